This is an optimization exercise on Yosys and OpenROAD, whose aim is a short achievable clock period and few clock cycles, not a production implementation. Function was checked by simulation only, so behaviour that the tests miss may differ from the original. The runs stand in the order in which they began. Some may have run side by side, so a run need not build on the results above it, and the first need not be the original design. Some runs may be left out. An edit can pass the tests and still lose a function that they never use. Power and IR drop assume default switching activity.

==> design.v <==
module regfile(clk,write,writenum,readnum,data_in,data_out);
  input clk,write;
  input [2:0] writenum, readnum;
  input [15:0] data_in;
  output [15:0] data_out;
  wire [7:0] readout, writeout;
  wire [15:0] R7, R6, R5, R4, R3, R2, R1, R0;
  dec #(3,8) read_num(readnum, readout);
  dec #(3,8) write_num(writenum, writeout);
  vDFFE #(16) write_reg0(clk, (write & writeout[0]), data_in, R0);
  vDFFE #(16) write_reg1(clk, (write & writeout[1]), data_in, R1);
  vDFFE #(16) write_reg2(clk, (write & writeout[2]), data_in, R2);
  vDFFE #(16) write_reg3(clk, (write & writeout[3]), data_in, R3);
  vDFFE #(16) write_reg4(clk, (write & writeout[4]), data_in, R4);
  vDFFE #(16) write_reg5(clk, (write & writeout[5]), data_in, R5);
  vDFFE #(16) write_reg6(clk, (write & writeout[6]), data_in, R6);
  vDFFE #(16) write_reg7(clk, (write & writeout[7]), data_in, R7);
  mux8 #(16) read_mux(R7, R6, R5, R4, R3, R2, R1, R0, readout, data_out);
endmodule
module dec(a,b);
  parameter n = 2;
  parameter m = 4;
  input [n-1:0] a;
  output [m-1:0] b;
  wire[m-1:0] b = 1<<a;
endmodule 
module vDFFE(clk,en,in,out);
  parameter n = 3;
  input clk, en;
  input [n-1:0] in;
  output reg [n-1:0] out;
  wire [n-1:0] nextout;
  assign nextout = en ? in:out;
  always @(posedge clk)
    out <= nextout;
  endmodule 
module mux8(r7, r6, r5, r4, r3, r2, r1, r0, s, b);
  parameter k = 1;
  input [k-1:0] r7, r6, r5, r4, r3, r2, r1, r0;
  input [7:0] s;
  output [k-1:0] b;
  wire [k-1:0] b = ({k{s[0]}} & r0) |
		   ({k{s[1]}} & r1) |    
		   ({k{s[2]}} & r2) |
		   ({k{s[3]}} & r3) | 
		   ({k{s[4]}} & r4) |
		   ({k{s[5]}} & r5) |
		   ({k{s[6]}} & r6) |
		   ({k{s[7]}} & r7) ;
endmodule
module shifter(shift,bin,out);
input [15:0] bin;
input [1:0] shift;
output reg [15:0] out;  
  always @(*) begin
    case(shift) 
      2'b01: out = bin << 1;  
      2'b10: out = bin >> 1;  
      2'b11: out = $signed(bin) >>> 1;  
      default: out = bin;  
    endcase 
  end 
endmodule 
module alu(ALUop,Ain,Bin,out,status);
  input [1:0] ALUop; 
  input [15:0] Ain, Bin;
  output reg [15:0] out;
  output [2:0] status;
  wire ovf;
  wire [15:0] sout;
  Addsub #(16) a(Ain, Bin, 1'b1, sout, ovf);
  assign status[2] = ((out == 16'b0) ? 1'b1:1'b0);  
  assign status[1] = ovf;  
  assign status[0] = out[15];  
  always @(*) begin
    case (ALUop)
      2'b00: out = Ain + Bin;
      2'b01: out = Ain - Bin; 
      2'b10: out = Ain & Bin;
      2'b11: out = ~Bin;
      default: out = 16'bx;
    endcase	
  end
endmodule
module Addsub(a,b,sub,s,ovf);
  parameter n = 8;
  input [n-1:0] a, b;  
  input sub ;  
  output [n-1:0] s;
  output ovf;   
  wire c1, c2;
  assign ovf = c1 ^ c2;  
  Adder1 #(n-1) ai(a[n-2:0],b[n-2:0]^{n-1{sub}},sub,c1,s[n-2:0]);
  Adder1 #(1) as(a[n-1],b[n-1]^sub,c1,c2,s[n-1]);
endmodule 
module Adder1(a,b,cin,cout,s);
  parameter n = 8;
  input [n-1:0] a, b;
  input cin ;
  output [n-1:0] s;
  output cout;
  assign {cout, s} = a + b + cin;
endmodule
module datapath(clk, readnum, vsel, loada, loadb, shift, asel, bsel,
		ALUop, loadc, loads, writenum, write, mdata, 
		status, C, sximm8, PC, sximm5, muxccontrol);
  input clk, loada, loadb, loadc, loads, asel, bsel, write, muxccontrol;
  input [1:0] vsel;
  input [1:0] shift, ALUop; 
  input [2:0] writenum, readnum;  
  input [15:0] mdata, sximm8, sximm5;
  input [8:0] PC;
  output wire [2:0] status;
  output wire [15:0] C;
  reg [15:0] data_in;
  wire [15:0] muxa, muxb, aout, bout, bout_shift, data_out, ALUout;
  wire [2:0] status_out;
  wire [15:0] muxc;
  always @(*)
    case(vsel)
      2'b00: data_in = C; 
      2'b01: data_in = {7'b0,PC};
      2'b10: data_in = sximm8;
      2'b11: data_in = mdata;
    endcase
  regfile REGFILE( .clk(clk), 
           		.write(write),
			.writenum(writenum),
			.readnum(readnum),
			.data_in(data_in),
			.data_out(data_out)
  );
  vDFFE #(16) reg_a(clk, loada, muxc, aout);
  vDFFE #(16) reg_b(clk, loadb, muxc, bout); 
  vDFFE #(16) reg_c(clk, loadc, ALUout, C);
  vDFFE #(3) status_block(.clk(clk), .en(loads), .in(status_out), .out(status));
  assign muxc = muxccontrol ? data_in:data_out;
  shifter shift_b(shift, bout, bout_shift);
  assign muxa = asel ? 16'b0:aout;
  assign muxb = bsel ? sximm5:bout_shift;
  alu ALU( .ALUop(ALUop), .Ain(muxa), .Bin(muxb), .out(ALUout), .status(status_out));
endmodule 
module FSM(clk, reset, opcode, op, cond, nsel,loada,loadb,loadc,vsel,write,loads,asel,bsel,reset_pc,load_pc,addr_sel,
		mem_cmd,load_ir,load_addr,muxccontrol,N,V,Z,PC_sel,halt);
  input clk, reset; 
  input [2:0] opcode;
  input [1:0] op;
  input [2:0] cond;
  input N,V,Z;  
  output reg load_ir;  
  output reg [2:0] nsel;
  output reg loada,loadb,loadc,loads,write,asel,bsel;
  output reg load_pc,reset_pc,addr_sel,load_addr;  
  output reg [1:0] vsel;
  output reg [1:0] mem_cmd;  
  output reg muxccontrol,PC_sel,halt;  
  wire [3:0] state;
  reg [3:0] next_state;
  assign state =  reset ? 4'b0000:next_state;
  always @(posedge clk) begin
    casex({reset,opcode,op,cond,state})
	{6'b1xxxxx,3'bx,4'b0000}: {nsel, next_state,loada,loadb,loadc,vsel,write,loads,asel,bsel,reset_pc,load_pc,addr_sel,load_ir,mem_cmd,load_addr,muxccontrol,PC_sel,halt} 
				<= {3'b000,4'b0101,1'b0,1'b0,1'b0,2'b00,1'b0,1'b0,1'b0,1'b0,1'b1,1'b1,1'b0,1'b0,2'b00,1'b0,1'b0,1'b0,1'b0};  
	{6'b0xxxxx,3'bx,4'b0101}: {nsel,next_state,loada,loadb,loadc,vsel,write,loads,asel,bsel,reset_pc,load_pc,addr_sel,load_ir,mem_cmd,load_addr,PC_sel,muxccontrol,halt}
				<= {3'b000,4'b0110,1'b0,1'b0,1'b0,2'b00,1'b0,1'b0,1'b0,1'b0,1'b0,1'b0,1'b1,1'b0,2'b01,1'b0,1'b0,1'b0,1'b0};  
	{6'b0xxxxx,3'bx,4'b0110}: {next_state,reset_pc,load_pc,addr_sel,load_ir,mem_cmd}
				<= {4'b0111,1'b0,1'b0,1'b1,1'b1,2'b01};  
        {6'b0xxxxx,3'bx,4'b0111}: {next_state,reset_pc,load_pc,addr_sel,load_ir,mem_cmd}
				<= {4'b1000,1'b0,1'b1,1'b0,1'b0,2'b00};  
        {6'b011010,3'bx,4'b1000}: {nsel, next_state,loada,loadb,loadc,vsel,write,loads,asel,bsel,load_pc,load_ir,PC_sel} 
				<= {3'b001,4'b0001,1'b0,1'b0,1'b0,2'b10,1'b1,1'b0,1'b0,1'b0,1'b0,1'b0,1'b0};  
	{6'b011010,3'bx,4'b0001}: {nsel, next_state,loada,loadb,loadc,vsel,write,loads,asel,bsel} 
				<= {3'b000,4'b0101,1'b0,1'b0,1'b0,2'b00,1'b0,1'b0,1'b0,1'b0};  
        {6'b011000,3'bx,4'b1000}: {nsel, next_state,loada,loadb,loadc,vsel,write,loads,asel,bsel,load_pc,load_ir,PC_sel} 
				<= {3'b100,4'b0001,1'b0,1'b1,1'b0,2'b00,1'b0,1'b0,1'b0,1'b1,1'b0,1'b0,1'b0};  
	{6'b011000,3'bx,4'b0001}: {nsel,next_state,loada,loadb,loadc,vsel,write,loads,asel,bsel}
				<= {3'b000,4'b0010,1'b0,1'b0,1'b1,2'b00,1'b0,1'b0,1'b1,1'b0};  
	{6'b011000,3'bx,4'b0010}: {nsel,next_state,loada,loadb,loadc,vsel,write,loads,asel,bsel}
				<= {3'b010,4'b0011,1'b0,1'b0,1'b0,2'b00,1'b1,1'b0,1'b0,1'b0};  
	{6'b011000,3'bx,4'b0011}: {nsel,next_state,loada,loadb,loadc,vsel,write,loads,asel,bsel}
				<= {3'b000,4'b0101,1'b0,1'b0,1'b0,2'b00,1'b0,1'b0,1'b0,1'b0};  
	{6'b010100,3'bx,4'b1000}: {nsel,next_state,loada,loadb,loadc,vsel,write,loads,asel,bsel,load_pc,load_ir,PC_sel}
				<= {3'b001,4'b0001,1'b1,1'b0,1'b0,2'b10,1'b0,1'b0,1'b0,1'b0,1'b0,1'b0,1'b0};  
	{6'b010100,3'bx,4'b0001}: {nsel,next_state,loada,loadb,loadc,vsel,write,loads,asel,bsel}
				<= {3'b100,4'b0010,1'b0,1'b1,1'b0,2'b10,1'b0,1'b0,1'b0,1'b0};  
	{6'b010100,3'bx,4'b0010}: {nsel,next_state,loada,loadb,loadc,vsel,write,loads,asel,bsel}
				<= {3'b000,4'b0011,1'b0,1'b0,1'b1,2'b00,1'b0,1'b0,1'b0,1'b0};  
	{6'b010100,3'bx,4'b0011}: {nsel,next_state,loada,loadb,loadc,vsel,write,loads,asel,bsel}
				<= {3'b010,4'b0100,1'b0,1'b0,1'b0,2'b00,1'b1,1'b0,1'b0,1'b0};  
	{6'b010100,3'bx,4'b0100}: {nsel,next_state,loada,loadb,loadc,vsel,write,loads,asel,bsel}
				<= {3'b000,4'b0101,1'b0,1'b0,1'b0,2'b00,1'b0,1'b0,1'b0,1'b0};  
	{6'b010101,3'bx,4'b1000}: {nsel,next_state,loada,loadb,loadc,vsel,write,loads,asel,bsel,load_pc,load_ir,PC_sel}
				<= {3'b001,4'b0001,1'b1,1'b0,1'b0,2'b10,1'b0,1'b0,1'b0,1'b0,1'b0,1'b0,1'b0};  
	{6'b010101,3'bx,4'b0001}: {nsel,next_state,loada,loadb,loadc,vsel,write,loads,asel,bsel}
				<= {3'b100,4'b0010,1'b0,1'b1,1'b0,2'b10,1'b0,1'b0,1'b0,1'b0};  
	{6'b010101,3'bx,4'b0010}: {nsel,next_state,loada,loadb,loadc,vsel,write,loads,asel,bsel}
				<= {3'b000,4'b0011,1'b0,1'b0,1'b0,2'b00,1'b0,1'b1,1'b0,1'b0};  
   	{6'b010101,3'bx,4'b0011}: {nsel,next_state,loada,loadb,loadc,vsel,write,loads,asel,bsel}
				<= {3'b000,4'b0101,1'b0,1'b0,1'b0,2'b00,1'b0,1'b0,1'b0,1'b0};  
	{6'b010110,3'bx,4'b1000}: {nsel,next_state,loada,loadb,loadc,vsel,write,loads,asel,bsel,load_pc,load_ir,PC_sel}
				<= {3'b001,4'b0001,1'b1,1'b0,1'b0,2'b10,1'b0,1'b0,1'b0,1'b0,1'b0,1'b0,1'b0};  
	{6'b010110,3'bx,4'b0001}: {nsel,next_state,loada,loadb,loadc,vsel,write,loads,asel,bsel}
				<= {3'b100,4'b0010,1'b0,1'b1,1'b0,2'b10,1'b0,1'b0,1'b0,1'b0};  
	{6'b010110,3'bx,4'b0010}: {nsel,next_state,loada,loadb,loadc,vsel,write,loads,asel,bsel}
				<= {3'b000,4'b0011,1'b0,1'b0,1'b1,2'b00,1'b0,1'b0,1'b0,1'b0};  
	{6'b010110,3'bx,4'b0011}: {nsel,next_state,loada,loadb,loadc,vsel,write,loads,asel,bsel}
				<= {3'b010,4'b0100,1'b0,1'b0,1'b0,2'b00,1'b1,1'b0,1'b0,1'b0};  
	{6'b010110,3'bx,4'b0100}: {nsel,next_state,loada,loadb,loadc,vsel,write,loads,asel,bsel}
				<= {3'b000,4'b0101,1'b0,1'b0,1'b0,2'b00,1'b0,1'b0,1'b0,1'b0};  
	{6'b010111,3'bx,4'b1000}: {nsel,next_state,loada,loadb,loadc,vsel,write,loads,asel,bsel,load_pc,load_ir,PC_sel}
				<= {3'b100,4'b0001,1'b0,1'b1,1'b0,2'b10,1'b0,1'b0,1'b1,1'b0,1'b0,1'b0,1'b0};  
	{6'b010111,3'bx,4'b0001}: {nsel,next_state,loada,loadb,loadc,vsel,write,loads,asel,bsel}
				<= {3'b000,4'b0010,1'b0,1'b0,1'b1,2'b00,1'b0,1'b0,1'b1,1'b0};  
	{6'b010111,3'bx,4'b0010}: {nsel,next_state,loada,loadb,loadc,vsel,write,loads,asel,bsel}
				<= {3'b010,4'b0011,1'b0,1'b0,1'b0,2'b00,1'b1,1'b0,1'b0,1'b0};  
	{6'b010111,3'bx,4'b0011}: {nsel,next_state,loada,loadb,loadc,vsel,write,loads,asel,bsel}
				<= {3'b000,4'b0101,1'b0,1'b0,1'b0,2'b00,1'b0,1'b0,1'b0,1'b0};  
	{6'b001100,3'bx,4'b1000}: {nsel,next_state,loada,loadb,loadc,vsel,write,loads,asel,bsel,load_pc,load_ir,PC_sel}
				<= {3'b001,4'b0001,1'b1,1'b0,1'b0,2'b10,1'b0,1'b0,1'b0,1'b0,1'b0,1'b0,1'b0};  
	{6'b001100,3'bx,4'b0001}: {nsel,next_state,loada,loadb,loadc,vsel,write,loads,asel,bsel}
				<= {3'b000,4'b0010,1'b0,1'b0,1'b1,2'b00,1'b0,1'b0,1'b0,1'b1};  
	{6'b001100,3'bx,4'b0010}: {next_state,load_addr} <= {4'b0011,1'b1};  
	{6'b001100,3'bx,4'b0011}: {next_state,addr_sel,mem_cmd} <= {4'b0100,1'b0,2'b01};  
	{6'b001100,3'bx,4'b0100}: {nsel,next_state,loada,loadb,loadc,vsel,write,loads,asel,bsel,load_addr}
				<= {3'b010,4'b1010,1'b0,1'b0,1'b0,2'b11,1'b1,1'b0,1'b0,1'b0,1'b0};  
	{6'b001100,3'bx,4'b1010}: {nsel,next_state,loada,loadb,loadc,vsel,write,loads,asel,bsel,addr_sel,mem_cmd}
				<= {3'b000,4'b0101,1'b0,1'b0,1'b0,2'b00,1'b0,1'b0,1'b0,1'b0,1'b1,2'b00};  
	{6'b010000,3'bx,4'b1000}: {nsel,next_state,loada,loadb,loadc,vsel,write,loads,asel,bsel,load_pc,load_ir,PC_sel}
				<= {3'b001,4'b0001,1'b1,1'b0,1'b0,2'b10,1'b0,1'b0,1'b0,1'b0,1'b0,1'b0,1'b0};  
	{6'b010000,3'bx,4'b0001}: {nsel,next_state,loada,loadb,loadc,vsel,write,loads,asel,bsel}
				<= {3'b000,4'b0010,1'b0,1'b0,1'b1,2'b00,1'b0,1'b0,1'b0,1'b1};  
	{6'b010000,3'bx,4'b0010}: {next_state,load_addr} <= {4'b0011,1'b1};  
        {6'b010000,3'bx,4'b0011}: {next_state,load_addr} <= {4'b0100,1'b0};  
        {6'b010000,3'bx,4'b0100}: {nsel,next_state,loada,loadb,loadc,vsel,write,loads,asel,bsel,load_pc}
				<= {3'b010,4'b1010,1'b0,1'b1,1'b0,2'b00,1'b0,1'b0,1'b0,1'b0,1'b0};  
	{6'b010000,3'bx,4'b1010}: {nsel,next_state,loada,loadb,loadc,vsel,write,loads,asel,bsel}
				<= {3'b000,4'b1011,1'b0,1'b0,1'b1,2'b00,1'b0,1'b0,1'b1,1'b0};  
	{6'b010000,3'bx,4'b1011}: {next_state,addr_sel,mem_cmd} <= {4'b0101,1'b0,2'b10};  
	{6'b011100,3'bx,4'b1000}: {next_state,load_pc,load_ir,halt,PC_sel} <= {4'b1001,1'b0,1'b0,1'b1,1'b0};  
	{6'b0xxxxx,3'bx,4'b1001}: {next_state} <= {4'b1001};  
        {6'b1xxxxx,3'bx,4'b1001}: {next_state,halt} <= {4'b0000,1'b0};
	{9'b000100000,4'b1000}: {nsel,next_state,loada,loadb,muxccontrol,loadc,vsel,write,loads,asel,bsel,load_ir,mem_cmd,load_addr,PC_sel,load_pc}
                  		<={3'b0,4'b0001,1'b1,1'b0,1'b1,1'b0,2'b10,1'b0,1'b0,1'b0,1'b0,1'b0,2'b00,1'b0,1'b0,1'b0};  
	{9'b000100xxx,4'b0001}: {nsel, next_state,loada,loadb,muxccontrol,loadc,vsel,write,loads,asel,bsel,load_addr,PC_sel}
                  		<={3'b0,4'b0010,1'b0,1'b1,1'b1,1'b0,2'b01,1'b0,1'b0,1'b0,1'b0,1'b0,1'b0};  
	{9'b000100xxx,4'b0010}: {nsel, next_state,loada,loadb,muxccontrol,loadc,vsel,write,loads,asel,bsel,load_addr, PC_sel}
                   		<={3'b0,4'b0011,1'b0,1'b0,1'b0,1'b1,2'b00,1'b0,1'b0,1'b0,1'b0,1'b0,1'b1};  
	{9'b000100xxx,4'b0011}: {nsel, next_state,loada,loadb,muxccontrol,loadc,vsel,write,loads,asel,bsel,load_addr,PC_sel}
                   		<={3'b0,4'b1100,1'b0,1'b0,1'b0,1'b0,2'b00,1'b0,1'b0,1'b0,1'b0,1'b0,1'b1};  
	{6'b0xxxxx,3'bx,4'b1100}: {nsel,next_state,loada,loadb,loadc,vsel,write,loads,asel,bsel,reset_pc,load_pc,addr_sel,load_ir,mem_cmd,load_addr,PC_sel,muxccontrol,halt}
				<= {3'b000,4'b1101,1'b0,1'b0,1'b0,2'b00,1'b0,1'b0,1'b0,1'b0,1'b0,1'b0,1'b1,1'b0,2'b01,1'b0,1'b1,1'b0,1'b0};  
	{6'b0xxxxx,3'bx,4'b1101}: {next_state,reset_pc,load_pc,addr_sel,load_ir,mem_cmd}
				<= {4'b1111,1'b0,1'b0,1'b1,1'b1,2'b01};  
        {6'b0xxxxx,3'bx,4'b1111}:{next_state,reset_pc,load_pc,addr_sel,load_ir,mem_cmd}
				<= {4'b1000,1'b0,1'b1,1'b0,1'b0,2'b00};  
	{9'b000100001,4'b1000}: if(Z ==1'b1) 
				{nsel,next_state,loada,loadb,muxccontrol,loadc,vsel,write,loads,asel,bsel,load_ir,mem_cmd,load_pc,load_addr,PC_sel}
                  		<={3'b0,4'b0001,1'b1,1'b0,1'b1,1'b0,2'b10,1'b0,1'b0,1'b0,1'b0,1'b0,2'b00,1'b0,1'b0,1'b0};  
                   	     else {next_state,load_pc} <= {4'b0101,1'b0};  
	{9'b000100010,4'b1000}: if(Z ==1'b0) 
				{nsel,next_state,loada,loadb,muxccontrol,loadc,vsel,write,loads,asel,bsel,load_ir,mem_cmd,load_addr,PC_sel,load_pc}
                  		<={3'b0,4'b0001,1'b1,1'b0,1'b1,1'b0,2'b10,1'b0,1'b0,1'b0,1'b0,1'b0,2'b00,1'b0,1'b0,1'b0};  
                   	     else {next_state,load_pc} <= {4'b0101,1'b0};  
	{9'b000100011,4'b1000}: if(N != V) 
				{nsel,next_state,loada,loadb,muxccontrol,loadc,vsel,write,loads,asel,bsel,load_ir,mem_cmd,load_addr,PC_sel,load_pc}
                  		<={3'b0,4'b0001,1'b1,1'b0,1'b1,1'b0,2'b10,1'b0,1'b0,1'b0,1'b0,1'b0,2'b00,1'b0,1'b0,1'b0};  
                  	    else {next_state,load_pc} <= {4'b0101,1'b0};   
	{9'b000100100,4'b1000}: if(N != V || Z == 1'b1) 
				{nsel,next_state,loada,loadb,muxccontrol,loadc,vsel,write,loads,asel,bsel,load_ir,mem_cmd,load_addr,PC_sel,load_pc}
                  		<={3'b0,4'b0001,1'b1,1'b0,1'b1,1'b0,2'b10,1'b0,1'b0,1'b0,1'b0,1'b0,2'b00,1'b0,1'b0,1'b0};  
                  	    else {next_state,load_pc} <= {4'b0101,1'b0};   
	{6'b001011,3'bx,4'b1000}: {nsel,next_state,loada,loadb,muxccontrol,loadc,vsel,write,loads,asel,bsel,load_ir,mem_cmd,load_addr,PC_sel,load_pc}
				<={3'b001,4'b0001,1'b0,1'b0,1'b0,1'b0,2'b01,1'b1,1'b0,1'b0,1'b0,1'b0,2'b00,1'b0,1'b0,1'b0};  
	{6'b001011,3'bx,4'b0001}:{nsel, next_state,loada,loadb,muxccontrol,loadc,vsel,write,loads,asel,bsel,load_addr,PC_sel}
                  		<={3'b0,4'b0010,1'b0,1'b1,1'b1,1'b0,2'b01,1'b0,1'b0,1'b0,1'b0,1'b0,1'b0};  
	{6'b001011,3'bx,4'b0010}:{nsel, next_state,loada,loadb,muxccontrol,loadc,vsel,write,loads,asel,bsel,load_addr,PC_sel}
                  		<={3'b0,4'b0011,1'b1,1'b0,1'b1,1'b0,2'b10,1'b0,1'b0,1'b0,1'b0,1'b0,1'b0}; 
	{6'b001011,3'bx,4'b0011}:{nsel, next_state,loada,loadb,muxccontrol,loadc,vsel,write,loads,asel,bsel,load_addr, PC_sel}
                   		<={3'b0,4'b0100,1'b0,1'b0,1'b0,1'b1,2'b00,1'b0,1'b0,1'b0,1'b0,1'b0,1'b1}; 
	{6'b001011,3'bx,4'b0100}:{nsel, next_state,loada,loadb,muxccontrol,loadc,vsel,write,loads,asel,bsel,load_addr,PC_sel}
                   		<={3'b0,4'b1100,1'b0,1'b0,1'b0,1'b0,2'b00,1'b0,1'b0,1'b0,1'b0,1'b0,1'b1};   
	{6'b001000,3'bx,4'b1000}:{nsel,next_state,loada,loadb,muxccontrol,loadc,vsel,write,loads,asel,bsel,load_ir,mem_cmd,load_addr,PC_sel,load_pc}
				<={3'b010,4'b0001,1'b0,1'b1,1'b0,1'b0,2'b00,1'b0,1'b0,1'b1,1'b0,1'b0,2'b00,1'b0,1'b0,1'b0};  
	{6'b001000,3'bx,4'b0001}:{next_state,loadb,loadc,PC_sel} <= {4'b0010,1'b0,1'b1,1'b1};  
	{6'b001000,3'bx,4'b0010}:{next_state,loadc,asel} <= {4'b1100,1'b0,1'b0};  
	{6'b001010,3'bx,4'b1000}:{nsel,next_state,loada,loadb,muxccontrol,loadc,vsel,write,loads,asel,bsel,load_ir,mem_cmd,load_addr,PC_sel,load_pc}
				<={3'b001,4'b0001,1'b0,1'b0,1'b0,1'b0,2'b01,1'b1,1'b0,1'b0,1'b0,1'b0,2'b00,1'b0,1'b0,1'b0};  
	{6'b001010,3'bx,4'b0001}:{nsel,next_state,loada,loadb,muxccontrol,loadc,vsel,write,loads,asel,bsel,load_addr,PC_sel}
				<={3'b010,4'b0010,1'b0,1'b1,1'b0,1'b0,2'b00,1'b0,1'b0,1'b1,1'b0,1'b0,1'b0};  
	{6'b001010,3'bx,4'b0010}:{nsel,next_state,loada,loadb,muxccontrol,loadc,vsel,write,loads,asel,bsel,load_addr,PC_sel}
				<={3'b000,4'b0011,1'b0,1'b0,1'b0,1'b1,2'b00,1'b0,1'b0,1'b1,1'b0,1'b0,1'b1};  
	{6'b001010,3'bx,4'b0011}:{nsel,next_state,loada,loadb,muxccontrol,loadc,vsel,write,loads,asel,bsel,load_addr,PC_sel}
				<={3'b000,4'b1100,1'b0,1'b0,1'b0,1'b0,2'b00,1'b0,1'b0,1'b0,1'b0,1'b0,1'b1}; 
	default: {nsel,next_state,loada,loadb,loadc,vsel,write,loads,asel,bsel,reset_pc,load_pc,addr_sel,load_ir,mem_cmd,load_addr,PC_sel,muxccontrol,load_pc}
				<= {3'b000,4'b0000,1'b0,1'b0,1'b0,2'b00,1'b0,1'b0,1'b0,1'b0,1'b0,1'b0,1'b0,1'b0,2'b00,1'b0,1'b0,1'b0,1'b0};  
   endcase
  end
endmodule 
module cpu(clk,reset,in,out,N,V,Z,mem_cmd,mem_addr,halt);
  input clk, reset;
  input [15:0] in;  
  output [15:0] out;  
  output [1:0] mem_cmd;
  output [8:0] mem_addr;
  output N, V, Z; 
  wire load_ir;  
  wire [15:0] instruction_out;
  wire loada,loadb,loads,loadc,write,asel,bsel;
  wire [2:0] status;
  wire [1:0] op, ALUop, shift, vsel;
  wire [2:0] opcode, readnum, writenum, nsel;  
  wire [15:0] sximm5, sximm8; 
  wire addr_sel; 
  wire load_pc; 
  wire reset_pc; 
  wire load_addr;
  wire [8:0] output_from_data_address;
  wire [2:0] cond;
  wire [8:0] PC_out;		
  wire PC_sel;		
  wire muxccontrol;
  output halt;
  wire [8:0] next_pc;
  wire [8:0] PC; 
  vDFFE #(16) instruct_reg(clk, load_ir, in, instruction_out); 
  instruct_decoder decoder(   .instruction_out(instruction_out),
			        .nsel(nsel),
				.opcode(opcode),
				.op(op),
				.ALUop(ALUop),
				.sximm5(sximm5),
				.sximm8(sximm8),
				.shift(shift),
				.readnum(readnum),
				.writenum(writenum),
				.cond(cond)
  );
  FSM FSM(    .clk(clk),
			.reset(reset),
			.opcode(opcode),
			.op(op),
			.nsel(nsel),
			.loada(loada),
			.loadb(loadb),
			.loadc(loadc),
			.loads(loads),
			.vsel(vsel),
			.write(write),
			.asel(asel),
		        .bsel(bsel),
		        .reset_pc(reset_pc),
		        .load_pc(load_pc),
		        .addr_sel(addr_sel),
		        .mem_cmd(mem_cmd),
		        .load_ir(load_ir),
		        .load_addr(load_addr),
			.cond(cond),
			.N(N),
			.V(V),
			.Z(Z),
			.PC_sel(PC_sel),
			.muxccontrol(muxccontrol),
			.halt(halt)
  );
  datapath DP(          .clk(clk),
			.readnum(readnum),
			.writenum(writenum),
			.write(write),
			.vsel(vsel),
			.loada(loada),
			.loadb(loadb),
			.loadc(loadc),
			.loads(loads),
			.shift(shift),
			.ALUop(ALUop),
			.asel(asel),
			.bsel(bsel),
			.mdata(in),
			.status(status),
			.C(out),
			.sximm8(sximm8),
			.sximm5(sximm5),
			.PC(PC_out),
			.muxccontrol(muxccontrol)
  );	
  vDFFE #(9) Program_counter(clk,load_pc,next_pc,PC_out);
  assign next_pc = reset_pc ? 9'b0:(PC+1'b1);
  vDFFE #(9) Data_address(clk,load_addr,out[8:0],output_from_data_address);
  assign mem_addr = addr_sel ? PC:output_from_data_address;
  assign PC = PC_sel ? out[8:0]:PC_out;
  assign N = status[0];
  assign V = status[1]; 
  assign Z = status[2];  
endmodule
module instruct_decoder( instruction_out, 
			 nsel, 
			 opcode,
			 op,
			 ALUop, 
			 sximm5, 
			 sximm8, 
			 shift,
			 readnum,
			 writenum,
			 cond);
  input [15:0] instruction_out;
  input [2:0] nsel;
  output [2:0] opcode,cond;
  output reg [2:0] readnum, writenum;
  output [1:0] shift, ALUop, op;
  output [15:0] sximm5, sximm8;
  wire [2:0] Rn, Rd, Rm;
  wire [4:0] imm5;
  wire [7:0] imm8;
  setval retval(instruction_out,opcode,op,cond,ALUop,imm5,imm8,shift,Rn,Rd,Rm);
  assign sximm5 = imm5[4] ? {11'b11111111111,imm5}:{11'b00000000000,imm5}; 
  assign sximm8 = imm8[7] ? {8'b11111111,imm8}:{8'b00000000,imm8};
  always @(*) 
    case(nsel)
      3'b001: {readnum,writenum} = {Rn,Rn};  
      3'b010: {readnum,writenum} = {Rd,Rd};  
      3'b100: {readnum,writenum} = {Rm,Rm};  
      default: {readnum,writenum} = 6'bx;  
    endcase
endmodule
module setval(instruction_out,opcode,op,cond,ALUop,imm5,imm8,shift,Rn,Rd,Rm);
  input [15:0] instruction_out;
  output reg [2:0] opcode,cond,Rn,Rd,Rm;
  output reg [1:0] op, ALUop, shift;
  output reg [4:0] imm5;
  output reg [7:0] imm8;
  always @(*) begin 
    cond = instruction_out[10:8];  
    casex(instruction_out)
	{5'b11010,11'bx}: {opcode,op,ALUop,Rn,imm8,imm5,Rd,shift,Rm} = {instruction_out[15:13],2'b10,2'b0,instruction_out[10:8],instruction_out[7:0],
						5'b0,3'b0,2'b0,3'b0}; 
	{8'b11000000,8'bx}: {opcode,op,ALUop,Rn,imm8,imm5,Rd,shift,Rm} = {instruction_out[15:13],2'b0,2'b0,3'b0,8'b0,5'b0, instruction_out[7:5],
						instruction_out[4:3],instruction_out[2:0]}; 
	{5'b10100,11'bx}: {opcode,op,ALUop,Rn,imm8,imm5,Rd,shift,Rm} = {instruction_out[15:13],2'b0,2'b0,instruction_out[10:8],
						8'b0,5'b0,instruction_out[7:5],instruction_out[4:3],instruction_out[2:0]}; 
	{5'b10101,11'bx}: {opcode,op,ALUop,Rn,imm8,imm5,Rd,shift,Rm} = {instruction_out[15:13],2'b01,2'b01,instruction_out[10:8],
						8'b0,5'b0,3'b0, instruction_out[4:3], instruction_out[2:0]}; 
 	{5'b10110,11'bx}: {opcode,op,ALUop,Rn,imm8,imm5,Rd,shift,Rm} = {instruction_out[15:13],2'b10,2'b10,instruction_out[10:8],
						8'b0,5'b0,instruction_out[7:5],instruction_out[4:3],instruction_out[2:0]}; 
	{5'b10111,11'bx}: {opcode,op,ALUop,Rn,imm8,imm5,Rd,shift,Rm} = {instruction_out[15:13],2'b11,2'b11,3'b0,
						8'b0,5'b0,instruction_out[7:5],instruction_out[4:3],instruction_out[2:0]}; 
	{5'b01100,11'bx}: {opcode,op,ALUop,Rn,imm8,imm5,Rd,shift,Rm} = {instruction_out[15:13],2'b0,2'b0,instruction_out[10:8],
						8'b0,instruction_out[4:0],instruction_out[7:5],2'b0,3'b0};  
	{5'b10000,11'bx}: {opcode,op,ALUop,Rn,imm8,imm5,Rd,shift,Rm} = {instruction_out[15:13],2'b0,2'b0,instruction_out[10:8],
						8'b0,instruction_out[4:0],instruction_out[7:5],2'b0,3'b0};  
	{3'b111,13'bx}: {opcode,op,ALUop,Rn,imm8,imm5,Rd,shift,Rm} = {instruction_out[15:13],2'b0,2'b0,3'b0,
						8'b0,5'b0,3'b0,2'b0,3'b0};  
	{5'b00100,11'bx}:{opcode,op,cond,ALUop,Rn,imm8,imm5,Rd,shift,Rm} = {instruction_out[15:13],instruction_out[12:11],instruction_out[10:8],
						2'b0,3'b0,instruction_out[7:0],5'b0,3'b0,2'b0,3'b0};  
	{3'b010,13'bx}:{opcode,op,ALUop,Rn,imm8,imm5,Rd,shift,Rm} = {instruction_out[15:13],instruction_out[12:11],2'b0,
						instruction_out[10:8],instruction_out[7:0],5'b0,instruction_out[7:5],2'b0,3'b0};  
	default: {opcode,op,cond,ALUop,Rn,imm8,imm5,Rd,shift,Rm} = {3'bx,2'bx,3'bx,2'bx,3'bx,8'bx,5'bx,3'bx,2'bx,3'bx};  
    endcase
end
endmodule
==> run.sh <==
#!/bin/bash
# synth_recipe.tcl (not shown) runs the flow's synth.tcl, then flattens the netlist and writes it again
# the make line also repeats each setting of config.mk as NAME=value (left out here)
make -C /OpenROAD-flow-scripts/flow DESIGN_CONFIG=/design/flow/config.mk WORK_HOME=/design/flow/orfs CLKGATE_MAP_FILE= SYNTH_SCRIPT=/design/flow/synth_recipe.tcl finish
==> config.mk <==
export PLATFORM = sky130hd
export DESIGN_NAME = cpu
export DESIGN_NICKNAME = cpu
export VERILOG_FILES = /design/flow/design.v
export SDC_FILE = /design/flow/constraint.sdc
export NUM_CORES = 4
export LEC_CHECK = 0
export CAP_MARGIN = 20
export CORE_MARGIN = 2
export CORE_UTILIZATION = 40
export PLACE_DENSITY = 0.6
export SLEW_MARGIN = 20
==> constraint.sdc <==
create_clock -name core_clock -period 6.0 [get_ports {clk}]
set_input_delay 1.2000 -clock core_clock [delete_from_list [all_inputs] [get_ports {clk}]]
set_output_delay 1.2000 -clock core_clock [all_outputs]
set_load 0.01 [all_outputs]
==> flow_summary.json, run 1 <==
{
  "numCtsBuffers": 25,
  "synth_edf_count": 235,
  "worstMarginPinSlew_ps": 1120,
  "cts_tree": "done",
  "cp_slowest_stage_delay_ps": 750,
  "synthArstFlopShare": 0,
  "die_area_mm2": 0.0357,
  "wl_per_cell_um": 24.4,
  "crit_type": "reg2reg",
  "yosys_warnings": 9,
  "r2r_cells": 18,
  "hold_depth": 0,
  "dp_hpwl_um": 31300,
  "cp_common_cell": "a21oi_1",
  "path_clk_slew_ps": 70,
  "ctsRootBufferMaster": "clkbuf_16",
  "drtIter0Drc": 963,
  "critPathBufInv": 0,
  "antenna_found_initial": 1,
  "via_per_inst": 6.03,
  "holdPathEnd": "Data_address.out[1]",
  "place_ws_ps": 388,
  "ant_nets": 0,
  "yosysMostFrequentCell": "edfxtp_1",
  "setup_ws_ps": 320,
  "grt_max_degree": 33,
  "synth_area_leader_cell": "edfxtp_1",
  "final-hold-violation-count": 0,
  "cts.sinks": 239,
  "fin_total_pwr_w": 0.00469,
  "status": "timing/DRC/antenna clean",
  "overflow": 0,
  "cp-end-kind": "flip-flop",
  "fin_crit_ps": 5680,
  "rrSetupSlack_ps": 320,
  "start_util": 0.407,
  "synth_area_leaders": "edfxtp_1 52%, ha_1 4.3%, a21oi_1 3.8%",
  "timing.rr.end": "DP.status_block.out[2]",
  "synth_cell_types": 98,
  "hold_buffers": 0,
  "r2r-start": "instruct_reg.out[10]",
  "tns_ps": 0,
  "grt_usage": 0.238,
  "setup_violations": 0,
  "cp_top_family": "simple AND/OR/NAND/NOR gates",
  "first_pass_iters": 5,
  "nNetsFinal": 1366,
  "hold_ws_ps": 560,
  "maxSlewHeadroom": 0.255,
  "hp-class": "reg2reg",
  "port_buffers": 48,
  "routed_wirelength_um": 43100,
  "grt_pass1_vias": 10300,
  "drv_slew": 0,
  "dieHeight_um": 189,
  "hp-start": "DP.reg_c.out[1]",
  "slowest_stage": "or4b_1",
  "path_max_fanout": 7,
  "clock_latency_ps": 570,
  "cp.required_ps": 6380,
  "synth_area_mm2": 0.0137,
  "area_delta_synth_final_pct": 12.5,
  "grt_pass1_wl_um": 64200,
  "cp_data_arrival_time_ps": 6050,
  "layout-drive-gt1-share": 0.0842,
  "worstSetupStartpointType": "flip-flop",
  "drv_cap": 0,
  "dpl.cell_count": 1721,
  "ys.flop_type": "edfxtp_1",
  "fillers": 3110,
  "clockBufferDepth": 3,
  "rsz0062_at_grt": "false",
  "cp_cell_sequence": "or4b_1, o21ai_4, a21oi_1, o31a_1, ha_1, nor2_1, a21oi_1, fa_1, nand2b_1, a21oi_1, o221ai_1, o311a_1, or3_1, or3b_1, nor4_2, o2111ai_1, nand4b_4, a2111oi_2",
  "synth-seq-cells": 239,
  "rows": 67,
  "drc": 0,
  "powerDensity_mw_per_mm2": 305,
  "yosysSeqAreaShare": 0.522,
  "synth.net_count": 1337,
  "vdd_drop_max_mv": 0.235,
  "fmax_mhz": 176,
  "ys_top_cells_by_count": "235 x edfxtp_1, 123 x nor2_1, 117 x nand2_1",
  "die_w_um": 189,
  "post-route-period-util": 0.947,
  "gp_congestion": 0.938,
  "synth_top_area_share": 0.516,
  "io_pins": 49,
  "p_leak_nw": 5.38,
  "htreeDepth": 1,
  "core_area_mm2": 0.0336,
  "finClkSkew_ps": 24.9,
  "avgSynthCellArea_um2": 10.8,
  "dr_total_vias": 10700,
  "synth_cells": 1271,
  "stdcell_count": 1767
}
kinds of logic (layout without fill, tap and decap cells):
logic type               Yosys count  in the layout  synth area share
buffers and inverters            111            158            0.0346
multiplexers                      47             47            0.0385
XOR/XNOR                          36             36            0.0231
flip-flops                       239            239             0.522
other                              0              1                 0
AND/OR/NAND/NOR                  449            449             0.166
adder cells (fa/ha/maj)           48             48            0.0445
AO/OA/AOI/OAI                    341            341             0.172
worst max-delay path by stage:
stage	from	end	cells after the start
after global placement	instruct_reg.out[9]	DP.status_block.out[2]	18
after floorplan	instruct_reg.out[8]	DP.status_block.out[2]	20
after global routing	instruct_reg.out[9]	DP.status_block.out[2]	19
after detailed placement	instruct_reg.out[9]	DP.status_block.out[2]	18
after CTS	instruct_reg.out[8]	DP.status_block.out[2]	18
final	instruct_reg.out[10]	DP.status_block.out[2]	18
timing repair:
item	in CTS	in global routing
endpoints found under the setup margin	0	1
setup buffers	0	0
resized for setup	0	2
hold endpoints to repair	0	0
flip-flops by register name, indices dropped and copies added, names as in the netlist, 2 cells and up:
signal                     cells
DP.REGFILE.write_reg2.out     16
instruct_reg.out              16
Program_counter.out            9
DP.reg_a.out                  16
DP.REGFILE.write_reg3.out     16
Data_address.out               9
FSM.vsel                       2
DP.reg_b.out                  16
FSM.next_state                 4
DP.REGFILE.write_reg4.out     16
DP.REGFILE.write_reg6.out     16
FSM.mem_cmd                    2
DP.REGFILE.write_reg7.out     16
DP.reg_c.out                  16
DP.REGFILE.write_reg0.out     16
DP.status_block.out            3
FSM.nsel                       3
DP.REGFILE.write_reg1.out     16
DP.REGFILE.write_reg5.out     16
stage by stage:
stage,area (um^2),util
floorplan,13700,-
global placement,14600,0.435
detailed placement,14600,0.435
CTS,15400,0.457
global route,15400,0.457
finish,15400,0.457
area by class of cell:
type,count,area (um^2),share of cell area
clock buffers,34,669,0.0435
inverters,37,139,0.00903
repair buffers,76,691,0.0449
diodes,1,2.50,0.000163
multi-input cells,921,6110,0.397
clock inverters,11,70.1,0.00456
well taps,448,561,0.0365
flip-flops and latches,239,7140,0.464
per-layer routing:
metal / vias to the layer above / GRT usage / routed length (um) / share of wire
met1: 5242 / 0.339 / 19100 / 0.44
met2: 488 / 0.378 / 19500 / 0.45
li1: 4862 / - / - / -
met4: 0 / 0.0679 / 1130 / 0.026
met3: 67 / 0.0378 / 3290 / 0.076
met5: - / 0 / 0 / 0
worst register-to-register path, cell delays in order, from the launching register on:
cell and delay, ps:
edfxtp_1 500, or4b_1 750, o21ai_4 270, a21oi_1 90, o31a_1 380, ha_1 330, nor2_1 100, a21oi_1 80
fa_1 430, nand2b_1 200, a21oi_1 240, o221ai_1 270, o311a_1 190, or3_1 390, or3b_1 390, nor4_2 160
o2111ai_1 170, nand4b_4 220, a2111oi_2 330
layout by cell type, fill, tap and decap left out, types with 9 or more instances in the layout:
cell type / n
nor3_1: 32
buf_4: 28
nand3_1: 27
a221oi_1: 14
and2_1: 12
xor2_1: 9
a31oi_1: 11
or3_1: 13
o21ai_1: 10
clkbuf_16: 25
o21a_1: 18
a22oi_1: 12
nor4_1: 10
and3_1: 12
a21oi_1: 104
a21o_1: 9
a221o_1: 9
nor2b_1: 31
mux2_1: 9
a211oi_1: 10
nand2b_1: 20
ha_1: 47
xnor2_1: 27
o211ai_1: 12
inv_1: 34
o21ai_0: 50
nor2_1: 123
clkdlybuf4s50_1: 48
nand2_1: 117
mux2i_1: 29
edfxtp_1: 235
report_power, final:
group / internal [W] / switching [W]
Combinational: 0.000421 / 0.000702
Clock: 0.000785 / 0.000665
Sequential: 0.00200 / 0.000113
Total: 0.00321 / 0.00148
Testbench counts, summed over its fixed seeds: cycles 150,650.
==> run 2, diff against run 1 <==
==> design.v (replaced) <==
module cpu(clk,reset,in,out,N,V,Z,mem_cmd,mem_addr,halt);
  input clk, reset;
  input [15:0] in;
  output [15:0] out;
  output N, V, Z;
  output [1:0] mem_cmd;
  output [8:0] mem_addr;
  output halt;
  reg [15:0] R0, R1, R2, R3, R4, R5, R6, R7;
  reg fN, fV, fZ;
  reg halted;
  reg [8:0] fpc;         
  reg       fv;          
  reg [8:0] fpn;         
  reg [2:0]  qv;
  reg [15:0] qi0, qi1, qi2;
  reg [8:0]  qp0, qp1, qp2;    
  reg [8:0]  qt0, qt1, qt2;    
  reg       mld, mst;
  reg [8:0] maddr;
  reg [15:0] mdata;
  reg [2:0] mrd;         
  reg       lv;          
  reg [2:0] lrd;
  wire [15:0] x = qi0;
  wire xv = qv[0];
  wire [2:0] op3 = x[15:13];
  wire [1:0] op2 = x[12:11];
  wire [2:0] rn = x[10:8], rd = x[7:5], rm = x[2:0];
  wire [1:0] sh = x[4:3];
  wire i_movi = op3 == 3'b110 &  op2[1];
  wire i_movr = op3 == 3'b110 & ~op2[1];
  wire i_alu  = op3 == 3'b101;
  wire i_add  = i_alu & op2 == 2'b00;
  wire i_cmp  = i_alu & op2 == 2'b01;
  wire i_and  = i_alu & op2 == 2'b10;
  wire i_mvn  = i_alu & op2 == 2'b11;
  wire i_ldr  = op3 == 3'b011;
  wire i_str  = op3 == 3'b100;
  wire i_b    = op3 == 3'b001;
  wire i_bx   = op3 == 3'b010 & op2 == 2'b00;
  wire i_blx  = op3 == 3'b010 & op2 == 2'b10;
  wire i_bl   = op3 == 3'b010 & op2 == 2'b11;
  wire i_halt = op3 == 3'b111;
  wire rd_rn = i_alu & ~i_mvn | i_ldr | i_str;
  wire rd_rm = i_movr | i_alu;
  wire rd_rd = i_str | i_bx | i_blx;
  wire wr_rn = i_movi | i_bl | i_blx;
  wire wr_rd = i_movr | i_alu & ~i_cmp;
  wire hz_m = mld & (rd_rn & rn == mrd | rd_rm & rm == mrd | rd_rd & rd == mrd |
                     wr_rn & rn == mrd | wr_rd & rd == mrd);
  wire hz_l = lv  & (rd_rn & rn == lrd | rd_rm & rm == lrd | rd_rd & rd == lrd);
  wire hz_h = i_halt & mst;
  wire go = xv & ~halted & ~(hz_m | hz_l | hz_h);
  function [15:0] rsel;
    input [2:0] s;
    input [15:0] a0, a1, a2, a3, a4, a5, a6, a7;
    case (s)
      3'd0: rsel = a0; 3'd1: rsel = a1; 3'd2: rsel = a2; 3'd3: rsel = a3;
      3'd4: rsel = a4; 3'd5: rsel = a5; 3'd6: rsel = a6; default: rsel = a7;
    endcase
  endfunction
  wire [15:0] vn = rsel(rn, R0, R1, R2, R3, R4, R5, R6, R7);
  wire [15:0] vm = rsel(rm, R0, R1, R2, R3, R4, R5, R6, R7);
  wire [15:0] vd = rsel(rd, R0, R1, R2, R3, R4, R5, R6, R7);
  reg [15:0] vs;
  always @(*)
    case (sh)
      2'b00: vs = vm;
      2'b01: vs = {vm[14:0], 1'b0};
      2'b10: vs = {1'b0, vm[15:1]};
      default: vs = {vm[15], vm[15:1]};
    endcase
  wire [15:0] sum = vn + vs;
  wire [15:0] dif = vn - vs;
  wire cN = dif[15];
  wire cZ = vn == vs;
  wire cV = (vn[15] ^ vs[15]) & (dif[15] ^ vn[15]);
  reg [15:0] res;
  always @(*) begin
    res = {{8{x[7]}}, x[7:0]};
    if (i_movr) res = vs;
    if (i_add)  res = sum;
    if (i_and)  res = vn & vs;
    if (i_mvn)  res = ~vs;
    if (i_bl | i_blx) res = {7'b0, qp0};
  end
  wire [2:0] wsel = wr_rn ? rn : rd;
  wire we = go & (wr_rn | wr_rd);
  reg ctake;
  always @(*)
    case (rn)
      3'd0: ctake = 1'b1;
      3'd1: ctake = fZ;
      3'd2: ctake = ~fZ;
      3'd3: ctake = fN ^ fV;
      3'd4: ctake = (fN ^ fV) | fZ;
      default: ctake = 1'b0;
    endcase
  wire take_imm = i_b & ctake | i_bl;
  wire take_reg = i_bx | i_blx;
  wire redir = go & (take_imm | take_reg);
  wire [8:0] rtgt = (i_blx & rd == rn) ? qp0 : vd[8:0];
  wire [8:0] tgt = take_reg ? rtgt : qt0;
  wire hnow = xv & ~halted & i_halt & ~mst;
  wire mbusy = mld | mst;
  wire arr = fv & ~redir;
  wire room = ~qv[2] & ~(qv[1] & arr);
  wire fetch = ~mbusy & ~halted & ~hnow & (redir | room);
  wire [8:0] faddr = redir ? tgt : fpc;
  assign mem_addr = mbusy ? maddr : faddr;
  assign mem_cmd = mld ? 2'b01 : mst ? 2'b10 : fetch ? 2'b01 : 2'b00;
  assign out = mdata;
  assign halt = halted | hnow;
  assign N = fN; assign V = fV; assign Z = fZ;
  wire [8:0] aaddr = vn[8:0] + {{4{x[4]}}, x[4:0]};
  wire pop = go;
  wire [33:0] e0 = {qi0, qp0, qt0};
  wire [33:0] e1 = {qi1, qp1, qt1};
  wire [33:0] e2 = {qi2, qp2, qt2};
  wire [33:0] ea = {in, fpn, fpn + {in[7], in[7:0]}};
  wire [2:0] sv = pop ? {1'b0, qv[2:1]} : qv;
  wire [33:0] s0 = pop ? e1 : e0;
  wire [33:0] s1 = pop ? e2 : e1;
  reg [33:0] n0, n1, n2;
  reg [2:0] nv;
  always @(*) begin
    n0 = s0; n1 = s1; n2 = e2; nv = sv;
    if (arr) begin
      if (~sv[0]) begin n0 = ea; nv[0] = 1'b1; end
      else if (~sv[1]) begin n1 = ea; nv[1] = 1'b1; end
      else begin n2 = ea; nv[2] = 1'b1; end
    end
    if (redir) nv = 3'b000;
  end
  always @(posedge clk) begin
    {qi0, qp0, qt0} <= n0;
    {qi1, qp1, qt1} <= n1;
    {qi2, qp2, qt2} <= n2;
    fpn <= faddr + 9'd1;
    if (fetch) fpc <= faddr + 9'd1;
    else if (redir) fpc <= tgt;
    lrd <= mrd;
    if (go & (i_ldr | i_str)) maddr <= aaddr;
    if (go & i_str) mdata <= vd;
    if (go & i_ldr) mrd <= rd;
    if (go & i_cmp) begin fN <= cN; fV <= cV; fZ <= cZ; end
    if (reset) begin
      qv <= 3'b000; fv <= 1'b0; fpc <= 9'd0; mld <= 1'b0; mst <= 1'b0;
      lv <= 1'b0; halted <= 1'b0;
    end else begin
      qv <= nv; fv <= fetch; mld <= go & i_ldr; mst <= go & i_str;
      lv <= mld;
      if (hnow) halted <= 1'b1;
    end
  end
  always @(posedge clk) begin
    if (we & wsel == 3'd0) R0 <= res; else if (lv & lrd == 3'd0) R0 <= in;
    if (we & wsel == 3'd1) R1 <= res; else if (lv & lrd == 3'd1) R1 <= in;
    if (we & wsel == 3'd2) R2 <= res; else if (lv & lrd == 3'd2) R2 <= in;
    if (we & wsel == 3'd3) R3 <= res; else if (lv & lrd == 3'd3) R3 <= in;
    if (we & wsel == 3'd4) R4 <= res; else if (lv & lrd == 3'd4) R4 <= in;
    if (we & wsel == 3'd5) R5 <= res; else if (lv & lrd == 3'd5) R5 <= in;
    if (we & wsel == 3'd6) R6 <= res; else if (lv & lrd == 3'd6) R6 <= in;
    if (we & wsel == 3'd7) R7 <= res; else if (lv & lrd == 3'd7) R7 <= in;
  end
endmodule
==> run 2 against run 1 <==
Compared with the run above:
- non-clock buffer count rose by 49
- final area rose by 36%
- critical path depth fell by 9
- combinational power rose to 7.7 times the previous value
- wire length rose by 64%
- critical path type is now reg2out
==> flow_summary.json, run 2 <==
{
  "dpl.cell_count": 2585,
  "final-hold-violation-count": 0,
  "gp_congestion": 1.03,
  "worstSetupStartpointType": "flip-flop",
  "synth_cells": 2012,
  "post-route-period-util": 0.932,
  "dieHeight_um": 220,
  "post-route-util": 0.452,
  "slowest_stage": "dfxtp_1",
  "yosys_warnings": 1,
  "wl_per_cell_um": 26.6,
  "place_ws_ps": 863,
  "synth_area_leaders": "edfxtp_1 31%, dfxtp_1 10%, nand2_1 5.2%",
  "worstMarginPinSlew_ps": 1200,
  "ctsRootBufferMaster": "clkbuf_16",
  "p_int_w": 0.00699,
  "htreeDepth": 2,
  "yosysSeqAreaShare": 0.414,
  "rrSetupSlack_ps": 700,
  "synthArstFlopShare": 0,
  "setup_ws_ps": 405,
  "clockBufferDepth": 3,
  "post_dp_cell_area_mm2": 0.0198,
  "synth_area_leader_cell": "edfxtp_1",
  "rsz0062_at_grt": "false",
  "crit_type": "reg2out",
  "fin_area_mm2": 0.0209,
  "ant_nets": 0,
  "setup_violations": 0,
  "cp.required_ps": 4800,
  "cp-end-kind": "output port",
  "synth_area_mm2": 0.0187,
  "mostFrequentLayoutCell": "nand2_1",
  "cts_resized": 0,
  "r2r_cells": 17,
  "cts.sinks": 290,
  "power_frac_seq": 0.232,
  "die_w_um": 220,
  "nNetsFinal": 2083,
  "stdcell_count": 2646,
  "fmax_mhz": 179,
  "synth.net_count": 2081,
  "overflow": 0,
  "port_buffers": 48,
  "hold_depth": 2,
  "power_frac_clock": 0.152,
  "ys_top_cells_by_count": "259 x nand2_1, 193 x edfxtp_1, 185 x nor2_1",
  "core_area_mm2": 0.0464,
  "powerDensity_mw_per_mm2": 666,
  "area_delta_synth_final_pct": 12.1,
  "path_depth": 9,
  "critPathBufInv": 1,
  "start_util": 0.403,
  "finClkSkew_ps": 15.9,
  "via_per_inst": 6.22,
  "avgSynthCellArea_um2": 9.28,
  "yosysMostFrequentCell": "nand2_1",
  "numCtsBuffers": 34,
  "drv_cap": 0,
  "path_clk_slew_ps": 60,
  "hold_buffers": 0,
  "synth-seq-cells": 290,
  "layout-drive-gt1-share": 0.131,
  "swShare": 0.498,
  "path_max_fanout": 18,
  "hp-class": "reg2reg",
  "grt_pass1_wl_um": 103000,
  "dp_hpwl_um": 51500,
  "drtIter0Drc": 2272,
  "dr_total_vias": 16500,
  "tns_ps": 0,
  "status": "timing/DRC/antenna clean",
  "grt_pass1_vias": 15500,
  "drv_slew": 0,
  "clock_latency_ps": 560,
  "cts_tree": "done",
  "grt_usage": 0.292,
  "rows": 79,
  "n_antenna_cell": 0,
  "vdd_drop_max_mv": 0.486,
  "cp_data_arrival_time_ps": 4390,
  "synth_edf_count": 193,
  "drc": 0,
  "fin_crit_ps": 5590,
  "cp_slowest_stage_delay_ps": 780,
  "layout_common_cells": "258 x nand2_1, 193 x edfxtp_1, 184 x nor2_1, 156 x a21oi_1, 100 x o21ai_0",
  "antenna_found_initial": 1,
  "cts_setup_buffers": 0,
  "grt_max_degree": 64,
  "synth_cell_types": 90,
  "die_area_mm2": 0.0484,
  "synth_top_area_share": 0.310,
  "switchingPower_w": 0.00695,
  "p_comb_frac": 0.616,
  "cp_cell_sequence": "nor2b_1, o21ai_1, or4_1, o211a_1, o211ai_2, a311oi_1, a21oi_1, o21ai_0, clkdlybuf4s50_1",
  "routed_wirelength_um": 70400,
  "cp_top_family": "compound AO/OA/AOI/OAI gates",
  "first_pass_iters": 8,
  "p_leak_nw": 7.74,
  "ys.flop_type": "edfxtp_1",
  "io_pins": 49,
  "maxSlewHeadroom": 0.199,
  "fillers": 4488
}
-- run 2: cell types whose count changed after synthesis, sizes merged, moves of 57 or more --
cell,before,now
nor2,124,186
nand2,118,259
dfxtp,4,97
o21ai,63,174
buf,30,87
mux2i,29,97
-- run 2: worst reg2reg max path: stages, from the launching register on --
cell and delay, ps:
dfxtp_2 800, buf_12 270, mux4_2 520, mux2i_1 420, nand2_1 120, o311a_1 140
a21oi_1 360, inv_1 100, ha_1 450, nand2_1 100, nor2_1 120, nand3_1 90
o211ai_1 380, a21oi_1 150, xor2_1 170, a211oi_1 110, a221oi_2 560, o21ai_1 160
-- run 2: metal layers --
| layer | routed length [um] | up-vias | track usage |
|---|---|---|---|
| met5 | 0 | - | 0 |
| met4 | 3440 | 0 | 0.134 |
| met3 | 6900 | 176 | 0.0582 |
| met2 | 31000 | 944 | 0.445 |
| met1 | 29100 | 7940 | 0.398 |
| li1 | - | 7395 | - |
-- run 2: cells by family after synthesis --
family,share of synthesized area
compound gates,0.202
xor+xnor,0.0285
fa+ha+maj,0.0354
buf+inv,0.0512
flops,0.414
mux,0.114
simple gates,0.155
-- run 2: power by group through the flow --
| stage | registers [W] | logic (W) | clock network [W] |
|---|---|---|---|
| final | 0.00324 | 0.00859 | 0.00211 |
| after global routing | 0.00328 | 0.00921 | 0.00221 |
| after CTS | 0.00323 | 0.00835 | 0.00214 |
| after detailed placement | 0.00327 | 0.00829 | 0 |
| after global placement | 0.00326 | 0.00822 | 0 |
| after floorplan | 0.00285 | 0.00590 | 0 |
-- run 2: through the flow --
step | hold slack (ps) | power (W)
finish | 476 | 0.0139
global route | 514 | 0.0147
CTS | 483 | 0.0137
detailed placement | 472 | 0.0116
global placement | 464 | 0.0115
floorplan | 403 | 0.00875
-- run 2: path summary, 6_finish.rpt --
| check | startpoint | endpoint |
|---|---|---|
| max reg2reg | qi0[0] | R1[11] |
| max | qi0[13] | mem_addr[8] |
| min reg2reg | qp1[4] | qp0[4] |
| min | qp1[4] | qp0[4] |
-- run 2: layout make-up --
type	count	area (um^2)	share of cell area
clock buffer	39	901	0.0430
timing repair buffer	125	1070	0.0512
inverter	54	203	0.00968
tap	607	759	0.0363
clock inverter	22	205	0.00980
sequential	290	7750	0.370
multi-input combinational	1509	10000	0.480
Testbench counts for the RTL of run 2, summed over its fixed seeds: cycles 29,089.
==> run 3, diff against run 2 <==
--- a/design.v
+++ b/design.v
@@ -11,17 +11,28 @@
   reg halted;
+  reg [8:0]  pa;
+  reg        pf, pl, ps, pr;    
+  reg [15:0] md;
+  reg [2:0]  plrd;              
+  reg        lv;                
+  reg [2:0]  lrd;
   reg [8:0] fpc;         
   reg       fv;          
-  reg [8:0] fpn;         
+  reg [8:0] fa, fa1;     
+  reg [8:0] fnp;         
+  reg [8:0] fno;         
+  reg       fhit;        
+  reg [31:0] bv, bret, bcall;
+  reg [3:0]  btag [0:31];
+  reg [8:0]  btgt [0:31];
+  reg [8:0]  ras;
   reg [2:0]  qv;
-  reg [15:0] qi0, qi1, qi2;
+  reg [15:0] qi0, qi1, qi2;    
+  reg [8:0]  qc0, qc1, qc2;    
   reg [8:0]  qp0, qp1, qp2;    
   reg [8:0]  qt0, qt1, qt2;    
-  reg       mld, mst;
-  reg [8:0] maddr;
-  reg [15:0] mdata;
-  reg [2:0] mrd;         
-  reg       lv;          
-  reg [2:0] lrd;
+  reg [8:0]  qn0, qn1, qn2;    
+  reg        qa0, qa1, qa2;    
+  reg        qb0, qb1, qb2;    
+  reg        qh0, qh1, qh2;    
   wire [15:0] x = qi0;
-  wire xv = qv[0];
   wire [2:0] op3 = x[15:13];
@@ -43,3 +54,2 @@
   wire i_bl   = op3 == 3'b010 & op2 == 2'b11;
-  wire i_halt = op3 == 3'b111;
   wire rd_rn = i_alu & ~i_mvn | i_ldr | i_str;
@@ -49,7 +59,7 @@
   wire wr_rd = i_movr | i_alu & ~i_cmp;
-  wire hz_m = mld & (rd_rn & rn == mrd | rd_rm & rm == mrd | rd_rd & rd == mrd |
-                     wr_rn & rn == mrd | wr_rd & rd == mrd);
-  wire hz_l = lv  & (rd_rn & rn == lrd | rd_rm & rm == lrd | rd_rd & rd == lrd);
-  wire hz_h = i_halt & mst;
-  wire go = xv & ~halted & ~(hz_m | hz_l | hz_h);
+  wire hz_m = pl & (rd_rn & rn == plrd | rd_rm & rm == plrd | rd_rd & rd == plrd |
+                    wr_rn & rn == plrd | wr_rd & rd == plrd);
+  wire hz_l = lv & (rd_rn & rn == lrd | rd_rm & rm == lrd | rd_rd & rd == lrd);
+  wire hnow = qv[0] & qh0 & ~ps & ~halted;
+  wire go = qv[0] & ~qh0 & ~halted & ~hz_m & ~hz_l;
   function [15:0] rsel;
@@ -101,26 +111,31 @@
   wire take_reg = i_bx | i_blx;
-  wire redir = go & (take_imm | take_reg);
   wire [8:0] rtgt = (i_blx & rd == rn) ? qp0 : vd[8:0];
-  wire [8:0] tgt = take_reg ? rtgt : qt0;
-  wire hnow = xv & ~halted & i_halt & ~mst;
-  wire mbusy = mld | mst;
-  wire arr = fv & ~redir;
-  wire room = ~qv[2] & ~(qv[1] & arr);
-  wire fetch = ~mbusy & ~halted & ~hnow & (redir | room);
-  wire [8:0] faddr = redir ? tgt : fpc;
-  assign mem_addr = mbusy ? maddr : faddr;
-  assign mem_cmd = mld ? 2'b01 : mst ? 2'b10 : fetch ? 2'b01 : 2'b00;
-  assign out = mdata;
-  assign halt = halted | hnow;
-  assign N = fN; assign V = fV; assign Z = fZ;
-  wire [8:0] aaddr = vn[8:0] + {{4{x[4]}}, x[4:0]};
+  wire [8:0] xt = take_imm ? qt0 : take_reg ? rtgt : qp0;    
+  wire xred = go & (take_imm ? ~qb0 : take_reg ? rtgt != qn0 : ~qa0);
+  wire a_b   = in[15:11] == 5'b00100;
+  wire a_bal = a_b & in[10:8] == 3'b000;
+  wire a_bl  = in[15:11] == 5'b01011;
+  wire a_bx  = in[15:11] == 5'b01000;
+  wire [8:0] aimm = {in[7], in[7:0]};
+  wire [8:0] atg = fa1 + aimm;
+  wire [8:0] roff = ras - fa1;
+  wire dred = fv & ~fhit & ~xred & (a_bal | a_bl | a_b & in[7] | a_bx);
+  wire [8:0] dtg = a_bx ? ras : atg;
+  wire ea_a = ~fv ? 1'b0 : dred ? (a_bx ? ras == fa1 : aimm == 9'd0) : fnp == fa1;
+  wire ea_b = ~fv ? 1'b0 : dred ? (a_bx ? roff == aimm : 1'b1) : fno == aimm;
+  wire [8:0] ea_n = dred ? dtg : fnp;
+  wire ea_h = in[15:13] == 3'b111;
+  wire [4:0] bi = pa[4:0];
+  wire hit = bv[bi] & btag[bi] == pa[8:5];
+  wire [8:0] pa1 = pa + 9'd1;
+  wire [8:0] pn = hit ? (bret[bi] ? ras : btgt[bi]) : pa1;
   wire pop = go;
-  wire [33:0] e0 = {qi0, qp0, qt0};
-  wire [33:0] e1 = {qi1, qp1, qt1};
-  wire [33:0] e2 = {qi2, qp2, qt2};
-  wire [33:0] ea = {in, fpn, fpn + {in[7], in[7:0]}};
+  wire [79:0] e0 = {qi0, qc0, qp0, qt0, qn0, qa0, qb0, qh0};
+  wire [79:0] e1 = {qi1, qc1, qp1, qt1, qn1, qa1, qb1, qh1};
+  wire [79:0] e2 = {qi2, qc2, qp2, qt2, qn2, qa2, qb2, qh2};
+  wire [79:0] ea = {in, fa, fa1, atg, ea_n, ea_a, ea_b, ea_h};
   wire [2:0] sv = pop ? {1'b0, qv[2:1]} : qv;
-  wire [33:0] s0 = pop ? e1 : e0;
-  wire [33:0] s1 = pop ? e2 : e1;
-  reg [33:0] n0, n1, n2;
+  wire [79:0] s0 = pop ? e1 : e0;
+  wire [79:0] s1 = pop ? e2 : e1;
+  reg [79:0] n0, n1, n2;
   reg [2:0] nv;
@@ -128,3 +143,3 @@
     n0 = s0; n1 = s1; n2 = e2; nv = sv;
-    if (arr) begin
+    if (fv) begin
       if (~sv[0]) begin n0 = ea; nv[0] = 1'b1; end
@@ -133,23 +148,45 @@
     end
-    if (redir) nv = 3'b000;
-  end
+    if (xred) nv = 3'b000;
+  end
+  wire dop = go & (i_ldr | i_str);
+  wire [8:0] aaddr = vn[8:0] + {{4{x[4]}}, x[4:0]};
+  wire [8:0] nfa = xred ? xt : dred ? dtg : pf ? pn : fpc;
+  wire nfv = pf & ~xred & ~dred;                  
+  wire room = ~nv[2] & ~(nv[1] & nfv);
+  wire nfetch = ~dop & ~hnow & ~halted & room;
   always @(posedge clk) begin
-    {qi0, qp0, qt0} <= n0;
-    {qi1, qp1, qt1} <= n1;
-    {qi2, qp2, qt2} <= n2;
-    fpn <= faddr + 9'd1;
-    if (fetch) fpc <= faddr + 9'd1;
-    else if (redir) fpc <= tgt;
-    lrd <= mrd;
-    if (go & (i_ldr | i_str)) maddr <= aaddr;
-    if (go & i_str) mdata <= vd;
-    if (go & i_ldr) mrd <= rd;
+    {qi0, qc0, qp0, qt0, qn0, qa0, qb0, qh0} <= n0;
+    {qi1, qc1, qp1, qt1, qn1, qa1, qb1, qh1} <= n1;
+    {qi2, qc2, qp2, qt2, qn2, qa2, qb2, qh2} <= n2;
+    fpc <= nfa;
+    pa <= dop ? aaddr : nfa;
+    fa <= pa; fa1 <= pa1; fnp <= pn; fno <= pn - pa1; fhit <= hit;
+    if (go & i_str) md <= vd;
+    if (go & i_ldr) plrd <= rd;
+    lrd <= plrd;
     if (go & i_cmp) begin fN <= cN; fV <= cV; fZ <= cZ; end
+    if (xred & (i_bl | i_blx)) ras <= qp0;
+    else if (dred & a_bl) ras <= fa1;
+    else if (nfv & hit & bcall[bi]) ras <= pa1;
+    if (go & (i_b | i_bl | i_bx | i_blx) & xt != qp0) begin
+      btag[qc0[4:0]] <= qc0[8:5];
+      btgt[qc0[4:0]] <= xt;
+      bret[qc0[4:0]] <= i_bx;
+      bcall[qc0[4:0]] <= i_bl | i_blx;
+    end
     if (reset) begin
-      qv <= 3'b000; fv <= 1'b0; fpc <= 9'd0; mld <= 1'b0; mst <= 1'b0;
-      lv <= 1'b0; halted <= 1'b0;
+      qv <= 3'b000; fv <= 1'b0; lv <= 1'b0; halted <= 1'b0; bv <= 32'd0;
+      pa <= 9'd0; pf <= 1'b1; pr <= 1'b1; pl <= 1'b0; ps <= 1'b0;
+      ras <= 9'd0;
     end else begin
-      qv <= nv; fv <= fetch; mld <= go & i_ldr; mst <= go & i_str;
-      lv <= mld;
+      qv <= nv;
+      fv <= nfv;
+      pf <= nfetch;
+      pl <= go & i_ldr;
+      ps <= go & i_str;
+      pr <= nfetch | go & i_ldr;
+      lv <= pl;
       if (hnow) halted <= 1'b1;
+      if (go & (i_b | i_bl | i_bx | i_blx) & xt != qp0) bv[qc0[4:0]] <= 1'b1;
+      else if (xred) bv[qc0[4:0]] <= 1'b0;
     end
@@ -166,2 +203,7 @@
   end
+  assign mem_addr = pa;
+  assign mem_cmd = {ps, pr};
+  assign out = md;
+  assign halt = halted | hnow;
+  assign N = fN; assign V = fV; assign Z = fZ;
 endmodule
--- a/config.mk
+++ b/config.mk
@@ -7,2 +7,3 @@
 export LEC_CHECK = 0
+export ABC_CLOCK_PERIOD_IN_PS = 2500
 export CAP_MARGIN = 20
@@ -11,2 +12,4 @@
 export PLACE_DENSITY = 0.6
+export SETUP_SLACK_MARGIN = 3.5
 export SLEW_MARGIN = 20
+export TNS_END_PERCENT = 100
==> run 3 against run 2 <==
Compared with the run above:
- still clean on timing, DRC and antenna
- count of clock-buffer cells in the layout is 86 higher
- die area increased by 140%
- wire length grew to 2.7 times the previous value
- setup slack gained 1400 ps
- sequential cell count up 614
- synthesized cell count increased by 86%
- critical endpoint is now fV
==> flow_summary.json, run 3 <==
{
  "endpoint": "fV",
  "rows": 122,
  "synth_area_mm2": 0.0447,
  "mostFrequentLayoutCell": "edfxtp_1",
  "start_util": 0.403,
  "grt_pass1_wl_um": 260000,
  "cp-startpoint": "qi0[1]",
  "wl_per_cell_um": 32.0,
  "final-hold-violation-count": 0,
  "ctsRootBufferMaster": "clkbuf_16",
  "slowest_stage": "dfxtp_4",
  "finClkSkew_ps": 58.4,
  "synth-seq-cells": 904,
  "die_area_mm2": 0.114,
  "status": "timing/DRC/antenna clean",
  "synth_cells": 3742,
  "synth-compound-area-share": 0.127,
  "synthMuxAreaShare": 0.140,
  "rrSetupSlack_ps": 1760,
  "p_leak_nw": 24.0,
  "area_delta_synth_final_pct": 45.2,
  "hp-class": "reg2reg",
  "largest_register_ffs": 288,
  "yosysMostFrequentCell": "edfxtp_1",
  "rsz0062_at_grt": "true",
  "synth_cell_types": 88,
  "synth_top_area_share": 0.460,
  "cts_tree": "done",
  "synth_simple_gate_area_share": 0.0915,
  "synth_top_family_by_area": "multiplexers",
  "multi_input_area_mm2": 0.0222,
  "dr_total_vias": 38500,
  "tns_ps": 0,
  "yosys_warnings": 1,
  "drtIter0Drc": 5325,
  "worstMarginPinSlew_ps": 1130,
  "clockBufferDepth": 3,
  "numCtsBuffers": 98,
  "drv_cap": 0,
  "crit_type": "reg2reg",
  "switchingPower_w": 0.0169,
  "layout_common_cells": "685 x edfxtp_1, 326 x nand2_1, 307 x buf_4, 215 x mux2i_1, 214 x buf_6",
  "synth.net_count": 3833,
  "path_max_fanout": 5,
  "antenna_found_initial": 5,
  "core_area_mm2": 0.111,
  "drv_slew": 0,
  "dp_hpwl_um": 94900,
  "cp.required_ps": 6470,
  "layout-drive-gt1-share": 0.416,
  "grt_pass1_vias": 35500,
  "gp_congestion": 0.922,
  "overflow": 0,
  "hold_ws_ps": 473,
  "synth_area_leaders": "edfxtp_1 46%, dfxtp_1 9.8%, mux4_2 6.3%",
  "first_pass_iters": 6,
  "timing.rr.end": "fV",
  "drc": 0,
  "synthAdderAreaFrac": 0.0213,
  "post-route-period-util": 0.707,
  "cp_data_arrival_time_ps": 4710,
  "fmax_mhz": 236,
  "synthArstFlopShare": 0,
  "power_frac_clock": 0.158,
  "synth_xor_xnor_area_share": 0.0243,
  "htreeDepth": 3,
  "cp_slowest_stage_delay_ps": 450,
  "fin_crit_ps": 4240,
  "r2r-start": "qi0[1]",
  "cp_common_cell": "buf_6",
  "synth_area_leader_cell": "edfxtp_1",
  "via_per_inst": 6.38,
  "setup_violations": 0,
  "ys_top_cells_by_count": "685 x edfxtp_1, 393 x nand2_1, 305 x o21ai_0",
  "fillers": 8265,
  "synth_edf_count": 685,
  "port_buffers": 48,
  "ant_nets": 0,
  "avgSynthCellArea_um2": 11.9,
  "die_w_um": 338,
  "maxSlewHeadroom": 0.245,
  "p_comb_frac": 0.603,
  "ys.flop_type": "edfxtp_1",
  "seqCellArea_mm2": 0.0251,
  "grt_usage": 0.311,
  "dieHeight_um": 338,
  "path_clk_slew_ps": 60,
  "p_int_w": 0.0227,
  "cp-end-kind": "flip-flop",
  "io_pins": 49,
  "swShare": 0.427,
  "cts.sinks": 904,
  "nNetsFinal": 4554,
  "routed_wirelength_um": 193000,
  "yosysSeqAreaShare": 0.558,
  "grt_max_degree": 35,
  "powerDensity_mw_per_mm2": 609,
  "clock_latency_ps": 730,
  "vdd_drop_max_mv": 0.423,
  "worstSetupStartpointType": "flip-flop",
  "r2r_cells": 25,
  "power_frac_seq": 0.239
}
## run 3: cell types whose count changed after synthesis, sizes merged, moves of 37 or more
cell,before,now
mux4,18,126
a22oi,7,53
inv,53,106
clkbuf,72,155
xor2,18,55
nand3,30,77
nand2,259,394
dfxtp,97,219
edfxtp,193,685
mux2i,97,246
o21ai,174,317
## run 3: metrics by stage
stage | cells | instance area [um^2] | setup WS, ps | utilization | total power, W
6_report | 6040 | 64900 | 1760 | 0.586 | 0.0396
5_1_grt | 6037 | 64900 | 1580 | 0.586 | 0.0406
4_1_cts | 5858 | 61500 | 1890 | 0.555 | 0.0359
3_5_place_dp | 5116 | 48100 | 994 | 0.434 | 0.0232
3_3_place_gp | 5116 | 48100 | 972 | 0.434 | 0.0232
2_1_floorplan | 3742 | 46800 | 2250 | - | 0.0192
## run 3: cell families after synthesis
family / count (synthesis)
AO/OA/AOI/OAI: 899
buffers and inverters: 383
multiplexers: 455
flip-flops: 904
AND/OR/NAND/NOR: 904
XOR/XNOR: 124
adder cells (fa/ha/maj): 73
## run 3: per-layer routing
layer  up-vias  global-route usage  part of all wire
met5         -                   0           0.00020
met4         6               0.203             0.084
met3       857              0.0895              0.13
met2      2966               0.464              0.43
met1     19000               0.396              0.36
li1      15700                   -                 -
## run 3: timing repair
| item | in CTS | in global routing |
|---|---|---|
| setup buffers | 449 | 155 |
| cloned | 107 | 24 |
| hold buffers | 0 | 0 |
| endpoints found under the setup margin | 1419 | 1380 |
| resized for setup | 985 | 412 |
| pin swaps | 177 | 144 |
## run 3: power groups by stage
| stage | Sequential [W] | Combinational, W | Clock [W] |
|---|---|---|---|
| floorplan | 0.00885 | 0.0104 | 0 |
| global placement | 0.00969 | 0.0135 | 0 |
| detailed placement | 0.00969 | 0.0136 | 0 |
| CTS | 0.00931 | 0.0203 | 0.00627 |
| global route | 0.00947 | 0.0246 | 0.00653 |
| finish | 0.00944 | 0.0239 | 0.00626 |
## run 3: worst min-delay path by stage
stage,start,end,slack [ps],depth (start not counted)
finish,fa[6],qc2[6],470,0
global route,fa[4],qc2[4],480,0
CTS,fa[5],qc2[5],460,0
detailed placement,fa[5],qc2[5],440,0
global placement,fa[7],qc2[7],440,0
floorplan,pa[1],fa[1],390,0
## run 3: cell type report
| class | count | share of cell area |
|---|---|---|
| tap | 1488 | 0.0287 |
| inverter | 109 | 0.00717 |
| multi-input combinational | 2475 | 0.342 |
| clock buffer | 125 | 0.0420 |
| antenna | 3 | 0.000116 |
| clock inverter | 61 | 0.00938 |
| sequential | 904 | 0.386 |
| timing repair buffer | 873 | 0.185 |
| timing repair inverter | 2 | 0.000250 |
## run 3: worst max-delay path, delay by kind of cell (launching register included)
family,cells,cell delay [ps]
AO/OA/AOI/OAI,9,1580
buffers and inverters,10,1070
flip-flops,1,450
AND/OR/NAND/NOR,3,330
adder cells (fa/ha/maj),1,140
XOR/XNOR,1,140
multiplexers,1,250
Testbench counts for the RTL of run 3, summed over its fixed seeds: cycles 27,003.
==> run 4, diff against run 3 <==
==> design.v (replaced) <==
module cpu(clk,reset,in,out,N,V,Z,mem_cmd,mem_addr,halt);
  input clk, reset;
  input [15:0] in;
  output [15:0] out;
  output N, V, Z;
  output [1:0] mem_cmd;
  output [8:0] mem_addr;
  output halt;
  function [15:0] add16;
    input [15:0] a, b;
    input cin;
    reg [15:0] g, p, G, P;
    integer i, d;
    begin
      g = a & b; p = a ^ b;
      G = g; P = p;
      G[0] = g[0] | (p[0] & cin);
      for (d = 1; d < 16; d = d * 2)
        for (i = 15; i >= d; i = i - 1) begin
          G[i] = G[i] | (P[i] & G[i-d]);
          P[i] = P[i] & P[i-d];
        end
      add16 = p ^ {G[14:0], cin};
    end
  endfunction
  reg [15:0] R0, R1, R2, R3, R4, R5, R6, R7;
  reg fN, fV, fZ;
  reg halted;
  reg [8:0]  pa;
  reg        pf, pl, ps, pr;    
  reg [15:0] md;
  reg [2:0]  plrd;              
  reg        lv;                
  reg [2:0]  lrd;
  reg       gv;          
  reg [8:0] ga;          
  reg       fv;          
  reg       fc;          
  reg       fr;          
  reg [15:0] cw;
  reg [8:0] fa, fa1;     
  reg [8:0] fnp;         
  reg [8:0] fno;         
  reg       fhit;        
  reg [31:0] bv, bret, bcall;
  reg [3:0]  btag [0:31];
  reg [8:0]  btgt [0:31];
  reg [8:0]  ras;
  reg [31:0] cv;
  reg [3:0]  ctag [0:31];
  reg [15:0] cdat [0:31];
  wire chit = cv[ga[4:0]] & ctag[ga[4:0]] == ga[8:5];
  wire gok = gv & (pf | chit);
  reg [2:0]  qv;
  reg [15:0] qi0, qi1, qi2;    
  reg [8:0]  qc0, qc1, qc2;    
  reg [8:0]  qp0, qp1, qp2;    
  reg [8:0]  qt0, qt1, qt2;    
  reg [8:0]  qn0, qn1, qn2;    
  reg        qa0, qa1, qa2;    
  reg        qb0, qb1, qb2;    
  reg        qh0, qh1, qh2;    
  reg        xv;
  reg        xadd, xand, xmvn, xcmp, xldr, xstr, xbc, xbl, xbx, xblx, xhalt, xsame;
  reg        xwe;
  reg [2:0]  xws, xrd, xcond;
  reg [4:0]  xim;
  reg [15:0] xA, xB, xD;
  reg [8:0]  xc, xp, xt, xn;
  reg        xqa, xqb;
  wire [15:0] sum = add16(xA, xB, 1'b0);
  wire [15:0] dif = add16(xA, ~xB, 1'b1);
  wire [15:0] xres = xadd ? sum : xand ? (xA & xB) : xmvn ? ~xB : xB;
  wire cN = dif[15];
  wire cZ = xA == xB;
  wire cV = (xA[15] ^ xB[15]) & (dif[15] ^ xA[15]);
  wire xw = xv & xwe;
  reg ctake;
  always @(*)
    case (xcond)
      3'd0: ctake = 1'b1;
      3'd1: ctake = fZ;
      3'd2: ctake = ~fZ;
      3'd3: ctake = fN ^ fV;
      3'd4: ctake = (fN ^ fV) | fZ;
      default: ctake = 1'b0;
    endcase
  wire take_imm = xbc & ctake | xbl;
  wire take_reg = xbx | xblx;
  wire [8:0] rtgt = xsame ? xp : xD[8:0];
  wire [8:0] xnext = take_imm ? xt : take_reg ? rtgt : xp;    
  wire xred = xv & (take_imm ? ~xqb : take_reg ? rtgt != xn : ~xqa);
  wire hnow = xv & xhalt & ~ps & ~halted;
  wire xstuck = xv & xhalt;
  wire dop = xv & (xldr | xstr);
  wire [8:0] aaddr = xA[8:0] + {{4{xim[4]}}, xim};
  wire xtrain = xv & (xbc | xbl | xbx | xblx) & xnext != xp;
  wire [15:0] d = qi0;
  wire [2:0] dop3 = d[15:13];
  wire [1:0] dop2 = d[12:11];
  wire [2:0] rn = d[10:8], rd = d[7:5], rm = d[2:0];
  wire [1:0] sh = d[4:3];
  wire i_movi = dop3 == 3'b110 &  dop2[1];
  wire i_movr = dop3 == 3'b110 & ~dop2[1];
  wire i_alu  = dop3 == 3'b101;
  wire i_add  = i_alu & dop2 == 2'b00;
  wire i_cmp  = i_alu & dop2 == 2'b01;
  wire i_and  = i_alu & dop2 == 2'b10;
  wire i_mvn  = i_alu & dop2 == 2'b11;
  wire i_ldr  = dop3 == 3'b011;
  wire i_str  = dop3 == 3'b100;
  wire i_b    = dop3 == 3'b001;
  wire i_bx   = dop3 == 3'b010 & dop2 == 2'b00;
  wire i_blx  = dop3 == 3'b010 & dop2 == 2'b10;
  wire i_bl   = dop3 == 3'b010 & dop2 == 2'b11;
  wire rd_rn = i_alu & ~i_mvn | i_ldr | i_str;
  wire rd_rm = i_movr | i_alu;
  wire rd_rd = i_str | i_bx | i_blx;
  wire wr_rn = i_movi | i_bl | i_blx;
  wire wr_rd = i_movr | i_alu & ~i_cmp;
  wire hz_x = xv & xldr & (rd_rn & rn == xrd | rd_rm & rm == xrd | rd_rd & rd == xrd |
                           wr_rn & rn == xrd | wr_rd & rd == xrd);
  wire hz_p = pl & (rd_rn & rn == plrd | rd_rm & rm == plrd | rd_rd & rd == plrd);
  wire dgo = qv[0] & ~hz_x & ~hz_p & ~xstuck & ~xred;
  function [15:0] rsel;
    input [2:0] s;
    input [15:0] a0, a1, a2, a3, a4, a5, a6, a7;
    case (s)
      3'd0: rsel = a0; 3'd1: rsel = a1; 3'd2: rsel = a2; 3'd3: rsel = a3;
      3'd4: rsel = a4; 3'd5: rsel = a5; 3'd6: rsel = a6; default: rsel = a7;
    endcase
  endfunction
  wire [15:0] rfn = rsel(rn, R0, R1, R2, R3, R4, R5, R6, R7);
  wire [15:0] rfm = rsel(rm, R0, R1, R2, R3, R4, R5, R6, R7);
  wire [15:0] rfd = rsel(rd, R0, R1, R2, R3, R4, R5, R6, R7);
  wire [15:0] vn = xw & xws == rn ? xres : lv & lrd == rn ? in : rfn;
  wire [15:0] vm = xw & xws == rm ? xres : lv & lrd == rm ? in : rfm;
  wire [15:0] vd = xw & xws == rd ? xres : lv & lrd == rd ? in : rfd;
  reg [15:0] vs;
  always @(*)
    case (sh)
      2'b00: vs = vm;
      2'b01: vs = {vm[14:0], 1'b0};
      2'b10: vs = {1'b0, vm[15:1]};
      default: vs = {vm[15], vm[15:1]};
    endcase
  wire [15:0] dB = i_movi ? {{8{d[7]}}, d[7:0]} : (i_bl | i_blx) ? {7'b0, qp0} : vs;
  wire [15:0] w = fc ? cw : in;
  wire a_b   = w[15:11] == 5'b00100;
  wire a_bal = a_b & w[10:8] == 3'b000;
  wire a_bl  = w[15:11] == 5'b01011;
  wire a_bx  = w[15:11] == 5'b01000;
  wire [8:0] aimm = {w[7], w[7:0]};
  wire [8:0] atg = fa1 + aimm;
  wire [8:0] roff = ras - fa1;
  wire dred = fv & ~fhit & ~xred & (a_bal | a_bl | a_b & w[7] | a_bx);
  wire [8:0] dtg = a_bx ? ras : atg;
  wire ea_a = ~fv ? 1'b0 : dred ? (a_bx ? ras == fa1 : aimm == 9'd0) : fnp == fa1;
  wire ea_b = ~fv ? 1'b0 : dred ? (a_bx ? roff == aimm : 1'b1) : fno == aimm;
  wire [8:0] ea_n = dred ? dtg : fnp;
  wire ea_h = w[15:13] == 3'b111;
  wire [4:0] bi = ga[4:0];
  wire hit = bv[bi] & btag[bi] == ga[8:5];
  wire [8:0] pa1 = ga + 9'd1;
  wire [8:0] pn = hit ? (bret[bi] ? ras : btgt[bi]) : pa1;
  wire pop = dgo;
  wire [79:0] e0 = {qi0, qc0, qp0, qt0, qn0, qa0, qb0, qh0};
  wire [79:0] e1 = {qi1, qc1, qp1, qt1, qn1, qa1, qb1, qh1};
  wire [79:0] e2 = {qi2, qc2, qp2, qt2, qn2, qa2, qb2, qh2};
  wire [79:0] ea = {w, fa, fa1, atg, ea_n, ea_a, ea_b, ea_h};
  wire [2:0] sv = pop ? {1'b0, qv[2:1]} : qv;
  wire [79:0] s0 = pop ? e1 : e0;
  wire [79:0] s1 = pop ? e2 : e1;
  reg [79:0] n0, n1, n2;
  reg [2:0] nv;
  always @(*) begin
    n0 = s0; n1 = s1; n2 = e2; nv = sv;
    if (fv) begin
      if (~sv[0]) begin n0 = ea; nv[0] = 1'b1; end
      else if (~sv[1]) begin n1 = ea; nv[1] = 1'b1; end
      else begin n2 = ea; nv[2] = 1'b1; end
    end
    if (xred) nv = 3'b000;
  end
  wire [8:0] nfa = xred ? xnext : dred ? dtg : gok ? pn : ga;
  wire nfv = gok & ~xred & ~dred;                 
  wire room = ~nv[2] & ~(nv[1] & nfv);
  wire ngv = ~hnow & ~xstuck & ~halted & room;
  wire nfetch = ~dop & ngv;
  always @(posedge clk) begin
    {qi0, qc0, qp0, qt0, qn0, qa0, qb0, qh0} <= n0;
    {qi1, qc1, qp1, qt1, qn1, qa1, qb1, qh1} <= n1;
    {qi2, qc2, qp2, qt2, qn2, qa2, qb2, qh2} <= n2;
    ga <= nfa;
    pa <= dop ? aaddr : nfa;
    cw <= cdat[ga[4:0]];
    fa <= ga; fa1 <= pa1; fnp <= pn; fno <= pn - pa1; fhit <= hit;
    if (xv & xstr) md <= xD;
    if (xv & xldr) plrd <= xrd;
    lrd <= plrd;
    if (xv & xcmp) begin fN <= cN; fV <= cV; fZ <= cZ; end
    if (~xstuck) begin
      xadd <= i_add; xand <= i_and; xmvn <= i_mvn; xcmp <= i_cmp;
      xldr <= i_ldr; xstr <= i_str; xbc <= i_b; xbl <= i_bl; xbx <= i_bx; xblx <= i_blx;
      xhalt <= qh0; xsame <= i_blx & rd == rn;
      xwe <= wr_rn | wr_rd;
      xws <= wr_rn ? rn : rd;
      xrd <= rd; xcond <= rn; xim <= d[4:0];
      xA <= vn; xB <= dB; xD <= vd;
      xc <= qc0; xp <= qp0; xt <= qt0; xn <= qn0; xqa <= qa0; xqb <= qb0;
    end
    if (xred & (xbl | xblx)) ras <= xp;
    else if (dred & a_bl) ras <= fa1;
    else if (nfv & hit & bcall[bi]) ras <= pa1;
    if (fr) begin ctag[fa[4:0]] <= fa[8:5]; cdat[fa[4:0]] <= in; end
    if (xtrain) begin
      btag[xc[4:0]] <= xc[8:5];
      btgt[xc[4:0]] <= xnext;
      bret[xc[4:0]] <= xbx;
      bcall[xc[4:0]] <= xbl | xblx;
    end
    if (reset) begin
      qv <= 3'b000; xv <= 1'b0; fv <= 1'b0; lv <= 1'b0; halted <= 1'b0;
      bv <= 32'd0; cv <= 32'd0; fr <= 1'b0; fc <= 1'b0; gv <= 1'b1; ga <= 9'd0;
      pa <= 9'd0; pf <= 1'b1; pr <= 1'b1; pl <= 1'b0; ps <= 1'b0;
      ras <= 9'd0;
    end else begin
      qv <= nv;
      if (~xstuck) xv <= dgo;
      fv <= nfv;
      fc <= ~pf;
      fr <= pf;
      gv <= ngv;
      if (fr) cv[fa[4:0]] <= 1'b1;
      if (ps) cv[pa[4:0]] <= 1'b0;
      pf <= nfetch;
      pl <= xv & xldr;
      ps <= xv & xstr;
      pr <= nfetch | xv & xldr;
      lv <= pl;
      if (hnow) halted <= 1'b1;
      if (xtrain) bv[xc[4:0]] <= 1'b1;
      else if (xred) bv[xc[4:0]] <= 1'b0;
    end
  end
  always @(posedge clk) begin
    if (xw & xws == 3'd0) R0 <= xres; else if (lv & lrd == 3'd0) R0 <= in;
    if (xw & xws == 3'd1) R1 <= xres; else if (lv & lrd == 3'd1) R1 <= in;
    if (xw & xws == 3'd2) R2 <= xres; else if (lv & lrd == 3'd2) R2 <= in;
    if (xw & xws == 3'd3) R3 <= xres; else if (lv & lrd == 3'd3) R3 <= in;
    if (xw & xws == 3'd4) R4 <= xres; else if (lv & lrd == 3'd4) R4 <= in;
    if (xw & xws == 3'd5) R5 <= xres; else if (lv & lrd == 3'd5) R5 <= in;
    if (xw & xws == 3'd6) R6 <= xres; else if (lv & lrd == 3'd6) R6 <= in;
    if (xw & xws == 3'd7) R7 <= xres; else if (lv & lrd == 3'd7) R7 <= in;
  end
  assign mem_addr = pa;
  assign mem_cmd = {ps, pr};
  assign out = md;
  assign halt = halted | hnow;
  assign N = fN; assign V = fV; assign Z = fZ;
endmodule
==> run 4 against run 3 <==
Compared with the run above:
- the layout now fails its checks (capacitance limit, slew limit)
- hold slack lost 46 ps
- utilization shrank 6.8 points
- setup slack lost 37 ps
- combinational power grew 12%
- total power grew 39%
- global-route usage shrank 6.0 points
- clock skew grew 13 ps
- sequential share of layout area grew 11 points
- wire length grew 32%
- synthesized area grew 69%
- via count grew 34%
==> flow_summary.json, run 4 <==
{
  "drv_cap": 1,
  "place_ws_ps": 944,
  "ant_nets": 0,
  "ys_top_cells_by_count": "1438 x edfxtp_1, 486 x nand2_1, 369 x mux4_2",
  "drc": 0,
  "synth_cell_types": 86,
  "hp-start": "xD[15]",
  "dieHeight_um": 439,
  "largest_register_ffs": 512,
  "via_per_inst": 6.06,
  "yosys_warnings": 1,
  "r2r_cells": 20,
  "cp_data_arrival_time_ps": 5050,
  "clockBufferDepth": 3,
  "drv_slew": 6,
  "failed_checks": "capacitance limit, slew limit",
  "drtIter0Drc": 6731,
  "grt_max_degree": 88,
  "final-hold-violation-count": 0,
  "port_buffers": 48,
  "rrSetupSlack_ps": 1720,
  "yosysMostFrequentCell": "edfxtp_1",
  "synthMuxAreaShare": 0.153,
  "synth_cells": 5241,
  "post-route-util": 0.518,
  "hp-class": "reg2reg",
  "p_leak_nw": 33.6,
  "crit_type": "reg2reg",
  "powerDensity_mw_per_mm2": 565,
  "grt_pass1_wl_um": 354000,
  "setup_ws_ps": 1720,
  "synth_area_mm2": 0.0758,
  "nNetsFinal": 5982,
  "gp_congestion": 0.910,
  "synth_top_area_share": 0.570,
  "cts_tree": "done",
  "finClkSkew_ps": 71.3,
  "worstSetupStartpointType": "flip-flop",
  "area_delta_synth_final_pct": 28.5,
  "io_pins": 49,
  "fmax_mhz": 234,
  "fin_crit_ps": 4280,
  "path_clk_slew_ps": 70,
  "ctsRootBufferMaster": "clkbuf_16",
  "synth-compound-area-share": 0.0805,
  "synth_area_leaders": "edfxtp_1 57%, mux4_2 11%, dfxtp_1 7.2%",
  "rsz0062_at_grt": "true",
  "tns_ps": 0,
  "cp_top_family": "multiplexers",
  "synthAdderAreaFrac": 0.0140,
  "core_area_mm2": 0.188,
  "hold_depth": 0,
  "path_depth": 20,
  "clock_latency_ps": 860,
  "grt_pass1_vias": 49400,
  "worstMarginPinSlew_ps": 1530,
  "cp-end-kind": "flip-flop",
  "dr_total_vias": 51700,
  "synth_simple_gate_area_share": 0.0674,
  "n_antenna_cell": 0,
  "wl_per_cell_um": 29.8,
  "mostFrequentLayoutCell": "edfxtp_1",
  "synthArstFlopShare": 0,
  "status": "complete, but fails checks",
  "routed_wirelength_um": 254000,
  "numCtsBuffers": 176,
  "r2r-start": "ga[0]",
  "yosysSeqAreaShare": 0.641,
  "path_max_fanout": 7,
  "cp.required_ps": 6770,
  "vdd_drop_max_mv": 0.389,
  "layout-drive-gt1-share": 0.352,
  "rows": 159,
  "timing.rr.end": "fno[8]",
  "die_area_mm2": 0.193,
  "overflow": 0,
  "seqCellArea_mm2": 0.0487,
  "cts.sinks": 1709,
  "holdPathEnd": "md[15]",
  "die_w_um": 439,
  "cp_slowest_stage_delay_ps": 560,
  "synth_top_family_by_area": "multiplexers",
  "critPathBufInv": 6,
  "post-route-period-util": 0.713,
  "slowest_stage": "mux4_2",
  "layout_common_cells": "1438 x edfxtp_1, 433 x nand2_1, 369 x mux4_2, 303 x buf_4, 247 x nor2_1",
  "setup_violations": 0,
  "dp_hpwl_um": 138000,
  "avgSynthCellArea_um2": 14.5,
  "grt_usage": 0.251,
  "htreeDepth": 4,
  "multi_input_area_mm2": 0.0292,
  "synth-seq-cells": 1709,
  "ys.flop_type": "edfxtp_1",
  "antenna_found_initial": 5,
  "synth_area_leader_cell": "edfxtp_1",
  "first_pass_iters": 6,
  "synth.net_count": 5341,
  "cp_cell_sequence": "buf_12, buf_12, buf_16, mux4_2, mux4_2, mux2i_4, buf_6, buf_8, nand3_1, o21ai_1, mux2i_4, buf_6, fa_2, a21o_1, a21oi_2, o21bai_1, a21oi_2, o21bai_1, a21oi_1, xnor2_1",
  "synth_xor_xnor_area_share": 0.0183,
  "fillers": 15000,
  "start_util": 0.403,
  "maxSlewHeadroom": -0.0197,
  "synth_edf_count": 1438
}
## run 4: cell count changes in the layout (fill, tap and decap cells not counted), moves of 70 or more
| cell | delta |
|---|---|
| edfxtp_1 | +753 |
| mux4_2 | +243 |
| nand2_1 | +107 |
| nor2_1 | +106 |
| o21ai_1 | -91 |
| clkbuf_16 | +78 |
| a21oi_1 | +74 |
| o21ai_0 | +70 |
## run 4: repair_timing
| action | CTS | global route |
|---|---|---|
| resized for setup | 1019 | 474 |
| pin swaps | 160 | 145 |
| endpoints found under the setup margin | 1790 | 1371 |
| gates cloned | 90 | 32 |
| hold buffers | 0 | 0 |
| buffers inserted | 315 | 142 |
## run 4: where the power goes
group / leakage, nW / internal, W / switching, W / total, W
sequential: 15.4 / 0.0156 / 0.00176 / 0.0173
combinational: 15.3 / 0.0121 / 0.0146 / 0.0267
clock: 2.82 / 0.00618 / 0.00482 / 0.0110
total: 33.6 / 0.0339 / 0.0211 / 0.0550
## run 4: per-stage QoR
stage	cells	power (W)	hold slack [ps]	cell area, um^2
after floorplan	5241	0.0283	326	75900
after global placement	7619	0.0340	412	79800
after detailed placement	7619	0.0342	407	79800
after CTS	8349	0.0514	428	93500
after global routing	8524	0.0568	436	97400
final	8524	0.0550	427	97400
## run 4: metal layers
metal	up-vias	GRT usage	wire [um]
li1	21700	-	-
met5	-	0	0
met2	3026	0.395	118000
met1	26400	0.347	99200
met4	0	0.0999	12100
met3	622	0.0432	24600
## run 4: how the worst max path moves through the flow
stage | start | end | slack (ps)
5_1_grt | ga[0] | fno[8] | 1610
3_5_place_dp | ga[1] | pr | 940
2_1_floorplan | fV | btag[14][0] | 1090
6_report | ga[0] | fno[8] | 1720
4_1_cts | ga[1] | fno[8] | 1750
3_3_place_gp | ga[1] | pr | 1010
## run 4: cells by family (layout without fill, tap and decap cells)
family,after synthesis,count (layout)
flip-flops,1709,1709
AND/OR/NAND/NOR,1170,1172
AO/OA/AOI/OAI,978,987
multiplexers,682,694
buffers and inverters,463,1228
XOR/XNOR,157,157
adder cells (fa/ha/maj),82,82
## run 4: cell type report
type	instances	area share
sequential	1709	0.500
multi-input combinational	3092	0.300
timing repair buffer	790	0.103
timing repair inverter	1	0.0000771
clock inverter	84	0.00959
tap	2495	0.0321
inverter	112	0.00459
clock buffer	241	0.0500
Testbench counts for the RTL of run 4, summed over its fixed seeds: cycles 26,769.
==> run 5, diff against run 4 <==
--- a/design.v
+++ b/design.v
@@ -47,2 +47,3 @@
   reg [8:0]  btgt [0:31];
+  reg [8:0]  boff [0:31];      
   reg [8:0]  ras;
@@ -67,2 +68,4 @@
   reg [4:0]  xim;
+  reg [8:0]  xoff;
+  reg        xzero;
   reg [15:0] xA, xB, xD;
@@ -96,3 +99,3 @@
   wire [8:0] aaddr = xA[8:0] + {{4{xim[4]}}, xim};
-  wire xtrain = xv & (xbc | xbl | xbx | xblx) & xnext != xp;
+  wire xtrain = xv & (take_imm & ~xzero | take_reg & ~xsame);
   wire [15:0] d = qi0;
@@ -123,3 +126,3 @@
   wire hz_p = pl & (rd_rn & rn == plrd | rd_rm & rm == plrd | rd_rd & rd == plrd);
-  wire dgo = qv[0] & ~hz_x & ~hz_p & ~xstuck & ~xred;
+  wire dgo = qv[0] & ~hz_x & ~hz_p & ~xstuck;
   function [15:0] rsel;
@@ -196,3 +199,3 @@
     cw <= cdat[ga[4:0]];
-    fa <= ga; fa1 <= pa1; fnp <= pn; fno <= pn - pa1; fhit <= hit;
+    fa <= ga; fa1 <= pa1; fnp <= pn; fno <= hit ? boff[bi] : 9'd0; fhit <= hit;
     if (xv & xstr) md <= xD;
@@ -208,2 +211,3 @@
       xrd <= rd; xcond <= rn; xim <= d[4:0];
+      xoff <= {d[7], d[7:0]}; xzero <= d[7:0] == 8'd0;
       xA <= vn; xB <= dB; xD <= vd;
@@ -213,3 +217,3 @@
     else if (dred & a_bl) ras <= fa1;
-    else if (nfv & hit & bcall[bi]) ras <= pa1;
+    else if (gok & hit & bcall[bi]) ras <= pa1;
     if (fr) begin ctag[fa[4:0]] <= fa[8:5]; cdat[fa[4:0]] <= in; end
@@ -218,2 +222,3 @@
       btgt[xc[4:0]] <= xnext;
+      boff[xc[4:0]] <= xoff;
       bret[xc[4:0]] <= xbx;
@@ -228,3 +233,3 @@
       qv <= nv;
-      if (~xstuck) xv <= dgo;
+      if (~xstuck) xv <= dgo & ~xred;
       fv <= nfv;
==> run 5 against run 4 <==
Compared with the run above:
- now clean on timing, DRC and antenna
- via count up 12%
- total power rose by 8.8%
- setup slack improved by 430 ps
- count of clock-buffer cells in the layout up 28
- clock power up 15%
- first-iteration DRC count rose by 24%
- final cell count increased by 10%
- critical path depth down 7
- sequential power increased by 12%
- hold slack lost 12 ps
- critical path type unchanged
==> flow_summary.json, run 5 <==
{
  "status": "timing/DRC/antenna clean",
  "synthArstFlopShare": 0,
  "port_buffers": 48,
  "start_util": 0.403,
  "worstSetupStartpointType": "flip-flop",
  "setup_violations": 0,
  "hold_depth": 0,
  "synth_cell_types": 94,
  "drv_slew": 0,
  "cp.required_ps": 6790,
  "numCtsBuffers": 199,
  "path_clk_slew_ps": 70,
  "synth_area_leaders": "edfxtp_1 60%, mux4_2 12%, dfxtp_1 6.3%",
  "ys.flop_type": "edfxtp_1",
  "antenna_found_initial": 11,
  "yosysMostFrequentCell": "edfxtp_1",
  "drc": 0,
  "slowest_stage": "mux4_2",
  "cts_tree": "done",
  "yosys_warnings": 1,
  "grt_pass1_wl_um": 409000,
  "setup_ws_ps": 2150,
  "htreeDepth": 4,
  "hold_buffers": 0,
  "grt_pass1_vias": 54900,
  "dp_hpwl_um": 151000,
  "cp_slowest_stage_delay_ps": 630,
  "fin_crit_ps": 3850,
  "tns_ps": 0,
  "r2r_cells": 13,
  "synth-seq-cells": 1965,
  "dr_total_vias": 58000,
  "worstMarginPinSlew_ps": 1440,
  "fmax_mhz": 260,
  "grt_max_degree": 77,
  "ys_top_cells_by_count": "1695 x edfxtp_1, 539 x nand2_1, 443 x mux4_2",
  "mostFrequentLayoutCell": "edfxtp_1",
  "yosysSeqAreaShare": 0.659,
  "layout_common_cells": "1695 x edfxtp_1, 448 x mux4_2, 443 x nand2_1, 328 x buf_4, 239 x clkbuf_16",
  "path_max_fanout": 8,
  "grt_usage": 0.263,
  "clock_latency_ps": 900,
  "largest_register_ffs": 512,
  "rrSetupSlack_ps": 2150,
  "cp_data_arrival_time_ps": 4640,
  "drv_cap": 0,
  "path_depth": 13,
  "nNetsFinal": 6513,
  "vdd_drop_max_mv": 0.345,
  "fin_total_pwr_w": 0.0599,
  "io_pins": 49,
  "rows": 169,
  "wl_per_cell_um": 32.0,
  "rsz0062_at_grt": "true",
  "core_area_mm2": 0.212,
  "post-route-period-util": 0.641,
  "ctsRootBufferMaster": "clkbuf_16",
  "drtIter0Drc": 8344,
  "dieHeight_um": 466,
  "synth_edf_count": 1695,
  "cp_top_family": "multiplexers",
  "cts.sinks": 1965,
  "post-route-util": 0.530,
  "powerDensity_mw_per_mm2": 532,
  "hp-class": "reg2reg",
  "critPathBufInv": 4,
  "avgSynthCellArea_um2": 15.3,
  "cp_cell_sequence": "buf_12, buf_16, buf_12, mux4_2, mux2i_1, mux4_2, or3_1, or4_4, clkinv_8, mux2i_4, nor2_4, or3_1, a311oi_2",
  "overflow": 0,
  "crit_type": "reg2reg",
  "finClkSkew_ps": 56.4,
  "via_per_inst": 6.16,
  "synth.net_count": 5688,
  "post_dp_cell_area_mm2": 0.0907,
  "die_w_um": 466,
  "layout-drive-gt1-share": 0.389,
  "gp_congestion": 0.892,
  "synth_area_leader_cell": "edfxtp_1",
  "p_leak_nw": 39.1,
  "place_ws_ps": 1140,
  "synth_top_area_share": 0.595,
  "maxSlewHeadroom": 0.0359,
  "cp-end-kind": "flip-flop",
  "final-hold-violation-count": 0,
  "clockBufferDepth": 3,
  "area_delta_synth_final_pct": 31.7,
  "first_pass_iters": 9,
  "fin_area_mm2": 0.113,
  "synth_cells": 5598,
  "die_area_mm2": 0.217,
  "synth_area_mm2": 0.0855,
  "routed_wirelength_um": 302000,
  "ant_nets": 0
}
[run 5: cell count changes in the layout (fill, tap and decap cells not counted), moves of 42 or more]
cell,change
edfxtp_1,+257
buf_12,+108
mux4_2,+79
nor2_1,-55
buf_16,+46
nor2_4,+42
[run 5: final timing paths]
check              start  endpoint
setup / recovery   ga[0]     ga[8]
hold / removal    xD[15]    md[15]
setup reg to reg   ga[0]     ga[8]
hold reg to reg   xD[15]    md[15]
[run 5: worst register-to-register path, cell delays in order (launching register included)]
cell and delay [ps]:
dfxtp_4 360, buf_12 150, buf_16 150, buf_12 140, mux4_2 330, mux2i_1 90, mux4_2 630, or3_1 350
or4_4 500, clkinv_8 100, mux2i_4 290, nor2_4 50, or3_1 360, a311oi_2 240
[run 5: metal layers]
metal | wire length (um) | GRT usage | share of wire | vias up
met2 | 135000 | 0.400 | 0.45 | 3715
met5 | 46 | 0 | 0.00015 | -
met4 | 17500 | 0.114 | 0.058 | 6
li1 | - | - | - | 23600
met3 | 36100 | 0.0642 | 0.12 | 863
met1 | 113000 | 0.358 | 0.38 | 29800
[run 5: metrics by stage]
step	hold WS, ps	instances
after floorplan	329	5598
after global routing	417	9416
after global placement	402	8271
after detailed placement	407	8279
final	415	9418
after CTS	410	9228
[run 5: area by class of cell]
type | instances | area [um^2]
fill | 16500 | 99700
inverter | 105 | 459
multi-input combinational | 3183 | 31600
clock inverter | 102 | 1140
tap | 2821 | 3530
sequential | 1965 | 56400
antenna | 4 | 10.0
timing repair buffer | 969 | 13900
clock buffer | 269 | 5540
[run 5: where the power goes]
group	switching [W]	leakage (nW)	internal (W)
clock network	0.00561	3.25	0.00714
registers	0.00160	17.7	0.0177
logic	0.0154	18.1	0.0124
[run 5: timing repair]
| action | CTS | global route |
|---|---|---|
| endpoints found under the setup margin | 1695 | 1638 |
| setup buffers | 447 | 143 |
| cloned | 131 | 43 |
| hold endpoints to repair | 0 | 0 |
| gates resized for setup | 978 | 539 |
| pin swaps | 207 | 184 |
[run 5: cell families (layout without fill, tap and decap cells)]
family                     Yosys count  after routing  synth area share
DFF                               1965           1965             0.659
and+or+nand+nor                   1221           1252            0.0632
xor gates and xnor gates           147            147            0.0152
adders and majority gates           73             73            0.0110
AOI/OAI and AO/OA                  927            931            0.0663
muxes                              780            780             0.161
other                                0              4                 0
buffers and inverters              485           1445            0.0246
Testbench counts for the RTL of run 5, summed over its fixed seeds: cycles 26,769.
==> run 6, diff against run 5 <==
--- a/design.v
+++ b/design.v
@@ -28,2 +28,3 @@
   reg halted;
+  reg hreg;              
   reg [8:0]  pa;
@@ -36,2 +37,3 @@
   reg [8:0] ga;          
+  reg [31:0] goh;        
   reg       fv;          
@@ -41,2 +43,3 @@
   reg [8:0] fa, fa1;     
+  reg [31:0] fa1_oh;
   reg [8:0] fnp;         
@@ -49,2 +52,3 @@
   reg [8:0]  ras;
+  reg [31:0] ras_oh;
   reg [31:0] cv;
@@ -52,3 +56,12 @@
   reg [15:0] cdat [0:31];
-  wire chit = cv[ga[4:0]] & ctag[ga[4:0]] == ga[8:5];
+  reg chit;
+  reg [15:0] cword;
+  integer k;
+  always @(*) begin
+    chit = 1'b0; cword = 16'd0;
+    for (k = 0; k < 32; k = k + 1) begin
+      chit = chit | goh[k] & cv[k] & ctag[k] == ga[8:5];
+      cword = cword | {16{goh[k]}} & cdat[k];
+    end
+  end
   wire gok = gv & (pf | chit);
@@ -123,5 +136,5 @@
   wire wr_rd = i_movr | i_alu & ~i_cmp;
-  wire hz_x = xv & xldr & (rd_rn & rn == xrd | rd_rm & rm == xrd | rd_rd & rd == xrd |
-                           wr_rn & rn == xrd | wr_rd & rd == xrd);
-  wire hz_p = pl & (rd_rn & rn == plrd | rd_rm & rm == plrd | rd_rd & rd == plrd);
+  reg hz_x, hz_p;           
+  reg fxn, fxm, fxd;        
+  reg fln, flm, fld;        
   wire dgo = qv[0] & ~hz_x & ~hz_p & ~xstuck;
@@ -138,5 +151,5 @@
   wire [15:0] rfd = rsel(rd, R0, R1, R2, R3, R4, R5, R6, R7);
-  wire [15:0] vn = xw & xws == rn ? xres : lv & lrd == rn ? in : rfn;
-  wire [15:0] vm = xw & xws == rm ? xres : lv & lrd == rm ? in : rfm;
-  wire [15:0] vd = xw & xws == rd ? xres : lv & lrd == rd ? in : rfd;
+  wire [15:0] vn = fxn ? xres : fln ? in : rfn;
+  wire [15:0] vm = fxm ? xres : flm ? in : rfm;
+  wire [15:0] vd = fxd ? xres : fld ? in : rfd;
   reg [15:0] vs;
@@ -151,11 +164,25 @@
   wire [15:0] w = fc ? cw : in;
-  wire a_b   = w[15:11] == 5'b00100;
-  wire a_bal = a_b & w[10:8] == 3'b000;
-  wire a_bl  = w[15:11] == 5'b01011;
-  wire a_bx  = w[15:11] == 5'b01000;
+  function [3:0] bdec;      
+    input [15:0] v;
+    reg b, bal, bl, bx;
+    begin
+      b = v[15:11] == 5'b00100; bal = b & v[10:8] == 3'b000;
+      bl = v[15:11] == 5'b01011; bx = v[15:11] == 5'b01000;
+      bdec = {bal | bl | b & v[7] | bx, bl, bx, ~bx};
+    end
+  endfunction
+  wire [3:0] bd_i = bdec(in), bd_c = bdec(cw);
+  wire [3:0] bd = fc ? bd_c : bd_i;
+  wire a_bl = bd[2];
+  wire a_bx = bd[1];
   wire [8:0] aimm = {w[7], w[7:0]};
-  wire [8:0] atg = fa1 + aimm;
+  wire [8:0] atg_i = fa1 + {in[7], in[7:0]};
+  wire [8:0] atg_c = fa1 + {cw[7], cw[7:0]};
+  wire [8:0] atg = fc ? atg_c : atg_i;
+  wire [31:0] atg_oh = fc ? (32'd1 << atg_c[4:0]) : (32'd1 << atg_i[4:0]);
   wire [8:0] roff = ras - fa1;
-  wire dred = fv & ~fhit & ~xred & (a_bal | a_bl | a_b & w[7] | a_bx);
+  wire dq = fv & ~fhit & bd[3];
+  wire dred = dq & ~xred;
   wire [8:0] dtg = a_bx ? ras : atg;
+  wire [31:0] dtg_oh = a_bx ? ras_oh : atg_oh;
   wire ea_a = ~fv ? 1'b0 : dred ? (a_bx ? ras == fa1 : aimm == 9'd0) : fnp == fa1;
@@ -164,6 +191,16 @@
   wire ea_h = w[15:13] == 3'b111;
-  wire [4:0] bi = ga[4:0];
-  wire hit = bv[bi] & btag[bi] == ga[8:5];
+  reg hit, hret, hcall;
+  reg [8:0] htgt, hoff;
+  always @(*) begin
+    hit = 1'b0; hret = 1'b0; hcall = 1'b0; htgt = 9'd0; hoff = 9'd0;
+    for (k = 0; k < 32; k = k + 1) begin
+      hit = hit | goh[k] & bv[k] & btag[k] == ga[8:5];
+      hret = hret | goh[k] & bret[k];
+      hcall = hcall | goh[k] & bcall[k];
+      htgt = htgt | {9{goh[k]}} & btgt[k];
+      hoff = hoff | {9{goh[k]}} & boff[k];
+    end
+  end
   wire [8:0] pa1 = ga + 9'd1;
-  wire [8:0] pn = hit ? (bret[bi] ? ras : btgt[bi]) : pa1;
+  wire [8:0] pn = hit ? (hret ? ras : htgt) : pa1;
   wire pop = dgo;
@@ -187,5 +224,28 @@
   end
-  wire [8:0] nfa = xred ? xnext : dred ? dtg : gok ? pn : ga;
+  wire [15:0] ni = n0[54:39];
+  wire [2:0] nrn = ni[10:8], nrd = ni[7:5], nrm = ni[2:0];
+  wire n_alu = ni[15:13] == 3'b101;
+  wire n_mvn = n_alu & ni[12:11] == 2'b11;
+  wire n_cmp = n_alu & ni[12:11] == 2'b01;
+  wire n_ldr = ni[15:13] == 3'b011;
+  wire n_str = ni[15:13] == 3'b100;
+  wire n_br  = ni[15:13] == 3'b010;
+  wire n_mov = ni[15:13] == 3'b110;
+  wire n_rdn = n_alu & ~n_mvn | n_ldr | n_str;
+  wire n_rdm = n_mov & ~ni[12] | n_alu;
+  wire n_rdd = n_str | n_br & ~ni[11];
+  wire n_wrn = n_mov & ni[12] | n_br & ni[12];
+  wire n_wrd = n_mov & ~ni[12] | n_alu & ~n_cmp;
+  wire dnext = pop & ~xred;                  
+  wire [2:0] dws = wr_rn ? rn : rd;
+  wire dwr = dnext & (wr_rn | wr_rd);
+  wire xl = xv & xldr;                       
+  wire [31:0] goh1 = {goh[30:0], goh[31]};
+  wire [31:0] pn_oh = hit ? (hret ? ras_oh : (32'd1 << htgt[4:0])) : goh1;
+  wire [8:0] nfb = xred ? xnext : gok ? pn : ga;
+  wire [31:0] nob = xred ? (32'd1 << xnext[4:0]) : gok ? pn_oh : goh;
+  wire [8:0] nfa = dred ? dtg : nfb;
+  wire [31:0] noh = dred ? dtg_oh : nob;
   wire nfv = gok & ~xred & ~dred;                 
-  wire room = ~nv[2] & ~(nv[1] & nfv);
+  wire room = ~nv[2] & (~nv[1] | ~gok | xred | dred);
   wire ngv = ~hnow & ~xstuck & ~halted & room;
@@ -197,5 +257,6 @@
     ga <= nfa;
+    goh <= noh;
     pa <= dop ? aaddr : nfa;
-    cw <= cdat[ga[4:0]];
-    fa <= ga; fa1 <= pa1; fnp <= pn; fno <= hit ? boff[bi] : 9'd0; fhit <= hit;
+    cw <= cword;
+    fa <= ga; fa1 <= pa1; fnp <= pn; fno <= hit ? hoff : 9'd0; fhit <= hit;
     if (xv & xstr) md <= xD;
@@ -204,2 +265,7 @@
     if (xv & xcmp) begin fN <= cN; fV <= cV; fZ <= cZ; end
+    hz_x <= dnext & i_ldr & (n_rdn & nrn == rd | n_rdm & nrm == rd | n_rdd & nrd == rd |
+                             n_wrn & nrn == rd | n_wrd & nrd == rd);
+    hz_p <= xl & (n_rdn & nrn == xrd | n_rdm & nrm == xrd | n_rdd & nrd == xrd);
+    fxn <= dwr & nrn == dws; fxm <= dwr & nrm == dws; fxd <= dwr & nrd == dws;
+    fln <= pl & nrn == plrd; flm <= pl & nrm == plrd; fld <= pl & nrd == plrd;
     if (~xstuck) begin
@@ -215,5 +281,6 @@
     end
-    if (xred & (xbl | xblx)) ras <= xp;
-    else if (dred & a_bl) ras <= fa1;
-    else if (gok & hit & bcall[bi]) ras <= pa1;
+    if (dred & a_bl) begin ras <= fa1; ras_oh <= fa1_oh; end
+    else if (xred & (xbl | xblx)) begin ras <= xp; ras_oh <= 32'd1 << xp[4:0]; end
+    else if (gok & hit & hcall) begin ras <= pa1; ras_oh <= goh1; end
+    fa1_oh <= goh1;
     if (fr) begin ctag[fa[4:0]] <= fa[8:5]; cdat[fa[4:0]] <= in; end
@@ -227,6 +294,6 @@
     if (reset) begin
-      qv <= 3'b000; xv <= 1'b0; fv <= 1'b0; lv <= 1'b0; halted <= 1'b0;
-      bv <= 32'd0; cv <= 32'd0; fr <= 1'b0; fc <= 1'b0; gv <= 1'b1; ga <= 9'd0;
+      qv <= 3'b000; xv <= 1'b0; fv <= 1'b0; lv <= 1'b0; halted <= 1'b0; hreg <= 1'b0;
+      bv <= 32'd0; cv <= 32'd0; fr <= 1'b0; fc <= 1'b0; gv <= 1'b1; ga <= 9'd0; goh <= 32'd1;
       pa <= 9'd0; pf <= 1'b1; pr <= 1'b1; pl <= 1'b0; ps <= 1'b0;
-      ras <= 9'd0;
+      ras <= 9'd0; ras_oh <= 32'd1;
     end else begin
@@ -246,2 +313,4 @@
       if (hnow) halted <= 1'b1;
+      hreg <= halted | hnow |
+              ~(xv & xstr) & (xstuck ? 1'b1 : dgo & ~xred & qh0);
       if (xtrain) bv[xc[4:0]] <= 1'b1;
@@ -263,3 +332,3 @@
   assign out = md;
-  assign halt = halted | hnow;
+  assign halt = hreg;
   assign N = fN; assign V = fV; assign Z = fZ;
--- a/config.mk
+++ b/config.mk
@@ -8,3 +8,3 @@
 export ABC_CLOCK_PERIOD_IN_PS = 2500
-export CAP_MARGIN = 20
+export CAP_MARGIN = 30
 export CORE_MARGIN = 2
@@ -13,3 +13,3 @@
 export SETUP_SLACK_MARGIN = 3.5
-export SLEW_MARGIN = 20
+export SLEW_MARGIN = 30
 export TNS_END_PERCENT = 100
==> run 6 against run 5 <==
Compared with the run above:
- fmax rose by 12%
- still clean on timing, DRC and antenna
- register-to-register slack improved by 420 ps
- critical endpoint is now ga[2]
- largest cell class unchanged
- critical path depth rose by 1
- highest routed layer unchanged
- global-route usage rose by 4.7 points
==> flow_summary.json, run 6 <==
{
  "maxSlewHeadroom": 0.366,
  "port_buffers": 48,
  "grt_pass1_wl_um": 498000,
  "ys_top_cells_by_count": "1695 x edfxtp_1, 448 x nand2_1, 425 x a22oi_1",
  "cts.sinks": 2070,
  "core_area_mm2": 0.222,
  "yosysMostFrequentCell": "edfxtp_1",
  "r2r_cells": 14,
  "drtIter0Drc": 11300,
  "final-hold-violation-count": 0,
  "yosysSeqAreaShare": 0.656,
  "tns_ps": 0,
  "die_w_um": 476,
  "cp_data_arrival_time_ps": 4230,
  "fmax_mhz": 291,
  "hp-class": "reg2reg",
  "cts_tree": "done",
  "path_max_fanout": 21,
  "clock_latency_ps": 940,
  "cp-end-kind": "flip-flop",
  "grt_max_degree": 66,
  "start_util": 0.401,
  "synthArstFlopShare": 0,
  "synth_cell_types": 89,
  "rsz0062_at_grt": "true",
  "wl_met3_um": 50100,
  "rows": 173,
  "synth_area_leaders": "edfxtp_1 57%, dfxtp_1 8.4%, a22oi_1 3.6%",
  "synth_top_area_share": 0.572,
  "powerDensity_mw_per_mm2": 540,
  "worstMarginPinSlew_ps": 925,
  "drc": 0,
  "synth_area_leader_cell": "edfxtp_1",
  "synth-seq-cells": 2070,
  "stdcell_count": 10800,
  "clockBufferDepth": 3,
  "dp_hpwl_um": 208000,
  "p_leak_nw": 40.3,
  "nNetsFinal": 7684,
  "post-route-util": 0.521,
  "routed-wl-met2_um": 160000,
  "hold_buffers": 0,
  "r2r-start": "ga[7]",
  "synth.net_count": 6968,
  "ys.flop_type": "edfxtp_1",
  "synth_edf_count": 1695,
  "post-route-period-util": 0.572,
  "numCtsBuffers": 208,
  "area_delta_synth_final_pct": 29.8,
  "rrSetupSlack_ps": 2570,
  "largest_register_ffs": 512,
  "dr_total_vias": 70700,
  "wl_per_cell_um": 34.8,
  "first_pass_iters": 10,
  "fin_crit_ps": 3430,
  "m1WireLength_um": 133000,
  "cp.required_ps": 6800,
  "gp_congestion": 0.948,
  "timing.rr.end": "ga[2]",
  "synth_area_mm2": 0.0890,
  "dpl.cell_count": 9691,
  "layout_common_cells": "1695 x edfxtp_1, 416 x a22oi_1, 408 x nand2_1, 393 x buf_4, 302 x dfxtp_1",
  "vdd_drop_max_mv": 0.325,
  "io_pins": 49,
  "status": "timing/DRC/antenna clean",
  "die_area_mm2": 0.226,
  "cp-startpoint": "ga[7]",
  "worstSetupStartpointType": "flip-flop",
  "grt_usage": 0.310,
  "avgSynthCellArea_um2": 13.0,
  "post_dp_cell_area_mm2": 0.0944,
  "drv_slew": 0,
  "routed_wirelength_um": 375000,
  "antenna_found_initial": 20,
  "maxUsedRoutingLayer": "met5",
  "dieHeight_um": 476,
  "crit_type": "reg2reg",
  "finClkSkew_ps": 77.7,
  "htreeDepth": 4,
  "path_clk_slew_ps": 60,
  "overflow": 0,
  "layout-drive-gt1-share": 0.283,
  "drv_cap": 0,
  "endpoint": "ga[2]",
  "setup_violations": 0,
  "ant_nets": 0,
  "via_per_inst": 6.57,
  "fin_area_mm2": 0.115,
  "ctsRootBufferMaster": "clkbuf_16",
  "grt_pass1_vias": 64700,
  "synth_cells": 6869,
  "mostFrequentLayoutCell": "edfxtp_1",
  "yosys_warnings": 1
}
[run 6: cell types whose count changed after synthesis, sizes merged, moves of 52 or more]
cell	previous run	this run
mux4	460	35
a221oi	24	127
xor2	67	200
nor2	324	408
nor3	50	116
a22oi	17	425
xnor2	79	137
nand4	42	180
nand2	539	449
a211oi	53	105
dfxtp	270	375
a22o	12	158
clkbuf	262	351
inv	102	169
[run 6: through the flow]
| step | hold WS [ps] | worst slack (ps) | total power, W |
|---|---|---|---|
| 2_1_floorplan | 332 | 789 | 0.0314 |
| 3_3_place_gp | 407 | 1060 | 0.0395 |
| 3_5_place_dp | 409 | 1030 | 0.0399 |
| 4_1_cts | 423 | 2730 | 0.0575 |
| 5_1_grt | 430 | 2530 | 0.0635 |
| 6_report | 419 | 2570 | 0.0624 |
[run 6: worst min path at each step]
stage               endpoint  slack [ps]  startpoint  cells after the start
floorplan              fa[5]         330       ga[5]                      0
global placement       xt[8]         410      qt0[8]                      0
detailed placement    md[12]         410      xD[12]                      0
CTS                   md[12]         420      xD[12]                      0
global route          md[14]         430      xD[14]                      0
finish                 xc[4]         420      qc0[4]                      0
[run 6: final cells by class]
cell class	count	area, um^2
clock buffer	305	5850
fill	18000	106000
sequential	2070	58600
clock inverter	93	1080
inverter	172	709
timing repair inverter	2	15.0
antenna	12	30.0
multi-input combinational	4151	32700
tap	2975	3720
timing repair buffer	980	12800
[run 6: routing by layer]
layer / track usage / vias up
li1: - / 28200
met1: 0.406 / 34800
met2: 0.467 / 5984
met3: 0.0769 / 1710
met4: 0.181 / 12
met5: 0 / -
[run 6: what timing repair did]
item	CTS	global route
resized for setup	1189	553
pin swaps	228	202
buffers inserted	400	144
gates cloned	72	43
endpoints found under the setup margin	1550	1709
[run 6: worst max-delay path: stages, from the launching register on]
cell and delay, ps:
dfxtp_4 430, buf_12 140, inv_12 70, o2111ai_1 260
nor3_1 90, or4_4 530, nor4_4 290, buf_6 190
buf_12 120, nand2_8 80, buf_6 130, buf_6 130
mux2i_4 180, a221o_1 410, nor3_2 250
[run 6: where the power goes]
group          switching [W]  internal, W
clock network        0.00594      0.00743
logic                 0.0176       0.0107
registers            0.00219       0.0185
total                 0.0257       0.0366
[run 6: cells by family (layout without fill, tap and decap cells)]
family	after synthesis	in the layout	share of synthesized area
flip-flops	2070	2070	0.656
AO/OA/AOI/OAI	1853	1856	0.144
AND/OR/NAND/NOR	1548	1554	0.0831
buffers and inverters	659	1552	0.0292
XOR/XNOR	337	337	0.0332
multiplexers	321	323	0.0422
adder cells (fa/ha/maj)	81	81	0.0118
other	0	12	0
Testbench counts for the RTL of run 6, summed over its fixed seeds: cycles 26,769.
==> run 7, diff against run 6 <==
--- a/design.v
+++ b/design.v
@@ -56,9 +56,12 @@
   reg [15:0] cdat [0:31];
-  reg chit;
+  reg chit_r;
   reg [15:0] cword;
+  reg dflag;             
+  reg [31:0] gohd;       
+  wire chit = chit_r & ~dflag;
   integer k;
   always @(*) begin
-    chit = 1'b0; cword = 16'd0;
+    chit_r = 1'b0; cword = 16'd0;
     for (k = 0; k < 32; k = k + 1) begin
-      chit = chit | goh[k] & cv[k] & ctag[k] == ga[8:5];
+      chit_r = chit_r | goh[k] & cv[k] & ctag[k] == ga[8:5];
       cword = cword | {16{goh[k]}} & cdat[k];
@@ -137,5 +140,6 @@
   reg hz_x, hz_p;           
+  reg hz_s;                 
   reg fxn, fxm, fxd;        
   reg fln, flm, fld;        
-  wire dgo = qv[0] & ~hz_x & ~hz_p & ~xstuck;
+  wire dgo = qv[0] & ~hz_x & ~hz_p & ~hz_s & ~xstuck;
   function [15:0] rsel;
@@ -152,3 +156,3 @@
   wire [15:0] vn = fxn ? xres : fln ? in : rfn;
-  wire [15:0] vm = fxm ? xres : flm ? in : rfm;
+  wire [15:0] vm = flm ? in : rfm;
   wire [15:0] vd = fxd ? xres : fld ? in : rfd;
@@ -162,3 +166,3 @@
     endcase
-  wire [15:0] dB = i_movi ? {{8{d[7]}}, d[7:0]} : (i_bl | i_blx) ? {7'b0, qp0} : vs;
+  wire [15:0] dB = fxm ? xres : i_movi ? {{8{d[7]}}, d[7:0]} : (i_bl | i_blx) ? {7'b0, qp0} : vs;
   wire [15:0] w = fc ? cw : in;
@@ -187,2 +191,5 @@
   wire [31:0] dtg_oh = a_bx ? ras_oh : atg_oh;
+  reg rpend;             
+  reg [8:0] rpv;
+  reg [31:0] rpoh;
   wire ea_a = ~fv ? 1'b0 : dred ? (a_bx ? ras == fa1 : aimm == 9'd0) : fnp == fa1;
@@ -191,8 +198,8 @@
   wire ea_h = w[15:13] == 3'b111;
-  reg hit, hret, hcall;
+  reg hit_r, hret, hcall;
   reg [8:0] htgt, hoff;
   always @(*) begin
-    hit = 1'b0; hret = 1'b0; hcall = 1'b0; htgt = 9'd0; hoff = 9'd0;
+    hit_r = 1'b0; hret = 1'b0; hcall = 1'b0; htgt = 9'd0; hoff = 9'd0;
     for (k = 0; k < 32; k = k + 1) begin
-      hit = hit | goh[k] & bv[k] & btag[k] == ga[8:5];
+      hit_r = hit_r | goh[k] & bv[k] & btag[k] == ga[8:5];
       hret = hret | goh[k] & bret[k];
@@ -204,2 +211,3 @@
   wire [8:0] pa1 = ga + 9'd1;
+  wire hit = hit_r & ~dflag;
   wire [8:0] pn = hit ? (hret ? ras : htgt) : pa1;
@@ -242,8 +250,8 @@
   wire xl = xv & xldr;                       
-  wire [31:0] goh1 = {goh[30:0], goh[31]};
+  wire [31:0] gohe = dflag ? gohd : goh;
+  wire [31:0] goh1 = {gohe[30:0], gohe[31]};
   wire [31:0] pn_oh = hit ? (hret ? ras_oh : (32'd1 << htgt[4:0])) : goh1;
   wire [8:0] nfb = xred ? xnext : gok ? pn : ga;
-  wire [31:0] nob = xred ? (32'd1 << xnext[4:0]) : gok ? pn_oh : goh;
+  wire [31:0] nob = xred ? (32'd1 << xnext[4:0]) : gok ? pn_oh : gohe;
   wire [8:0] nfa = dred ? dtg : nfb;
-  wire [31:0] noh = dred ? dtg_oh : nob;
   wire nfv = gok & ~xred & ~dred;                 
@@ -257,3 +265,4 @@
     ga <= nfa;
-    goh <= noh;
+    goh <= nob;
+    gohd <= dtg_oh;
     pa <= dop ? aaddr : nfa;
@@ -268,3 +277,4 @@
     hz_p <= xl & (n_rdn & nrn == xrd | n_rdm & nrm == xrd | n_rdd & nrd == xrd);
-    fxn <= dwr & nrn == dws; fxm <= dwr & nrm == dws; fxd <= dwr & nrd == dws;
+    fxn <= dwr & nrn == dws; fxm <= dwr & n_rdm & nrm == dws;
+    hz_s <= dwr & n_rdm & nrm == dws & ni[4:3] != 2'b00; fxd <= dwr & nrd == dws;
     fln <= pl & nrn == plrd; flm <= pl & nrm == plrd; fld <= pl & nrd == plrd;
@@ -281,5 +291,6 @@
     end
-    if (dred & a_bl) begin ras <= fa1; ras_oh <= fa1_oh; end
-    else if (xred & (xbl | xblx)) begin ras <= xp; ras_oh <= 32'd1 << xp[4:0]; end
+    if (xred & (xbl | xblx)) begin ras <= xp; ras_oh <= 32'd1 << xp[4:0]; end
+    else if (rpend) begin ras <= rpv; ras_oh <= rpoh; end
     else if (gok & hit & hcall) begin ras <= pa1; ras_oh <= goh1; end
+    rpv <= fa1; rpoh <= fa1_oh;
     fa1_oh <= goh1;
@@ -297,5 +308,7 @@
       pa <= 9'd0; pf <= 1'b1; pr <= 1'b1; pl <= 1'b0; ps <= 1'b0;
-      ras <= 9'd0; ras_oh <= 32'd1;
+      ras <= 9'd0; ras_oh <= 32'd1; dflag <= 1'b0; rpend <= 1'b0;
     end else begin
       qv <= nv;
+      dflag <= dred;
+      rpend <= dred & a_bl;
       if (~xstuck) xv <= dgo & ~xred;
==> run 7 against run 6 <==
Compared with the run above:
- still clean on timing, DRC and antenna
- global-route usage about the same
- sequential share of layout area increased by 0.43 points
- final area increased by 1.8%
- combinational power decreased by 17%
- clock power about the same
==> flow_summary.json, run 7 <==
{
  "wl_per_cell_um": 34.7,
  "grt_max_degree": 80,
  "cp_slowest_stage_delay_ps": 700,
  "synth.net_count": 7171,
  "powerDensity_mw_per_mm2": 494,
  "r2r-start": "goh[17]",
  "p_leak_nw": 40.8,
  "cp_top_family": "simple AND/OR/NAND/NOR gates",
  "hold_ws_ps": 318,
  "setup_violations": 0,
  "drtIter0Drc": 12600,
  "hp-start": "fa1_oh[20]",
  "cts_tree": "done",
  "clockBufferDepth": 3,
  "rows": 174,
  "dieHeight_um": 480,
  "die_area_mm2": 0.230,
  "routed_wirelength_um": 380000,
  "tns_ps": 0,
  "rsz0062_at_grt": "true",
  "maxSlewHeadroom": 0.195,
  "ys_top_cells_by_count": "1695 x edfxtp_1, 654 x nand2_1, 451 x dfxtp_1",
  "synth_top_area_share": 0.561,
  "worstMarginPinSlew_ps": 1200,
  "numCtsBuffers": 211,
  "crit_type": "reg2reg",
  "gp_congestion": 0.924,
  "synth_area_mm2": 0.0907,
  "synth_cell_types": 93,
  "start_util": 0.403,
  "ys.flop_type": "edfxtp_1",
  "fin_total_pwr_w": 0.0581,
  "drv_slew": 0,
  "cp_cell_sequence": "a22oi_2, nand4_1, or4_4, nor2b_2, buf_6, a21oi_1, mux2_4, and3_4, o41a_1",
  "synth_edf_count": 1695,
  "dp_hpwl_um": 212000,
  "layout_common_cells": "1695 x edfxtp_1, 619 x nand2_1, 428 x a22oi_1, 381 x buf_4, 375 x dfxtp_1",
  "timing.rr.end": "pa[4]",
  "path_clk_slew_ps": 70,
  "synth-seq-cells": 2146,
  "port_buffers": 48,
  "switchingPower_w": 0.0227,
  "fmax_mhz": 301,
  "hold_buffers": 0,
  "fin_crit_ps": 3320,
  "avgSynthCellArea_um2": 12.8,
  "vdd_drop_max_mv": 0.283,
  "ant_nets": 0,
  "power_frac_clock": 0.235,
  "layout-drive-gt1-share": 0.274,
  "cp-end-kind": "flip-flop",
  "synth_area_leaders": "edfxtp_1 56%, dfxtp_1 10%, a22oi_1 3.6%",
  "slowest_stage": "or4_4",
  "rrSetupSlack_ps": 2680,
  "core_area_mm2": 0.225,
  "grt_pass1_wl_um": 508000,
  "die_w_um": 480,
  "p_int_w": 0.0354,
  "overflow": 0,
  "antenna_found_initial": 15,
  "io_pins": 49,
  "htreeDepth": 4,
  "holdPathEnd": "rpoh[20]",
  "swShare": 0.391,
  "area_delta_synth_final_pct": 29.6,
  "grt_pass1_vias": 65400,
  "final-hold-violation-count": 0,
  "synthArstFlopShare": 0,
  "yosys_warnings": 1,
  "mostFrequentLayoutCell": "edfxtp_1",
  "post-route-util": 0.522,
  "synth_cells": 7072,
  "cp_data_arrival_time_ps": 4080,
  "largest_register_ffs": 512,
  "hp-class": "reg2reg",
  "r2r_cells": 9,
  "drc": 0,
  "drv_cap": 0,
  "grt_usage": 0.309,
  "fin_area_mm2": 0.118,
  "critPathBufInv": 1,
  "post-route-period-util": 0.554,
  "cp.required_ps": 6750,
  "first_pass_iters": 8,
  "dr_total_vias": 71400,
  "cts.sinks": 2146,
  "path_max_fanout": 13,
  "yosysMostFrequentCell": "edfxtp_1",
  "synth_area_leader_cell": "edfxtp_1",
  "hold_depth": 0,
  "clock_latency_ps": 940,
  "nNetsFinal": 7860,
  "p_comb_frac": 0.405,
  "post_dp_cell_area_mm2": 0.0964,
  "power_frac_seq": 0.360,
  "ctsRootBufferMaster": "clkbuf_16",
  "via_per_inst": 6.51,
  "status": "timing/DRC/antenna clean",
  "worstSetupStartpointType": "flip-flop",
  "finClkSkew_ps": 102,
  "yosysSeqAreaShare": 0.661
}
==> run 7: cell count changes in the layout (fill, tap and decap cells not counted), sizes merged, moves of 19 or more <==
cell	delta
nand3	+37
a222oi	-22
a221oi	-19
a21oi	-61
clkinv	+19
mux2i	-32
a211oi	-50
clkbuf	-29
a31oi	+66
nor2	-34
nor3	+29
dfxtp	+76
nand2	+210
o21ai	-31
==> run 7: timing repair <==
item | 4_1_cts | 5_1_grt
gates resized for setup | 1084 | 506
pin swaps | 248 | 231
cloned | 93 | 22
buffers inserted | 420 | 128
setup endpoints to repair | 2005 | 1660
==> run 7: layout make-up <==
class                   count  area (um^2)
repair buffers            963        13000
repair inverters            3         20.0
multi-input cells        4273        33000
well taps                2992         3740
flip-flops and latches   2146        60100
fillers                 18200       108000
clock buffers             288         5840
inverters                 163          644
clock inverters           115         1200
diodes                     16         40.0
==> run 7: power groups by stage <==
stage | clock (W) | combinational (W) | sequential (W)
global placement | 0 | 0.0154 | 0.0215
floorplan | 0 | 0.0105 | 0.0201
CTS | 0.0136 | 0.0204 | 0.0208
detailed placement | 0 | 0.0158 | 0.0215
finish | 0.0136 | 0.0235 | 0.0209
global route | 0.0142 | 0.0243 | 0.0210
==> run 7: metrics by stage <==
step | worst slack [ps] | instances
finish | 2680 | 11000
global route | 2680 | 10900
CTS | 2800 | 10800
detailed placement | 1440 | 9876
global placement | 1430 | 9844
floorplan | 2680 | 7072
==> run 7: worst max-delay path by stage <==
stage	start	slack, ps	cells after the start	endpoint
3_3_place_gp	in[9]	1430	11	ga[8]
4_1_cts	xA[4]	2800	11	xD[15]
5_1_grt	xA[1]	2680	11	xD[15]
2_1_floorplan	in[0]	2680	11	pa[8]
3_5_place_dp	in[2]	1440	12	ga[8]
6_report	goh[17]	2680	9	pa[4]
==> run 7: cell families after synthesis <==
group / after synthesis / synth area share
multiplexers: 281 / 0.0371
XOR/XNOR: 366 / 0.0354
adder cells (fa/ha/maj): 81 / 0.0116
AND/OR/NAND/NOR: 1780 / 0.0913
buffers and inverters: 670 / 0.0303
flip-flops: 2146 / 0.661
AO/OA/AOI/OAI: 1748 / 0.133
==> run 7: per-layer routing <==
layer / track usage / up-vias / wire, um
li1: - / 28600 / -
met5: 0.00290 / - / 131
met1: 0.414 / 35500 / 138000
met2: 0.464 / 5796 / 164000
met3: 0.0716 / 1383 / 50900
met4: 0.169 / 8 / 26800
Testbench counts for the RTL of run 7, summed over its fixed seeds: cycles 27,257.
==> run 8, diff against run 7 <==
--- a/design.v
+++ b/design.v
@@ -8,9 +8,8 @@
   output halt;
-  function [15:0] add16;
-    input [15:0] a, b;
+  function [15:0] carry16;
+    input [15:0] g, p;
     input cin;
-    reg [15:0] g, p, G, P;
+    reg [15:0] G, P;
     integer i, d;
     begin
-      g = a & b; p = a ^ b;
       G = g; P = p;
@@ -22,3 +21,3 @@
         end
-      add16 = p ^ {G[14:0], cin};
+      carry16 = G;
     end
@@ -28,2 +27,3 @@
   reg halted;
+  reg rst2;
   reg hreg;              
@@ -87,10 +87,13 @@
   reg [15:0] xA, xB, xD;
+  reg [15:0] xP, xG, xK;      
   reg [8:0]  xc, xp, xt, xn;
   reg        xqa, xqb;
-  wire [15:0] sum = add16(xA, xB, 1'b0);
-  wire [15:0] dif = add16(xA, ~xB, 1'b1);
-  wire [15:0] xres = xadd ? sum : xand ? (xA & xB) : xmvn ? ~xB : xB;
+  wire [15:0] csum = carry16(xG, xP, 1'b0);
+  wire [15:0] cdif = carry16(xK, ~xP, 1'b1);
+  wire [15:0] sum = xP ^ {csum[14:0], 1'b0};
+  wire [15:0] dif = ~xP ^ {cdif[14:0], 1'b1};
+  wire [15:0] xres = xadd ? sum : xand ? xG : xmvn ? ~xB : xB;
   wire cN = dif[15];
-  wire cZ = xA == xB;
-  wire cV = (xA[15] ^ xB[15]) & (dif[15] ^ xA[15]);
+  wire cZ = ~|xP;
+  wire cV = xP[15] & (dif[15] ^ xA[15]);
   wire xw = xv & xwe;
@@ -116,2 +119,5 @@
   wire xtrain = xv & (take_imm & ~xzero | take_reg & ~xsame);
+  reg tw, ti;                 
+  reg [8:0] ta, tt, to;
+  reg tr, tc;
   wire [15:0] d = qi0;
@@ -192,2 +198,4 @@
   reg rpend;             
+  reg fpend;             
+  wire rpend_n = dred & a_bl;
   reg [8:0] rpv;
@@ -289,2 +297,3 @@
       xA <= vn; xB <= dB; xD <= vd;
+      xP <= vn ^ dB; xG <= vn & dB; xK <= vn & ~dB;
       xc <= qc0; xp <= qp0; xt <= qt0; xn <= qn0; xqa <= qa0; xqb <= qb0;
@@ -293,12 +302,14 @@
     else if (rpend) begin ras <= rpv; ras_oh <= rpoh; end
-    else if (gok & hit & hcall) begin ras <= pa1; ras_oh <= goh1; end
-    rpv <= fa1; rpoh <= fa1_oh;
+    else if (fpend & ~xred) begin ras <= rpv; ras_oh <= rpoh; end
+    fpend <= gok & hit & hcall & ~xred & ~dred;
+    rpv <= rpend_n ? fa1 : pa1; rpoh <= rpend_n ? fa1_oh : goh1;
     fa1_oh <= goh1;
     if (fr) begin ctag[fa[4:0]] <= fa[8:5]; cdat[fa[4:0]] <= in; end
-    if (xtrain) begin
-      btag[xc[4:0]] <= xc[8:5];
-      btgt[xc[4:0]] <= xnext;
-      boff[xc[4:0]] <= xoff;
-      bret[xc[4:0]] <= xbx;
-      bcall[xc[4:0]] <= xbl | xblx;
+    ta <= xc; tt <= xnext; to <= xoff; tr <= xbx; tc <= xbl | xblx;
+    if (tw) begin
+      btag[ta[4:0]] <= ta[8:5];
+      btgt[ta[4:0]] <= tt;
+      boff[ta[4:0]] <= to;
+      bret[ta[4:0]] <= tr;
+      bcall[ta[4:0]] <= tc;
     end
@@ -306,5 +317,5 @@
       qv <= 3'b000; xv <= 1'b0; fv <= 1'b0; lv <= 1'b0; halted <= 1'b0; hreg <= 1'b0;
-      bv <= 32'd0; cv <= 32'd0; fr <= 1'b0; fc <= 1'b0; gv <= 1'b1; ga <= 9'd0; goh <= 32'd1;
+      tw <= 1'b0; ti <= 1'b0; fr <= 1'b0; fc <= 1'b0; gv <= 1'b1; ga <= 9'd0; goh <= 32'd1;
       pa <= 9'd0; pf <= 1'b1; pr <= 1'b1; pl <= 1'b0; ps <= 1'b0;
-      ras <= 9'd0; ras_oh <= 32'd1; dflag <= 1'b0; rpend <= 1'b0;
+      dflag <= 1'b0; rpend <= 1'b0; fpend <= 1'b0;
     end else begin
@@ -328,4 +339,9 @@
               ~(xv & xstr) & (xstuck ? 1'b1 : dgo & ~xred & qh0);
-      if (xtrain) bv[xc[4:0]] <= 1'b1;
-      else if (xred) bv[xc[4:0]] <= 1'b0;
+      tw <= xtrain; ti <= xred;
+      if (tw) bv[ta[4:0]] <= 1'b1;
+      else if (ti) bv[ta[4:0]] <= 1'b0;
+    end
+    rst2 <= reset;
+    if (rst2) begin
+      bv <= 32'd0; cv <= 32'd0; ras <= 9'd0; ras_oh <= 32'd1;
     end
==> run 8 against run 7 <==
Compared with the run above:
- still clean on timing, DRC and antenna
- synthesized cell count decreased by 0.79%
- final cell count decreased by 2.2%
- wire length decreased by 7.0%
- critical path depth increased by 2
- global-route usage decreased by 2.1 points
- via count decreased by 5.0%
- die area increased by 2.2%
- highest routed layer unchanged
==> flow_summary.json, run 8 <==
{
  "status": "timing/DRC/antenna clean",
  "multi_input_area_mm2": 0.0330,
  "yosysMostFrequentCell": "edfxtp_1",
  "area_delta_synth_final_pct": 24.0,
  "dr_total_vias": 67800,
  "worstSetupStartpointType": "flip-flop",
  "synth_area_mm2": 0.0927,
  "grt_max_degree": 94,
  "rrSetupSlack_ps": 2690,
  "io_pins": 49,
  "rows": 176,
  "setup_violations": 0,
  "maxSlewHeadroom": 0.212,
  "worstMarginPinSlew_ps": 1180,
  "rsz0062_at_grt": "true",
  "die_w_um": 485,
  "largest_register_ffs": 512,
  "drtIter0Drc": 10200,
  "powerDensity_mw_per_mm2": 509,
  "crit_type": "reg2reg",
  "ys.flop_type": "edfxtp_1",
  "synthAdderAreaFrac": 0.0113,
  "grt_pass1_vias": 63100,
  "ant_nets": 0,
  "dp_hpwl_um": 210000,
  "die_area_mm2": 0.236,
  "cp.required_ps": 6850,
  "nNetsFinal": 7591,
  "drv_cap": 0,
  "setup_ws_ps": 2690,
  "ys_top_cells_by_count": "1736 x edfxtp_1, 509 x nor2_1, 483 x dfxtp_1",
  "grt_pass1_wl_um": 486000,
  "hold_buffers": 0,
  "synth_area_leader_cell": "edfxtp_1",
  "synthMuxAreaShare": 0.0556,
  "gp_congestion": 0.925,
  "via_per_inst": 6.32,
  "synth_edf_count": 1736,
  "hold_depth": 0,
  "cp-end-kind": "flip-flop",
  "synth-compound-area-share": 0.127,
  "path_clk_slew_ps": 70,
  "overflow": 0,
  "synth_xor_xnor_area_share": 0.0340,
  "fmax_mhz": 302,
  "synth-seq-cells": 2219,
  "r2r_cells": 11,
  "dieHeight_um": 485,
  "synth_cell_types": 96,
  "vdd_drop_max_mv": 0.366,
  "mostFrequentLayoutCell": "edfxtp_1",
  "routed_wirelength_um": 353000,
  "numCtsBuffers": 217,
  "cts.sinks": 2219,
  "yosys_warnings": 1,
  "place_ws_ps": 1430,
  "clock_latency_ps": 920,
  "final-hold-violation-count": 0,
  "hp-class": "reg2reg",
  "grt_usage": 0.288,
  "cts_tree": "done",
  "finClkSkew_ps": 62.9,
  "htreeDepth": 4,
  "post-route-period-util": 0.552,
  "antenna_found_initial": 18,
  "p_leak_nw": 40.5,
  "synthArstFlopShare": 0,
  "layout_common_cells": "1736 x edfxtp_1, 405 x a22oi_1, 390 x buf_4, 384 x dfxtp_1, 367 x nor2_1",
  "wl_per_cell_um": 32.9,
  "synth_area_leaders": "edfxtp_1 56%, dfxtp_1 10%, a22oi_1 3.3%",
  "path_max_fanout": 11,
  "seqCellArea_mm2": 0.0620,
  "first_pass_iters": 8,
  "drc": 0,
  "yosysSeqAreaShare": 0.667,
  "fin_crit_ps": 3310,
  "synth_simple_gate_area_share": 0.0777,
  "layout-drive-gt1-share": 0.269,
  "fillers": 19100,
  "start_util": 0.403,
  "synth_top_area_share": 0.562,
  "ctsRootBufferMaster": "clkbuf_16",
  "avgSynthCellArea_um2": 13.2,
  "port_buffers": 48,
  "synth_cells": 7016,
  "synth_top_family_by_area": "compound AO/OA/AOI/OAI gates",
  "cp_data_arrival_time_ps": 4160,
  "tns_ps": 0,
  "core_area_mm2": 0.230,
  "clockBufferDepth": 3,
  "synth.net_count": 7115,
  "drv_slew": 0
}
-- run 8: where the power goes --
part	total, W	leakage [nW]	switching [W]	internal (W)
combinational	0.0223	17.0	0.0133	0.00894
clock	0.0141	3.59	0.00622	0.00793
sequential	0.0221	19.9	0.00257	0.0195
-- run 8: final cells by class --
type                            instances  area share
Antenna cell                           11    0.000239
Clock buffer                          283      0.0513
Clock inverter                        129      0.0127
Inverter                              150     0.00513
Multi-Input combinational cell       4185       0.287
Sequential cell                      2219       0.540
Tap cell                             3026      0.0329
Timing Repair Buffer                  719      0.0710
-- run 8: routing by layer --
layer | part of all wire | GRT usage
met1 | 0.38 | 0.384
met3 | 0.12 | 0.0616
met4 | 0.058 | 0.138
met2 | 0.45 | 0.446
met5 | 0.00023 | 0
-- run 8: final timing paths --
path	start	end
worst max register to register	ga[6]	ga[2]
worst min-delay path	xc[6]	ta[6]
worst max-delay path	ga[6]	ga[2]
worst min register to register	xc[6]	ta[6]
-- run 8: through the flow --
step                 util  total power [W]  area, um^2  std cells  hold slack (ps)
floorplan               -           0.0313       93900       7016              323
global placement    0.424           0.0374       97700       9830              332
detailed placement  0.427           0.0377       98200       9849              334
CTS                 0.487           0.0556      112000      10600              345
global route        0.499           0.0602      115000      10700              356
finish              0.500           0.0585      115000      10700              349
-- run 8: kinds of logic (layout without fill, tap and decap cells) --
logic type               count (synthesis)  count (layout)
flip-flops                            2219            2219
AO/OA/AOI/OAI                         1743            1743
AND/OR/NAND/NOR                       1537            1554
buffers and inverters                  629            1281
multiplexers                           447             447
XOR/XNOR                               360             360
adder cells (fa/ha/maj)                 81              81
other                                    0              11
-- run 8: critical path, cell delays in order, from the launching register on --
cell       delay [ps]
dfxtp_4           440
buf_16            190
inv_2             150
o2111ai_1         250
nor3_1            110
nor4_2            350
nand4_1           170
o41a_4            640
buf_4             200
mux2_4            310
a211oi_4          270
and2_1            160
-- run 8: timing repair --
action	4_1_cts	5_1_grt
gates cloned	38	9
setup buffers	287	115
gates resized for setup	869	421
endpoints found under the setup margin	1645	771
pin swaps	181	176
hold endpoints to repair	0	0
Testbench counts for the RTL of run 8, summed over its fixed seeds: cycles 27,257.
==> run 9, diff against run 8 <==
--- a/design.v
+++ b/design.v
@@ -70,11 +70,11 @@
   wire gok = gv & (pf | chit);
-  reg [2:0]  qv;
-  reg [15:0] qi0, qi1, qi2;    
-  reg [8:0]  qc0, qc1, qc2;    
-  reg [8:0]  qp0, qp1, qp2;    
-  reg [8:0]  qt0, qt1, qt2;    
-  reg [8:0]  qn0, qn1, qn2;    
-  reg        qa0, qa1, qa2;    
-  reg        qb0, qb1, qb2;    
-  reg        qh0, qh1, qh2;    
+  reg [4:0]  qv;
+  reg [15:0] qi0;    
+  reg [8:0]  qc0;    
+  reg [8:0]  qp0;    
+  reg [8:0]  qt0;    
+  reg [8:0]  qn0;    
+  reg        qa0;    
+  reg        qb0;    
+  reg        qh0;    
   reg        xv;
@@ -111,5 +111,8 @@
   wire take_reg = xbx | xblx;
-  wire [8:0] rtgt = xsame ? xp : xD[8:0];
-  wire [8:0] xnext = take_imm ? xt : take_reg ? rtgt : xp;    
-  wire xred = xv & (take_imm ? ~xqb : take_reg ? rtgt != xn : ~xqa);
+  reg  [8:0] xrt;             
+  reg        xrmis;           
+  reg  [31:0] xt_oh, xp_oh, xrt_oh;    
+  wire [8:0] xnext = take_imm ? xt : take_reg ? xrt : xp;    
+  wire [31:0] xnext_oh = take_imm ? xt_oh : take_reg ? xrt_oh : xp_oh;
+  wire xred = xv & (take_imm ? ~xqb : take_reg ? xrmis : ~xqa);
   wire hnow = xv & xhalt & ~ps & ~halted;
@@ -173,2 +176,3 @@
   wire [15:0] dB = fxm ? xres : i_movi ? {{8{d[7]}}, d[7:0]} : (i_bl | i_blx) ? {7'b0, qp0} : vs;
+  wire [8:0] d_rt = (i_blx & rd == rn) ? qp0 : vd[8:0];
   wire [15:0] w = fc ? cw : in;
@@ -223,19 +227,19 @@
   wire [79:0] e0 = {qi0, qc0, qp0, qt0, qn0, qa0, qb0, qh0};
-  wire [79:0] e1 = {qi1, qc1, qp1, qt1, qn1, qa1, qb1, qh1};
-  wire [79:0] e2 = {qi2, qc2, qp2, qt2, qn2, qa2, qb2, qh2};
+  reg [79:0] qe [1:4];
   wire [79:0] ea = {w, fa, fa1, atg, ea_n, ea_a, ea_b, ea_h};
-  wire [2:0] sv = pop ? {1'b0, qv[2:1]} : qv;
-  wire [79:0] s0 = pop ? e1 : e0;
-  wire [79:0] s1 = pop ? e2 : e1;
-  reg [79:0] n0, n1, n2;
-  reg [2:0] nv;
+  wire [4:0] sv = pop ? {1'b0, qv[4:1]} : qv;
+  reg [79:0] nq [0:4];
+  reg [4:0] nv;
+  reg placed;
+  integer m;
   always @(*) begin
-    n0 = s0; n1 = s1; n2 = e2; nv = sv;
-    if (fv) begin
-      if (~sv[0]) begin n0 = ea; nv[0] = 1'b1; end
-      else if (~sv[1]) begin n1 = ea; nv[1] = 1'b1; end
-      else begin n2 = ea; nv[2] = 1'b1; end
-    end
-    if (xred) nv = 3'b000;
+    nq[0] = pop ? qe[1] : e0;
+    for (m = 1; m < 4; m = m + 1) nq[m] = pop ? qe[m+1] : qe[m];
+    nq[4] = qe[4];
+    nv = sv; placed = 1'b0;
+    for (m = 0; m < 5; m = m + 1)
+      if (fv & ~placed & ~sv[m]) begin nq[m] = ea; nv[m] = 1'b1; placed = 1'b1; end
+    if (xred) nv = 5'd0;
   end
+  wire [79:0] n0 = nq[0];
   wire [15:0] ni = n0[54:39];
@@ -262,6 +266,6 @@
   wire [8:0] nfb = xred ? xnext : gok ? pn : ga;
-  wire [31:0] nob = xred ? (32'd1 << xnext[4:0]) : gok ? pn_oh : gohe;
+  wire [31:0] nob = xred ? xnext_oh : gok ? pn_oh : gohe;
   wire [8:0] nfa = dred ? dtg : nfb;
   wire nfv = gok & ~xred & ~dred;                 
-  wire room = ~nv[2] & (~nv[1] | ~gok | xred | dred);
+  wire room = ~nv[4] & (~nv[3] | ~gok | xred | dred);
   wire ngv = ~hnow & ~xstuck & ~halted & room;
@@ -270,4 +274,3 @@
     {qi0, qc0, qp0, qt0, qn0, qa0, qb0, qh0} <= n0;
-    {qi1, qc1, qp1, qt1, qn1, qa1, qb1, qh1} <= n1;
-    {qi2, qc2, qp2, qt2, qn2, qa2, qb2, qh2} <= n2;
+    for (m = 1; m < 5; m = m + 1) qe[m] <= nq[m];
     ga <= nfa;
@@ -292,2 +295,4 @@
       xhalt <= qh0; xsame <= i_blx & rd == rn;
+      xrt <= d_rt; xrmis <= d_rt != qn0; xrt_oh <= 32'd1 << d_rt[4:0];
+      xt_oh <= 32'd1 << qt0[4:0]; xp_oh <= 32'd1 << qp0[4:0];
       xwe <= wr_rn | wr_rd;
@@ -300,3 +305,3 @@
     end
-    if (xred & (xbl | xblx)) begin ras <= xp; ras_oh <= 32'd1 << xp[4:0]; end
+    if (xred & (xbl | xblx)) begin ras <= xp; ras_oh <= xp_oh; end
     else if (rpend) begin ras <= rpv; ras_oh <= rpoh; end
@@ -316,3 +321,3 @@
     if (reset) begin
-      qv <= 3'b000; xv <= 1'b0; fv <= 1'b0; lv <= 1'b0; halted <= 1'b0; hreg <= 1'b0;
+      qv <= 5'd0; xv <= 1'b0; fv <= 1'b0; lv <= 1'b0; halted <= 1'b0; hreg <= 1'b0;
       tw <= 1'b0; ti <= 1'b0; fr <= 1'b0; fc <= 1'b0; gv <= 1'b1; ga <= 9'd0; goh <= 32'd1;
==> run 9 against run 8 <==
Compared with the run above:
- largest power group is now sequential cells
- count of clock-buffer cells in the layout up 93
- clock skew down 4.2 ps
- wire length up 19%
- via count up 15%
- largest cell class unchanged
==> flow_summary.json, run 9 <==
{
  "ys.flop_type": "edfxtp_1",
  "cp_data_arrival_time_ps": 4150,
  "grt_pass1_vias": 71800,
  "io_pins": 49,
  "rows": 185,
  "yosysMostFrequentCell": "edfxtp_1",
  "powerDensity_mw_per_mm2": 485,
  "worstMarginPinSlew_ps": 1050,
  "clockBufferDepth": 4,
  "cp.required_ps": 6820,
  "yosysSeqAreaShare": 0.678,
  "ant_nets": 0,
  "path_clk_slew_ps": 60,
  "overflow": 0,
  "worstSetupStartpointType": "primary input",
  "synth_area_leaders": "edfxtp_1 60%, dfxtp_1 7.7%, a22oi_1 3.1%",
  "place_ws_ps": 1390,
  "post_dp_cell_area_mm2": 0.107,
  "drv_cap": 0,
  "htreeDepth": 5,
  "start_util": 0.401,
  "drtIter0Drc": 12700,
  "routed_wirelength_um": 419000,
  "first_pass_iters": 6,
  "die_w_um": 508,
  "synth_top_area_share": 0.601,
  "nNetsFinal": 8600,
  "post-route-period-util": 0.555,
  "synth.net_count": 7851,
  "die_area_mm2": 0.259,
  "synthMuxAreaShare": 0.0394,
  "area_delta_synth_final_pct": 29.3,
  "synth_area_leader_cell": "edfxtp_1",
  "synth_cell_types": 99,
  "gp_congestion": 0.939,
  "path_max_fanout": 13,
  "fin_area_mm2": 0.132,
  "numCtsBuffers": 274,
  "layout_common_cells": "2037 x edfxtp_1, 512 x nand2_1, 467 x buf_4, 409 x a22oi_1, 341 x nor2_1",
  "rsz0062_at_grt": "true",
  "ctsRootBufferMaster": "clkbuf_16",
  "wl_per_cell_um": 34.7,
  "grt_usage": 0.305,
  "synthArstFlopShare": 0,
  "final-hold-violation-count": 0,
  "avgSynthCellArea_um2": 13.1,
  "drc": 0,
  "crit_type": "in2reg",
  "cp-end-kind": "flip-flop",
  "hp-class": "reg2reg",
  "setup_violations": 0,
  "grt_pass1_wl_um": 559000,
  "antenna_found_initial": 21,
  "p_leak_nw": 46.5,
  "port_buffers": 48,
  "layout-drive-gt1-share": 0.306,
  "ys_top_cells_by_count": "2037 x edfxtp_1, 671 x nand2_1, 509 x o21ai_0",
  "synth-compound-area-share": 0.127,
  "clock_latency_ps": 950,
  "fin_crit_ps": 3330,
  "core_area_mm2": 0.254,
  "grt_max_degree": 90,
  "dp_hpwl_um": 230000,
  "yosys_warnings": 3,
  "dr_total_vias": 77800,
  "status": "timing/DRC/antenna clean",
  "vdd_drop_max_mv": 0.398,
  "cts.sinks": 2428,
  "largest_register_ffs": 512,
  "synth_xor_xnor_area_share": 0.0315,
  "synth-seq-cells": 2428,
  "mostFrequentLayoutCell": "edfxtp_1",
  "synth_top_family_by_area": "compound AO/OA/AOI/OAI gates",
  "synth_area_mm2": 0.102,
  "cts_tree": "done",
  "synth_cells": 7753,
  "finClkSkew_ps": 58.7,
  "setup_ws_ps": 2670,
  "dieHeight_um": 508,
  "synth_edf_count": 2037,
  "fmax_mhz": 300,
  "synthAdderAreaFrac": 0.0101,
  "tns_ps": 0,
  "synth_simple_gate_area_share": 0.0864,
  "maxSlewHeadroom": 0.297,
  "via_per_inst": 6.44,
  "drv_slew": 0
}
run 9: cell types whose count changed after synthesis, moves of 76 or more:
cell | before | now
edfxtp_1 | 1736 | 2037
a21oi_1 | 415 | 256
nand3_1 | 112 | 188
nand2_1 | 369 | 671
o21ai_0 | 285 | 509
dfxtp_1 | 483 | 391
run 9: logic make-up after synthesis:
family                   after synthesis
AND/OR/NAND/NOR                     1910
multiplexers                         361
buffers and inverters                695
adder cells (fa/ha/maj)               80
AO/OA/AOI/OAI                       1913
XOR/XNOR                             366
flip-flops                          2428
run 9: power by group:
| group | internal [W] | switching (W) | leakage (nW) |
|---|---|---|---|
| Combinational | 0.00915 | 0.0141 | 20.0 |
| Clock | 0.00968 | 0.00686 | 4.21 |
| Sequential | 0.0213 | 0.00267 | 22.3 |
run 9: metrics by stage:
stage	util	hold slack, ps	power, W	instances
finish	0.519	342	0.0638	12100
floorplan	-	323	0.0316	7753
global placement	0.421	334	0.0382	10900
CTS	0.498	341	0.0601	11900
detailed placement	0.422	327	0.0385	10900
global route	0.519	352	0.0651	12100
run 9: worst paths after layout:
check,start,end,slack (ps),depth (start not counted)
max reg2reg,fa1[0],pa[8],2680,11
max,in[2],pa[8],2670,11
min,xc[6],ta[6],340,0
min reg2reg,xc[6],ta[6],340,0
run 9: timing repair:
action                                  CTS  global route
cloned                                   86            32
endpoints found under the hold margin     0             0
setup endpoints to repair              2008          1405
buffers inserted                        403           168
hold buffers                              0             0
pin swaps                               356           340
gates resized for setup                1445           837
run 9: worst max-delay path, stage by stage:
cell	delay, ps
buf_4	200
ha_1	380
a21o_1	220
a211o_1	360
a2111oi_4	380
nor2_1	100
and3_1	170
or4_4	490
o21ai_4	260
a21oi_2	100
a221oi_2	270
run 9: area by class of cell:
| cell class | count | area, um^2 |
|---|---|---|
| antenna | 18 | 45.0 |
| inverter | 174 | 714 |
| fill | 20900 | 122000 |
| clock buffer | 376 | 7680 |
| timing repair buffer | 973 | 11900 |
| clock inverter | 97 | 937 |
| tap | 3366 | 4210 |
| sequential | 2428 | 69200 |
| multi-input combinational | 4651 | 36900 |
run 9: metal layers:
| layer | global-route usage | vias up | part of all wire |
|---|---|---|---|
| li1 | - | 31200 | - |
| met1 | 0.412 | 39000 | 0.37 |
| met2 | 0.449 | 6129 | 0.43 |
| met3 | 0.0808 | 1406 | 0.14 |
| met4 | 0.162 | 18 | 0.066 |
| met5 | 0 | - | 0.00029 |
Testbench counts for the RTL of run 9, summed over its fixed seeds: cycles 27,027.
==> run 10, diff against run 9 <==
--- a/design.v
+++ b/design.v
@@ -112,3 +112,2 @@
   reg  [8:0] xrt;             
-  reg        xrmis;           
   reg  [31:0] xt_oh, xp_oh, xrt_oh;    
@@ -116,3 +115,3 @@
   wire [31:0] xnext_oh = take_imm ? xt_oh : take_reg ? xrt_oh : xp_oh;
-  wire xred = xv & (take_imm ? ~xqb : take_reg ? xrmis : ~xqa);
+  wire xred = xv & (take_imm ? ~xqb : take_reg ? xrt != xn : ~xqa);
   wire hnow = xv & xhalt & ~ps & ~halted;
@@ -295,3 +294,3 @@
       xhalt <= qh0; xsame <= i_blx & rd == rn;
-      xrt <= d_rt; xrmis <= d_rt != qn0; xrt_oh <= 32'd1 << d_rt[4:0];
+      xrt <= d_rt; xrt_oh <= 32'd1 << d_rt[4:0];
       xt_oh <= 32'd1 << qt0[4:0]; xp_oh <= 32'd1 << qp0[4:0];
==> run 10 against run 9 <==
Compared with the run above:
- register-to-register slack about the same
- fmax is 0.43% higher
- synthesized cell count shrank 0.14%
- critical path depth rose by 3
- non-clock buffer count shrank 19
- critical path type is now reg2reg
==> flow_summary.json, run 10 <==
{
  "status": "timing/DRC/antenna clean",
  "gp_congestion": 0.938,
  "grt_max_degree": 103,
  "setup_ws_ps": 2680,
  "port_buffers": 48,
  "overflow": 0,
  "htreeDepth": 4,
  "antenna_found_initial": 28,
  "core_area_mm2": 0.253,
  "routed_wirelength_um": 407000,
  "mostFrequentLayoutCell": "edfxtp_1",
  "clock_latency_ps": 950,
  "rsz0062_at_grt": "true",
  "avgSynthCellArea_um2": 13.1,
  "die_area_mm2": 0.258,
  "area_delta_synth_final_pct": 26.9,
  "via_per_inst": 6.43,
  "seqCellArea_mm2": 0.0695,
  "dp_hpwl_um": 223000,
  "drc": 0,
  "maxSlewHeadroom": 0.165,
  "grt_pass1_vias": 71700,
  "multi_input_area_mm2": 0.0347,
  "cp_cell_sequence": "ha_2, o21a_1, o21a_1, o2111a_2, o41ai_4, buf_4, nand2_2, a21oi_2, xnor2_1, a21oi_1, buf_4, mux2_4, ha_4, inv_2",
  "ctsRootBufferMaster": "clkbuf_16",
  "finClkSkew_ps": 79.7,
  "worstMarginPinSlew_ps": 1220,
  "start_util": 0.401,
  "numCtsBuffers": 241,
  "io_pins": 49,
  "largest_register_ffs": 512,
  "clockBufferDepth": 3,
  "yosysSeqAreaShare": 0.681,
  "synth_cell_types": 89,
  "final-hold-violation-count": 0,
  "crit_type": "reg2reg",
  "fmax_mhz": 302,
  "synth_cells": 7742,
  "nNetsFinal": 8531,
  "fin_crit_ps": 3320,
  "ys_top_cells_by_count": "2045 x edfxtp_1, 691 x nand2_1, 520 x o21ai_0",
  "drv_slew": 0,
  "synth_top_area_share": 0.604,
  "critPathBufInv": 3,
  "synth_area_leaders": "edfxtp_1 60%, dfxtp_1 7.7%, a22oi_1 3.0%",
  "synth_edf_count": 2045,
  "place_ws_ps": 1210,
  "vdd_drop_max_mv": 0.369,
  "ys.flop_type": "edfxtp_1",
  "setup_violations": 0,
  "cp.required_ps": 6630,
  "slowest_stage": "edfxtp_1",
  "wl_per_cell_um": 33.8,
  "dieHeight_um": 508,
  "cts.sinks": 2436,
  "path_depth": 14,
  "drv_cap": 0,
  "post-route-period-util": 0.553,
  "p_leak_nw": 45.6,
  "post_dp_cell_area_mm2": 0.107,
  "synth_area_leader_cell": "edfxtp_1",
  "cp_top_family": "compound AO/OA/AOI/OAI gates",
  "synthArstFlopShare": 0,
  "hold_depth": 0,
  "worstSetupStartpointType": "flip-flop",
  "yosysMostFrequentCell": "edfxtp_1",
  "ant_nets": 0,
  "cp_slowest_stage_delay_ps": 420,
  "cp_data_arrival_time_ps": 3950,
  "synth_area_mm2": 0.102,
  "layout-drive-gt1-share": 0.275,
  "hp-class": "reg2reg",
  "synth-seq-cells": 2436,
  "powerDensity_mw_per_mm2": 436,
  "cp-end-kind": "flip-flop",
  "fin_area_mm2": 0.129,
  "die_w_um": 508,
  "synth.net_count": 7840,
  "grt_usage": 0.297,
  "first_pass_iters": 6,
  "r2r_cells": 14,
  "drtIter0Drc": 12900,
  "dr_total_vias": 77300,
  "tns_ps": 0,
  "yosys_warnings": 3,
  "layout_common_cells": "2045 x edfxtp_1, 622 x nand2_1, 456 x buf_4, 405 x a22oi_1, 326 x o21ai_0",
  "hold_buffers": 0,
  "grt_pass1_wl_um": 546000,
  "rows": 185,
  "fillers": 20800,
  "path_max_fanout": 3,
  "path_clk_slew_ps": 60,
  "cts_tree": "done",
  "hold_ws_ps": 325
}
-- run 10: cell type report --
class,instances,share of cell area
Sequential cell,2436,0.539
Multi-Input combinational cell,4620,0.269
Timing Repair Buffer,954,0.0884
Clock buffer,334,0.0521
Tap cell,3366,0.0327
Clock inverter,127,0.0127
Inverter,179,0.00575
Antenna cell,11,0.000213
Timing Repair inverter,1,0.0000582
-- run 10: layer usage --
layer	up-vias	wire length [um]	track usage
li1	31100	-	-
met1	38900	150000	0.400
met2	5998	176000	0.444
met3	1352	52600	0.0705
met4	18	27800	0.158
met5	-	121	0
-- run 10: timing repair --
item,CTS,global route
gates resized for setup,1294,548
cloned,79,37
endpoints found under the setup margin,1945,1184
setup buffers,400,151
pin swaps,319,175
hold endpoints to repair,0,0
-- run 10: worst reg2reg max path, delay by kind of cell (launching register included) --
kind / cells / cell delay [ps]
adder cells (fa/ha/maj): 2 / 460
flip-flops: 1 / 420
multiplexers: 1 / 280
AO/OA/AOI/OAI: 6 / 1320
XOR/XNOR: 1 / 130
buffers and inverters: 3 / 390
AND/OR/NAND/NOR: 1 / 50
-- run 10: final timing paths --
check	from	to	slack (ps)
worst min register to register	xc[4]	ta[4]	320
worst max register to register	xG[0]	xP[10]	2680
worst max-delay path	xG[0]	xP[10]	2680
worst min-delay path	xc[4]	ta[4]	320
-- run 10: cells by family (layout without fill, tap and decap cells) --
kind of cell             Yosys count  in the layout  share of synthesized area
flip-flops                      2436           2436                      0.681
AO/OA/AOI/OAI                   1972           1974                      0.129
AND/OR/NAND/NOR                 1867           1890                     0.0839
buffers and inverters            711           1595                     0.0287
XOR/XNOR                         342            342                     0.0295
multiplexers                     334            334                     0.0375
adder cells (fa/ha/maj)           80             80                     0.0101
other                              0             11                          0
-- run 10: per-stage QoR --
| stage | util | std cells | power (W) |
|---|---|---|---|
| after global routing | 0.509 | 12000 | 0.0576 |
| after CTS | 0.493 | 11800 | 0.0537 |
| final | 0.509 | 12000 | 0.0563 |
| after global placement | 0.420 | 10900 | 0.0337 |
| after floorplan | - | 7742 | 0.0289 |
| after detailed placement | 0.421 | 10900 | 0.0339 |
-- run 10: power by group --
part	switching (W)	leakage, nW	internal, W	total (W)
logic	0.0104	19.1	0.00693	0.0174
clock network	0.00689	4.06	0.00909	0.0160
registers	0.00202	22.4	0.0209	0.0229
Testbench counts for the RTL of run 10, summed over its fixed seeds: cycles 27,027.
==> run 11, diff against run 10 <==
--- a/design.v
+++ b/design.v
@@ -35,2 +35,5 @@
   reg [2:0]  lrd;
+  reg [15:0] inr;               
+  reg        fr2, fk2;          
+  reg [8:0]  fa2;
   reg       gv;          
@@ -75,5 +78,10 @@
   reg [8:0]  qt0;    
-  reg [8:0]  qn0;    
-  reg        qa0;    
-  reg        qb0;    
+  reg [8:0]  qf0;    
+  reg [8:0]  qr0;    
+  reg        qd0;    
+  reg        qca0;   
+  reg        qcz0;   
+  reg        qcr0;   
+  reg        qcf0;   
+  reg        qco0;   
   reg        qh0;    
@@ -147,2 +155,5 @@
   wire wr_rd = i_movr | i_alu & ~i_cmp;
+  wire [8:0] qn0 = qd0 ? (i_bx ? qr0 : qt0) : qf0;
+  wire qa0 = qd0 ? (i_bx ? qcr0 : qcz0) : qca0;
+  wire qb0 = qd0 ? (i_bx ? qco0 : 1'b1) : qcf0;
   reg hz_x, hz_p;           
@@ -205,6 +216,3 @@
   reg [31:0] rpoh;
-  wire ea_a = ~fv ? 1'b0 : dred ? (a_bx ? ras == fa1 : aimm == 9'd0) : fnp == fa1;
-  wire ea_b = ~fv ? 1'b0 : dred ? (a_bx ? roff == aimm : 1'b1) : fno == aimm;
-  wire [8:0] ea_n = dred ? dtg : fnp;
-  wire ea_h = w[15:13] == 3'b111;
+  wire [6:0] ea_c = {dred, fnp == fa1, aimm == 9'd0, ras == fa1, fno == aimm, roff == aimm, w[15:13] == 3'b111};
   reg hit_r, hret, hcall;
@@ -221,3 +229,6 @@
   end
-  wire [8:0] pa1 = ga + 9'd1;
+  reg [8:0] gad;
+  reg dsel;              
+  wire [8:0] gae = dflag ? gad : ga;
+  wire [8:0] pa1 = gae + 9'd1;
   wire hit = hit_r & ~dflag;
@@ -225,7 +236,7 @@
   wire pop = dgo;
-  wire [79:0] e0 = {qi0, qc0, qp0, qt0, qn0, qa0, qb0, qh0};
-  reg [79:0] qe [1:4];
-  wire [79:0] ea = {w, fa, fa1, atg, ea_n, ea_a, ea_b, ea_h};
+  wire [67:0] e0 = {qi0, qc0, qp0, qt0, qf0, qr0, qd0, qca0, qcz0, qcr0, qcf0, qco0, qh0};
+  reg [67:0] qe [1:4];
+  wire [67:0] ea = {w, fa, fa1, atg, fnp, ras, ea_c};
   wire [4:0] sv = pop ? {1'b0, qv[4:1]} : qv;
-  reg [79:0] nq [0:4];
+  reg [67:0] nq [0:4];
   reg [4:0] nv;
@@ -242,4 +253,4 @@
   end
-  wire [79:0] n0 = nq[0];
-  wire [15:0] ni = n0[54:39];
+  wire [67:0] n0 = nq[0];
+  wire [15:0] ni = n0[67:52];
   wire [2:0] nrn = ni[10:8], nrd = ni[7:5], nrm = ni[2:0];
@@ -264,7 +275,6 @@
   wire [31:0] pn_oh = hit ? (hret ? ras_oh : (32'd1 << htgt[4:0])) : goh1;
-  wire [8:0] nfb = xred ? xnext : gok ? pn : ga;
+  wire [8:0] nfb = xred ? xnext : gok ? pn : gae;
   wire [31:0] nob = xred ? xnext_oh : gok ? pn_oh : gohe;
-  wire [8:0] nfa = dred ? dtg : nfb;
   wire nfv = gok & ~xred & ~dred;                 
-  wire room = ~nv[4] & (~nv[3] | ~gok | xred | dred);
+  wire room = ~nv[4] & (~nv[3] | ~gok | xred);
   wire ngv = ~hnow & ~xstuck & ~halted & room;
@@ -272,10 +282,11 @@
   always @(posedge clk) begin
-    {qi0, qc0, qp0, qt0, qn0, qa0, qb0, qh0} <= n0;
+    {qi0, qc0, qp0, qt0, qf0, qr0, qd0, qca0, qcz0, qcr0, qcf0, qco0, qh0} <= n0;
     for (m = 1; m < 5; m = m + 1) qe[m] <= nq[m];
-    ga <= nfa;
+    ga <= nfb;
+    gad <= dtg;
     goh <= nob;
     gohd <= dtg_oh;
-    pa <= dop ? aaddr : nfa;
+    pa <= dop ? aaddr : nfb;
     cw <= cword;
-    fa <= ga; fa1 <= pa1; fnp <= pn; fno <= hit ? hoff : 9'd0; fhit <= hit;
+    fa <= gae; fa1 <= pa1; fnp <= pn; fno <= hit ? hoff : 9'd0; fhit <= hit;
     if (xv & xstr) md <= xD;
@@ -310,3 +321,5 @@
     fa1_oh <= goh1;
-    if (fr) begin ctag[fa[4:0]] <= fa[8:5]; cdat[fa[4:0]] <= in; end
+    inr <= in; fa2 <= fa;
+    fk2 <= ~(ps & pa[4:0] == fa[4:0]);
+    if (fr2) begin ctag[fa2[4:0]] <= fa2[8:5]; cdat[fa2[4:0]] <= inr; end
     ta <= xc; tt <= xnext; to <= xoff; tr <= xbx; tc <= xbl | xblx;
@@ -321,5 +334,5 @@
       qv <= 5'd0; xv <= 1'b0; fv <= 1'b0; lv <= 1'b0; halted <= 1'b0; hreg <= 1'b0;
-      tw <= 1'b0; ti <= 1'b0; fr <= 1'b0; fc <= 1'b0; gv <= 1'b1; ga <= 9'd0; goh <= 32'd1;
+      tw <= 1'b0; ti <= 1'b0; fr <= 1'b0; fr2 <= 1'b0; fc <= 1'b0; gv <= 1'b1; ga <= 9'd0; goh <= 32'd1;
       pa <= 9'd0; pf <= 1'b1; pr <= 1'b1; pl <= 1'b0; ps <= 1'b0;
-      dflag <= 1'b0; rpend <= 1'b0; fpend <= 1'b0;
+      dflag <= 1'b0; dsel <= 1'b0; rpend <= 1'b0; fpend <= 1'b0;
     end else begin
@@ -327,2 +340,3 @@
       dflag <= dred;
+      dsel <= dred & ~dop;
       rpend <= dred & a_bl;
@@ -333,3 +347,4 @@
       gv <= ngv;
-      if (fr) cv[fa[4:0]] <= 1'b1;
+      fr2 <= fr;
+      if (fr2 & fk2) cv[fa2[4:0]] <= 1'b1;
       if (ps) cv[pa[4:0]] <= 1'b0;
@@ -362,3 +377,3 @@
   end
-  assign mem_addr = pa;
+  assign mem_addr = dsel ? gad : pa;
   assign mem_cmd = {ps, pr};
==> run 11 against run 10 <==
Compared with the run above:
- wire length rose by 5.0%
- setup slack worse by 48 ps
- die area grew 3.5%
- hold slack improved by 2.9 ps
- via count grew 2.7%
- combinational power is 36% higher
- sequential power grew 9%
- synthesized area up 3.6%
==> flow_summary.json, run 11 <==
{
  "cp_cell_sequence": "buf_12, clkinvlp_4, buf_8, buf_6, a222oi_1, a2111oi_4, nand4_1, o31a_4, buf_12, mux2_4, a221o_1, o2bb2ai_1",
  "start_util": 0.402,
  "r2r_cells": 12,
  "drtIter0Drc": 12300,
  "layout-drive-gt1-share": 0.291,
  "ant_nets": 0,
  "maxSlewHeadroom": 0.198,
  "via_per_inst": 6.35,
  "drv_slew": 0,
  "port_buffers": 48,
  "synth_edf_count": 2110,
  "yosys_warnings": 3,
  "p_comb_frac": 0.363,
  "gp_congestion": 0.942,
  "cp_slowest_stage_delay_ps": 680,
  "holdPathEnd": "ta[0]",
  "nNetsFinal": 8866,
  "p_leak_nw": 48.1,
  "power_frac_clock": 0.256,
  "wl_per_cell_um": 34.2,
  "switchingPower_w": 0.0244,
  "synth_top_area_share": 0.602,
  "path_max_fanout": 8,
  "setup_violations": 0,
  "grt_max_degree": 142,
  "cts.sinks": 2538,
  "place_ws_ps": 1200,
  "synthArstFlopShare": 0,
  "fmax_mhz": 297,
  "worstSetupStartpointType": "flip-flop",
  "synth_cells": 7980,
  "synth_area_leader_cell": "edfxtp_1",
  "cp.required_ps": 6780,
  "cts_tree": "done",
  "hp-class": "reg2reg",
  "timing.rr.end": "pa[5]",
  "clockBufferDepth": 4,
  "synth.net_count": 8078,
  "ctsRootBufferMaster": "clkbuf_16",
  "vdd_drop_max_mv": 0.426,
  "avgSynthCellArea_um2": 13.2,
  "ys_top_cells_by_count": "2110 x edfxtp_1, 736 x nand2_1, 516 x nor2_1",
  "overflow": 0,
  "power_frac_seq": 0.382,
  "mostFrequentLayoutCell": "edfxtp_1",
  "swShare": 0.373,
  "grt_pass1_vias": 73700,
  "htreeDepth": 5,
  "cp-end-kind": "flip-flop",
  "dr_total_vias": 79400,
  "yosysSeqAreaShare": 0.683,
  "p_int_w": 0.0409,
  "ys.flop_type": "edfxtp_1",
  "final-hold-violation-count": 0,
  "hold_depth": 0,
  "die_w_um": 517,
  "slowest_stage": "a222oi_1",
  "cp_top_family": "compound AO/OA/AOI/OAI gates",
  "rsz0062_at_grt": "true",
  "status": "timing/DRC/antenna clean",
  "synth_area_mm2": 0.105,
  "core_area_mm2": 0.262,
  "powerDensity_mw_per_mm2": 483,
  "numCtsBuffers": 278,
  "worstMarginPinSlew_ps": 1200,
  "die_area_mm2": 0.267,
  "synth_cell_types": 85,
  "yosysMostFrequentCell": "edfxtp_1",
  "grt_pass1_wl_um": 575000,
  "grt_usage": 0.304,
  "rows": 188,
  "layout_common_cells": "2110 x edfxtp_1, 653 x nand2_1, 463 x buf_4, 403 x a22oi_1, 367 x nor2_1",
  "synth-seq-cells": 2538,
  "clock_latency_ps": 970,
  "dp_hpwl_um": 236000,
  "first_pass_iters": 7,
  "drc": 0,
  "routed_wirelength_um": 427000,
  "post-route-period-util": 0.561,
  "path_clk_slew_ps": 70,
  "setup_ws_ps": 2640,
  "cp_common_cell": "buf_12",
  "antenna_found_initial": 27,
  "hp-start": "xc[0]",
  "crit_type": "reg2reg",
  "area_delta_synth_final_pct": 28.6,
  "largest_register_ffs": 512,
  "fin_crit_ps": 3360,
  "critPathBufInv": 5,
  "synth_area_leaders": "edfxtp_1 60%, dfxtp_1 8.1%, a22oi_1 2.9%",
  "rrSetupSlack_ps": 2640,
  "cp_data_arrival_time_ps": 4150,
  "r2r-start": "ga[5]",
  "io_pins": 49,
  "dieHeight_um": 517,
  "tns_ps": 0,
  "drv_cap": 0,
  "finClkSkew_ps": 90.2
}
## run 11: stage by stage
stage | instance area [um^2] | util | cells | power (W) | hold WS, ps
6_report | 135000 | 0.516 | 12500 | 0.0653 | 328
5_1_grt | 135000 | 0.516 | 12500 | 0.0667 | 341
4_1_cts | 130000 | 0.497 | 12300 | 0.0615 | 339
3_5_place_dp | 111000 | 0.423 | 11300 | 0.0405 | 341
3_3_place_gp | 111000 | 0.422 | 11300 | 0.0402 | 339
2_1_floorplan | 105000 | - | 7980 | 0.0326 | 323
## run 11: worst max-delay path by stage
stage                      start  cells past startpoint  slack (ps)       end
after global placement    in[11]                     10        1180  rpoh[30]
final                      ga[5]                     12        2640     pa[5]
after global routing       ga[6]                     15        2700   goh[21]
after floorplan            in[0]                     11        2690    qt0[8]
after CTS                  xP[1]                     12        2700    xG[14]
after detailed placement  in[11]                     10        1200  rpoh[15]
## run 11: what timing repair did
action,in CTS,in global routing
hold buffers,0,0
cloned,96,29
setup endpoints to repair,1872,1157
buffers inserted,432,163
pin swaps,249,264
gates resized for setup,1441,679
## run 11: area by class of cell
class                   count  area [um^2]
diodes                     12         30.0
clock buffers             382         7700
clock inverters            95          928
fillers                 21300       127000
inverters                 177          744
multi-input cells        4767        36800
flip-flops and latches   2538        72200
well taps                3515         4400
repair buffers           1004        12400
repair inverters            2         15.0
## run 11: power by group through the flow
stage,Clock (W),Sequential (W),Combinational (W)
6_report,0.0167,0.0249,0.0237
5_1_grt,0.0174,0.0250,0.0243
4_1_cts,0.0167,0.0247,0.0201
3_5_place_dp,0,0.0252,0.0153
3_3_place_gp,0,0.0251,0.0151
2_1_floorplan,0,0.0234,0.00924
## run 11: worst reg2reg max path, stage by stage (launching register included)
cell and delay, ps:
dfxtp_4 450, buf_12 150, clkinvlp_4 80, buf_8 150, buf_6 130, a222oi_1 680, a2111oi_4 170, nand4_1 160
o31a_4 280, buf_12 190, mux2_4 320, a221o_1 340, o2bb2ai_1 140
## run 11: routing by layer
layer  share of wire  track usage  wire length [um]
met1            0.36        0.391            152000
met4           0.077        0.188             32900
met5         0.00024            0               102
met3            0.13       0.0811             54900
met2            0.44        0.459            187000
## run 11: logic make-up (layout without fill, tap and decap cells)
kind of cell | count (synthesis) | in the layout | share of synthesized area
DFF | 2538 | 2538 | 0.683
buffers and inverters | 716 | 1660 | 0.0274
AOI/OAI and AO/OA | 1883 | 1884 | 0.119
and+or+nand+nor | 1991 | 2031 | 0.0859
xor gates and xnor gates | 365 | 365 | 0.0304
other | 0 | 12 | 0
adders and majority gates | 80 | 80 | 0.00980
muxes | 407 | 407 | 0.0445
Testbench counts for the RTL of run 11, summed over its fixed seeds: cycles 27,028.
==> run 12, diff against run 11 <==
--- a/design.v
+++ b/design.v
@@ -35,5 +35,2 @@
   reg [2:0]  lrd;
-  reg [15:0] inr;               
-  reg        fr2, fk2;          
-  reg [8:0]  fa2;
   reg       gv;          
@@ -78,10 +75,5 @@
   reg [8:0]  qt0;    
-  reg [8:0]  qf0;    
-  reg [8:0]  qr0;    
-  reg        qd0;    
-  reg        qca0;   
-  reg        qcz0;   
-  reg        qcr0;   
-  reg        qcf0;   
-  reg        qco0;   
+  reg [8:0]  qn0;    
+  reg        qa0;    
+  reg        qb0;    
   reg        qh0;    
@@ -126,4 +118,2 @@
   wire xstuck = xv & xhalt;
-  wire dop = xv & (xldr | xstr);
-  wire [8:0] aaddr = xA[8:0] + {{4{xim[4]}}, xim};
   wire xtrain = xv & (take_imm & ~xzero | take_reg & ~xsame);
@@ -155,6 +145,3 @@
   wire wr_rd = i_movr | i_alu & ~i_cmp;
-  wire [8:0] qn0 = qd0 ? (i_bx ? qr0 : qt0) : qf0;
-  wire qa0 = qd0 ? (i_bx ? qcr0 : qcz0) : qca0;
-  wire qb0 = qd0 ? (i_bx ? qco0 : 1'b1) : qcf0;
-  reg hz_x, hz_p;           
+  reg hz_x;                 
   reg hz_s;                 
@@ -162,3 +149,4 @@
   reg fln, flm, fld;        
-  wire dgo = qv[0] & ~hz_x & ~hz_p & ~hz_s & ~xstuck;
+  wire hz_m = (i_ldr | i_str) & (fxn | fln);
+  wire dgo = qv[0] & ~hz_x & ~hz_s & ~hz_m & ~xstuck;
   function [15:0] rsel;
@@ -187,2 +175,4 @@
   wire [8:0] d_rt = (i_blx & rd == rn) ? qp0 : vd[8:0];
+  wire dop = dgo & ~xred & (i_ldr | i_str);           
+  wire [8:0] aaddr = rfn[8:0] + {{4{d[4]}}, d[4:0]};
   wire [15:0] w = fc ? cw : in;
@@ -216,3 +206,6 @@
   reg [31:0] rpoh;
-  wire [6:0] ea_c = {dred, fnp == fa1, aimm == 9'd0, ras == fa1, fno == aimm, roff == aimm, w[15:13] == 3'b111};
+  wire ea_a = ~fv ? 1'b0 : dred ? (a_bx ? ras == fa1 : aimm == 9'd0) : fnp == fa1;
+  wire ea_b = ~fv ? 1'b0 : dred ? (a_bx ? roff == aimm : 1'b1) : fno == aimm;
+  wire [8:0] ea_n = dred ? dtg : fnp;
+  wire ea_h = w[15:13] == 3'b111;
   reg hit_r, hret, hcall;
@@ -229,6 +222,3 @@
   end
-  reg [8:0] gad;
-  reg dsel;              
-  wire [8:0] gae = dflag ? gad : ga;
-  wire [8:0] pa1 = gae + 9'd1;
+  wire [8:0] pa1 = ga + 9'd1;
   wire hit = hit_r & ~dflag;
@@ -236,7 +226,7 @@
   wire pop = dgo;
-  wire [67:0] e0 = {qi0, qc0, qp0, qt0, qf0, qr0, qd0, qca0, qcz0, qcr0, qcf0, qco0, qh0};
-  reg [67:0] qe [1:4];
-  wire [67:0] ea = {w, fa, fa1, atg, fnp, ras, ea_c};
+  wire [79:0] e0 = {qi0, qc0, qp0, qt0, qn0, qa0, qb0, qh0};
+  reg [79:0] qe [1:4];
+  wire [79:0] ea = {w, fa, fa1, atg, ea_n, ea_a, ea_b, ea_h};
   wire [4:0] sv = pop ? {1'b0, qv[4:1]} : qv;
-  reg [67:0] nq [0:4];
+  reg [79:0] nq [0:4];
   reg [4:0] nv;
@@ -253,4 +243,4 @@
   end
-  wire [67:0] n0 = nq[0];
-  wire [15:0] ni = n0[67:52];
+  wire [79:0] n0 = nq[0];
+  wire [15:0] ni = n0[54:39];
   wire [2:0] nrn = ni[10:8], nrd = ni[7:5], nrm = ni[2:0];
@@ -271,3 +261,2 @@
   wire dwr = dnext & (wr_rn | wr_rd);
-  wire xl = xv & xldr;                       
   wire [31:0] gohe = dflag ? gohd : goh;
@@ -275,6 +264,7 @@
   wire [31:0] pn_oh = hit ? (hret ? ras_oh : (32'd1 << htgt[4:0])) : goh1;
-  wire [8:0] nfb = xred ? xnext : gok ? pn : gae;
+  wire [8:0] nfb = xred ? xnext : gok ? pn : ga;
   wire [31:0] nob = xred ? xnext_oh : gok ? pn_oh : gohe;
+  wire [8:0] nfa = dred ? dtg : nfb;
   wire nfv = gok & ~xred & ~dred;                 
-  wire room = ~nv[4] & (~nv[3] | ~gok | xred);
+  wire room = ~nv[4] & (~nv[3] | ~gok | xred | dred);
   wire ngv = ~hnow & ~xstuck & ~halted & room;
@@ -282,18 +272,15 @@
   always @(posedge clk) begin
-    {qi0, qc0, qp0, qt0, qf0, qr0, qd0, qca0, qcz0, qcr0, qcf0, qco0, qh0} <= n0;
+    {qi0, qc0, qp0, qt0, qn0, qa0, qb0, qh0} <= n0;
     for (m = 1; m < 5; m = m + 1) qe[m] <= nq[m];
-    ga <= nfb;
-    gad <= dtg;
+    ga <= nfa;
     goh <= nob;
     gohd <= dtg_oh;
-    pa <= dop ? aaddr : nfb;
+    pa <= dop ? aaddr : nfa;
     cw <= cword;
-    fa <= gae; fa1 <= pa1; fnp <= pn; fno <= hit ? hoff : 9'd0; fhit <= hit;
-    if (xv & xstr) md <= xD;
-    if (xv & xldr) plrd <= xrd;
+    fa <= ga; fa1 <= pa1; fnp <= pn; fno <= hit ? hoff : 9'd0; fhit <= hit;
+    if (dop & i_str) md <= vd;
+    if (dop & i_ldr) plrd <= rd;
     lrd <= plrd;
     if (xv & xcmp) begin fN <= cN; fV <= cV; fZ <= cZ; end
-    hz_x <= dnext & i_ldr & (n_rdn & nrn == rd | n_rdm & nrm == rd | n_rdd & nrd == rd |
-                             n_wrn & nrn == rd | n_wrd & nrd == rd);
-    hz_p <= xl & (n_rdn & nrn == xrd | n_rdm & nrm == xrd | n_rdd & nrd == xrd);
+    hz_x <= dnext & i_ldr & (n_rdn & nrn == rd | n_rdm & nrm == rd | n_rdd & nrd == rd);
     fxn <= dwr & nrn == dws; fxm <= dwr & n_rdm & nrm == dws;
@@ -321,5 +308,3 @@
     fa1_oh <= goh1;
-    inr <= in; fa2 <= fa;
-    fk2 <= ~(ps & pa[4:0] == fa[4:0]);
-    if (fr2) begin ctag[fa2[4:0]] <= fa2[8:5]; cdat[fa2[4:0]] <= inr; end
+    if (fr) begin ctag[fa[4:0]] <= fa[8:5]; cdat[fa[4:0]] <= in; end
     ta <= xc; tt <= xnext; to <= xoff; tr <= xbx; tc <= xbl | xblx;
@@ -334,5 +319,5 @@
       qv <= 5'd0; xv <= 1'b0; fv <= 1'b0; lv <= 1'b0; halted <= 1'b0; hreg <= 1'b0;
-      tw <= 1'b0; ti <= 1'b0; fr <= 1'b0; fr2 <= 1'b0; fc <= 1'b0; gv <= 1'b1; ga <= 9'd0; goh <= 32'd1;
+      tw <= 1'b0; ti <= 1'b0; fr <= 1'b0; fc <= 1'b0; gv <= 1'b1; ga <= 9'd0; goh <= 32'd1;
       pa <= 9'd0; pf <= 1'b1; pr <= 1'b1; pl <= 1'b0; ps <= 1'b0;
-      dflag <= 1'b0; dsel <= 1'b0; rpend <= 1'b0; fpend <= 1'b0;
+      dflag <= 1'b0; rpend <= 1'b0; fpend <= 1'b0;
     end else begin
@@ -340,3 +325,2 @@
       dflag <= dred;
-      dsel <= dred & ~dop;
       rpend <= dred & a_bl;
@@ -347,9 +331,8 @@
       gv <= ngv;
-      fr2 <= fr;
-      if (fr2 & fk2) cv[fa2[4:0]] <= 1'b1;
+      if (fr) cv[fa[4:0]] <= 1'b1;
       if (ps) cv[pa[4:0]] <= 1'b0;
       pf <= nfetch;
-      pl <= xv & xldr;
-      ps <= xv & xstr;
-      pr <= nfetch | xv & xldr;
+      pl <= dop & i_ldr;
+      ps <= dop & i_str;
+      pr <= nfetch | dop & i_ldr;
       lv <= pl;
@@ -357,3 +340,3 @@
       hreg <= halted | hnow |
-              ~(xv & xstr) & (xstuck ? 1'b1 : dgo & ~xred & qh0);
+              (xstuck ? 1'b1 : dgo & ~xred & qh0);
       tw <= xtrain; ti <= xred;
@@ -377,3 +360,3 @@
   end
-  assign mem_addr = dsel ? gad : pa;
+  assign mem_addr = pa;
   assign mem_cmd = {ps, pr};
==> run 12 against run 11 <==
Compared with the run above:
- sequential power down 2%
- synthesized area down 4.4%
- hold slack better by 14 ps
- count of clock-buffer cells in the layout down 49
- clock skew down 6.1 ps
- non-clock buffer count down 117
- first-iteration DRC count down 0.88%
- wire length down 7.4%
- sequential cell count down 130
- critical endpoint is now pa[8]
==> flow_summary.json, run 12 <==
{
  "port_buffers": 48,
  "drtIter0Drc": 12200,
  "clock_latency_ps": 960,
  "grt_max_degree": 77,
  "cts.sinks": 2408,
  "yosysMostFrequentCell": "edfxtp_1",
  "cp_data_arrival_time_ps": 4180,
  "place_ws_ps": 1390,
  "start_util": 0.401,
  "ys.flop_type": "edfxtp_1",
  "dpl.cell_count": 10800,
  "ys_top_cells_by_count": "2018 x edfxtp_1, 588 x nand2_1, 538 x nor2_1",
  "timing.rr.end": "pa[8]",
  "antenna_found_initial": 29,
  "overflow": 0,
  "setup_ws_ps": 2640,
  "post-route-util": 0.509,
  "worstMarginPinSlew_ps": 1050,
  "mostFrequentLayoutCell": "edfxtp_1",
  "rrSetupSlack_ps": 2640,
  "post-route-period-util": 0.561,
  "r2r_cells": 14,
  "slowest_stage": "dfxtp_4",
  "hold_depth": 0,
  "maxSlewHeadroom": 0.298,
  "holdPathEnd": "ta[1]",
  "post_dp_cell_area_mm2": 0.106,
  "dieHeight_um": 505,
  "synth_cells": 7664,
  "p_leak_nw": 44.8,
  "core_area_mm2": 0.251,
  "grt_pass1_wl_um": 535000,
  "synth_area_leaders": "edfxtp_1 60%, dfxtp_1 7.8%, a22oi_1 3.0%",
  "cp-end-kind": "flip-flop",
  "wl_per_cell_um": 33.3,
  "final-hold-violation-count": 0,
  "yosysSeqAreaShare": 0.680,
  "stdcell_count": 11900,
  "cp-startpoint": "qi0[8]",
  "cts_tree": "done",
  "synth_area_mm2": 0.101,
  "hp-start": "xc[1]",
  "dp_hpwl_um": 223000,
  "hp-class": "reg2reg",
  "synth_edf_count": 2018,
  "cp_top_family": "compound AO/OA/AOI/OAI gates",
  "synth_cell_types": 94,
  "synth.net_count": 7764,
  "ctsRootBufferMaster": "clkbuf_16",
  "grt_usage": 0.292,
  "worstSetupStartpointType": "flip-flop",
  "rows": 184,
  "nNetsFinal": 8396,
  "first_pass_iters": 7,
  "yosys_warnings": 3,
  "tns_ps": 0,
  "path_max_fanout": 6,
  "synthArstFlopShare": 0,
  "area_delta_synth_final_pct": 26.8,
  "synth_area_leader_cell": "edfxtp_1",
  "die_area_mm2": 0.255,
  "ant_nets": 0,
  "rsz0062_at_grt": "true",
  "fin_area_mm2": 0.128,
  "fin_crit_ps": 3360,
  "die_w_um": 505,
  "layout_common_cells": "2018 x edfxtp_1, 505 x nand2_1, 433 x buf_4, 401 x a22oi_1, 391 x nor2_1",
  "gp_congestion": 0.937,
  "drv_cap": 0,
  "path_clk_slew_ps": 60,
  "fillers": 20600,
  "r2r-start": "qi0[8]",
  "drc": 0,
  "synth-seq-cells": 2408,
  "routed_wirelength_um": 396000,
  "via_per_inst": 6.40,
  "largest_register_ffs": 512,
  "crit_type": "reg2reg",
  "setup_violations": 0,
  "fmax_mhz": 297,
  "critPathBufInv": 1,
  "numCtsBuffers": 240,
  "synth_top_area_share": 0.603,
  "cp.required_ps": 6820,
  "finClkSkew_ps": 84.1,
  "grt_pass1_vias": 70000,
  "htreeDepth": 4,
  "cp_cell_sequence": "clkinvlp_4, nand2_2, o22ai_1, a211oi_2, ha_1, a21oi_2, nor2_1, nor2_1, o21bai_1, a21oi_2, o21ai_1, xnor3_2, nor3_4, a311o_1",
  "status": "timing/DRC/antenna clean",
  "avgSynthCellArea_um2": 13.1,
  "dr_total_vias": 76000,
  "cp_slowest_stage_delay_ps": 420,
  "clockBufferDepth": 3,
  "io_pins": 49,
  "drv_slew": 0,
  "powerDensity_mw_per_mm2": 527,
  "vdd_drop_max_mv": 0.392,
  "layout-drive-gt1-share": 0.274
}
[run 12: changes by cell type in the layout (fill, tap and decap cells not counted), moves of 35 or more]
cell	change
nand2_1	-148
edfxtp_1	-92
o21ai_0	-50
nand3_1	-49
a21oi_1	+37
buf_12	-36
a22o_1	+35
[run 12: stage by stage]
stage / total power, W / hold WS, ps
finish: 0.0672 / 342
global route: 0.0688 / 346
CTS: 0.0627 / 338
detailed placement: 0.0423 / 327
global placement: 0.0419 / 327
floorplan: 0.0342 / 323
[run 12: kinds of logic (layout without fill, tap and decap cells)]
family          after synthesis  count (layout)  synth area share
flops                      2408            2408             0.680
compound gates             1958            1962             0.130
simple gates               1853            1886            0.0847
buf+inv                     701            1514            0.0289
xor+xnor                    346             346            0.0303
mux                         316             316            0.0350
fa+ha+maj                    82              82            0.0105
other cells                   0              13                 0
[run 12: metal layers]
metal | vias up | wire length, um | global-route usage | share of wire
met5 | - | 115 | 0 | 0.00029
met4 | 16 | 26100 | 0.142 | 0.066
met3 | 1300 | 50500 | 0.0652 | 0.13
met2 | 5839 | 172000 | 0.439 | 0.43
met1 | 38100 | 147000 | 0.400 | 0.37
li1 | 30700 | - | - | -
[run 12: layout make-up]
type,instances,area (um^2),area share
Antenna cell,13,32.5,0.000255
Tap cell,3348,4190,0.0328
Clock inverter,127,1330,0.0104
Clock buffer,333,6710,0.0526
Timing Repair Buffer,887,10700,0.0836
Inverter,167,716,0.00561
Sequential cell,2408,68600,0.538
Multi-Input combinational cell,4592,35300,0.277
[run 12: how the worst max path moves through the flow]
| stage | cells past startpoint | to | slack [ps] |
|---|---|---|---|
| 2_1_floorplan | 9 | qe[4][0] | 2220 |
| 3_3_place_gp | 10 | qe[1][3] | 1470 |
| 3_5_place_dp | 10 | qe[1][3] | 1390 |
| 4_1_cts | 11 | pa[8] | 2720 |
| 5_1_grt | 12 | pa[0] | 2610 |
| 6_report | 14 | pa[8] | 2640 |
[run 12: where the power goes]
| part | switching, W | total [W] | internal (W) |
|---|---|---|---|
| Sequential | 0.00247 | 0.0243 | 0.0218 |
| Combinational | 0.0169 | 0.0275 | 0.0106 |
| Clock | 0.00677 | 0.0154 | 0.00862 |
[run 12: repair_timing]
item	4_1_cts	5_1_grt
hold buffers	0	0
pin swaps	264	291
setup endpoints to repair	1916	1255
buffers inserted	312	153
gates resized for setup	1172	677
gates cloned	69	42
Testbench counts for the RTL of run 12, summed over its fixed seeds: cycles 26,603.
==> run 13, diff against run 12 <==
--- a/design.v
+++ b/design.v
@@ -35,2 +35,5 @@
   reg [2:0]  lrd;
+  reg [15:0] inr;               
+  reg        fr2, fk2;          
+  reg [8:0]  fa2;
   reg       gv;          
@@ -75,5 +78,10 @@
   reg [8:0]  qt0;    
-  reg [8:0]  qn0;    
-  reg        qa0;    
-  reg        qb0;    
+  reg [8:0]  qf0;    
+  reg [8:0]  qr0;    
+  reg        qd0;    
+  reg        qca0;   
+  reg        qcz0;   
+  reg        qcr0;   
+  reg        qcf0;   
+  reg        qco0;   
   reg        qh0;    
@@ -145,2 +153,5 @@
   wire wr_rd = i_movr | i_alu & ~i_cmp;
+  wire [8:0] qn0 = qd0 ? (i_bx ? qr0 : qt0) : qf0;
+  wire qa0 = qd0 ? (i_bx ? qcr0 : qcz0) : qca0;
+  wire qb0 = qd0 ? (i_bx ? qco0 : 1'b1) : qcf0;
   reg hz_x;                 
@@ -206,6 +217,3 @@
   reg [31:0] rpoh;
-  wire ea_a = ~fv ? 1'b0 : dred ? (a_bx ? ras == fa1 : aimm == 9'd0) : fnp == fa1;
-  wire ea_b = ~fv ? 1'b0 : dred ? (a_bx ? roff == aimm : 1'b1) : fno == aimm;
-  wire [8:0] ea_n = dred ? dtg : fnp;
-  wire ea_h = w[15:13] == 3'b111;
+  wire [6:0] ea_c = {dred, fnp == fa1, aimm == 9'd0, ras == fa1, fno == aimm, roff == aimm, w[15:13] == 3'b111};
   reg hit_r, hret, hcall;
@@ -222,3 +230,6 @@
   end
-  wire [8:0] pa1 = ga + 9'd1;
+  reg [8:0] gad;
+  reg dsel;              
+  wire [8:0] gae = dflag ? gad : ga;
+  wire [8:0] pa1 = gae + 9'd1;
   wire hit = hit_r & ~dflag;
@@ -226,7 +237,7 @@
   wire pop = dgo;
-  wire [79:0] e0 = {qi0, qc0, qp0, qt0, qn0, qa0, qb0, qh0};
-  reg [79:0] qe [1:4];
-  wire [79:0] ea = {w, fa, fa1, atg, ea_n, ea_a, ea_b, ea_h};
+  wire [67:0] e0 = {qi0, qc0, qp0, qt0, qf0, qr0, qd0, qca0, qcz0, qcr0, qcf0, qco0, qh0};
+  reg [67:0] qe [1:4];
+  wire [67:0] ea = {w, fa, fa1, atg, fnp, ras, ea_c};
   wire [4:0] sv = pop ? {1'b0, qv[4:1]} : qv;
-  reg [79:0] nq [0:4];
+  reg [67:0] nq [0:4];
   reg [4:0] nv;
@@ -243,4 +254,4 @@
   end
-  wire [79:0] n0 = nq[0];
-  wire [15:0] ni = n0[54:39];
+  wire [67:0] n0 = nq[0];
+  wire [15:0] ni = n0[67:52];
   wire [2:0] nrn = ni[10:8], nrd = ni[7:5], nrm = ni[2:0];
@@ -264,7 +275,6 @@
   wire [31:0] pn_oh = hit ? (hret ? ras_oh : (32'd1 << htgt[4:0])) : goh1;
-  wire [8:0] nfb = xred ? xnext : gok ? pn : ga;
+  wire [8:0] nfb = xred ? xnext : gok ? pn : gae;
   wire [31:0] nob = xred ? xnext_oh : gok ? pn_oh : gohe;
-  wire [8:0] nfa = dred ? dtg : nfb;
   wire nfv = gok & ~xred & ~dred;                 
-  wire room = ~nv[4] & (~nv[3] | ~gok | xred | dred);
+  wire room = ~nv[4] & (~nv[3] | ~gok | xred);
   wire ngv = ~hnow & ~xstuck & ~halted & room;
@@ -272,10 +282,11 @@
   always @(posedge clk) begin
-    {qi0, qc0, qp0, qt0, qn0, qa0, qb0, qh0} <= n0;
+    {qi0, qc0, qp0, qt0, qf0, qr0, qd0, qca0, qcz0, qcr0, qcf0, qco0, qh0} <= n0;
     for (m = 1; m < 5; m = m + 1) qe[m] <= nq[m];
-    ga <= nfa;
+    ga <= nfb;
+    gad <= dtg;
     goh <= nob;
     gohd <= dtg_oh;
-    pa <= dop ? aaddr : nfa;
+    pa <= dop ? aaddr : nfb;
     cw <= cword;
-    fa <= ga; fa1 <= pa1; fnp <= pn; fno <= hit ? hoff : 9'd0; fhit <= hit;
+    fa <= gae; fa1 <= pa1; fnp <= pn; fno <= hit ? hoff : 9'd0; fhit <= hit;
     if (dop & i_str) md <= vd;
@@ -308,3 +319,5 @@
     fa1_oh <= goh1;
-    if (fr) begin ctag[fa[4:0]] <= fa[8:5]; cdat[fa[4:0]] <= in; end
+    inr <= in; fa2 <= fa;
+    fk2 <= ~(ps & pa[4:0] == fa[4:0]);
+    if (fr2) begin ctag[fa2[4:0]] <= fa2[8:5]; cdat[fa2[4:0]] <= inr; end
     ta <= xc; tt <= xnext; to <= xoff; tr <= xbx; tc <= xbl | xblx;
@@ -319,5 +332,5 @@
       qv <= 5'd0; xv <= 1'b0; fv <= 1'b0; lv <= 1'b0; halted <= 1'b0; hreg <= 1'b0;
-      tw <= 1'b0; ti <= 1'b0; fr <= 1'b0; fc <= 1'b0; gv <= 1'b1; ga <= 9'd0; goh <= 32'd1;
+      tw <= 1'b0; ti <= 1'b0; fr <= 1'b0; fr2 <= 1'b0; fc <= 1'b0; gv <= 1'b1; ga <= 9'd0; goh <= 32'd1;
       pa <= 9'd0; pf <= 1'b1; pr <= 1'b1; pl <= 1'b0; ps <= 1'b0;
-      dflag <= 1'b0; rpend <= 1'b0; fpend <= 1'b0;
+      dflag <= 1'b0; dsel <= 1'b0; rpend <= 1'b0; fpend <= 1'b0;
     end else begin
@@ -325,2 +338,3 @@
       dflag <= dred;
+      dsel <= dred & ~dop;
       rpend <= dred & a_bl;
@@ -331,3 +345,4 @@
       gv <= ngv;
-      if (fr) cv[fa[4:0]] <= 1'b1;
+      fr2 <= fr;
+      if (fr2 & fk2) cv[fa2[4:0]] <= 1'b1;
       if (ps) cv[pa[4:0]] <= 1'b0;
@@ -360,3 +375,3 @@
   end
-  assign mem_addr = pa;
+  assign mem_addr = dsel ? gad : pa;
   assign mem_cmd = {ps, pr};
==> run 13 against run 12 <==
Compared with the run above:
- still clean on timing, DRC and antenna
- sequential share of layout area shrank 2.2 points
- utilization grew 2.5 points
- total power grew 11%
- critical path type unchanged
- largest cell class unchanged
==> flow_summary.json, run 13 <==
{
  "antenna_found_initial": 38,
  "synth_top_area_share": 0.601,
  "grt_pass1_vias": 74700,
  "hold_ws_ps": 344,
  "numCtsBuffers": 275,
  "vdd_drop_max_mv": 0.425,
  "layout_common_cells": "2083 x edfxtp_1, 508 x nand2_1, 478 x buf_4, 403 x nor2_1, 396 x a22oi_1",
  "cts.sinks": 2510,
  "slowest_stage": "edfxtp_1",
  "r2r_cells": 12,
  "rows": 187,
  "hp-class": "reg2reg",
  "port_buffers": 48,
  "gp_congestion": 0.935,
  "die_w_um": 514,
  "synth-seq-cells": 2510,
  "io_pins": 49,
  "grt_max_degree": 97,
  "synth_edf_count": 2083,
  "first_pass_iters": 8,
  "post_dp_cell_area_mm2": 0.110,
  "grt_pass1_wl_um": 574000,
  "drv_cap": 0,
  "stdcell_count": 12500,
  "tns_ps": 0,
  "mostFrequentLayoutCell": "edfxtp_1",
  "layout-drive-gt1-share": 0.333,
  "worstSetupStartpointType": "flip-flop",
  "post-route-period-util": 0.598,
  "clockBufferDepth": 4,
  "hp-start": "xc[0]",
  "wl_per_cell_um": 35.8,
  "worstMarginPinSlew_ps": 1170,
  "die_area_mm2": 0.264,
  "dpl.cell_count": 11100,
  "path_clk_slew_ps": 60,
  "synthArstFlopShare": 0,
  "start_util": 0.401,
  "cp.required_ps": 6850,
  "area_delta_synth_final_pct": 32.9,
  "ys_top_cells_by_count": "2083 x edfxtp_1, 729 x nand2_1, 560 x o21ai_0",
  "dieHeight_um": 514,
  "synth.net_count": 7976,
  "cp-startpoint": "fZ",
  "clock_latency_ps": 970,
  "cp_slowest_stage_delay_ps": 650,
  "core_area_mm2": 0.259,
  "dp_hpwl_um": 227000,
  "endpoint": "pa[8]",
  "fin_crit_ps": 3590,
  "cp-end-kind": "flip-flop",
  "synth_area_mm2": 0.104,
  "timing.rr.end": "pa[8]",
  "drc": 0,
  "crit_type": "reg2reg",
  "cts_tree": "done",
  "powerDensity_mw_per_mm2": 541,
  "fin_area_mm2": 0.138,
  "cp_cell_sequence": "inv_1, nor3_2, o41a_1, buf_6, buf_4, nor2_4, buf_8, a21oi_4, nand2_1, and3_1, a22o_1, a311oi_1",
  "overflow": 0,
  "yosysSeqAreaShare": 0.683,
  "finClkSkew_ps": 95.9,
  "routed_wirelength_um": 446000,
  "via_per_inst": 6.63,
  "yosys_warnings": 3,
  "fmax_mhz": 279,
  "avgSynthCellArea_um2": 13.2,
  "r2r-start": "fZ",
  "p_leak_nw": 49.4,
  "drv_slew": 0,
  "maxSlewHeadroom": 0.194,
  "largest_register_ffs": 512,
  "synth_cell_types": 86,
  "ctsRootBufferMaster": "clkbuf_16",
  "path_max_fanout": 6,
  "ys.flop_type": "edfxtp_1",
  "cp_data_arrival_time_ps": 4440,
  "grt_usage": 0.306,
  "rrSetupSlack_ps": 2410,
  "fin_total_pwr_w": 0.0748,
  "setup_violations": 0,
  "ant_nets": 0,
  "dr_total_vias": 82600,
  "status": "timing/DRC/antenna clean",
  "fillers": 20200,
  "htreeDepth": 5,
  "hold_buffers": 0,
  "yosysMostFrequentCell": "edfxtp_1",
  "drtIter0Drc": 14400,
  "synth_area_leader_cell": "edfxtp_1",
  "nNetsFinal": 8939,
  "final-hold-violation-count": 0,
  "synth_cells": 7876,
  "rsz0062_at_grt": "true",
  "synth_area_leaders": "edfxtp_1 60%, dfxtp_1 8.2%, a22oi_1 2.9%"
}
-- run 13: layout make-up --
type / count / area [um^2] / area share
timing repair buffer: 1152 / 15200 / 0.110
clock buffer: 366 / 7660 / 0.0554
multi-input combinational: 4758 / 38000 / 0.275
inverter: 142 / 587 / 0.00424
sequential: 2510 / 71400 / 0.516
tap: 3402 / 4260 / 0.0308
clock inverter: 107 / 1080 / 0.00782
antenna: 21 / 52.6 / 0.000380
-- run 13: stage by stage --
| step | worst slack (ps) | utilization |
|---|---|---|
| floorplan | 1200 | - |
| global placement | 1070 | 0.421 |
| detailed placement | 1370 | 0.423 |
| CTS | 2900 | 0.504 |
| global route | 2500 | 0.533 |
| finish | 2410 | 0.533 |
-- run 13: layer usage --
metal | part of all wire | up-vias | GRT usage | wire length, um
met1 | 0.34 | 40900 | 0.393 | 152000
li1 | - | 32000 | - | -
met5 | 0.00067 | - | 0 | 301
met2 | 0.43 | 7348 | 0.462 | 190000
met4 | 0.087 | 32 | 0.189 | 39000
met3 | 0.14 | 2313 | 0.0801 | 64200
-- run 13: kinds of logic after synthesis --
| family | synth area share |
|---|---|
| flops | 0.683 |
| buf+inv | 0.0258 |
| fa+ha+maj | 0.0101 |
| simple gates | 0.0833 |
| xor+xnor | 0.0328 |
| mux | 0.0438 |
| compound gates | 0.121 |
-- run 13: timing repair --
action / 4_1_cts / 5_1_grt
resized for setup: 1567 / 1084
setup endpoints to repair: 1962 / 1524
buffers inserted: 457 / 262
pin swaps: 327 / 409
gates cloned: 124 / 52
-- run 13: how the worst min path moves through the flow --
stage	cells past startpoint	endpoint	slack, ps
floorplan	0	ta[0]	320
global placement	0	ta[5]	330
detailed placement	0	ta[0]	330
CTS	0	ta[0]	340
global route	0	ta[1]	350
finish	0	ta[0]	340
-- run 13: critical path, delay by kind of cell (launching register included) --
family	cells	cell delay [ps]
AO/OA/AOI/OAI	4	1200
buffers and inverters	4	650
flip-flops	1	650
AND/OR/NAND/NOR	4	990
-- run 13: power breakdown --
group          leakage (nW)  internal [W]  switching, W
Sequential             23.0        0.0227       0.00319
Clock                  4.29       0.00986       0.00713
Combinational          22.2        0.0129        0.0190
Testbench counts for the RTL of run 13, summed over its fixed seeds: cycles 26,598.
==> run 14, diff against run 13 <==
--- a/design.v
+++ b/design.v
@@ -36,2 +36,4 @@
   reg [15:0] inr;               
+  reg        lv2;               
+  reg [2:0]  lrd2;
   reg        fr2, fk2;          
@@ -156,3 +158,3 @@
   wire qb0 = qd0 ? (i_bx ? qco0 : 1'b1) : qcf0;
-  reg hz_x;                 
+  reg hz_x, hz_l;           
   reg hz_s;                 
@@ -161,3 +163,3 @@
   wire hz_m = (i_ldr | i_str) & (fxn | fln);
-  wire dgo = qv[0] & ~hz_x & ~hz_s & ~hz_m & ~xstuck;
+  wire dgo = qv[0] & ~hz_x & ~hz_l & ~hz_s & ~hz_m & ~xstuck;
   function [15:0] rsel;
@@ -173,5 +175,5 @@
   wire [15:0] rfd = rsel(rd, R0, R1, R2, R3, R4, R5, R6, R7);
-  wire [15:0] vn = fxn ? xres : fln ? in : rfn;
-  wire [15:0] vm = flm ? in : rfm;
-  wire [15:0] vd = fxd ? xres : fld ? in : rfd;
+  wire [15:0] vn = fxn ? xres : fln ? inr : rfn;
+  wire [15:0] vm = flm ? inr : rfm;
+  wire [15:0] vd = fxd ? xres : fld ? inr : rfd;
   reg [15:0] vs;
@@ -187,3 +189,5 @@
   wire dop = dgo & ~xred & (i_ldr | i_str);           
-  wire [8:0] aaddr = rfn[8:0] + {{4{d[4]}}, d[4:0]};
+  wire [4:0] alo = {1'b0, rfn[3:0]} + {1'b0, d[3:0]};
+  wire [4:0] ahi = rfn[8:4], ahip = rfn[8:4] + 5'd1, ahim = rfn[8:4] - 5'd1;
+  wire [8:0] aaddr = {d[4] == alo[4] ? ahi : alo[4] ? ahip : ahim, alo[3:0]};
   wire [15:0] w = fc ? cw : in;
@@ -232,2 +236,4 @@
   reg dsel;              
+  reg [8:0] gadm;        
+  wire dseln = dred & ~dop;
   wire [8:0] gae = dflag ? gad : ga;
@@ -288,3 +294,4 @@
     gohd <= dtg_oh;
-    pa <= dop ? aaddr : nfb;
+    pa <= (dop ? aaddr : nfb) & {9{~dseln}};
+    gadm <= dtg & {9{dseln}};
     cw <= cword;
@@ -295,6 +302,8 @@
     if (xv & xcmp) begin fN <= cN; fV <= cV; fZ <= cZ; end
-    hz_x <= dnext & i_ldr & (n_rdn & nrn == rd | n_rdm & nrm == rd | n_rdd & nrd == rd);
+    hz_x <= dnext & i_ldr & (n_rdn & nrn == rd | n_rdm & nrm == rd | n_rdd & nrd == rd |
+                             n_wrn & nrn == rd | n_wrd & nrd == rd);
+    hz_l <= pl & (n_rdn & nrn == plrd | n_rdm & nrm == plrd | n_rdd & nrd == plrd);
     fxn <= dwr & nrn == dws; fxm <= dwr & n_rdm & nrm == dws;
     hz_s <= dwr & n_rdm & nrm == dws & ni[4:3] != 2'b00; fxd <= dwr & nrd == dws;
-    fln <= pl & nrn == plrd; flm <= pl & nrm == plrd; fld <= pl & nrd == plrd;
+    fln <= lv & nrn == lrd; flm <= lv & nrm == lrd; fld <= lv & nrd == lrd;
     if (~xstuck) begin
@@ -319,3 +328,3 @@
     fa1_oh <= goh1;
-    inr <= in; fa2 <= fa;
+    inr <= in; lrd2 <= lrd; fa2 <= fa;
     fk2 <= ~(ps & pa[4:0] == fa[4:0]);
@@ -331,5 +340,5 @@
     if (reset) begin
-      qv <= 5'd0; xv <= 1'b0; fv <= 1'b0; lv <= 1'b0; halted <= 1'b0; hreg <= 1'b0;
+      qv <= 5'd0; xv <= 1'b0; fv <= 1'b0; lv <= 1'b0; lv2 <= 1'b0; halted <= 1'b0; hreg <= 1'b0;
       tw <= 1'b0; ti <= 1'b0; fr <= 1'b0; fr2 <= 1'b0; fc <= 1'b0; gv <= 1'b1; ga <= 9'd0; goh <= 32'd1;
-      pa <= 9'd0; pf <= 1'b1; pr <= 1'b1; pl <= 1'b0; ps <= 1'b0;
+      pa <= 9'd0; gadm <= 9'd0; pf <= 1'b1; pr <= 1'b1; pl <= 1'b0; ps <= 1'b0;
       dflag <= 1'b0; dsel <= 1'b0; rpend <= 1'b0; fpend <= 1'b0;
@@ -338,3 +347,3 @@
       dflag <= dred;
-      dsel <= dred & ~dop;
+      dsel <= dseln;
       rpend <= dred & a_bl;
@@ -353,2 +362,3 @@
       lv <= pl;
+      lv2 <= lv;
       if (hnow) halted <= 1'b1;
@@ -366,12 +376,12 @@
   always @(posedge clk) begin
-    if (xw & xws == 3'd0) R0 <= xres; else if (lv & lrd == 3'd0) R0 <= in;
-    if (xw & xws == 3'd1) R1 <= xres; else if (lv & lrd == 3'd1) R1 <= in;
-    if (xw & xws == 3'd2) R2 <= xres; else if (lv & lrd == 3'd2) R2 <= in;
-    if (xw & xws == 3'd3) R3 <= xres; else if (lv & lrd == 3'd3) R3 <= in;
-    if (xw & xws == 3'd4) R4 <= xres; else if (lv & lrd == 3'd4) R4 <= in;
-    if (xw & xws == 3'd5) R5 <= xres; else if (lv & lrd == 3'd5) R5 <= in;
-    if (xw & xws == 3'd6) R6 <= xres; else if (lv & lrd == 3'd6) R6 <= in;
-    if (xw & xws == 3'd7) R7 <= xres; else if (lv & lrd == 3'd7) R7 <= in;
+    if (xw & xws == 3'd0) R0 <= xres; else if (lv2 & lrd2 == 3'd0) R0 <= inr;
+    if (xw & xws == 3'd1) R1 <= xres; else if (lv2 & lrd2 == 3'd1) R1 <= inr;
+    if (xw & xws == 3'd2) R2 <= xres; else if (lv2 & lrd2 == 3'd2) R2 <= inr;
+    if (xw & xws == 3'd3) R3 <= xres; else if (lv2 & lrd2 == 3'd3) R3 <= inr;
+    if (xw & xws == 3'd4) R4 <= xres; else if (lv2 & lrd2 == 3'd4) R4 <= inr;
+    if (xw & xws == 3'd5) R5 <= xres; else if (lv2 & lrd2 == 3'd5) R5 <= inr;
+    if (xw & xws == 3'd6) R6 <= xres; else if (lv2 & lrd2 == 3'd6) R6 <= inr;
+    if (xw & xws == 3'd7) R7 <= xres; else if (lv2 & lrd2 == 3'd7) R7 <= inr;
   end
-  assign mem_addr = dsel ? gad : pa;
+  assign mem_addr = pa | gadm;
   assign mem_cmd = {ps, pr};
==> run 14 against run 13 <==
Compared with the run above:
- total power shrank 13%
- synthesized area grew 0.35%
- non-clock buffer count shrank 168
- first-iteration DRC count shrank 1.8%
- via count shrank 3.4%
- sequential share of layout area grew 1.3 points
- final cell count shrank 0.85%
- sequential power shrank 5%
- global-route usage shrank 1.3 points
- clock power grew 3%
- critical path type unchanged
- highest routed layer unchanged
==> flow_summary.json, run 14 <==
{
  "via_per_inst": 6.46,
  "vdd_drop_max_mv": 0.331,
  "synth_area_mm2": 0.104,
  "gp_congestion": 0.926,
  "io_pins": 49,
  "maxSlewHeadroom": 0.257,
  "cp-startpoint": "xrt[6]",
  "dieHeight_um": 515,
  "synth_edf_count": 2083,
  "drtIter0Drc": 14100,
  "area_delta_synth_final_pct": 29.7,
  "drc": 0,
  "ctsRootBufferMaster": "clkbuf_16",
  "avgSynthCellArea_um2": 13.1,
  "grt_max_degree": 143,
  "drv_slew": 0,
  "status": "timing/DRC/antenna clean",
  "finClkSkew_ps": 68.7,
  "cts.sinks": 2523,
  "ys.flop_type": "edfxtp_1",
  "synth_cells": 7952,
  "grt_pass1_wl_um": 554000,
  "crit_type": "reg2reg",
  "path_max_fanout": 9,
  "synth_area_leader_cell": "edfxtp_1",
  "port_buffers": 48,
  "hp-class": "reg2reg",
  "fin_crit_ps": 3810,
  "layout-drive-gt1-share": 0.308,
  "dr_total_vias": 79800,
  "multi_input_area_mm2": 0.0373,
  "core_area_mm2": 0.260,
  "rows": 187,
  "timing.rr.end": "pa[0]",
  "fmax_mhz": 262,
  "overflow": 0,
  "cp_data_arrival_time_ps": 4620,
  "die_area_mm2": 0.265,
  "first_pass_iters": 11,
  "antenna_found_initial": 30,
  "ant_nets": 0,
  "seqCellArea_mm2": 0.0716,
  "worstMarginPinSlew_ps": 1110,
  "htreeDepth": 5,
  "yosysMostFrequentCell": "edfxtp_1",
  "largest_register_ffs": 512,
  "synth.net_count": 8051,
  "endpoint": "pa[0]",
  "grt_pass1_vias": 72600,
  "p_leak_nw": 48.1,
  "path_clk_slew_ps": 60,
  "wl_per_cell_um": 34.4,
  "worstSetupStartpointType": "flip-flop",
  "yosys_warnings": 3,
  "post-route-period-util": 0.635,
  "synth_cell_types": 91,
  "drv_cap": 0,
  "cts_tree": "done",
  "die_w_um": 515,
  "synth_area_leaders": "edfxtp_1 60%, dfxtp_1 8.4%, nand2_1 3.1%",
  "synthArstFlopShare": 0,
  "post-route-util": 0.521,
  "start_util": 0.402,
  "dp_hpwl_um": 227000,
  "fillers": 20900,
  "r2r_cells": 8,
  "tns_ps": 0,
  "numCtsBuffers": 282,
  "nNetsFinal": 8829,
  "grt_usage": 0.293,
  "r2r-start": "xrt[6]",
  "synth_top_area_share": 0.599,
  "yosysSeqAreaShare": 0.683,
  "powerDensity_mw_per_mm2": 482,
  "mostFrequentLayoutCell": "edfxtp_1",
  "synth-seq-cells": 2523,
  "clock_latency_ps": 940,
  "ys_top_cells_by_count": "2083 x edfxtp_1, 851 x nand2_1, 486 x nor2_1",
  "clockBufferDepth": 4,
  "rrSetupSlack_ps": 2190,
  "routed_wirelength_um": 425000,
  "rsz0062_at_grt": "true",
  "cp.required_ps": 6800,
  "setup_violations": 0,
  "final-hold-violation-count": 0,
  "cp-end-kind": "flip-flop",
  "layout_common_cells": "2083 x edfxtp_1, 648 x nand2_1, 451 x buf_4, 404 x a22oi_1, 346 x nor2_1"
}
run 14: cell count changes in the layout (fill, tap and decap cells not counted), moves of 48 or more:
cell,change
buf_12,-49
nor2_1,-57
o21ai_2,-68
a22o_1,+48
nand2_1,+140
buf_6,-64
o21ai_0,-52
run 14: how the worst min path moves through the flow:
stage | startpoint | to | cells past startpoint
final | xc[8] | ta[8] | 0
after global routing | xc[8] | ta[8] | 0
after CTS | xc[8] | ta[8] | 0
after detailed placement | xc[8] | ta[8] | 0
after global placement | xc[7] | ta[7] | 0
after floorplan | xc[0] | ta[0] | 0
run 14: cell type report:
type / instances / share of cell area
sequential: 2523 / 0.529
multi-input combinational: 4806 / 0.275
timing repair buffer: 984 / 0.0918
clock buffer: 367 / 0.0575
tap: 3402 / 0.0314
clock inverter: 122 / 0.0105
inverter: 130 / 0.00394
antenna: 15 / 0.000277
timing repair inverter: 3 / 0.000231
run 14: where the power goes:
group          leakage [nW]  switching [W]  internal [W]
logic                  20.5         0.0141       0.00898
registers              23.1        0.00258        0.0221
clock network          4.51        0.00717        0.0104
total                  48.1         0.0239        0.0414
run 14: cells by family (layout without fill, tap and decap cells):
logic type	after synthesis	after routing	share of synthesized area
AOI/OAI and AO/OA	1879	1879	0.120
muxes	356	356	0.0392
DFF	2523	2523	0.683
buffers and inverters	674	1606	0.0266
adders and majority gates	81	81	0.0101
other	0	15	0
xor gates and xnor gates	375	375	0.0314
and+or+nand+nor	2064	2115	0.0894
run 14: repair_timing:
item,4_1_cts,5_1_grt
pin swaps,279,359
gates resized for setup,1227,837
hold buffers,0,0
setup buffers,366,205
cloned,82,74
setup endpoints to repair,1597,1086
run 14: layer usage:
layer / track usage / part of all wire / up-vias / routed length, um
met1: 0.398 / 0.36 / 39900 / 154000
met2: 0.438 / 0.43 / 6603 / 183000
met4: 0.139 / 0.066 / 20 / 28000
li1: - / - / 31800 / -
met3: 0.0740 / 0.14 / 1487 / 60100
met5: 0 / 0.00058 / - / 246
run 14: worst max-delay path, stage by stage, from the launching register on:
cell and delay, ps:
edfxtp_1 600, xnor2_1 290, nand4_1 460, o31ai_4 730, mux2i_4 200, and2_4 230, or3_4 440, a21o_1 380
a211oi_1 360
run 14: per-stage QoR:
stage	instance area, um^2	hold WS, ps	total power [W]	setup slack, ps	std cells
2_1_floorplan	106000	323	0.0326	2310	7952
5_1_grt	135000	349	0.0666	2260	12300
3_3_place_gp	110000	326	0.0387	1550	11100
6_report	135000	341	0.0653	2190	12400
4_1_cts	129000	342	0.0611	2380	12100
3_5_place_dp	110000	329	0.0389	1530	11100
Testbench counts for the RTL of run 14, summed over its fixed seeds: cycles 26,654.
==> run 15, diff against run 14 <==
--- a/design.v
+++ b/design.v
@@ -35,7 +35,2 @@
   reg [2:0]  lrd;
-  reg [15:0] inr;               
-  reg        lv2;               
-  reg [2:0]  lrd2;
-  reg        fr2, fk2;          
-  reg [8:0]  fa2;
   reg       gv;          
@@ -80,10 +75,5 @@
   reg [8:0]  qt0;    
-  reg [8:0]  qf0;    
-  reg [8:0]  qr0;    
-  reg        qd0;    
-  reg        qca0;   
-  reg        qcz0;   
-  reg        qcr0;   
-  reg        qcf0;   
-  reg        qco0;   
+  reg [8:0]  qn0;    
+  reg        qa0;    
+  reg        qb0;    
   reg        qh0;    
@@ -155,6 +145,3 @@
   wire wr_rd = i_movr | i_alu & ~i_cmp;
-  wire [8:0] qn0 = qd0 ? (i_bx ? qr0 : qt0) : qf0;
-  wire qa0 = qd0 ? (i_bx ? qcr0 : qcz0) : qca0;
-  wire qb0 = qd0 ? (i_bx ? qco0 : 1'b1) : qcf0;
-  reg hz_x, hz_l;           
+  reg hz_x;                 
   reg hz_s;                 
@@ -163,3 +150,3 @@
   wire hz_m = (i_ldr | i_str) & (fxn | fln);
-  wire dgo = qv[0] & ~hz_x & ~hz_l & ~hz_s & ~hz_m & ~xstuck;
+  wire dgo = qv[0] & ~hz_x & ~hz_s & ~hz_m & ~xstuck;
   function [15:0] rsel;
@@ -175,5 +162,5 @@
   wire [15:0] rfd = rsel(rd, R0, R1, R2, R3, R4, R5, R6, R7);
-  wire [15:0] vn = fxn ? xres : fln ? inr : rfn;
-  wire [15:0] vm = flm ? inr : rfm;
-  wire [15:0] vd = fxd ? xres : fld ? inr : rfd;
+  wire [15:0] vn = fxn ? xres : fln ? in : rfn;
+  wire [15:0] vm = flm ? in : rfm;
+  wire [15:0] vd = fxd ? xres : fld ? in : rfd;
   reg [15:0] vs;
@@ -221,3 +208,6 @@
   reg [31:0] rpoh;
-  wire [6:0] ea_c = {dred, fnp == fa1, aimm == 9'd0, ras == fa1, fno == aimm, roff == aimm, w[15:13] == 3'b111};
+  wire ea_a = ~fv ? 1'b0 : dred ? (a_bx ? ras == fa1 : aimm == 9'd0) : fnp == fa1;
+  wire ea_b = ~fv ? 1'b0 : dred ? (a_bx ? roff == aimm : 1'b1) : fno == aimm;
+  wire [8:0] ea_n = dred ? dtg : fnp;
+  wire ea_h = w[15:13] == 3'b111;
   reg hit_r, hret, hcall;
@@ -234,8 +224,3 @@
   end
-  reg [8:0] gad;
-  reg dsel;              
-  reg [8:0] gadm;        
-  wire dseln = dred & ~dop;
-  wire [8:0] gae = dflag ? gad : ga;
-  wire [8:0] pa1 = gae + 9'd1;
+  wire [8:0] pa1 = ga + 9'd1;
   wire hit = hit_r & ~dflag;
@@ -243,7 +228,7 @@
   wire pop = dgo;
-  wire [67:0] e0 = {qi0, qc0, qp0, qt0, qf0, qr0, qd0, qca0, qcz0, qcr0, qcf0, qco0, qh0};
-  reg [67:0] qe [1:4];
-  wire [67:0] ea = {w, fa, fa1, atg, fnp, ras, ea_c};
+  wire [79:0] e0 = {qi0, qc0, qp0, qt0, qn0, qa0, qb0, qh0};
+  reg [79:0] qe [1:4];
+  wire [79:0] ea = {w, fa, fa1, atg, ea_n, ea_a, ea_b, ea_h};
   wire [4:0] sv = pop ? {1'b0, qv[4:1]} : qv;
-  reg [67:0] nq [0:4];
+  reg [79:0] nq [0:4];
   reg [4:0] nv;
@@ -260,4 +245,4 @@
   end
-  wire [67:0] n0 = nq[0];
-  wire [15:0] ni = n0[67:52];
+  wire [79:0] n0 = nq[0];
+  wire [15:0] ni = n0[54:39];
   wire [2:0] nrn = ni[10:8], nrd = ni[7:5], nrm = ni[2:0];
@@ -281,6 +266,7 @@
   wire [31:0] pn_oh = hit ? (hret ? ras_oh : (32'd1 << htgt[4:0])) : goh1;
-  wire [8:0] nfb = xred ? xnext : gok ? pn : gae;
+  wire [8:0] nfb = xred ? xnext : gok ? pn : ga;
   wire [31:0] nob = xred ? xnext_oh : gok ? pn_oh : gohe;
+  wire [8:0] nfa = dred ? dtg : nfb;
   wire nfv = gok & ~xred & ~dred;                 
-  wire room = ~nv[4] & (~nv[3] | ~gok | xred);
+  wire room = ~nv[4] & (~nv[3] | ~gok | xred | dred);
   wire ngv = ~hnow & ~xstuck & ~halted & room;
@@ -288,12 +274,10 @@
   always @(posedge clk) begin
-    {qi0, qc0, qp0, qt0, qf0, qr0, qd0, qca0, qcz0, qcr0, qcf0, qco0, qh0} <= n0;
+    {qi0, qc0, qp0, qt0, qn0, qa0, qb0, qh0} <= n0;
     for (m = 1; m < 5; m = m + 1) qe[m] <= nq[m];
-    ga <= nfb;
-    gad <= dtg;
+    ga <= nfa;
     goh <= nob;
     gohd <= dtg_oh;
-    pa <= (dop ? aaddr : nfb) & {9{~dseln}};
-    gadm <= dtg & {9{dseln}};
+    pa <= dop ? aaddr : nfa;
     cw <= cword;
-    fa <= gae; fa1 <= pa1; fnp <= pn; fno <= hit ? hoff : 9'd0; fhit <= hit;
+    fa <= ga; fa1 <= pa1; fnp <= pn; fno <= hit ? hoff : 9'd0; fhit <= hit;
     if (dop & i_str) md <= vd;
@@ -302,8 +286,6 @@
     if (xv & xcmp) begin fN <= cN; fV <= cV; fZ <= cZ; end
-    hz_x <= dnext & i_ldr & (n_rdn & nrn == rd | n_rdm & nrm == rd | n_rdd & nrd == rd |
-                             n_wrn & nrn == rd | n_wrd & nrd == rd);
-    hz_l <= pl & (n_rdn & nrn == plrd | n_rdm & nrm == plrd | n_rdd & nrd == plrd);
+    hz_x <= dnext & i_ldr & (n_rdn & nrn == rd | n_rdm & nrm == rd | n_rdd & nrd == rd);
     fxn <= dwr & nrn == dws; fxm <= dwr & n_rdm & nrm == dws;
     hz_s <= dwr & n_rdm & nrm == dws & ni[4:3] != 2'b00; fxd <= dwr & nrd == dws;
-    fln <= lv & nrn == lrd; flm <= lv & nrm == lrd; fld <= lv & nrd == lrd;
+    fln <= pl & nrn == plrd; flm <= pl & nrm == plrd; fld <= pl & nrd == plrd;
     if (~xstuck) begin
@@ -328,5 +310,3 @@
     fa1_oh <= goh1;
-    inr <= in; lrd2 <= lrd; fa2 <= fa;
-    fk2 <= ~(ps & pa[4:0] == fa[4:0]);
-    if (fr2) begin ctag[fa2[4:0]] <= fa2[8:5]; cdat[fa2[4:0]] <= inr; end
+    if (fr) begin ctag[fa[4:0]] <= fa[8:5]; cdat[fa[4:0]] <= in; end
     ta <= xc; tt <= xnext; to <= xoff; tr <= xbx; tc <= xbl | xblx;
@@ -340,6 +320,6 @@
     if (reset) begin
-      qv <= 5'd0; xv <= 1'b0; fv <= 1'b0; lv <= 1'b0; lv2 <= 1'b0; halted <= 1'b0; hreg <= 1'b0;
-      tw <= 1'b0; ti <= 1'b0; fr <= 1'b0; fr2 <= 1'b0; fc <= 1'b0; gv <= 1'b1; ga <= 9'd0; goh <= 32'd1;
-      pa <= 9'd0; gadm <= 9'd0; pf <= 1'b1; pr <= 1'b1; pl <= 1'b0; ps <= 1'b0;
-      dflag <= 1'b0; dsel <= 1'b0; rpend <= 1'b0; fpend <= 1'b0;
+      qv <= 5'd0; xv <= 1'b0; fv <= 1'b0; lv <= 1'b0; halted <= 1'b0; hreg <= 1'b0;
+      tw <= 1'b0; ti <= 1'b0; fr <= 1'b0; fc <= 1'b0; gv <= 1'b1; ga <= 9'd0; goh <= 32'd1;
+      pa <= 9'd0; pf <= 1'b1; pr <= 1'b1; pl <= 1'b0; ps <= 1'b0;
+      dflag <= 1'b0; rpend <= 1'b0; fpend <= 1'b0;
     end else begin
@@ -347,3 +327,2 @@
       dflag <= dred;
-      dsel <= dseln;
       rpend <= dred & a_bl;
@@ -354,4 +333,3 @@
       gv <= ngv;
-      fr2 <= fr;
-      if (fr2 & fk2) cv[fa2[4:0]] <= 1'b1;
+      if (fr) cv[fa[4:0]] <= 1'b1;
       if (ps) cv[pa[4:0]] <= 1'b0;
@@ -362,3 +340,2 @@
       lv <= pl;
-      lv2 <= lv;
       if (hnow) halted <= 1'b1;
@@ -376,12 +353,12 @@
   always @(posedge clk) begin
-    if (xw & xws == 3'd0) R0 <= xres; else if (lv2 & lrd2 == 3'd0) R0 <= inr;
-    if (xw & xws == 3'd1) R1 <= xres; else if (lv2 & lrd2 == 3'd1) R1 <= inr;
-    if (xw & xws == 3'd2) R2 <= xres; else if (lv2 & lrd2 == 3'd2) R2 <= inr;
-    if (xw & xws == 3'd3) R3 <= xres; else if (lv2 & lrd2 == 3'd3) R3 <= inr;
-    if (xw & xws == 3'd4) R4 <= xres; else if (lv2 & lrd2 == 3'd4) R4 <= inr;
-    if (xw & xws == 3'd5) R5 <= xres; else if (lv2 & lrd2 == 3'd5) R5 <= inr;
-    if (xw & xws == 3'd6) R6 <= xres; else if (lv2 & lrd2 == 3'd6) R6 <= inr;
-    if (xw & xws == 3'd7) R7 <= xres; else if (lv2 & lrd2 == 3'd7) R7 <= inr;
+    if (xw & xws == 3'd0) R0 <= xres; else if (lv & lrd == 3'd0) R0 <= in;
+    if (xw & xws == 3'd1) R1 <= xres; else if (lv & lrd == 3'd1) R1 <= in;
+    if (xw & xws == 3'd2) R2 <= xres; else if (lv & lrd == 3'd2) R2 <= in;
+    if (xw & xws == 3'd3) R3 <= xres; else if (lv & lrd == 3'd3) R3 <= in;
+    if (xw & xws == 3'd4) R4 <= xres; else if (lv & lrd == 3'd4) R4 <= in;
+    if (xw & xws == 3'd5) R5 <= xres; else if (lv & lrd == 3'd5) R5 <= in;
+    if (xw & xws == 3'd6) R6 <= xres; else if (lv & lrd == 3'd6) R6 <= in;
+    if (xw & xws == 3'd7) R7 <= xres; else if (lv & lrd == 3'd7) R7 <= in;
   end
-  assign mem_addr = pa | gadm;
+  assign mem_addr = pa;
   assign mem_cmd = {ps, pr};
==> run 15 against run 14 <==
Compared with the run above:
- first-iteration DRC count decreased by 12%
- global-route usage increased by 0.61 points
- non-clock buffer count decreased by 31
- largest cell class unchanged
- combinational power increased by 31%
- still clean on timing, DRC and antenna
- final cell count decreased by 3.3%
- critical path depth increased by 8
- wire length decreased by 4.2%
- count of clock-buffer cells in the layout decreased by 31
- fmax decreased by 1.8%
- clock power decreased by 13%
- sequential power about the same
==> flow_summary.json, run 15 <==
{
  "mostFrequentLayoutCell": "edfxtp_1",
  "grt_use_met1": 0.399,
  "worstMarginPinSlew_ps": 1130,
  "status": "timing/DRC/antenna clean",
  "synth_edf_count": 2018,
  "clock_latency_ps": 930,
  "post-route-util": 0.515,
  "avgSynthCellArea_um2": 13.1,
  "p_leak_nw": 45.2,
  "ys_top_cells_by_count": "2018 x edfxtp_1, 578 x nand2_1, 566 x nor2_1",
  "finClkSkew_ps": 77.0,
  "worstSetupStartpointType": "flip-flop",
  "antenna_found_initial": 18,
  "synth_simple_gate_area_share": 0.0847,
  "drtIter0Drc": 12500,
  "grt_usage": 0.299,
  "synth-seq-cells": 2408,
  "synthMuxAreaShare": 0.0365,
  "path_clk_slew_ps": 70,
  "cp_top_family": "compound AO/OA/AOI/OAI gates",
  "vdd_drop_max_mv": 0.348,
  "synth_area_leaders": "edfxtp_1 60%, dfxtp_1 7.8%, a22oi_1 3.0%",
  "synth_cell_types": 96,
  "area_delta_synth_final_pct": 28.3,
  "setup_violations": 0,
  "path_max_fanout": 16,
  "yosysSeqAreaShare": 0.680,
  "grt_max_degree": 100,
  "cp_data_arrival_time_ps": 4700,
  "fin_total_pwr_w": 0.0702,
  "core_area_mm2": 0.251,
  "post-route-period-util": 0.647,
  "grt_pass1_wl_um": 546000,
  "cp_slowest_stage_delay_ps": 430,
  "drv_cap": 0,
  "synth_area_mm2": 0.101,
  "first_pass_iters": 9,
  "synth-compound-area-share": 0.128,
  "layout-drive-gt1-share": 0.300,
  "die_area_mm2": 0.256,
  "synth_xor_xnor_area_share": 0.0317,
  "numCtsBuffers": 241,
  "ant_nets": 0,
  "yosys_warnings": 3,
  "io_pins": 49,
  "dp_hpwl_um": 226000,
  "maxSlewHeadroom": 0.249,
  "grt_pass1_vias": 71300,
  "use_met2": 0.448,
  "cp_common_cell": "nor2b_2",
  "fin_area_mm2": 0.129,
  "dr_total_vias": 76700,
  "ys.flop_type": "edfxtp_1",
  "largest_register_ffs": 512,
  "port_buffers": 48,
  "clockBufferDepth": 3,
  "grt_busiest_layer": "met2",
  "final-hold-violation-count": 0,
  "crit_type": "reg2reg",
  "gp_congestion": 0.925,
  "fin_crit_ps": 3880,
  "synth.net_count": 7764,
  "routed_wirelength_um": 407000,
  "ctsRootBufferMaster": "clkbuf_16",
  "synthAdderAreaFrac": 0.0104,
  "post_dp_cell_area_mm2": 0.106,
  "hp-class": "reg2reg",
  "cts.sinks": 2408,
  "dieHeight_um": 505,
  "synth_cells": 7665,
  "rsz0062_at_grt": "true",
  "synth_area_leader_cell": "edfxtp_1",
  "nNetsFinal": 8470,
  "cp.required_ps": 6820,
  "start_util": 0.401,
  "cp_cell_sequence": "buf_12, nor2b_2, a22oi_1, a21oi_1, o22a_1, ha_1, a21o_1, a21oi_4, inv_2, fa_2, nor2b_2, o21ai_2, and4_1, a21oi_2, xnor2_2, o32ai_1",
  "synth_top_area_share": 0.602,
  "wl_per_cell_um": 34.1,
  "tns_ps": 0,
  "critPathBufInv": 2,
  "die_w_um": 505,
  "drv_slew": 0,
  "rows": 184,
  "powerDensity_mw_per_mm2": 544,
  "yosysMostFrequentCell": "edfxtp_1",
  "slowest_stage": "nor2b_2",
  "cts_tree": "done",
  "htreeDepth": 4,
  "drc": 0,
  "synth_top_family_by_area": "compound AO/OA/AOI/OAI gates",
  "met3_usage": 0.0666,
  "layout_common_cells": "2018 x edfxtp_1, 516 x nand2_1, 465 x buf_4, 402 x a22oi_1, 375 x nor2_1",
  "cp-end-kind": "flip-flop",
  "synthArstFlopShare": 0,
  "via_per_inst": 6.42,
  "overflow": 0,
  "fmax_mhz": 258
}
run 15: changes by cell type after synthesis, moves of 23 or more:
cell / before / now
nor4_1: 27 / 52
dfxtp_1: 440 / 390
a21oi_1: 340 / 388
a32oi_1: 5 / 28
a211oi_1: 140 / 102
nand2_1: 851 / 578
inv_1: 126 / 165
edfxtp_1: 2083 / 2018
nor2_1: 486 / 566
mux2_2: 149 / 76
run 15: kinds of logic after synthesis:
kind of cell | after synthesis
DFF | 2408
muxes | 317
adders and majority gates | 81
buffers and inverters | 705
AOI/OAI and AO/OA | 1926
xor gates and xnor gates | 364
and+or+nand+nor | 1864
run 15: metrics by stage:
stage | instances | setup WS, ps | hold slack (ps)
after floorplan | 7665 | 2440 | 323
after global placement | 10800 | 1260 | 328
after detailed placement | 10800 | 1240 | 327
after CTS | 11800 | 2240 | 338
after global routing | 11900 | 2100 | 345
final | 11900 | 2120 | 338
run 15: routing by layer:
metal | vias to the layer above | routed length [um]
met5 | - | 133
met4 | 15 | 29400
met3 | 1384 | 51400
met2 | 5910 | 177000
met1 | 38600 | 149000
li1 | 30800 | -
run 15: layout make-up:
cell class,instances,area (um^2)
clock inverters,121,1250
well taps,3348,4190
fillers,20400,122000
clock buffers,336,6740
repair buffers,953,11200
multi-input cells,4592,36300
flip-flops and latches,2408,68600
inverters,175,718
diodes,9,22.5
run 15: power breakdown:
| group | leakage [nW] | switching (W) | internal (W) |
|---|---|---|---|
| Combinational | 19.2 | 0.0186 | 0.0117 |
| Clock | 3.90 | 0.00675 | 0.00856 |
| Sequential | 22.1 | 0.00275 | 0.0219 |
| Total | 45.2 | 0.0281 | 0.0421 |
run 15: path summary, 6_finish.rpt:
kind | startpoint | to | cells after the start | slack (ps)
worst max-delay path | qi0[10] | pa[8] | 16 | 2120
worst min-delay path | xc[4] | ta[4] | 0 | 340
worst min register to register | xc[4] | ta[4] | 0 | 340
worst max register to register | qi0[10] | pa[8] | 16 | 2120
run 15: repair_timing:
action                                  in CTS  in global routing
buffers inserted                           441                116
cloned                                      74                 37
hold buffers                                 0                  0
gates resized for setup                   1403                626
endpoints found under the setup margin    2050               1170
pin swaps                                  341                248
Testbench counts for the RTL of run 15, summed over its fixed seeds: cycles 26,603.
==> run 16, diff against run 15 <==
--- a/design.v
+++ b/design.v
@@ -176,5 +176,11 @@
   wire dop = dgo & ~xred & (i_ldr | i_str);           
-  wire [4:0] alo = {1'b0, rfn[3:0]} + {1'b0, d[3:0]};
-  wire [4:0] ahi = rfn[8:4], ahip = rfn[8:4] + 5'd1, ahim = rfn[8:4] - 5'd1;
-  wire [8:0] aaddr = {d[4] == alo[4] ? ahi : alo[4] ? ahip : ahim, alo[3:0]};
+  wire [8:0] sx5 = {{4{d[4]}}, d[4:0]};
+  wire [8:0] ad0 = R0[8:0] + sx5, ad1 = R1[8:0] + sx5, ad2 = R2[8:0] + sx5, ad3 = R3[8:0] + sx5;
+  wire [8:0] ad4 = R4[8:0] + sx5, ad5 = R5[8:0] + sx5, ad6 = R6[8:0] + sx5, ad7 = R7[8:0] + sx5;
+  reg [8:0] aaddr;
+  always @(*)
+    case (rn)
+      3'd0: aaddr = ad0; 3'd1: aaddr = ad1; 3'd2: aaddr = ad2; 3'd3: aaddr = ad3;
+      3'd4: aaddr = ad4; 3'd5: aaddr = ad5; 3'd6: aaddr = ad6; default: aaddr = ad7;
+    endcase
   wire [15:0] w = fc ? cw : in;
==> run 16 against run 15 <==
Compared with the run above:
- critical path type unchanged
- utilization barely moved
- hold slack worse by 17 ps
- non-clock buffer count is 58 lower
- highest routed layer unchanged
- combinational power is 7.6% lower
- count of clock-buffer cells in the layout up 38
- final area hardly changed
- die area is 0.18% higher
- global-route usage fell by 0.52 points
- final cell count fell by 0.23%
- sequential cell count did not move
- setup slack better by 340 ps
- sequential power about the same
==> flow_summary.json, run 16 <==
{
  "status": "timing/DRC/antenna clean",
  "switchingPower_w": 0.0267,
  "via_per_inst": 6.38,
  "fillers": 20800,
  "critPathBufInv": 1,
  "setup_violations": 0,
  "cp_cell_sequence": "buf_4, a22o_1, a221oi_1, nand4_1, nor3_2, o21ai_0, mux2_4, a311o_1, a311o_1",
  "maxSlewHeadroom": 0.222,
  "grt_busiest_layer": "met2",
  "die_area_mm2": 0.256,
  "hold_buffers": 0,
  "hp-class": "reg2reg",
  "synth_edf_count": 2018,
  "overflow": 0,
  "timing.rr.end": "pa[7]",
  "ctsRootBufferMaster": "clkbuf_16",
  "synth_cell_types": 93,
  "dp_hpwl_um": 221000,
  "avgSynthCellArea_um2": 13.2,
  "slowest_stage": "nor3_2",
  "use_met2": 0.443,
  "core_area_mm2": 0.251,
  "dieHeight_um": 506,
  "dr_total_vias": 76000,
  "start_util": 0.402,
  "post-route-period-util": 0.590,
  "power_frac_seq": 0.359,
  "cp-startpoint": "goh[17]",
  "rsz0062_at_grt": "true",
  "met3_usage": 0.0657,
  "cp_data_arrival_time_ps": 4350,
  "grt_usage": 0.294,
  "clockBufferDepth": 4,
  "tns_ps": 0,
  "cp_top_family": "compound AO/OA/AOI/OAI gates",
  "final-hold-violation-count": 0,
  "rows": 184,
  "path_max_fanout": 26,
  "synth.net_count": 7755,
  "yosys_warnings": 3,
  "gp_congestion": 0.929,
  "power_frac_clock": 0.234,
  "crit_type": "reg2reg",
  "synthArstFlopShare": 0,
  "ant_nets": 0,
  "ys.flop_type": "edfxtp_1",
  "cts_tree": "done",
  "die_w_um": 506,
  "synth_area_leaders": "edfxtp_1 60%, dfxtp_1 7.7%, a22oi_1 3.1%",
  "seqCellArea_mm2": 0.0686,
  "path_clk_slew_ps": 60,
  "fmax_mhz": 282,
  "swShare": 0.388,
  "grt_pass1_vias": 71500,
  "io_pins": 49,
  "rrSetupSlack_ps": 2460,
  "fin_total_pwr_w": 0.0688,
  "antenna_found_initial": 15,
  "fin_crit_ps": 3540,
  "numCtsBuffers": 276,
  "largest_register_ffs": 512,
  "drv_slew": 0,
  "drc": 0,
  "first_pass_iters": 9,
  "path_depth": 9,
  "r2r-start": "goh[17]",
  "cp_slowest_stage_delay_ps": 560,
  "layout-drive-gt1-share": 0.299,
  "area_delta_synth_final_pct": 28.1,
  "hold_depth": 0,
  "worstSetupStartpointType": "flip-flop",
  "synth_area_mm2": 0.101,
  "grt_max_degree": 86,
  "p_int_w": 0.0421,
  "synth_cells": 7656,
  "synth_area_leader_cell": "edfxtp_1",
  "yosysMostFrequentCell": "edfxtp_1",
  "drv_cap": 0,
  "p_leak_nw": 45.0,
  "layout_common_cells": "2018 x edfxtp_1, 505 x nand2_1, 411 x a22oi_1, 411 x buf_4, 301 x clkbuf_16",
  "clock_latency_ps": 960,
  "htreeDepth": 5,
  "cts.sinks": 2408,
  "grt_pass1_wl_um": 540000,
  "drtIter0Drc": 11800,
  "endpoint": "pa[7]",
  "p_comb_frac": 0.407,
  "synth_top_area_share": 0.601,
  "wl_per_cell_um": 33.5,
  "mostFrequentLayoutCell": "edfxtp_1",
  "multi_input_area_mm2": 0.0365,
  "r2r_cells": 9,
  "ys_top_cells_by_count": "2018 x edfxtp_1, 620 x nand2_1, 498 x o21ai_0",
  "finClkSkew_ps": 74.9,
  "cp-end-kind": "flip-flop",
  "worstMarginPinSlew_ps": 1150,
  "cp.required_ps": 6810,
  "cp_common_cell": "a311o_1",
  "yosysSeqAreaShare": 0.679,
  "grt_use_met1": 0.388,
  "routed_wirelength_um": 400000,
  "vdd_drop_max_mv": 0.288,
  "synth-seq-cells": 2408,
  "nNetsFinal": 8458,
  "port_buffers": 48,
  "powerDensity_mw_per_mm2": 533
}
==> run 16: how the worst min path moves through the flow <==
stage | start | end | slack (ps)
global route | xc[0] | ta[0] | 340
global placement | xc[6] | ta[6] | 330
floorplan | xc[0] | ta[0] | 320
detailed placement | xc[0] | ta[0] | 330
CTS | xc[0] | ta[0] | 320
finish | xc[0] | ta[0] | 320
==> run 16: stage by stage <==
| stage | std cells | hold WS, ps | setup slack (ps) | utilization | cell area, um^2 |
|---|---|---|---|---|---|
| after detailed placement | 10800 | 327 | 1420 | 0.423 | 106000 |
| final | 11900 | 321 | 2460 | 0.514 | 129000 |
| after floorplan | 7656 | 323 | 2160 | - | 101000 |
| after CTS | 11700 | 324 | 2570 | 0.494 | 124000 |
| after global placement | 10800 | 329 | 1050 | 0.421 | 106000 |
| after global routing | 11900 | 338 | 2400 | 0.514 | 129000 |
==> run 16: area by class of cell <==
type,instances,area share
diodes,12,0.000233
clock buffers,374,0.0591
clock inverters,99,0.00613
inverters,161,0.00514
multi-input cells,4616,0.282
flip-flops and latches,2408,0.532
well taps,3348,0.0324
repair buffers,895,0.0827
repair inverters,1,0.0000872
==> run 16: worst reg2reg max path, delay by kind of cell, from the launching register on <==
family                 cells  cell delay [ps]
AO/OA/AOI/OAI              5             1360
buffers and inverters      1              460
flip-flops                 1              530
multiplexers               1              330
AND/OR/NAND/NOR            2              750
==> run 16: cell families (layout without fill, tap and decap cells) <==
family / after synthesis / count (layout) / synth area share
xor gates and xnor gates: 345 / 345 / 0.0300
other: 0 / 12 / 0
and+or+nand+nor: 1832 / 1880 / 0.0844
muxes: 366 / 366 / 0.0411
AOI/OAI and AO/OA: 1942 / 1944 / 0.128
buffers and inverters: 682 / 1530 / 0.0275
adders and majority gates: 81 / 81 / 0.0104
DFF: 2408 / 2408 / 0.679
==> run 16: routing by layer <==
metal  part of all wire  wire length (um)  up-vias
met5            0.00021                84        -
met4              0.073             29000       14
met3               0.12             48900     1413
met2               0.44            175000     5611
met1               0.37            147000    38100
li1                   -                 -    30900
==> run 16: timing repair <==
item	4_1_cts	5_1_grt
resized for setup	1313	826
cloned	72	40
buffers inserted	399	128
pin swaps	269	358
endpoints found under the setup margin	1827	1364
==> run 16: power by group through the flow <==
stage / combinational [W] / sequential, W / clock [W]
global route: 0.0288 / 0.0248 / 0.0168
CTS: 0.0235 / 0.0245 / 0.0161
detailed placement: 0.0173 / 0.0250 / 0
global placement: 0.0170 / 0.0250 / 0
finish: 0.0280 / 0.0247 / 0.0161
floorplan: 0.0111 / 0.0232 / 0
Testbench counts for the RTL of run 16, summed over its fixed seeds: cycles 26,603.
==> run 17, diff against run 16 <==
--- a/design.v
+++ b/design.v
@@ -35,2 +35,7 @@
   reg [2:0]  lrd;
+  reg [15:0] inr;               
+  reg        lv2;               
+  reg [2:0]  lrd2;
+  reg        fr2, fk2;          
+  reg [8:0]  fa2;
   reg       gv;          
@@ -145,3 +150,3 @@
   wire wr_rd = i_movr | i_alu & ~i_cmp;
-  reg hz_x;                 
+  reg hz_x, hz_l;           
   reg hz_s;                 
@@ -150,3 +155,3 @@
   wire hz_m = (i_ldr | i_str) & (fxn | fln);
-  wire dgo = qv[0] & ~hz_x & ~hz_s & ~hz_m & ~xstuck;
+  wire dgo = qv[0] & ~hz_x & ~hz_l & ~hz_s & ~hz_m & ~xstuck;
   function [15:0] rsel;
@@ -162,5 +167,5 @@
   wire [15:0] rfd = rsel(rd, R0, R1, R2, R3, R4, R5, R6, R7);
-  wire [15:0] vn = fxn ? xres : fln ? in : rfn;
-  wire [15:0] vm = flm ? in : rfm;
-  wire [15:0] vd = fxd ? xres : fld ? in : rfd;
+  wire [15:0] vn = fxn ? xres : fln ? inr : rfn;
+  wire [15:0] vm = flm ? inr : rfm;
+  wire [15:0] vd = fxd ? xres : fld ? inr : rfd;
   reg [15:0] vs;
@@ -292,6 +297,8 @@
     if (xv & xcmp) begin fN <= cN; fV <= cV; fZ <= cZ; end
-    hz_x <= dnext & i_ldr & (n_rdn & nrn == rd | n_rdm & nrm == rd | n_rdd & nrd == rd);
+    hz_x <= dnext & i_ldr & (n_rdn & nrn == rd | n_rdm & nrm == rd | n_rdd & nrd == rd |
+                             n_wrn & nrn == rd | n_wrd & nrd == rd);
+    hz_l <= pl & (n_rdn & nrn == plrd | n_rdm & nrm == plrd | n_rdd & nrd == plrd);
     fxn <= dwr & nrn == dws; fxm <= dwr & n_rdm & nrm == dws;
     hz_s <= dwr & n_rdm & nrm == dws & ni[4:3] != 2'b00; fxd <= dwr & nrd == dws;
-    fln <= pl & nrn == plrd; flm <= pl & nrm == plrd; fld <= pl & nrd == plrd;
+    fln <= lv & nrn == lrd; flm <= lv & nrm == lrd; fld <= lv & nrd == lrd;
     if (~xstuck) begin
@@ -316,3 +323,5 @@
     fa1_oh <= goh1;
-    if (fr) begin ctag[fa[4:0]] <= fa[8:5]; cdat[fa[4:0]] <= in; end
+    inr <= in; lrd2 <= lrd; fa2 <= fa;
+    fk2 <= ~(ps & pa[4:0] == fa[4:0]);
+    if (fr2) begin ctag[fa2[4:0]] <= fa2[8:5]; cdat[fa2[4:0]] <= inr; end
     ta <= xc; tt <= xnext; to <= xoff; tr <= xbx; tc <= xbl | xblx;
@@ -326,3 +335,3 @@
     if (reset) begin
-      qv <= 5'd0; xv <= 1'b0; fv <= 1'b0; lv <= 1'b0; halted <= 1'b0; hreg <= 1'b0;
+      qv <= 5'd0; xv <= 1'b0; fv <= 1'b0; lv <= 1'b0; lv2 <= 1'b0; fr2 <= 1'b0; halted <= 1'b0; hreg <= 1'b0;
       tw <= 1'b0; ti <= 1'b0; fr <= 1'b0; fc <= 1'b0; gv <= 1'b1; ga <= 9'd0; goh <= 32'd1;
@@ -339,3 +348,3 @@
       gv <= ngv;
-      if (fr) cv[fa[4:0]] <= 1'b1;
+      if (fr2 & fk2) cv[fa2[4:0]] <= 1'b1;
       if (ps) cv[pa[4:0]] <= 1'b0;
@@ -346,2 +355,4 @@
       lv <= pl;
+      lv2 <= lv;
+      fr2 <= fr;
       if (hnow) halted <= 1'b1;
@@ -359,10 +370,10 @@
   always @(posedge clk) begin
-    if (xw & xws == 3'd0) R0 <= xres; else if (lv & lrd == 3'd0) R0 <= in;
-    if (xw & xws == 3'd1) R1 <= xres; else if (lv & lrd == 3'd1) R1 <= in;
-    if (xw & xws == 3'd2) R2 <= xres; else if (lv & lrd == 3'd2) R2 <= in;
-    if (xw & xws == 3'd3) R3 <= xres; else if (lv & lrd == 3'd3) R3 <= in;
-    if (xw & xws == 3'd4) R4 <= xres; else if (lv & lrd == 3'd4) R4 <= in;
-    if (xw & xws == 3'd5) R5 <= xres; else if (lv & lrd == 3'd5) R5 <= in;
-    if (xw & xws == 3'd6) R6 <= xres; else if (lv & lrd == 3'd6) R6 <= in;
-    if (xw & xws == 3'd7) R7 <= xres; else if (lv & lrd == 3'd7) R7 <= in;
+    if (xw & xws == 3'd0) R0 <= xres; else if (lv2 & lrd2 == 3'd0) R0 <= inr;
+    if (xw & xws == 3'd1) R1 <= xres; else if (lv2 & lrd2 == 3'd1) R1 <= inr;
+    if (xw & xws == 3'd2) R2 <= xres; else if (lv2 & lrd2 == 3'd2) R2 <= inr;
+    if (xw & xws == 3'd3) R3 <= xres; else if (lv2 & lrd2 == 3'd3) R3 <= inr;
+    if (xw & xws == 3'd4) R4 <= xres; else if (lv2 & lrd2 == 3'd4) R4 <= inr;
+    if (xw & xws == 3'd5) R5 <= xres; else if (lv2 & lrd2 == 3'd5) R5 <= inr;
+    if (xw & xws == 3'd6) R6 <= xres; else if (lv2 & lrd2 == 3'd6) R6 <= inr;
+    if (xw & xws == 3'd7) R7 <= xres; else if (lv2 & lrd2 == 3'd7) R7 <= inr;
   end
==> run 17 against run 16 <==
Compared with the run above:
- combinational power down 16%
- clock power about the same
- via count rose by 0.73%
- fmax rose by 7.2%
- wire length is 0.43% higher
- critical endpoint is now pa[3]
- largest power group is now sequential cells
- critical path type unchanged
- count of clock-buffer cells in the layout is 54 lower
- utilization shrank 0.49 points
- largest cell class unchanged
==> flow_summary.json, run 17 <==
{
  "status": "timing/DRC/antenna clean",
  "switchingPower_w": 0.0236,
  "synth_cell_types": 93,
  "synth_top_area_share": 0.595,
  "htreeDepth": 4,
  "worstSetupStartpointType": "flip-flop",
  "met3_usage": 0.0745,
  "cp_top_family": "compound AO/OA/AOI/OAI gates",
  "final-hold-violation-count": 0,
  "largest_register_ffs": 512,
  "grt_pass1_vias": 71400,
  "antenna_found_initial": 22,
  "rsz0062_at_grt": "true",
  "swShare": 0.372,
  "synth_area_mm2": 0.102,
  "yosysMostFrequentCell": "edfxtp_1",
  "first_pass_iters": 8,
  "drtIter0Drc": 11800,
  "use_met2": 0.451,
  "post-route-period-util": 0.550,
  "area_delta_synth_final_pct": 26.9,
  "cp_common_cell": "buf_6",
  "cts.sinks": 2440,
  "slowest_stage": "o41a_4",
  "synth-seq-cells": 2440,
  "synth.net_count": 7893,
  "core_area_mm2": 0.253,
  "gp_congestion": 0.927,
  "cp-end-kind": "flip-flop",
  "fin_area_mm2": 0.129,
  "cp_data_arrival_time_ps": 4030,
  "ys.flop_type": "edfxtp_1",
  "nNetsFinal": 8554,
  "cp.required_ps": 6730,
  "grt_usage": 0.295,
  "synth_cells": 7795,
  "yosys_warnings": 3,
  "worstMarginPinSlew_ps": 1130,
  "via_per_inst": 6.35,
  "wl_per_cell_um": 33.3,
  "dp_hpwl_um": 229000,
  "dr_total_vias": 76600,
  "hp-class": "reg2reg",
  "drv_slew": 0,
  "p_leak_nw": 45.4,
  "path_max_fanout": 7,
  "power_frac_seq": 0.376,
  "avgSynthCellArea_um2": 13.1,
  "vdd_drop_max_mv": 0.364,
  "port_buffers": 48,
  "grt_max_degree": 85,
  "ant_nets": 0,
  "clockBufferDepth": 3,
  "die_w_um": 508,
  "ctsRootBufferMaster": "clkbuf_16",
  "synthArstFlopShare": 0,
  "synth_edf_count": 2018,
  "maxSlewHeadroom": 0.236,
  "power_frac_clock": 0.254,
  "crit_type": "reg2reg",
  "post_dp_cell_area_mm2": 0.107,
  "start_util": 0.402,
  "fmax_mhz": 303,
  "overflow": 0,
  "ys_top_cells_by_count": "2018 x edfxtp_1, 684 x nand2_1, 504 x nor2_1",
  "synth_area_leader_cell": "edfxtp_1",
  "grt_use_met1": 0.389,
  "grt_busiest_layer": "met2",
  "tns_ps": 0,
  "synth_area_leaders": "edfxtp_1 60%, dfxtp_1 8.3%, a22oi_1 3.0%",
  "mostFrequentLayoutCell": "edfxtp_1",
  "layout_common_cells": "2018 x edfxtp_1, 606 x nand2_1, 474 x buf_4, 401 x a22oi_1, 335 x nor2_1",
  "p_int_w": 0.0399,
  "rows": 185,
  "routed_wirelength_um": 401000,
  "cp_cell_sequence": "buf_8, buf_16, buf_6, xnor2_1, o2111ai_1, nor3_1, nor4_1, nand4_1, buf_6, o41a_4, buf_6, mux2i_2, o211ai_1, a32oi_1",
  "io_pins": 49,
  "p_comb_frac": 0.370,
  "drc": 0,
  "post-route-util": 0.510,
  "grt_pass1_wl_um": 545000,
  "finClkSkew_ps": 44.8,
  "fin_crit_ps": 3300,
  "drv_cap": 0,
  "dieHeight_um": 508,
  "powerDensity_mw_per_mm2": 492,
  "clock_latency_ps": 910,
  "cts_tree": "done",
  "cp_slowest_stage_delay_ps": 470,
  "path_clk_slew_ps": 60,
  "critPathBufInv": 5,
  "setup_violations": 0,
  "die_area_mm2": 0.258,
  "yosysSeqAreaShare": 0.678,
  "numCtsBuffers": 241,
  "layout-drive-gt1-share": 0.280,
  "fin_total_pwr_w": 0.0635
}
[run 17: logic make-up (layout without fill, tap and decap cells)]
logic type                 count (synthesis)  after routing  share of synthesized area
DFF                                     2440           2440                      0.678
AOI/OAI and AO/OA                       1971           1975                      0.129
and+or+nand+nor                         1916           1954                     0.0864
buffers and inverters                    696           1533                     0.0283
xor gates and xnor gates                 355            355                     0.0306
muxes                                    337            338                     0.0375
adders and majority gates                 80             80                     0.0101
other                                      0             15                          0
[run 17: routing by layer]
layer | vias up | share of wire
li1 | 31200 | -
met1 | 38400 | 0.37
met2 | 5621 | 0.44
met3 | 1313 | 0.12
met4 | 12 | 0.066
met5 | - | 0.00021
[run 17: worst paths after layout]
kind / cells after the start / slack (ps) / start / to
worst max register to register: 14 / 2700 / ga[8] / pa[3]
worst min-delay path: 0 / 350 / xc[5] / ta[5]
worst max-delay path: 14 / 2700 / ga[8] / pa[3]
worst min register to register: 0 / 350 / xc[5] / ta[5]
[run 17: worst reg2reg max path: stages, from the launching register on]
cell	delay (ps)
dfxtp_4	380
buf_8	170
buf_16	160
buf_6	160
xnor2_1	130
o2111ai_1	80
nor3_1	70
nor4_1	280
nand4_1	240
buf_6	220
o41a_4	470
buf_6	140
mux2i_2	150
o211ai_1	290
a32oi_1	170
[run 17: layout make-up]
| type | instances | area (um^2) |
|---|---|---|
| Antenna cell | 15 | 37.5 |
| Clock buffer | 320 | 6770 |
| Clock inverter | 142 | 1710 |
| Fill cell | 20900 | 124000 |
| Inverter | 175 | 716 |
| Multi-Input combinational cell | 4702 | 36000 |
| Sequential cell | 2440 | 69300 |
| Tap cell | 3366 | 4210 |
| Timing Repair Buffer | 895 | 10500 |
| Timing Repair inverter | 1 | 7.51 |
[run 17: power by group through the flow]
stage | Combinational [W] | Sequential [W] | Clock (W)
global placement | 0.0146 | 0.0242 | 0
detailed placement | 0.0148 | 0.0243 | 0
CTS | 0.0203 | 0.0237 | 0.0162
finish | 0.0235 | 0.0239 | 0.0162
floorplan | 0.00946 | 0.0227 | 0
global route | 0.0242 | 0.0240 | 0.0168
[run 17: repair_timing]
| item | in CTS | in global routing |
|---|---|---|
| resized for setup | 1243 | 662 |
| cloned | 72 | 32 |
| pin swaps | 298 | 261 |
| buffers inserted | 373 | 153 |
| hold buffers | 0 | 0 |
| endpoints found under the setup margin | 1541 | 1134 |
[run 17: through the flow]
stage / worst slack [ps] / hold WS, ps / instances
after floorplan: 2470 / 323 / 7795
after global placement: 1310 / 345 / 10900
after detailed placement: 1260 / 333 / 10900
after CTS: 2810 / 347 / 11900
after global routing: 2660 / 357 / 12000
final: 2700 / 345 / 12100
Testbench counts for the RTL of run 17, summed over its fixed seeds: cycles 26,654.

separate check: timing with driven ports:
The flow's constraints put no driver on any port. The routed layouts listed below were extracted and timed again, unchanged, in two steps. Step 1: set_driving_cell puts a clkbuf_16 on clk and a buf_2 on each other input, an assumption about the parent block. Step 2, shift: input delay + t, output delay - t, t = (earliest + latest rising clock arrival at the registers) / 2. This alone moves slack from input paths to output paths. Slacks: ideal / step 1 / step 2; pairs: ideal / step 1.
| run | t (ns) | setup slack, ns | clock arrival spread, ns | cell pins on the clock port's net |
|---|---|---|---|---|
| run 1 | 0.607 | 0.320 / 0.320 / 0.320 | 0.025 / 0.025 | 1 |
| run 2 | 0.613 | 0.405 / 0.346 / 0.703 | 0.016 / 0.016 | 1 |
| run 3 | 0.778 | 1.759 / 1.759 / 1.603 | 0.059 / 0.059 | 1 |
| run 4 | 0.916 | 1.721 / 1.721 / 1.476 | 0.072 / 0.072 | 1 |
| run 5 | 0.957 | 2.152 / 2.152 / 1.715 | 0.075 / 0.075 | 1 |
| run 6 | 0.990 | 2.567 / 2.567 / 1.921 | 0.082 / 0.082 | 1 |
| run 7 | 0.976 | 2.678 / 2.678 / 1.997 | 0.104 / 0.104 | 1 |
| run 8 | 0.971 | 2.689 / 2.689 / 1.992 | 0.064 / 0.064 | 1 |
| run 9 | 1.014 | 2.669 / 2.647 / 1.633 | 0.059 / 0.059 | 1 |
| run 10 | 0.993 | 2.684 / 2.684 / 1.791 | 0.084 / 0.084 | 1 |
| run 11 | 1.013 | 2.636 / 2.636 / 2.043 | 0.091 / 0.090 | 1 |
| run 12 | 1.017 | 2.637 / 2.637 / 1.930 | 0.084 / 0.084 | 1 |
| run 13 | 1.024 | 2.413 / 2.413 / 1.889 | 0.097 / 0.097 | 1 |
| run 14 | 1.002 | 2.189 / 2.189 / 2.135 | 0.085 / 0.085 | 1 |
| run 15 | 0.989 | 2.121 / 2.121 / 1.983 | 0.079 / 0.080 | 1 |
| run 16 | 1.012 | 2.459 / 2.459 / 1.640 | 0.075 / 0.074 | 1 |
| run 17 | 0.981 | 2.699 / 2.699 / 2.132 | 0.051 / 0.050 | 1 |
The setup slack of run 9, which loses most, moves by -0.022 ns with the drivers and by -1.036 ns with both steps.
